From an optimization exercise on the open Yosys and OpenROAD flow, aimed at small area, a short achievable clock period and few clock cycles; shortcuts taken in it are not production practice.
Where RTL was checked, it was by simulation tests only, not by an equivalence proof against the original.
Order is by start time. A run may have started before the one above it ended, and the first run may already hold edits.
Some runs may be left out. An edit can pass the tests and still lose a function that they never use.
No functional check of the RTL was part of runs 5 to 10.
No activity file was given, so power comes from the tool's default toggle rates.

<file path="flow/design.v">
`default_nettype none
module proc (
    clk, rst,
    imem_addr, imem_rd, imem_rdata,
    dmem_addr, dmem_wdata, dmem_wr, dmem_rd, dmem_rdata,
    wb_en, wb_reg, wb_data, st_en, st_addr, st_data, halt
    );
    input  wire        clk;
    input  wire        rst;
    output wire [15:0] imem_addr;
    output wire        imem_rd;
    input  wire [15:0] imem_rdata;
    output wire [15:0] dmem_addr;
    output wire [15:0] dmem_wdata;
    output wire        dmem_wr;
    output wire        dmem_rd;
    input  wire [15:0] dmem_rdata;
    output wire        wb_en;
    output wire [2:0]  wb_reg;
    output wire [15:0] wb_data;
    output wire        st_en;
    output wire [15:0] st_addr;
    output wire [15:0] st_data;
    output wire        halt;
    function stop_op;
        input [15:0] i;
        begin
            stop_op = (i[15:13] == 3'b001) | (i[15:11] == 5'b00000) |
                      ((i[15:13] == 3'b011) & (i[11] & ~i[12] | i[7]));
        end
    endfunction
    reg  [15:1] fa;               
    reg         l1, l2;           
    reg         iv1, iv2, iv3;    
    reg  [1:0]  ib1, ib2, ib3;    
    reg         fstop;            
    reg  [15:0] q0, q1, q2, q3;
    reg  [2:0]  qc;
    reg  [15:1] pcd;              
    reg         dstop;            
    reg  [15:0] rf [0:7];
    reg  [7:0]  rfv;              
    reg         ev;
    reg  [15:0] eA, eB, eimm;
    reg  [15:1] epcx;             
    reg  [2:0]  edst;
    reg         ewr, eld, est, ehalt, ebr, ejr, epredT;
    reg  [1:0]  ebc;              
    reg  [2:0]  efa, efb;         
    reg         euimm;            
    reg         einv;             
    reg  [1:0]  eshop;            
    reg  [1:0]  esetop;           
    reg         rs_sum, rs_xor, rs_andn, rs_sh, rs_btr, rs_imm, rs_slbi, rs_set, rs_link;
    reg         m1v, m1wr, m1ld, m1st, m1halt;
    reg  [15:0] m1res, m1sd;
    reg  [2:0]  m1dst;
    reg         dv1, dv2, dv3;
    reg  [1:0]  db1, db2, db3;
    reg         m2v, m2wr, m2ld, m2halt;
    reg  [15:0] m2res;
    reg  [2:0]  m2dst;
    reg         m3v, m3wr, m3ld, m3halt;
    reg  [15:0] m3res;
    reg  [2:0]  m3dst;
    reg         wen, whalt;
    reg  [2:0]  wreg;
    reg  [15:0] wdat;
    wire [1:0] mbank = m1res[2:1];
    wire m1mem = m1v & (m1ld | m1st);
    wire m1_stall = m1mem & ((dv1 & (db1 == mbank)) | (dv2 & (db2 == mbank)) | (dv3 & (db3 == mbank)));
    wire m1_go = m1mem & ~m1_stall;
    wire [15:0] m3val = m3ld ? dmem_rdata : m3res;
    wire m3w = m3v & m3wr;
    wire [15:0] opA = efa[0] ? m1res : efa[1] ? m2res : efa[2] ? m3res : eA;
    wire [15:0] rB  = efb[0] ? m1res : efb[1] ? m2res : efb[2] ? m3res : eB;
    wire [15:0] opB = euimm ? eimm : rB;
    wire [15:0] ain = einv ? ~opA : opA;
    wire [16:0] sum17 = {1'b0, ain} + {1'b0, opB} + {16'b0, einv};
    wire [15:0] sum = sum17[15:0];
    wire        cout = sum17[16];
    wire        shr = eshop[1];
    wire [3:0]  sa  = opB[3:0];
    wire [3:0]  ka  = shr ? ~sa : sa;
    wire [15:0] r0  = shr ? {opA[14:0], opA[15]} : opA;
    wire [15:0] r1  = ka[0] ? {r0[14:0], r0[15]}    : r0;
    wire [15:0] r2  = ka[1] ? {r1[13:0], r1[15:14]} : r1;
    wire [15:0] r3  = ka[2] ? {r2[11:0], r2[15:12]} : r2;
    wire [15:0] r4  = ka[3] ? {r3[7:0],  r3[15:8]}  : r3;
    wire [15:0] lmask = 16'hffff << sa;
    wire [15:0] rmask = 16'hffff >> sa;
    wire [15:0] shmask = ~eshop[0] ? 16'hffff : (shr ? rmask : lmask);
    wire [15:0] shres = r4 & shmask;
    wire [15:0] btr;
    genvar gi;
    generate for (gi = 0; gi < 16; gi = gi + 1) begin : g_btr
        assign btr[gi] = opA[15 - gi];
    end endgenerate
    wire eq  = (opA == rB);
    wire sle = (opA[15] ^ rB[15]) ? opA[15] : ~sum[15];
    wire setv = (esetop == 2'b00) ? eq :
                (esetop == 2'b01) ? (sle & ~eq) :
                (esetop == 2'b10) ? sle : cout;
    wire [15:0] eres =
        ({16{rs_sum}}  & sum) |
        ({16{rs_xor}}  & (opA ^ opB)) |
        ({16{rs_andn}} & (opA & ~opB)) |
        ({16{rs_sh}}   & shres) |
        ({16{rs_btr}}  & btr) |
        ({16{rs_imm}}  & eimm) |
        ({16{rs_slbi}} & {opA[7:0], eimm[7:0]}) |
        ({16{rs_set}}  & {15'b0, setv}) |
        ({16{rs_link}} & {epcx, 1'b0});
    wire azero = (opA == 16'h0000);
    wire taken = (ebc == 2'b00) ? azero :
                 (ebc == 2'b01) ? ~azero :
                 (ebc == 2'b10) ? opA[15] : ~opA[15];
    wire e_redir = ev & ~m1_stall & (ejr | (ebr & (taken ^ epredT)));
    wire [15:1] e_target = ejr ? sum[15:1] : epcx;
    wire [15:0] ir = q0;
    wire [4:0]  op = ir[15:11];
    wire dv = (qc != 3'd0) & ~dstop;
    wire is_rr    = (op == 5'b11011);                   
    wire is_rsh   = (op == 5'b11010);                   
    wire is_set   = (op[4:2] == 3'b111);                
    wire is_btr   = (op == 5'b11001);
    wire is_ia    = (op[4:2] == 3'b010);                
    wire is_ish   = (op[4:2] == 3'b101);                
    wire is_st    = (op == 5'b10000);
    wire is_ld    = (op == 5'b10001);
    wire is_stu   = (op == 5'b10011);
    wire is_lbi   = (op == 5'b11000);
    wire is_slbi  = (op == 5'b10010);
    wire is_br    = (op[4:2] == 3'b011);
    wire is_j     = (op == 5'b00100);
    wire is_jal   = (op == 5'b00110);
    wire is_jr    = (op == 5'b00101);
    wire is_jalr  = (op == 5'b00111);
    wire is_halt  = (op == 5'b00000);
    wire [2:0] rsA = ir[10:8];
    wire [2:0] rsB = ir[7:5];
    wire useA = is_rr | is_rsh | is_set | is_btr | is_ia | is_ish | is_st | is_ld | is_stu |
                is_slbi | is_br | is_jr | is_jalr;
    wire useB = is_rr | is_rsh | is_set | is_st | is_stu;
    wire dwr  = is_rr | is_rsh | is_set | is_btr | is_ia | is_ish | is_ld | is_stu |
                is_lbi | is_slbi | is_jal | is_jalr;
    wire [2:0] ddst = (is_rr | is_rsh | is_set | is_btr) ? ir[4:2] :
                      (is_ia | is_ish | is_ld) ? ir[7:5] :
                      (is_jal | is_jalr) ? 3'd7 : ir[10:8];
    wire [15:0] sx5 = {{11{ir[4]}}, ir[4:0]};
    wire [15:0] zx5 = {11'b0, ir[4:0]};
    wire [15:0] sx8 = {{8{ir[7]}}, ir[7:0]};
    wire [15:0] zx8 = {8'b0, ir[7:0]};
    wire [15:0] dimm = (is_lbi | is_jr | is_jalr) ? sx8 :
                       is_slbi ? zx8 :
                       ((op[4:1] == 4'b0101) | is_ish) ? zx5 : sx5;
    wire predT = is_br & (ir[7] | (op[1:0] == 2'b01));
    wire [15:1] pc2 = pcd + 15'd1;
    wire [15:0] boff = is_br ? sx8 : {{5{ir[10]}}, ir[10:0]};
    wire [15:1] dtgt = pc2 + boff[15:1];
    function ldpend;
        input [2:0] r;
        begin
            ldpend = (ev & eld & (edst == r)) | (m1v & m1ld & (m1dst == r)) |
                     (m2v & m2ld & (m2dst == r));
        end
    endfunction
    wire hazard = (useA & ldpend(rsA)) | (useB & ldpend(rsB));
    wire d_go = dv & ~hazard & ~m1_stall & ~e_redir;
    wire d_redir = d_go & (is_j | is_jal | predT);
    wire redirect = e_redir | d_redir;
    wire [15:1] rtarget = e_redir ? e_target : dtgt;
    wire [15:0] rdA = (m3w & (m3dst == rsA)) ? m3val : (rfv[rsA] ? rf[rsA] : 16'h0000);
    wire [15:0] rdB = (m3w & (m3dst == rsB)) ? m3val : (rfv[rsB] ? rf[rsB] : 16'h0000);
    wire ewrv  = ev & ewr;
    wire m1wrv = m1v & m1wr;
    wire m2wrv = m2v & m2wr;
    wire [2:0] fA = (ewrv & (edst == rsA)) ? 3'b001 :
                    (m1wrv & (m1dst == rsA)) ? 3'b010 :
                    (m2wrv & (m2dst == rsA)) ? 3'b100 : 3'b000;
    wire [2:0] fB = (ewrv & (edst == rsB)) ? 3'b001 :
                    (m1wrv & (m1dst == rsB)) ? 3'b010 :
                    (m2wrv & (m2dst == rsB)) ? 3'b100 : 3'b000;
    wire [1:0] fbank = fa[2:1];
    wire ibusy = (iv1 & (ib1 == fbank)) | (iv2 & (ib2 == fbank)) | (iv3 & (ib3 == fbank));
    wire [2:0] inq = qc + {2'b0, l1} + {2'b0, l2};
    wire issue = ~rst & ~fstop & ~ibusy & (inq < 3'd4);
    assign imem_rd = issue;
    assign imem_addr = {fa, 1'b0};
    wire push = l2 & ~redirect;
    always @(posedge clk) begin
        if (rst) begin
            fa <= 15'd0;
            l1 <= 1'b0; l2 <= 1'b0;
            iv1 <= 1'b0; iv2 <= 1'b0; iv3 <= 1'b0;
            fstop <= 1'b0;
        end else begin
            if (redirect) fa <= rtarget;
            else if (issue) fa <= fa + 15'd1;
            l1 <= issue & ~redirect;
            l2 <= l1 & ~redirect;
            iv1 <= issue; iv2 <= iv1; iv3 <= iv2;
            if (redirect) fstop <= 1'b0;
            else if (push & stop_op(imem_rdata)) fstop <= 1'b1;
        end
        ib1 <= fbank; ib2 <= ib1; ib3 <= ib2;
        if (rst | redirect) begin
            qc <= 3'd0;
        end else begin
            qc <= qc - {2'b0, d_go} + {2'b0, push};
        end
        if (d_go) begin
            q0 <= (push && qc == 3'd1) ? imem_rdata : q1;
            q1 <= (push && qc == 3'd2) ? imem_rdata : q2;
            q2 <= (push && qc == 3'd3) ? imem_rdata : q3;
            q3 <= imem_rdata;
        end else begin
            if (push && qc == 3'd0) q0 <= imem_rdata;
            if (push && qc == 3'd1) q1 <= imem_rdata;
            if (push && qc == 3'd2) q2 <= imem_rdata;
            if (push && qc == 3'd3) q3 <= imem_rdata;
        end
        if (rst) begin
            pcd <= 15'd0;
            dstop <= 1'b0;
        end else begin
            if (redirect) pcd <= rtarget;
            else if (d_go) pcd <= pc2;
            if (d_go & is_halt) dstop <= 1'b1;
        end
        if (rst) begin
            ev <= 1'b0;
        end else if (m1_stall) begin
            eA <= opA;
            eB <= rB;
            efa <= 3'b000;
            efb <= 3'b000;
        end else begin
            ev <= d_go;
        end
        if (~m1_stall) begin
            eA <= rdA;
            eB <= rdB;
            efa <= useA ? fA : 3'b000;
            efb <= useB ? fB : 3'b000;
            eimm <= dimm;
            epcx <= (is_br & ~predT) ? dtgt : pc2;
            edst <= ddst;
            ewr <= dwr;
            eld <= is_ld;
            est <= is_st | is_stu;
            ehalt <= is_halt;
            ebr <= is_br;
            ejr <= is_jr | is_jalr;
            epredT <= predT;
            ebc <= op[1:0];
            euimm <= ~(is_rr | is_rsh | is_set);
            einv <= (is_rr & (ir[1:0] == 2'b01)) | (op == 5'b01001) | (is_set & (op[1:0] != 2'b11));
            eshop <= is_rsh ? ir[1:0] : op[1:0];
            esetop <= op[1:0];
            rs_sum  <= (is_rr & (ir[1:0] == 2'b00 || ir[1:0] == 2'b01)) | (op == 5'b01000) | (op == 5'b01001) | is_ld | is_st | is_stu;
            rs_xor  <= (is_rr & (ir[1:0] == 2'b10)) | (op == 5'b01010);
            rs_andn <= (is_rr & (ir[1:0] == 2'b11)) | (op == 5'b01011);
            rs_sh   <= is_rsh | is_ish;
            rs_btr  <= is_btr;
            rs_imm  <= is_lbi;
            rs_slbi <= is_slbi;
            rs_set  <= is_set;
            rs_link <= is_jal | is_jalr;
        end
        if (rst) begin
            m1v <= 1'b0;
        end else if (~m1_stall) begin
            m1v <= ev;
        end
        if (~m1_stall) begin
            m1wr <= ewr; m1ld <= eld; m1st <= est; m1halt <= ehalt;
            m1res <= eres; m1sd <= rB; m1dst <= edst;
        end
        if (rst) begin
            dv1 <= 1'b0; dv2 <= 1'b0; dv3 <= 1'b0;
        end else begin
            dv1 <= m1_go; dv2 <= dv1; dv3 <= dv2;
        end
        db1 <= mbank; db2 <= db1; db3 <= db2;
        if (rst) begin
            m2v <= 1'b0; m3v <= 1'b0;
        end else begin
            m2v <= m1v & ~m1_stall;
            m3v <= m2v;
        end
        m2wr <= m1wr; m2ld <= m1ld; m2halt <= m1halt; m2res <= m1res; m2dst <= m1dst;
        m3wr <= m2wr; m3ld <= m2ld; m3halt <= m2halt; m3res <= m2res; m3dst <= m2dst;
        if (m3w) rf[m3dst] <= m3val;
        if (rst) begin
            rfv <= 8'h00;
            wen <= 1'b0;
            whalt <= 1'b0;
        end else begin
            if (m3w) rfv[m3dst] <= 1'b1;
            wen <= m3w;
            if (m3v & m3halt) whalt <= 1'b1;
        end
        wreg <= m3dst;
        wdat <= m3val;
    end
    assign dmem_addr  = m1res;
    assign dmem_wdata = m1sd;
    assign dmem_rd    = m1v & m1ld & ~m1_stall;
    assign dmem_wr    = m1v & m1st & ~m1_stall;
    assign st_en      = m1v & m1st & ~m1_stall;
    assign st_addr    = m1res;
    assign st_data    = m1sd;
    assign wb_en      = wen;
    assign wb_reg     = wreg;
    assign wb_data    = wdat;
    assign halt       = whalt;
endmodule
`default_nettype wire
</file>
<file path="flow/run.sh">
#!/bin/bash
# synth_recipe.tcl (not shown) runs the flow's synth.tcl, then flattens the netlist and writes it again
# the make line also repeats each setting of config.mk as NAME=value (left out here)
make -C /OpenROAD-flow-scripts/flow DESIGN_CONFIG=/design/flow/config.mk WORK_HOME=/design/flow/orfs CLKGATE_MAP_FILE= SYNTH_SCRIPT=/design/flow/synth_recipe.tcl finish
</file>
<file path="flow/config.mk">
export PLATFORM = sky130hd
export DESIGN_NAME = proc
export DESIGN_NICKNAME = proc
export VERILOG_FILES = /design/flow/design.v
export SDC_FILE = /design/flow/constraint.sdc
export NUM_CORES = 4
export LEC_CHECK = 0
export CAP_MARGIN = 20
export CORE_MARGIN = 2
export CORE_UTILIZATION = 40
export SLEW_MARGIN = 20
</file>
<file path="flow/constraint.sdc">
create_clock -name core_clock -period 12.0 [get_ports {clk}]
set_input_delay 2.4000 -clock core_clock [delete_from_list [all_inputs] [get_ports {clk}]]
set_output_delay 2.4000 -clock core_clock [all_outputs]
set_load 0.01 [all_outputs]
</file>
==> key figures, run 1 <==
Place
  – Buffers on Ports: 137
  – DP HPWL: 54,300 um
  – Post-place setup slack: 5.07 ns
  – Gpl congestion: 0.967

CTS
  – CTS Sinks: 452
  – Skew-Pair Late Insertion Delay: 0.61 ns
  – Post-cts sizing count: 0
  – Setup bufs post-CTS: 0
  – Num CTS Buffers: 47
  – Clock root cell: clkbuf_16
  – Hold-fix buffers, CTS: 0
  – CTS clock-pin slew for the worst setup and hold paths: 0.06 ns
  – Worst-case clock buffer depth: 3
  – H-tree depth: 2
  – CTS tree: built

Synthesis
  – Yosys top cell by area: edfxtp_1
  – Ys async rst share: 0%
  – Ys Warns: 1
  – Post-synth EDFFs: 270
  – Syn_area_per_cell: 10.9 um2
  – Seq/Total Area, Yosys: 47.1%
  – Synth Flop Type: edfxtp_1
  – Synthesized area: 0.0250 mm2
  – Netlist cell types: 91
  – Leading cell types by total area after synthesis: edfxtp_1, dfxtp_1, mux4_2
  – Share of the synthesized area in the top cell type: 32.5%
  – Post-Syn Instances: 2,283
  – Top-count cell post-synth: edfxtp_1
  – Most frequent cells after synthesis: edfxtp_1, dfxtp_1, nor2_1
  – Syn nets: 2,373
  – Number of synthesized register bits: 452

Timing
  – Tmin final: 6.92 ns
  – Period utilization: 57.6%
  – Tightest Pin Transition: 1.15 ns
  – Max Slew Vio Count: 0
  – RSZ-0062 raised after global routing: false
  – Setup WS post-layout: 5.08 ns
  – Hold Vio Cnt, Final: 0
  – WHS: 0.329 ns
  – Setup TNS: 0 ns
  – Final worst clock skew: 0.0201 ns
  – Final setup viols: 0
  – Relative slew slack: 22.8%
  – Max Fclk: 0.145 GHz

Critical path
  – Crit-path max FO: 45
  – Reg2reg start: efb[2]
  – Crit-path leading delay family: buffers and inverters
  – Crit end category: primary output
  – CP Cell Sequence: buf_2 > buf_4 > a311o_1 > or3_1 > inv_1 > clkdlybuf4s50_1
  – Slowest CP cell: clkdlybuf4s50_1
  – Crit Path Class: input pin to primary output
  – Crit path launch type: input pin
  – WP buf/inv: 4
  – CP Data Arrival Time: 4.52 ns
  – Worst EP required: 9.60 ns
  – Slowest stage delay, CP: 0.59 ns
  – Launch point of the critical path: rst

Global route
  – Vias in the first global route: 18,500
  – First-pass GRT wire length: 116,000 um
  – GRT Util Overall: 23.8%
  – Largest net degree at the start of global routing: 59
  – Initial antenna violation count: 1
  – Grt total ovfl: 0

Final layout
  – Area of the multi-input gates: 0.0120 mm2
  – Final #Nets: 2,436
  – Share of post-route cells with drive strength above 1: 14.5%
  – Register area: 0.0118 mm2
  – Fillers: 5,728
  – Diodes inserted: 0
  – Area growth syn-to-layout: 14.5%
  – Max reg flops: 128
  – Biggest register: rf

Power
  – Switching Share: 42.2%
  – Clock power frac: 18.8%
  – Int Power: 4.52 mW
  – Power per cell area: 273 mW/mm2
  – Pwr Total: 7.81 mW
  – Seq pwr share: 32.9%
  – Comb power frac: 48.4%
  – Net Sw Power: 3.30 mW
  – Peak supply drop: 136 uV
  – Static leakage: 10.8 nW

Floorplanning
  – Initial core utilization: 40.4%
  – Die width: 254 um
  – CORE AREA: 0.0617 mm2
  – Cell Rows: 91
  – DIE AREA: 0.0644 mm2
  – I/O pin cnt: 139
  – Chip Height: 254 um

Hold path
  – HP Class: flip-flop to flip-flop
  – Min-delay src: m2halt

Status
  – Status: timing/DRC/antenna clean

Drt
  – DR WL/cell: 24.0 um
  – Initial DRC count: 1,822
  – Antenna Nets Post-Route: 0
  – First drt pass iteration count: 7
  – Drt total wl: 77,200 um
  – Via density: 5.96
  – # DRC: 0
  – Total number of vias: 19,200

Run
  – Max cap viols: 0
cell type report:
class / count / share of cell area, %
multi-input cells: 1530 / 41.9
flip-flops and latches: 452 / 41.1
repair buffers: 190 / 6.21
clock buffers: 74 / 5.02
well taps: 837 / 3.66
inverters: 125 / 1.65
clock inverters: 14 / 0.398
power by group through the flow:
| stage | logic [mW] | clock network, mW | registers, mW |
|---|---|---|---|
| after floorplan | 2.81 | 0 | 2.32 |
| after global placement | 3.68 | 0 | 2.58 |
| after detailed placement | 3.73 | 0 | 2.59 |
| after CTS | 3.75 | 1.49 | 2.56 |
| after global routing | 4.09 | 1.55 | 2.61 |
| final | 3.78 | 1.47 | 2.57 |
worst paths after layout:
kind	end	slack [ns]	cells after the start
setup / recovery	imem_rd	5.08	6
hold / removal	m3halt	0.33	0
setup reg to reg	fa[14]	6.73	17
hold reg to reg	m3halt	0.33	0
layout by cell type, fill, tap and decap left out, drive strengths merged, types with 46 or more instances in the layout:
master	netlist	routed
nand2	164	164
dfxtp	182	182
xnor2	70	70
mux2i	65	65
xor2	46	46
inv	121	123
mux4	77	77
a21oi	136	136
mux2	106	106
o21ai	87	87
a221oi	55	55
buf	73	54
clkbuf	103	74
ha	53	53
clkdlybuf4s50	0	136
edfxtp	270	270
nor2	175	175
logic make-up (layout without fill, tap and decap cells):
kind of cell | Yosys count | in the layout | share of synthesized area (%)
AO/OA/AOI/OAI | 517 | 517 | 14.6
XOR/XNOR | 116 | 116 | 4.10
adder cells (fa/ha/maj) | 57 | 57 | 2.94
flip-flops | 452 | 452 | 47.1
buffers and inverters | 301 | 403 | 5.29
other | 1 | 1 | 0.0150
multiplexers | 248 | 248 | 14.5
AND/OR/NAND/NOR | 591 | 591 | 11.4
per-layer routing:
layer  GRT usage (%)  wire [um]  up-vias
met5               0          0        -
met2            38.0      35600      829
met3            3.48       5760      114
met1            33.3      33700     9567
li1                -          -     8703
met4            7.63       2250        0
through the flow:
step | util, % | instances | cell area (um2)
after floorplan | - | 2283 | 25000
after global placement | 43.7 | 3132 | 27000
after detailed placement | 43.7 | 3132 | 27000
after CTS | 46.3 | 3220 | 28500
after global routing | 46.3 | 3222 | 28600
final | 46.3 | 3222 | 28600
Testbench counts, summed over its fixed seeds: cycles 115,156.
==> run 2, diff against run 1 <==
--- a/flow/design.v
+++ b/flow/design.v
@@ -46,7 +46,7 @@
     reg  [2:0]  edst;
     reg         ewr, eld, est, ehalt, ebr, ejr, epredT;
     reg  [1:0]  ebc;              
-    reg  [2:0]  efa, efb;         
+    reg  [3:0]  efa, efb;         
     reg         euimm;            
     reg         einv;             
     reg  [1:0]  eshop;            
@@ -72,8 +72,8 @@
     wire m1_go = m1mem & ~m1_stall;
     wire [15:0] m3val = m3ld ? dmem_rdata : m3res;
     wire m3w = m3v & m3wr;
-    wire [15:0] opA = efa[0] ? m1res : efa[1] ? m2res : efa[2] ? m3res : eA;
-    wire [15:0] rB  = efb[0] ? m1res : efb[1] ? m2res : efb[2] ? m3res : eB;
+    wire [15:0] opA = ({16{efa[0]}} & m1res) | ({16{efa[1]}} & m2res) | ({16{efa[2]}} & m3res) | ({16{efa[3]}} & eA);
+    wire [15:0] rB  = ({16{efb[0]}} & m1res) | ({16{efb[1]}} & m2res) | ({16{efb[2]}} & m3res) | ({16{efb[3]}} & eB);
     wire [15:0] opB = euimm ? eimm : rB;
     wire [15:0] ain = einv ? ~opA : opA;
     wire [16:0] sum17 = {1'b0, ain} + {1'b0, opB} + {16'b0, einv};
@@ -154,7 +154,6 @@
     wire [15:0] dimm = (is_lbi | is_jr | is_jalr) ? sx8 :
                        is_slbi ? zx8 :
                        ((op[4:1] == 4'b0101) | is_ish) ? zx5 : sx5;
-    wire predT = is_br & (ir[7] | (op[1:0] == 2'b01));
     wire [15:1] pc2 = pcd + 15'd1;
     wire [15:0] boff = is_br ? sx8 : {{5{ir[10]}}, ir[10:0]};
     wire [15:1] dtgt = pc2 + boff[15:1];
@@ -166,10 +165,26 @@
         end
     endfunction
     wire hazard = (useA & ldpend(rsA)) | (useB & ldpend(rsB));
+    wire e_early = rs_imm | rs_slbi;
+    wire [15:0] e_early_val = rs_slbi ? {opA[7:0], eimm[7:0]} : eimm;
+    wire sA_E  = ev & ewr & (edst == rsA);
+    wire sA_M1 = m1v & m1wr & (m1dst == rsA);
+    wire sA_M2 = m2v & m2wr & (m2dst == rsA);
+    wire sA_M3 = m3w & (m3dst == rsA);
+    wire [15:0] rfA = rfv[rsA] ? rf[rsA] : 16'h0000;
+    wire availA = sA_E ? e_early : sA_M1 ? ~m1ld : sA_M2 ? ~m2ld : sA_M3 ? ~m3ld : 1'b1;
+    wire [15:0] dvalA = sA_E ? e_early_val : sA_M1 ? m1res : sA_M2 ? m2res : sA_M3 ? m3res : rfA;
+    wire dzero = (dvalA == 16'h0000);
+    wire dtaken = (op[1:0] == 2'b00) ? dzero :
+                  (op[1:0] == 2'b01) ? ~dzero :
+                  (op[1:0] == 2'b10) ? dvalA[15] : ~dvalA[15];
+    wire predT = is_br & (availA ? dtaken : (ir[7] | (op[1:0] == 2'b01)));
+    wire is_jrx = is_jr | is_jalr;
+    wire [15:0] jsum = dvalA + sx8;
     wire d_go = dv & ~hazard & ~m1_stall & ~e_redir;
-    wire d_redir = d_go & (is_j | is_jal | predT);
+    wire d_redir = d_go & (is_j | is_jal | predT | (is_jrx & availA));
     wire redirect = e_redir | d_redir;
-    wire [15:1] rtarget = e_redir ? e_target : dtgt;
+    wire [15:1] rtarget = e_redir ? e_target : is_jrx ? jsum[15:1] : dtgt;
     wire [15:0] rdA = (m3w & (m3dst == rsA)) ? m3val : (rfv[rsA] ? rf[rsA] : 16'h0000);
     wire [15:0] rdB = (m3w & (m3dst == rsB)) ? m3val : (rfv[rsB] ? rf[rsB] : 16'h0000);
     wire ewrv  = ev & ewr;
@@ -184,7 +199,7 @@
     wire [1:0] fbank = fa[2:1];
     wire ibusy = (iv1 & (ib1 == fbank)) | (iv2 & (ib2 == fbank)) | (iv3 & (ib3 == fbank));
     wire [2:0] inq = qc + {2'b0, l1} + {2'b0, l2};
-    wire issue = ~rst & ~fstop & ~ibusy & (inq < 3'd4);
+    wire issue = ~fstop & ~ibusy & (inq < 3'd4);
     assign imem_rd = issue;
     assign imem_addr = {fa, 1'b0};
     wire push = l2 & ~redirect;
@@ -202,6 +217,7 @@
             iv1 <= issue; iv2 <= iv1; iv3 <= iv2;
             if (redirect) fstop <= 1'b0;
             else if (push & stop_op(imem_rdata)) fstop <= 1'b1;
+            else if (d_go & is_br & ~predT) fstop <= 1'b0;
         end
         ib1 <= fbank; ib2 <= ib1; ib3 <= ib2;
         if (rst | redirect) begin
@@ -233,16 +249,16 @@
         end else if (m1_stall) begin
             eA <= opA;
             eB <= rB;
-            efa <= 3'b000;
-            efb <= 3'b000;
+            efa <= 4'b1000;
+            efb <= 4'b1000;
         end else begin
             ev <= d_go;
         end
         if (~m1_stall) begin
             eA <= rdA;
             eB <= rdB;
-            efa <= useA ? fA : 3'b000;
-            efb <= useB ? fB : 3'b000;
+            efa <= (useA & (fA != 3'b000)) ? {1'b0, fA} : 4'b1000;
+            efb <= (useB & (fB != 3'b000)) ? {1'b0, fB} : 4'b1000;
             eimm <= dimm;
             epcx <= (is_br & ~predT) ? dtgt : pc2;
             edst <= ddst;
@@ -250,8 +266,8 @@
             eld <= is_ld;
             est <= is_st | is_stu;
             ehalt <= is_halt;
-            ebr <= is_br;
-            ejr <= is_jr | is_jalr;
+            ebr <= is_br & ~availA;
+            ejr <= is_jrx & ~availA;
             epredT <= predT;
             ebc <= op[1:0];
             euimm <= ~(is_rr | is_rsh | is_set);
==> flow/flow/run.sh (new file) <==
#!/bin/bash
set -euo pipefail
bash standard.sh SETUP_SLACK_MARGIN=7 finish > make.log 2>&1
==> flow/standard.sh (new file) <==
#!/bin/bash
# synth_recipe.tcl (not shown) runs the flow's synth.tcl, then flattens the netlist and writes it again
# the make line also repeats each setting of config.mk as NAME=value (left out here)
make -C /OpenROAD-flow-scripts/flow DESIGN_CONFIG=/design/flow/config.mk WORK_HOME=/design/flow/orfs CLKGATE_MAP_FILE= SYNTH_SCRIPT=/design/flow/synth_recipe.tcl "${@:-finish}"
removed: flow/run.sh
==> key figures, run 2 <==
Run
  – Max cap viols: 0 (unchanged)

Global route
  – Initial antenna violation count: 2 (was 1)
  – First-pass GRT wire length: 130,000 um (was 116,000 um)
  – Vias in the first global route: 20,000 (was 18,500)
  – Grt total ovfl: 0 (unchanged)
  – Largest net degree at the start of global routing: 104 (was 59)
  – GRT Util Overall: 25.7% (was 23.8%)

Synthesis
  – Ys Warns: 1 (unchanged)
  – Syn nets: 2,556 (was 2,373)
  – Number of synthesized register bits: 454 (was 452)
  – Post-synthesis mux area share: 11.6% (was 14.5%)
  – Post-Syn Instances: 2,451 (was 2,283)
  – Netlist cell types: 88 (was 91)
  – Top-count cell post-synth: edfxtp_1 (unchanged)
  – Largest family of logic cells by synthesized area: compound AO/OA/AOI/OAI gates (unchanged)
  – Leading cell types by total area after synthesis: edfxtp_1, dfxtp_1, mux4_2 (unchanged)
  – Synth Area in Simple Gates: 11.9% (was 11.4%)
  – Yosys top cell by area: edfxtp_1 (unchanged)
  – Share of the synthesized area in the top cell type: 31.7% (was 32.5%)
  – Seq/Total Area, Yosys: 45.8% (was 47.1%)
  – Synth Flop Type: edfxtp_1 (unchanged)
  – Compound-Gate Fraction of Synth Area: 17.1% (was 14.6%)
  – Synthesized area: 0.0258 mm2 (was 0.0250 mm2)
  – Post-synth EDFFs: 272 (was 270)
  – Most frequent cells after synthesis: edfxtp_1, nand2_1, dfxtp_1 (was edfxtp_1, dfxtp_1, nor2_1)
  – Syn_area_per_cell: 10.5 um2 (was 10.9 um2)
  – Ys async rst share: 0% (unchanged)
  – XOR/XNOR Fraction of Synth Area: 4.76% (was 4.10%)
  – Post-synthesis adder-cell area fraction: 3.56% (was 2.94%)

Final layout
  – Biggest register: rf (unchanged)
  – Final #Nets: 2,643 (was 2,436)
  – Cell Count, Final, Fillers Out: 3,437 (was 3,222)
  – Area growth syn-to-layout: 17.2% (was 14.5%)
  – Max reg flops: 128 (unchanged)
  – Commonest non-fill, non-tap cell in the layout: edfxtp_1 (unchanged)
  – Share of post-route cells with drive strength above 1: 15.6% (was 14.5%)
  – Fillers: 5,828 (was 5,728)
  – Most frequent cells in the layout: edfxtp_1, nand2_1, dfxtp_1, nor2_1, clkdlybuf4s50_1 (was edfxtp_1, dfxtp_1, nor2_1, nand2_1, clkdlybuf4s50_1)
  – Finished Cell Area: 0.0302 mm2 (was 0.0286 mm2)

CTS
  – Worst-case clock buffer depth: 3 (unchanged)
  – CTS clock-pin slew for the worst setup and hold paths: 0.07 ns (was 0.06 ns)
  – Num CTS Buffers: 51 (was 47)
  – H-tree depth: 2 (unchanged)
  – Hold-fix buffers, CTS: 0 (unchanged)
  – CTS tree: built (unchanged)
  – Clock root cell: clkbuf_16 (unchanged)
  – CTS Sinks: 454 (was 452)
  – Skew-Pair Late Insertion Delay: 0.62 ns (was 0.61 ns)

Drt
  – Antenna Nets Post-Route: 0 (unchanged)
  – First drt pass iteration count: 6 (was 7)
  – Total number of vias: 21,000 (was 19,200)
  – Initial DRC count: 2,250 (was 1,822)
  – Drt total wl: 88,400 um (was 77,200 um)
  – Via density: 6.10 (was 5.96)
  – DR WL/cell: 25.7 um (was 24.0 um)
  – # DRC: 0 (unchanged)

Critical path
  – Reg-to-reg setup timing slack: 7.02 ns (was 6.73 ns)
  – R2R Path End: qc[2] (was fa[14])
  – Slowest CP cell: or4_4 (was clkdlybuf4s50_1)
  – CP Cell Sequence: buf_4 > a22o_1 > o21ai_0 > nand3_1 > o221ai_1 > o32ai_1 > or4_4 > o21a_1 > nor3_4 > buf_12 > inv_2 > o21ai_4 > nand2_1 > ha_1 > inv_1 > ha_1 > inv_1 > fa_1 > xnor2_1 > nor3_1 (was buf_2 > buf_4 > a311o_1 > or3_1 > inv_1 > clkdlybuf4s50_1)
  – Reg2reg start: m1res[2] (was efb[2])
  – CP Data Arrival Time: 5.45 ns (was 4.52 ns)
  – Crit-path max FO: 10 (was 45)
  – Slowest stage delay, CP: 0.60 ns (was 0.59 ns)
  – Crit-path leading delay family: compound AO/OA/AOI/OAI gates (was buffers and inverters)
  – Worst EP required: 12.47 ns (was 9.60 ns)
  – Crit end category: flip-flop (was primary output)
  – Crit Path Class: flip-flop to flip-flop (was input pin to primary output)
  – Reg2reg path depth: 20 (was 17)
  – Crit path launch type: flip-flop (was input pin)
  – WP buf/inv: 5 (was 4)

Hold path
  – Hold Path End: m3halt (unchanged)
  – Min-delay src: m2halt (unchanged)
  – Hold depth: 0 (unchanged)
  – HP Class: flip-flop to flip-flop (unchanged)

Timing
  – Hold Vio Cnt, Final: 0 (unchanged)
  – Tightest Pin Transition: 1.09 ns (was 1.15 ns)
  – Tmin final: 4.98 ns (was 6.92 ns)
  – Relative slew slack: 27.2% (was 22.8%)
  – Setup WS post-layout: 7.02 ns (was 5.08 ns)
  – Period utilization: 41.5% (was 57.6%)
  – WHS: 0.329 ns (about the same)
  – Final setup viols: 0 (unchanged)
  – Setup TNS: 0 ns (unchanged)
  – RSZ-0062 raised after global routing: true (was false)
  – Max Fclk: 0.201 GHz (was 0.145 GHz)
  – Final worst clock skew: 0.0399 ns (was 0.0201 ns)
  – Max Slew Vio Count: 0 (unchanged)

Floorplanning
  – Die width: 258 um (was 254 um)
  – DIE AREA: 0.0665 mm2 (was 0.0644 mm2)
  – Cell Rows: 93 (was 91)
  – Chip Height: 258 um (was 254 um)
  – Initial core utilization: 40.2% (was 40.4%)
  – I/O pin cnt: 139 (unchanged)
  – CORE AREA: 0.0641 mm2 (was 0.0617 mm2)

Status
  – Status: timing/DRC/antenna clean (unchanged)

Place
  – DP Cell Count: 3,290 (was 3,132)
  – Cell Area, Placed: 0.0277 mm2 (was 0.0270 mm2)
  – Post-place setup slack: 5.96 ns (was 5.07 ns)
  – Gpl congestion: 0.986 (was 0.967)
  – DP HPWL: 63,000 um (was 54,300 um)
  – Buffers on Ports: 137 (unchanged)

Power
  – Peak supply drop: 138 uV (was 136 uV)
  – Power per cell area: 293 mW/mm2 (was 273 mW/mm2)
  – Static leakage: 11.8 nW (was 10.8 nW)
[run 2: changes by cell type in the layout (fill, tap and decap cells not counted), moves of 19 or more]
cell / before / now
a22oi_1: 11 / 69
xor2_1: 46 / 71
a221o_1: 25 / 3
a221oi_1: 53 / 12
nand2_1: 162 / 209
mux2i_1: 65 / 93
mux2_2: 82 / 42
nor2_1: 173 / 148
o21ai_0: 85 / 110
or2_2: 6 / 25
[run 2: logic make-up (layout without fill, tap and decap cells)]
family                     count (synthesis)  after routing
AOI/OAI and AO/OA                        622            623
xor gates and xnor gates                 140            140
adders and majority gates                 71             71
buffers and inverters                    318            445
DFF                                      454            454
muxes                                    205            205
other                                      1              2
and+or+nand+nor                          640            642
[run 2: how the worst max path moves through the flow]
stage | start | endpoint | slack, ns | cells after the start
final | m1res[2] | qc[2] | 7.02 | 20
after global routing | q0[9] | qc[2] | 6.86 | 20
after CTS | efa[2] | qc[2] | 6.94 | 17
after detailed placement | q0[8] | qc[2] | 5.96 | 18
after global placement | q0[8] | qc[2] | 5.97 | 18
after floorplan | m1res[1] | efb[3] | 7.03 | 10
[run 2: what timing repair did]
item,in CTS,in global routing
pin swaps,6,13
setup buffers,20,22
gates resized for setup,34,34
cloned,2,3
endpoints found under the setup margin,109,69
[run 2: routing by layer]
layer  vias to the layer above  GRT usage (%)  wire, um
li1                       9374              -         -
met1                     10400           35.0     36800
met2                      1024           41.4     40700
met3                       218           3.77      7010
met4                         4           10.3      3750
met5                         -              0        27
[run 2: report_power, final]
group	switching [mW]	internal, mW	total [mW]
Sequential	0.513	2.15	2.66
Combinational	2.67	1.88	4.55
Clock	0.687	0.969	1.66
Total	3.87	5.00	8.87
[run 2: worst reg2reg max path, stage by stage (launching register included)]
cell and delay, ns:
edfxtp_1 0.55, buf_4 0.23, a22o_1 0.21, o21ai_0 0.58, nand3_1 0.24, o221ai_1 0.16, o32ai_1 0.19, or4_4 0.60
o21a_1 0.22, nor3_4 0.16, buf_12 0.15, inv_2 0.11, o21ai_4 0.19, nand2_1 0.08, ha_1 0.29, inv_1 0.06
ha_1 0.13, inv_1 0.05, fa_1 0.40, xnor2_1 0.17, nor3_1 0.06
[run 2: cell type report]
class / count / area, um2 / area share, %
clock inverter: 28 / 323 / 1.07
clock buffer: 68 / 1460 / 4.81
timing repair buffer: 219 / 2150 / 7.10
multi-input combinational: 1682 / 12900 / 42.7
inverter: 130 / 495 / 1.64
sequential: 454 / 11800 / 39.1
antenna: 1 / 2.50 / 0.00828
tap: 855 / 1070 / 3.54
[run 2: stage by stage]
| step | power [mW] | util, % |
|---|---|---|
| 2_1_floorplan | 5.55 | - |
| 3_3_place_gp | 6.87 | 43.2 |
| 3_5_place_dp | 6.94 | 43.2 |
| 4_1_cts | 8.72 | 46.5 |
| 5_1_grt | 9.34 | 47.1 |
| 6_report | 8.87 | 47.1 |
Testbench counts for the RTL of run 2, summed over its fixed seeds: cycles 109,946.
==> run 3, diff against run 2 <==
==> flow/run.sh (new file) <==
#!/bin/bash
# synth_recipe.tcl (not shown) runs the flow's synth.tcl, then flattens the netlist and writes it again
# the make line also repeats each setting of config.mk as NAME=value (left out here)
make -C /OpenROAD-flow-scripts/flow DESIGN_CONFIG=/design/flow/config.mk WORK_HOME=/design/flow/orfs CLKGATE_MAP_FILE= SYNTH_SCRIPT=/design/flow/synth_recipe.tcl finish
removed: flow/flow/run.sh
removed: flow/standard.sh
==> key figures, run 3 <==
Synthesis
  – Ys Warns: 1 (unchanged)
  – Leading cell types by total area after synthesis: edfxtp_1, dfxtp_1, mux4_2 (unchanged)
  – Seq/Total Area, Yosys: 45.8% (unchanged)
  – Top-count cell post-synth: edfxtp_1 (unchanged)
  – Ys async rst share: 0% (unchanged)
  – Syn nets: 2,556 (unchanged)
  – Netlist cell types: 88 (unchanged)
  – Most frequent cells after synthesis: edfxtp_1, nand2_1, dfxtp_1 (unchanged)
  – Synthesized area: 0.0258 mm2 (unchanged)
  – Number of synthesized register bits: 454 (unchanged)
  – Yosys top cell by area: edfxtp_1 (unchanged)
  – Synth Flop Type: edfxtp_1 (unchanged)
  – Post-Syn Instances: 2,451 (unchanged)
  – Syn_area_per_cell: 10.5 um2 (unchanged)
  – Post-synth EDFFs: 272 (unchanged)
  – Share of the synthesized area in the top cell type: 31.7% (unchanged)

Place
  – Buffers on Ports: 137 (unchanged)
  – Post-place setup slack: 5.96 ns (unchanged)
  – DP Cell Count: 3,290 (unchanged)
  – Cell Area, Placed: 0.0277 mm2 (unchanged)
  – DP HPWL: 63,000 um (unchanged)
  – Gpl congestion: 0.986 (unchanged)

Floorplanning
  – Chip Height: 258 um (unchanged)
  – Cell Rows: 93 (unchanged)
  – Die width: 258 um (unchanged)
  – DIE AREA: 0.0665 mm2 (unchanged)
  – CORE AREA: 0.0641 mm2 (unchanged)
  – Initial core utilization: 40.2% (unchanged)
  – I/O pin cnt: 139 (unchanged)

CTS
  – Post-cts sizing count: 0 (was 34)
  – CTS clock-pin slew for the worst setup and hold paths: 0.06 ns (was 0.07 ns)
  – CTS tree: built (unchanged)
  – Hold-fix buffers, CTS: 0 (unchanged)
  – CTS Sinks: 454 (unchanged)
  – H-tree depth: 2 (unchanged)
  – Skew-Pair Late Insertion Delay: 0.62 ns (about the same)
  – Num CTS Buffers: 51 (unchanged)
  – Setup bufs post-CTS: 0 (was 20)
  – Clock root cell: clkbuf_16 (unchanged)
  – Worst-case clock buffer depth: 3 (unchanged)

Drt
  – Via density: 6.07 (was 6.10)
  – Drt total wl: 86,500 um (was 88,400 um)
  – Antenna Nets Post-Route: 0 (unchanged)
  – # DRC: 0 (unchanged)
  – First drt pass iteration count: 6 (unchanged)
  – Total number of vias: 20,600 (was 21,000)
  – DR WL/cell: 25.5 um (was 25.7 um)
  – Initial DRC count: 2,160 (was 2,250)

Critical path
  – Reg2reg start: q0[8] (was m1res[2])
  – Reg2reg path depth: 18 (was 20)
  – CP Data Arrival Time: 6.57 ns (was 5.45 ns)
  – Worst EP required: 12.46 ns (was 12.47 ns)
  – Reg-to-reg setup timing slack: 5.89 ns (was 7.02 ns)
  – Crit path launch type: flip-flop (unchanged)
  – Crit Path Class: flip-flop to flip-flop (unchanged)
  – Crit end category: flip-flop (unchanged)
  – R2R Path End: qc[2] (unchanged)
  – Crit-path max FO: 25 (was 10)

Global route
  – Vias in the first global route: 19,900 (was 20,000)
  – Grt total ovfl: 0 (unchanged)
  – GRT Util Overall: 25.4% (was 25.7%)
  – Largest net degree at the start of global routing: 104 (unchanged)
  – Initial antenna violation count: 3 (was 2)
  – First-pass GRT wire length: 129,000 um (was 130,000 um)

Final layout
  – Diodes inserted: 0 (was 1)
  – Area growth syn-to-layout: 14.5% (was 17.2%)
  – Share of post-route cells with drive strength above 1: 12.5% (was 15.6%)
  – Cell Count, Final, Fillers Out: 3,389 (was 3,437)
  – Commonest non-fill, non-tap cell in the layout: edfxtp_1 (unchanged)
  – Finished Cell Area: 0.0295 mm2 (was 0.0302 mm2)
  – Fin util: 46.0% (was 47.1%)
  – Final #Nets: 2,596 (was 2,643)
  – Biggest register: rf (unchanged)
  – Max reg flops: 128 (unchanged)
  – Most frequent cells in the layout: edfxtp_1, nand2_1, dfxtp_1, nor2_1, clkdlybuf4s50_1 (unchanged)

Timing
  – Max Slew Vio Count: 0 (unchanged)
  – Hold Vio Cnt, Final: 0 (unchanged)
  – WHS: 0.329 ns (about the same)
  – Max Fclk: 0.164 GHz (was 0.201 GHz)
  – Tmin final: 6.11 ns (was 4.98 ns)
  – RSZ-0062 raised after global routing: false (was true)
  – Final setup viols: 0 (unchanged)
  – Tightest Pin Transition: 1.06 ns (was 1.09 ns)
  – Setup WS post-layout: 5.89 ns (was 7.02 ns)
  – Final worst clock skew: 0.0380 ns (was 0.0399 ns)
  – Relative slew slack: 28.8% (was 27.2%)
  – Period utilization: 50.9% (was 41.5%)
  – Setup TNS: 0 ns (unchanged)

Power
  – Peak supply drop: 133 uV (was 138 uV)
  – Static leakage: 11.5 nW (was 11.8 nW)
  – Power per cell area: 294 mW/mm2 (was 293 mW/mm2)
  – Pwr Total: 8.66 mW (was 8.87 mW)

Run
  – Max cap viols: 0 (unchanged)

Hold path
  – Min-delay src: m2halt (unchanged)
  – Hold depth: 0 (unchanged)
  – Hold Path End: m3halt (unchanged)
  – HP Class: flip-flop to flip-flop (unchanged)

Status
  – Status: timing/DRC/antenna clean (unchanged)
-- run 3: changes by cell type in the layout (fill, tap and decap cells not counted), moves of 3 or more --
cell / delta
o21ai_0: +4
o21ai_1: -3
dfxtp_1: +6
dlygate4sd2_1: -3
nand2_2: -3
o221ai_2: -3
buf_12: -8
dfxtp_2: -4
clkdlybuf4s50_1: +3
or3_4: -3
o221ai_1: +3
buf_4: -33
nand2_1: +4
-- run 3: where the power goes --
group	internal, mW	switching, mW
Combinational	1.76	2.56
Sequential	2.15	0.540
Clock	0.970	0.683
Total	4.88	3.79
-- run 3: cell families after synthesis --
logic type / Yosys count / synth area share [%]
adders and majority gates: 71 / 3.56
muxes: 205 / 11.6
AOI/OAI and AO/OA: 622 / 17.1
buffers and inverters: 318 / 5.36
other: 1 / 0.0145
xor gates and xnor gates: 140 / 4.76
DFF: 454 / 45.8
and+or+nand+nor: 640 / 11.9
-- run 3: cell type report --
type,instances,area [um2]
clock buffer,68,1460
clock inverter,28,323
fill,5875,34600
inverter,130,493
multi-input combinational,1679,12700
sequential,454,11800
tap,855,1070
timing repair buffer,175,1670
-- run 3: critical path, cell delays in order (launching register included) --
cell and delay [ns]:
edfxtp_1 0.60, xnor2_1 0.23, and4b_1 0.44, or3_1 0.74, a211o_1 0.45, o2bb2ai_1 0.16, or4_1 0.60, o21a_1 0.27
nor3_4 0.38, inv_2 0.19, o21ai_4 0.61, nand2_1 0.13, ha_1 0.31, inv_1 0.06, ha_1 0.13, inv_1 0.05
fa_1 0.40, xnor2_1 0.17, nor3_1 0.06
-- run 3: per-layer routing --
layer | GRT usage (%) | vias to the layer above | part of all wire, %
li1 | - | 9241 | -
met1 | 34.4 | 10100 | 41
met2 | 41.0 | 997 | 46
met3 | 4.00 | 200 | 8.2
met4 | 9.81 | 6 | 4.1
met5 | 0 | - | 0.039
-- run 3: worst max-delay path by stage --
stage | start | to | cells after the start
5_1_grt | q0[8] | qc[2] | 18
6_report | q0[8] | qc[2] | 18
2_1_floorplan | m1res[1] | efb[3] | 10
3_3_place_gp | q0[8] | qc[2] | 18
3_5_place_dp | q0[8] | qc[2] | 18
4_1_cts | q0[8] | qc[2] | 18
==> run 4, diff against run 3 <==
==> flow/flow/run.sh (new file) <==
#!/bin/bash
set -euo pipefail
bash standard.sh SETUP_SLACK_MARGIN=8 finish > make.log 2>&1
==> flow/standard.sh (new file) <==
#!/bin/bash
# synth_recipe.tcl (not shown) runs the flow's synth.tcl, then flattens the netlist and writes it again
# the make line also repeats each setting of config.mk as NAME=value (left out here)
make -C /OpenROAD-flow-scripts/flow DESIGN_CONFIG=/design/flow/config.mk WORK_HOME=/design/flow/orfs CLKGATE_MAP_FILE= SYNTH_SCRIPT=/design/flow/synth_recipe.tcl "${@:-finish}"
removed: flow/run.sh
==> key figures, run 4 <==
Critical path
  – Launch point of the critical path: q0[8] (unchanged)
  – CP Data Arrival Time: 5.19 ns (was 6.57 ns)
  – Worst EP required: 12.44 ns (was 12.46 ns)
  – Reg2reg path depth: 20 (was 18)
  – Crit end category: flip-flop (unchanged)
  – Crit-path leading delay family: compound AO/OA/AOI/OAI gates (was simple AND/OR/NAND/NOR gates)
  – Crit-path max FO: 7 (was 25)
  – Reg2reg start: q0[8] (unchanged)
  – CP Cell Sequence: buf_4 > buf_6 > mux4_2 > mux2i_4 > buf_12 > buf_16 > nor3_4 > a211oi_4 > o32ai_2 > or4_4 > buf_6 > nor3_4 > nor3_4 > buf_12 > inv_12 > o21ai_4 > buf_6 > buf_8 > o2111a_2 > a222oi_1 (was xnor2_1 > and4b_1 > or3_1 > a211o_1 > o2bb2ai_1 > or4_1 > o21a_1 > nor3_4 > inv_2 > o21ai_4 > nand2_1 > ha_1 > inv_1 > ha_1 > inv_1 > fa_1 > xnor2_1 > nor3_1)
  – Slowest stage delay, CP: 0.59 ns (was 0.74 ns)
  – Slowest CP cell: or4_4 (was or3_1)
  – Crit path launch type: flip-flop (unchanged)
  – Reg-to-reg setup timing slack: 7.24 ns (was 5.89 ns)
  – Critical Path Stages: 20 (was 18)
  – WP buf/inv: 9 (was 3)
  – Crit Path Class: flip-flop to flip-flop (unchanged)

Final layout
  – Share of post-route cells with drive strength above 1: 25.7% (was 12.5%)
  – Most frequent cells in the layout: edfxtp_1, nand2_1, dfxtp_1, buf_4, nor2_1 (was edfxtp_1, nand2_1, dfxtp_1, nor2_1, clkdlybuf4s50_1)
  – Finished Cell Area: 0.0329 mm2 (was 0.0295 mm2)
  – Fillers: 5,600 (was 5,875)
  – Fin util: 51.2% (was 46.0%)
  – Max reg flops: 128 (unchanged)
  – Commonest non-fill, non-tap cell in the layout: edfxtp_1 (unchanged)
  – Biggest register: rf (unchanged)
  – Register area: 0.0118 mm2 (about the same)
  – Area growth syn-to-layout: 27.4% (was 14.5%)
  – Area of the multi-input gates: 0.0140 mm2 (was 0.0127 mm2)
  – Final #Nets: 2,792 (was 2,596)

CTS
  – CTS Sinks: 454 (unchanged)
  – Worst-case clock buffer depth: 3 (unchanged)
  – H-tree depth: 2 (unchanged)
  – Num CTS Buffers: 51 (unchanged)
  – CTS tree: built (unchanged)
  – Skew-Pair Late Insertion Delay: 0.63 ns (was 0.62 ns)
  – CTS clock-pin slew for the worst setup and hold paths: 0.07 ns (was 0.06 ns)
  – Hold-fix buffers, CTS: 0 (unchanged)
  – Clock root cell: clkbuf_16 (unchanged)

Synthesis
  – Leading cell types by total area after synthesis: edfxtp_1, dfxtp_1, mux4_2 (unchanged)
  – Synth Flop Type: edfxtp_1 (unchanged)
  – Seq/Total Area, Yosys: 45.8% (unchanged)
  – Netlist cell types: 88 (unchanged)
  – Syn nets: 2,556 (unchanged)
  – Share of the synthesized area in the top cell type: 31.7% (unchanged)
  – Synthesized area: 0.0258 mm2 (unchanged)
  – Post-Syn Instances: 2,451 (unchanged)
  – Ys async rst share: 0% (unchanged)
  – Top-count cell post-synth: edfxtp_1 (unchanged)
  – Yosys top cell by area: edfxtp_1 (unchanged)
  – Post-synth EDFFs: 272 (unchanged)
  – Ys Warns: 1 (unchanged)
  – Syn_area_per_cell: 10.5 um2 (unchanged)
  – Number of synthesized register bits: 454 (unchanged)
  – Most frequent cells after synthesis: edfxtp_1, nand2_1, dfxtp_1 (unchanged)

Global route
  – Grt total ovfl: 0 (unchanged)
  – Initial antenna violation count: 1 (was 3)
  – First-pass GRT wire length: 136,000 um (was 129,000 um)
  – Vias in the first global route: 21,000 (was 19,900)
  – Largest net degree at the start of global routing: 82 (was 104)
  – GRT Util Overall: 27.2% (was 25.4%)

Timing
  – RSZ-0062 raised after global routing: true (was false)
  – Max Fclk: 0.210 GHz (was 0.164 GHz)
  – Hold Vio Cnt, Final: 0 (unchanged)
  – Period utilization: 39.6% (was 50.9%)
  – Final worst clock skew: 0.0452 ns (was 0.0380 ns)
  – Final setup viols: 0 (unchanged)
  – Setup WS post-layout: 7.24 ns (was 5.89 ns)
  – Setup TNS: 0 ns (unchanged)
  – Tmin final: 4.76 ns (was 6.11 ns)
  – Relative slew slack: 28.2% (was 28.8%)
  – Max Slew Vio Count: 0 (unchanged)
  – Tightest Pin Transition: 1.07 ns (was 1.06 ns)

Drt
  – Initial DRC count: 2,383 (was 2,160)
  – Via density: 6.06 (was 6.07)
  – Antenna Nets Post-Route: 0 (unchanged)
  – DR WL/cell: 26.3 um (was 25.5 um)
  – Total number of vias: 21,700 (was 20,600)
  – First drt pass iteration count: 7 (was 6)
  – # DRC: 0 (unchanged)
  – Drt total wl: 94,200 um (was 86,500 um)

Status
  – Status: timing/DRC/antenna clean (unchanged)

Power
  – Pwr Total: 9.87 mW (was 8.66 mW)
  – Peak supply drop: 139 uV (was 133 uV)
  – Power per cell area: 300 mW/mm2 (was 294 mW/mm2)
  – Static leakage: 13.1 nW (was 11.5 nW)

Hold path
  – Min-delay src: m2halt (unchanged)
  – HP Class: flip-flop to flip-flop (unchanged)

Place
  – Gpl congestion: 0.967 (was 0.986)
  – Post-place setup slack: 6.17 ns (was 5.96 ns)
  – Buffers on Ports: 137 (unchanged)
  – DP HPWL: 63,200 um (was 63,000 um)
  – Cell Area, Placed: 0.0277 mm2 (about the same)

Floorplanning
  – Chip Height: 258 um (unchanged)
  – DIE AREA: 0.0665 mm2 (unchanged)
  – Die width: 258 um (unchanged)
  – CORE AREA: 0.0641 mm2 (unchanged)
  – Initial core utilization: 40.2% (unchanged)
  – Cell Rows: 93 (unchanged)
  – I/O pin cnt: 139 (unchanged)

Run
  – Max cap viols: 0 (unchanged)
## run 4: cell counts after synthesis
Identical to the previous run, type by type.
## run 4: logic make-up (layout without fill, tap and decap cells)
family	Yosys count	after routing	share of synthesized area [%]
mux	205	205	11.6
other cells	1	2	0.0145
fa+ha+maj	71	71	3.56
flops	454	454	45.8
xor+xnor	140	140	4.76
compound gates	622	625	17.1
simple gates	640	642	11.9
buf+inv	318	592	5.36
## run 4: layout make-up
type / count / area share (%)
antenna: 1 / 0.00762
clock buffer: 66 / 4.46
clock inverter: 30 / 1.04
inverter: 130 / 1.57
multi-input combinational: 1684 / 42.5
sequential: 454 / 36.0
tap: 855 / 3.26
timing repair buffer: 366 / 11.1
## run 4: where the power goes
group          internal, mW  switching [mW]  total (mW)
Combinational          2.47            3.08        5.55
Sequential             2.15           0.490        2.64
Clock                 0.982           0.696        1.68
## run 4: worst min-delay path by stage
stage	slack, ns	to	depth (start not counted)
finish	0.33	m3halt	0
global route	0.34	m3halt	0
CTS	0.33	m3halt	0
detailed placement	0.32	m3halt	0
global placement	0.31	m3halt	0
floorplan	0.31	m3halt	0
## run 4: metrics by stage
stage | std cells | hold slack, ns
final | 3586 | 0.328
after global routing | 3585 | 0.344
after CTS | 3526 | 0.333
after detailed placement | 3288 | 0.319
after global placement | 3288 | 0.314
after floorplan | 2451 | 0.310
## run 4: layer usage
metal  global-route usage, %  up-vias  share of wire, %
met5                       0        -                 0
met4                    10.8        0               4.5
met3                    4.42      223               7.9
met2                    44.7     1057                47
met1                    35.9    10800                41
li1                        -     9674                 -
## run 4: what timing repair did
action / in CTS / in global routing
setup endpoints to repair: 202 / 159
cloned: 9 / 6
hold endpoints to repair: 0 / 0
buffers inserted: 133 / 49
pin swaps: 51 / 56
gates resized for setup: 300 / 120
==> run 5, diff against run 4 <==
--- a/flow/design.v
+++ b/flow/design.v
@@ -30,9 +30,10 @@
         end
     endfunction
     reg  [15:1] fa;               
+    reg         issue;            
     reg         l1, l2;           
-    reg         iv1, iv2, iv3;    
-    reg  [1:0]  ib1, ib2, ib3;    
+    reg         iv1, iv2;         
+    reg  [1:0]  ib1, ib2;         
     reg         fstop;            
     reg  [15:0] q0, q1, q2, q3;
     reg  [2:0]  qc;
@@ -42,10 +43,9 @@
     reg  [7:0]  rfv;              
     reg         ev;
     reg  [15:0] eA, eB, eimm;
-    reg  [15:1] epcx;             
+    reg  [15:1] elink;
     reg  [2:0]  edst;
-    reg         ewr, eld, est, ehalt, ebr, ejr, epredT;
-    reg  [1:0]  ebc;              
+    reg         ewr, eld, est, ehalt;
     reg  [3:0]  efa, efb;         
     reg         euimm;            
     reg         einv;             
@@ -55,8 +55,10 @@
     reg         m1v, m1wr, m1ld, m1st, m1halt;
     reg  [15:0] m1res, m1sd;
     reg  [2:0]  m1dst;
-    reg         dv1, dv2, dv3;
-    reg  [1:0]  db1, db2, db3;
+    reg         m1_stall;         
+    reg         m1rd, m1wrq;      
+    reg         dv1, dv2;
+    reg  [1:0]  db1, db2;
     reg         m2v, m2wr, m2ld, m2halt;
     reg  [15:0] m2res;
     reg  [2:0]  m2dst;
@@ -66,10 +68,6 @@
     reg         wen, whalt;
     reg  [2:0]  wreg;
     reg  [15:0] wdat;
-    wire [1:0] mbank = m1res[2:1];
-    wire m1mem = m1v & (m1ld | m1st);
-    wire m1_stall = m1mem & ((dv1 & (db1 == mbank)) | (dv2 & (db2 == mbank)) | (dv3 & (db3 == mbank)));
-    wire m1_go = m1mem & ~m1_stall;
     wire [15:0] m3val = m3ld ? dmem_rdata : m3res;
     wire m3w = m3v & m3wr;
     wire [15:0] opA = ({16{efa[0]}} & m1res) | ({16{efa[1]}} & m2res) | ({16{efa[2]}} & m3res) | ({16{efa[3]}} & eA);
@@ -110,13 +108,7 @@
         ({16{rs_imm}}  & eimm) |
         ({16{rs_slbi}} & {opA[7:0], eimm[7:0]}) |
         ({16{rs_set}}  & {15'b0, setv}) |
-        ({16{rs_link}} & {epcx, 1'b0});
-    wire azero = (opA == 16'h0000);
-    wire taken = (ebc == 2'b00) ? azero :
-                 (ebc == 2'b01) ? ~azero :
-                 (ebc == 2'b10) ? opA[15] : ~opA[15];
-    wire e_redir = ev & ~m1_stall & (ejr | (ebr & (taken ^ epredT)));
-    wire [15:1] e_target = ejr ? sum[15:1] : epcx;
+        ({16{rs_link}} & {elink, 1'b0});
     wire [15:0] ir = q0;
     wire [4:0]  op = ir[15:11];
     wire dv = (qc != 3'd0) & ~dstop;
@@ -134,13 +126,13 @@
     wire is_br    = (op[4:2] == 3'b011);
     wire is_j     = (op == 5'b00100);
     wire is_jal   = (op == 5'b00110);
-    wire is_jr    = (op == 5'b00101);
+    wire is_jrx   = (op[4:2] == 3'b001) & op[0];       
     wire is_jalr  = (op == 5'b00111);
     wire is_halt  = (op == 5'b00000);
     wire [2:0] rsA = ir[10:8];
     wire [2:0] rsB = ir[7:5];
     wire useA = is_rr | is_rsh | is_set | is_btr | is_ia | is_ish | is_st | is_ld | is_stu |
-                is_slbi | is_br | is_jr | is_jalr;
+                is_slbi | is_br | is_jrx;
     wire useB = is_rr | is_rsh | is_set | is_st | is_stu;
     wire dwr  = is_rr | is_rsh | is_set | is_btr | is_ia | is_ish | is_ld | is_stu |
                 is_lbi | is_slbi | is_jal | is_jalr;
@@ -151,12 +143,9 @@
     wire [15:0] zx5 = {11'b0, ir[4:0]};
     wire [15:0] sx8 = {{8{ir[7]}}, ir[7:0]};
     wire [15:0] zx8 = {8'b0, ir[7:0]};
-    wire [15:0] dimm = (is_lbi | is_jr | is_jalr) ? sx8 :
+    wire [15:0] dimm = (is_lbi | is_jrx) ? sx8 :
                        is_slbi ? zx8 :
                        ((op[4:1] == 4'b0101) | is_ish) ? zx5 : sx5;
-    wire [15:1] pc2 = pcd + 15'd1;
-    wire [15:0] boff = is_br ? sx8 : {{5{ir[10]}}, ir[10:0]};
-    wire [15:1] dtgt = pc2 + boff[15:1];
     function ldpend;
         input [2:0] r;
         begin
@@ -175,66 +164,86 @@
     wire availA = sA_E ? e_early : sA_M1 ? ~m1ld : sA_M2 ? ~m2ld : sA_M3 ? ~m3ld : 1'b1;
     wire [15:0] dvalA = sA_E ? e_early_val : sA_M1 ? m1res : sA_M2 ? m2res : sA_M3 ? m3res : rfA;
     wire dzero = (dvalA == 16'h0000);
-    wire dtaken = (op[1:0] == 2'b00) ? dzero :
-                  (op[1:0] == 2'b01) ? ~dzero :
-                  (op[1:0] == 2'b10) ? dvalA[15] : ~dvalA[15];
-    wire predT = is_br & (availA ? dtaken : (ir[7] | (op[1:0] == 2'b01)));
-    wire is_jrx = is_jr | is_jalr;
+    wire taken = (op[1:0] == 2'b00) ? dzero :
+                 (op[1:0] == 2'b01) ? ~dzero :
+                 (op[1:0] == 2'b10) ? dvalA[15] : ~dvalA[15];
+    wire ctl_wait = (is_br | is_jrx) & ~availA;
+    wire [15:1] pc2 = pcd + 15'd1;
+    wire [15:0] boff = is_br ? sx8 : {{5{ir[10]}}, ir[10:0]};
+    wire [15:1] dtgt = pc2 + boff[15:1];
     wire [15:0] jsum = dvalA + sx8;
-    wire d_go = dv & ~hazard & ~m1_stall & ~e_redir;
-    wire d_redir = d_go & (is_j | is_jal | predT | (is_jrx & availA));
-    wire redirect = e_redir | d_redir;
-    wire [15:1] rtarget = e_redir ? e_target : is_jrx ? jsum[15:1] : dtgt;
-    wire [15:0] rdA = (m3w & (m3dst == rsA)) ? m3val : (rfv[rsA] ? rf[rsA] : 16'h0000);
+    wire d_go = dv & ~hazard & ~ctl_wait & ~m1_stall;
+    wire redirect = d_go & (is_j | is_jal | is_jrx | (is_br & taken));
+    wire [15:1] rtarget = is_jrx ? jsum[15:1] : dtgt;
+    wire [15:0] rdA = sA_M3 ? m3val : rfA;
     wire [15:0] rdB = (m3w & (m3dst == rsB)) ? m3val : (rfv[rsB] ? rf[rsB] : 16'h0000);
-    wire ewrv  = ev & ewr;
     wire m1wrv = m1v & m1wr;
     wire m2wrv = m2v & m2wr;
-    wire [2:0] fA = (ewrv & (edst == rsA)) ? 3'b001 :
-                    (m1wrv & (m1dst == rsA)) ? 3'b010 :
-                    (m2wrv & (m2dst == rsA)) ? 3'b100 : 3'b000;
-    wire [2:0] fB = (ewrv & (edst == rsB)) ? 3'b001 :
-                    (m1wrv & (m1dst == rsB)) ? 3'b010 :
-                    (m2wrv & (m2dst == rsB)) ? 3'b100 : 3'b000;
-    wire [1:0] fbank = fa[2:1];
-    wire ibusy = (iv1 & (ib1 == fbank)) | (iv2 & (ib2 == fbank)) | (iv3 & (ib3 == fbank));
-    wire [2:0] inq = qc + {2'b0, l1} + {2'b0, l2};
-    wire issue = ~fstop & ~ibusy & (inq < 3'd4);
+    wire [3:0] fA = ~useA ? 4'b1000 :
+                    sA_E ? 4'b0001 :
+                    sA_M1 ? 4'b0010 :
+                    sA_M2 ? 4'b0100 : 4'b1000;
+    wire [3:0] fB = ~useB ? 4'b1000 :
+                    (ev & ewr & (edst == rsB)) ? 4'b0001 :
+                    (m1wrv & (m1dst == rsB)) ? 4'b0010 :
+                    (m2wrv & (m2dst == rsB)) ? 4'b0100 : 4'b1000;
     assign imem_rd = issue;
     assign imem_addr = {fa, 1'b0};
     wire push = l2 & ~redirect;
+    wire [15:1] fa_seq = issue ? fa + 15'd1 : fa;
+    wire fstop_nr = (push & stop_op(imem_rdata)) ? 1'b1 :
+                    (d_go & is_br) ? 1'b0 : fstop;
+    wire [2:0] qc_go   = qc - 3'd1 + {2'b0, l2};
+    wire [2:0] qc_nogo = qc + {2'b0, l2};
+    function nbusy;
+        input [1:0] b;
+        begin
+            nbusy = (issue & (fa[2:1] == b)) | (iv1 & (ib1 == b)) | (iv2 & (ib2 == b));
+        end
+    endfunction
+    wire [2:0] inf_n = {2'b0, issue} + {2'b0, l1};
+    wire room_go   = (qc_go + inf_n) < 3'd4;
+    wire room_nogo = (qc_nogo + inf_n) < 3'd4;
+    wire issue_nr = ~fstop_nr & ~nbusy(fa_seq[2:1]) & (d_go ? room_go : room_nogo);
+    wire issue_r  = ~nbusy(rtarget[2:1]);
+    wire [1:0] mbank = m1res[2:1];
+    wire m1mem = m1v & (m1ld | m1st);
+    wire [1:0] ebank = sum[2:1];
+    wire emem = ev & (eld | est);
+    wire stall_n = m1_stall ?
+        (m1mem & ((dv1 & (db1 == mbank)) | (dv2 & (db2 == mbank)))) :
+        (emem & ((m1mem & (mbank == ebank)) | (dv1 & (db1 == ebank)) | (dv2 & (db2 == ebank))));
     always @(posedge clk) begin
         if (rst) begin
             fa <= 15'd0;
+            issue <= 1'b1;
             l1 <= 1'b0; l2 <= 1'b0;
-            iv1 <= 1'b0; iv2 <= 1'b0; iv3 <= 1'b0;
+            iv1 <= 1'b0; iv2 <= 1'b0;
             fstop <= 1'b0;
         end else begin
-            if (redirect) fa <= rtarget;
-            else if (issue) fa <= fa + 15'd1;
+            fa <= redirect ? rtarget : fa_seq;
+            issue <= redirect ? issue_r : issue_nr;
             l1 <= issue & ~redirect;
             l2 <= l1 & ~redirect;
-            iv1 <= issue; iv2 <= iv1; iv3 <= iv2;
-            if (redirect) fstop <= 1'b0;
-            else if (push & stop_op(imem_rdata)) fstop <= 1'b1;
-            else if (d_go & is_br & ~predT) fstop <= 1'b0;
+            iv1 <= issue; iv2 <= iv1;
+            fstop <= redirect ? 1'b0 : fstop_nr;
         end
-        ib1 <= fbank; ib2 <= ib1; ib3 <= ib2;
+        ib1 <= fa[2:1]; ib2 <= ib1;
         if (rst | redirect) begin
             qc <= 3'd0;
         end else begin
-            qc <= qc - {2'b0, d_go} + {2'b0, push};
+            qc <= d_go ? qc_go : qc_nogo;
         end
         if (d_go) begin
-            q0 <= (push && qc == 3'd1) ? imem_rdata : q1;
-            q1 <= (push && qc == 3'd2) ? imem_rdata : q2;
-            q2 <= (push && qc == 3'd3) ? imem_rdata : q3;
+            q0 <= (l2 && qc == 3'd1) ? imem_rdata : q1;
+            q1 <= (l2 && qc == 3'd2) ? imem_rdata : q2;
+            q2 <= (l2 && qc == 3'd3) ? imem_rdata : q3;
             q3 <= imem_rdata;
         end else begin
-            if (push && qc == 3'd0) q0 <= imem_rdata;
-            if (push && qc == 3'd1) q1 <= imem_rdata;
-            if (push && qc == 3'd2) q2 <= imem_rdata;
-            if (push && qc == 3'd3) q3 <= imem_rdata;
+            if (l2 && qc == 3'd0) q0 <= imem_rdata;
+            if (l2 && qc == 3'd1) q1 <= imem_rdata;
+            if (l2 && qc == 3'd2) q2 <= imem_rdata;
+            if (l2 && qc == 3'd3) q3 <= imem_rdata;
         end
         if (rst) begin
             pcd <= 15'd0;
@@ -246,35 +255,31 @@
         end
         if (rst) begin
             ev <= 1'b0;
-        end else if (m1_stall) begin
+        end else if (~m1_stall) begin
+            ev <= d_go;
+        end
+        if (m1_stall) begin
             eA <= opA;
             eB <= rB;
             efa <= 4'b1000;
             efb <= 4'b1000;
         end else begin
-            ev <= d_go;
-        end
-        if (~m1_stall) begin
             eA <= rdA;
             eB <= rdB;
-            efa <= (useA & (fA != 3'b000)) ? {1'b0, fA} : 4'b1000;
-            efb <= (useB & (fB != 3'b000)) ? {1'b0, fB} : 4'b1000;
+            efa <= fA;
+            efb <= fB;
             eimm <= dimm;
-            epcx <= (is_br & ~predT) ? dtgt : pc2;
+            elink <= pc2;
             edst <= ddst;
             ewr <= dwr;
             eld <= is_ld;
             est <= is_st | is_stu;
             ehalt <= is_halt;
-            ebr <= is_br & ~availA;
-            ejr <= is_jrx & ~availA;
-            epredT <= predT;
-            ebc <= op[1:0];
             euimm <= ~(is_rr | is_rsh | is_set);
             einv <= (is_rr & (ir[1:0] == 2'b01)) | (op == 5'b01001) | (is_set & (op[1:0] != 2'b11));
             eshop <= is_rsh ? ir[1:0] : op[1:0];
             esetop <= op[1:0];
-            rs_sum  <= (is_rr & (ir[1:0] == 2'b00 || ir[1:0] == 2'b01)) | (op == 5'b01000) | (op == 5'b01001) | is_ld | is_st | is_stu;
+            rs_sum  <= (is_rr & ~ir[1]) | (op[4:1] == 4'b0100) | is_ld | is_st | is_stu;
             rs_xor  <= (is_rr & (ir[1:0] == 2'b10)) | (op == 5'b01010);
             rs_andn <= (is_rr & (ir[1:0] == 2'b11)) | (op == 5'b01011);
             rs_sh   <= is_rsh | is_ish;
@@ -286,19 +291,25 @@
         end
         if (rst) begin
             m1v <= 1'b0;
-        end else if (~m1_stall) begin
-            m1v <= ev;
+            m1_stall <= 1'b0;
+            m1rd <= 1'b0;
+            m1wrq <= 1'b0;
+        end else begin
+            if (~m1_stall) m1v <= ev;
+            m1_stall <= stall_n;
+            m1rd  <= (m1_stall ? (m1v & m1ld) : (ev & eld)) & ~stall_n;
+            m1wrq <= (m1_stall ? (m1v & m1st) : (ev & est)) & ~stall_n;
         end
         if (~m1_stall) begin
             m1wr <= ewr; m1ld <= eld; m1st <= est; m1halt <= ehalt;
             m1res <= eres; m1sd <= rB; m1dst <= edst;
         end
         if (rst) begin
-            dv1 <= 1'b0; dv2 <= 1'b0; dv3 <= 1'b0;
+            dv1 <= 1'b0; dv2 <= 1'b0;
         end else begin
-            dv1 <= m1_go; dv2 <= dv1; dv3 <= dv2;
+            dv1 <= m1rd | m1wrq; dv2 <= dv1;
         end
-        db1 <= mbank; db2 <= db1; db3 <= db2;
+        db1 <= mbank; db2 <= db1;
         if (rst) begin
             m2v <= 1'b0; m3v <= 1'b0;
         end else begin
@@ -322,9 +333,9 @@
     end
     assign dmem_addr  = m1res;
     assign dmem_wdata = m1sd;
-    assign dmem_rd    = m1v & m1ld & ~m1_stall;
-    assign dmem_wr    = m1v & m1st & ~m1_stall;
-    assign st_en      = m1v & m1st & ~m1_stall;
+    assign dmem_rd    = m1rd;
+    assign dmem_wr    = m1wrq;
+    assign st_en      = m1wrq;
     assign st_addr    = m1res;
     assign st_data    = m1sd;
     assign wb_en      = wen;
==> key figures, run 5 <==
Status
  – Status: timing/DRC/antenna clean (unchanged)

Drt
  – Via density: 6.13 (was 6.06)
  – DR WL/cell: 25.3 um (was 26.3 um)
  – Antenna Nets Post-Route: 0 (unchanged)
  – # DRC: 0 (unchanged)
  – Drt total wl: 84,900 um (was 94,200 um)
  – First drt pass iteration count: 6 (was 7)
  – Initial DRC count: 2,268 (was 2,383)
  – Total number of vias: 20,500 (was 21,700)

Power
  – Int Power: 4.85 mW (was 5.61 mW)
  – Comb power frac: 51.1% (was 56.2%)
  – Clock power frac: 18.3% (was 17.0%)
  – Pwr Total: 8.57 mW (was 9.87 mW)
  – Power per cell area: 288 mW/mm2 (was 300 mW/mm2)
  – Switching Share: 43.4% (was 43.2%)
  – Net Sw Power: 3.72 mW (was 4.26 mW)
  – Static leakage: 11.5 nW (was 13.1 nW)
  – Peak supply drop: 158 uV (was 139 uV)
  – Seq pwr share: 30.6% (was 26.8%)

Timing
  – Final setup viols: 0 (unchanged)
  – Setup TNS: 0 ns (unchanged)
  – Hold Vio Cnt, Final: 0 (unchanged)
  – Tightest Pin Transition: 1.08 ns (was 1.07 ns)
  – Tmin final: 4.31 ns (was 4.76 ns)
  – RSZ-0062 raised after global routing: true (unchanged)
  – Max Fclk: 0.232 GHz (was 0.210 GHz)
  – Max Slew Vio Count: 0 (unchanged)
  – Period utilization: 35.9% (was 39.6%)
  – Relative slew slack: 28.3% (was 28.2%)
  – Final worst clock skew: 0.0406 ns (was 0.0452 ns)

Hold path
  – Hold Path End: m3halt (unchanged)
  – HP Class: flip-flop to flip-flop (unchanged)
  – Min-delay src: m2halt (unchanged)
  – Hold depth: 0 (unchanged)

Floorplanning
  – Die width: 252 um (was 258 um)
  – I/O pin cnt: 139 (unchanged)
  – Initial core utilization: 40.6% (was 40.2%)
  – Cell Rows: 90 (was 93)
  – Chip Height: 252 um (was 258 um)
  – DIE AREA: 0.0635 mm2 (was 0.0665 mm2)
  – CORE AREA: 0.0606 mm2 (was 0.0641 mm2)

Final layout
  – Area growth syn-to-layout: 21.0% (was 27.4%)
  – Area of the multi-input gates: 0.0130 mm2 (was 0.0140 mm2)
  – Commonest non-fill, non-tap cell in the layout: edfxtp_1 (unchanged)
  – Biggest register: rf (unchanged)
  – Cell Count, Final, Fillers Out: 3,353 (was 3,586)
  – Fillers: 5,466 (was 5,600)
  – Max reg flops: 128 (unchanged)
  – Register area: 0.0113 mm2 (was 0.0118 mm2)
  – Share of post-route cells with drive strength above 1: 21.4% (was 25.7%)
  – Most frequent cells in the layout: edfxtp_1, nor2_1, dfxtp_1, nand2_1, buf_4 (was edfxtp_1, nand2_1, dfxtp_1, buf_4, nor2_1)
  – Final #Nets: 2,636 (was 2,792)
  – Fin util: 49.2% (was 51.2%)
  – Finished Cell Area: 0.0298 mm2 (was 0.0329 mm2)

Synthesis
  – Leading cell types by total area after synthesis: edfxtp_1, dfxtp_1, mux4_2 (unchanged)
  – Synthesized area: 0.0246 mm2 (was 0.0258 mm2)
  – XOR/XNOR Fraction of Synth Area: 5.02% (was 4.76%)
  – Top-count cell post-synth: edfxtp_1 (unchanged)
  – Synth Flop Type: edfxtp_1 (unchanged)
  – Netlist cell types: 83 (was 88)
  – Most frequent cells after synthesis: edfxtp_1, dfxtp_1, nor2_1 (was edfxtp_1, nand2_1, dfxtp_1)
  – Compound-Gate Fraction of Synth Area: 15.9% (was 17.1%)
  – Post-synth EDFFs: 229 (was 272)
  – Largest family of logic cells by synthesized area: compound AO/OA/AOI/OAI gates (unchanged)
  – Synth Area in Simple Gates: 12.8% (was 11.9%)
  – Ys async rst share: 0% (unchanged)
  – Ys Warns: 1 (unchanged)
  – Seq/Total Area, Yosys: 45.9% (was 45.8%)
  – Post-Syn Instances: 2,371 (was 2,451)
  – Share of the synthesized area in the top cell type: 27.9% (was 31.7%)
  – Post-synthesis adder-cell area fraction: 3.96% (was 3.56%)
  – Number of synthesized register bits: 449 (was 454)
  – Syn_area_per_cell: 10.4 um2 (was 10.5 um2)
  – Yosys top cell by area: edfxtp_1 (unchanged)
  – Syn nets: 2,481 (was 2,556)
  – Post-synthesis mux area share: 11.8% (was 11.6%)

Critical path
  – Reg2reg path depth: 18 (was 20)
  – Worst EP required: 12.52 ns (was 12.44 ns)
  – Crit path launch type: flip-flop (unchanged)
  – R2R Path End: pcd[15]
  – Crit-path max FO: 8 (was 7)
  – Crit end category: flip-flop (unchanged)
  – Reg2reg start: q0[10] (was q0[8])
  – Crit Path Class: flip-flop to flip-flop (unchanged)
  – CP Data Arrival Time: 4.83 ns (was 5.19 ns)
  – Reg-to-reg setup timing slack: 7.69 ns (was 7.24 ns)

CTS
  – Skew-Pair Late Insertion Delay: 0.64 ns (was 0.63 ns)
  – Worst-case clock buffer depth: 3 (unchanged)
  – Clock root cell: clkbuf_16 (unchanged)
  – CTS clock-pin slew for the worst setup and hold paths: 0.06 ns (was 0.07 ns)
  – H-tree depth: 2 (unchanged)
  – Num CTS Buffers: 50 (was 51)
  – CTS Sinks: 449 (was 454)
  – CTS tree: built (unchanged)

Global route
  – Largest net degree at the start of global routing: 60 (was 82)
  – First-pass GRT wire length: 125,000 um (was 136,000 um)
  – Vias in the first global route: 19,700 (was 21,000)
  – Initial antenna violation count: 5 (was 1)
  – GRT Util Overall: 25.9% (was 27.2%)
  – Grt total ovfl: 0 (unchanged)

Place
  – Cell Area, Placed: 0.0264 mm2 (was 0.0277 mm2)
  – DP HPWL: 57,900 um (was 63,200 um)
  – DP Cell Count: 3,142 (was 3,288)
  – Buffers on Ports: 137 (unchanged)
  – Gpl congestion: 0.957 (was 0.967)

Run
  – Max cap viols: 0 (unchanged)
==> run 5: per-stage QoR <==
step / hold WS, ns / worst slack [ns]
global route: 0.336 / 7.49
detailed placement: 0.322 / 6.79
floorplan: 0.310 / 8.00
finish: 0.329 / 7.69
global placement: 0.316 / 6.88
CTS: 0.335 / 7.77
==> run 5: worst max path at each step <==
stage / start / to / slack (ns) / cells past startpoint
after floorplan: q0[9] / pcd[14] / 8.00 / 20
after global placement: flip-flop / pcd[11] / 6.88 / 17
after detailed placement: flip-flop / pcd[11] / 6.79 / 17
after CTS: q0[8] / pcd[4] / 7.77 / 13
after global routing: q0[8] / pcd[12] / 7.49 / 19
final: q0[10] / pcd[15] / 7.69 / 18
==> run 5: kinds of logic (layout without fill, tap and decap cells) <==
family / Yosys count / in the layout
and+or+nand+nor: 679 / 681
AOI/OAI and AO/OA: 574 / 575
DFF: 449 / 449
buffers and inverters: 259 / 453
muxes: 192 / 192
xor gates and xnor gates: 141 / 141
adders and majority gates: 76 / 76
other: 1 / 4
==> run 5: worst max-delay path, cell delays in order (launching register included) <==
cell      delay [ns]
edfxtp_1        0.54
buf_4           0.21
xnor2_1         0.24
and4_4          0.39
buf_4           0.19
buf_4           0.13
nor3_1          0.04
a311oi_1        0.60
nand2b_2        0.34
ha_1            0.28
a21o_1          0.16
a21oi_2         0.07
nor3b_1         0.14
o211ai_1        0.09
a31oi_1         0.12
xnor2_1         0.14
mux2i_1         0.20
nand2_1         0.08
a221oi_1        0.24
==> run 5: area by class of cell <==
cell class | count | area share, %
timing repair inverter | 3 | 0.0588
inverter | 78 | 1.04
clock buffer | 74 | 4.98
multi-input combinational | 1666 | 43.5
timing repair buffer | 278 | 8.42
sequential | 449 | 38.0
tap | 782 | 3.29
clock inverter | 20 | 0.672
antenna | 3 | 0.0252
==> run 5: timing repair <==
action	CTS	global route
endpoints found under the setup margin	182	111
cloned	1	6
pin swaps	26	36
resized for setup	150	98
setup buffers	70	35
hold buffers	0	0
==> run 5: routing by layer <==
| layer | routed length (um) | global-route usage [%] | vias to the layer above |
|---|---|---|---|
| met5 | 32 | 0 | - |
| met4 | 3030 | 9.69 | 6 |
| met3 | 7130 | 4.63 | 169 |
| met2 | 38900 | 41.1 | 985 |
| met1 | 35800 | 35.2 | 10200 |
| li1 | - | - | 9213 |
==> run 5: power groups by stage <==
| stage | logic (mW) | clock network, mW | registers, mW |
|---|---|---|---|
| 2_1_floorplan | 2.85 | 0 | 2.38 |
| 3_3_place_gp | 3.79 | 0 | 2.68 |
| 3_5_place_dp | 3.83 | 0 | 2.70 |
| 4_1_cts | 4.14 | 1.59 | 2.60 |
| 5_1_grt | 4.74 | 1.65 | 2.66 |
| 6_report | 4.38 | 1.57 | 2.62 |
==> run 6, diff against run 5 <==
--- a/flow/design.v
+++ b/flow/design.v
@@ -42,8 +42,10 @@
     reg  [15:0] rf [0:7];
     reg  [7:0]  rfv;              
     reg         ev;
-    reg  [15:0] eA, eB, eimm;
-    reg  [15:1] elink;
+    reg  [15:0] eA, eB;
+    reg  [7:0]  eimm;
+    reg         esx;              
+    reg  [1:0]  ebk;              
     reg  [2:0]  edst;
     reg         ewr, eld, est, ehalt;
     reg  [3:0]  efa, efb;         
@@ -55,10 +57,9 @@
     reg         m1v, m1wr, m1ld, m1st, m1halt;
     reg  [15:0] m1res, m1sd;
     reg  [2:0]  m1dst;
-    reg         m1_stall;         
     reg         m1rd, m1wrq;      
-    reg         dv1, dv2;
-    reg  [1:0]  db1, db2;
+    reg         dv1;
+    reg  [1:0]  db1;
     reg         m2v, m2wr, m2ld, m2halt;
     reg  [15:0] m2res;
     reg  [2:0]  m2dst;
@@ -72,7 +73,8 @@
     wire m3w = m3v & m3wr;
     wire [15:0] opA = ({16{efa[0]}} & m1res) | ({16{efa[1]}} & m2res) | ({16{efa[2]}} & m3res) | ({16{efa[3]}} & eA);
     wire [15:0] rB  = ({16{efb[0]}} & m1res) | ({16{efb[1]}} & m2res) | ({16{efb[2]}} & m3res) | ({16{efb[3]}} & eB);
-    wire [15:0] opB = euimm ? eimm : rB;
+    wire [15:0] eimm16 = {{8{esx & eimm[7]}}, eimm};
+    wire [15:0] opB = euimm ? eimm16 : rB;
     wire [15:0] ain = einv ? ~opA : opA;
     wire [16:0] sum17 = {1'b0, ain} + {1'b0, opB} + {16'b0, einv};
     wire [15:0] sum = sum17[15:0];
@@ -105,10 +107,10 @@
         ({16{rs_andn}} & (opA & ~opB)) |
         ({16{rs_sh}}   & shres) |
         ({16{rs_btr}}  & btr) |
-        ({16{rs_imm}}  & eimm) |
+        ({16{rs_imm}}  & eimm16) |
         ({16{rs_slbi}} & {opA[7:0], eimm[7:0]}) |
         ({16{rs_set}}  & {15'b0, setv}) |
-        ({16{rs_link}} & {elink, 1'b0});
+        ({16{rs_link}} & rB);
     wire [15:0] ir = q0;
     wire [4:0]  op = ir[15:11];
     wire dv = (qc != 3'd0) & ~dstop;
@@ -155,7 +157,7 @@
     endfunction
     wire hazard = (useA & ldpend(rsA)) | (useB & ldpend(rsB));
     wire e_early = rs_imm | rs_slbi;
-    wire [15:0] e_early_val = rs_slbi ? {opA[7:0], eimm[7:0]} : eimm;
+    wire [15:0] e_early_val = rs_slbi ? {opA[7:0], eimm[7:0]} : eimm16;
     wire sA_E  = ev & ewr & (edst == rsA);
     wire sA_M1 = m1v & m1wr & (m1dst == rsA);
     wire sA_M2 = m2v & m2wr & (m2dst == rsA);
@@ -168,11 +170,17 @@
                  (op[1:0] == 2'b01) ? ~dzero :
                  (op[1:0] == 2'b10) ? dvalA[15] : ~dvalA[15];
     wire ctl_wait = (is_br | is_jrx) & ~availA;
+    wire is_mem = is_ld | is_st | is_stu;
+    wire [1:0] dbank = dvalA[2:1] + ir[2:1] + {1'b0, dvalA[0] & ir[0]};
+    wire mem_wait = is_mem & (~availA |
+        (ev & (eld | est) & (ebk == dbank)) |
+        (m1v & (m1ld | m1st) & (m1res[2:1] == dbank)) |
+        (dv1 & (db1 == dbank)));
     wire [15:1] pc2 = pcd + 15'd1;
     wire [15:0] boff = is_br ? sx8 : {{5{ir[10]}}, ir[10:0]};
     wire [15:1] dtgt = pc2 + boff[15:1];
     wire [15:0] jsum = dvalA + sx8;
-    wire d_go = dv & ~hazard & ~ctl_wait & ~m1_stall;
+    wire d_go = dv & ~hazard & ~ctl_wait & ~mem_wait;
     wire redirect = d_go & (is_j | is_jal | is_jrx | (is_br & taken));
     wire [15:1] rtarget = is_jrx ? jsum[15:1] : dtgt;
     wire [15:0] rdA = sA_M3 ? m3val : rfA;
@@ -206,13 +214,6 @@
     wire room_nogo = (qc_nogo + inf_n) < 3'd4;
     wire issue_nr = ~fstop_nr & ~nbusy(fa_seq[2:1]) & (d_go ? room_go : room_nogo);
     wire issue_r  = ~nbusy(rtarget[2:1]);
-    wire [1:0] mbank = m1res[2:1];
-    wire m1mem = m1v & (m1ld | m1st);
-    wire [1:0] ebank = sum[2:1];
-    wire emem = ev & (eld | est);
-    wire stall_n = m1_stall ?
-        (m1mem & ((dv1 & (db1 == mbank)) | (dv2 & (db2 == mbank)))) :
-        (emem & ((m1mem & (mbank == ebank)) | (dv1 & (db1 == ebank)) | (dv2 & (db2 == ebank))));
     always @(posedge clk) begin
         if (rst) begin
             fa <= 15'd0;
@@ -253,67 +254,51 @@
             else if (d_go) pcd <= pc2;
             if (d_go & is_halt) dstop <= 1'b1;
         end
-        if (rst) begin
-            ev <= 1'b0;
-        end else if (~m1_stall) begin
-            ev <= d_go;
-        end
-        if (m1_stall) begin
-            eA <= opA;
-            eB <= rB;
-            efa <= 4'b1000;
-            efb <= 4'b1000;
-        end else begin
-            eA <= rdA;
-            eB <= rdB;
-            efa <= fA;
-            efb <= fB;
-            eimm <= dimm;
-            elink <= pc2;
-            edst <= ddst;
-            ewr <= dwr;
-            eld <= is_ld;
-            est <= is_st | is_stu;
-            ehalt <= is_halt;
-            euimm <= ~(is_rr | is_rsh | is_set);
-            einv <= (is_rr & (ir[1:0] == 2'b01)) | (op == 5'b01001) | (is_set & (op[1:0] != 2'b11));
-            eshop <= is_rsh ? ir[1:0] : op[1:0];
-            esetop <= op[1:0];
-            rs_sum  <= (is_rr & ~ir[1]) | (op[4:1] == 4'b0100) | is_ld | is_st | is_stu;
-            rs_xor  <= (is_rr & (ir[1:0] == 2'b10)) | (op == 5'b01010);
-            rs_andn <= (is_rr & (ir[1:0] == 2'b11)) | (op == 5'b01011);
-            rs_sh   <= is_rsh | is_ish;
-            rs_btr  <= is_btr;
-            rs_imm  <= is_lbi;
-            rs_slbi <= is_slbi;
-            rs_set  <= is_set;
-            rs_link <= is_jal | is_jalr;
-        end
+        if (rst) ev <= 1'b0;
+        else ev <= d_go;
+        eA <= rdA;
+        eB <= (is_jal | is_jalr) ? {pc2, 1'b0} : rdB;
+        efa <= fA;
+        efb <= fB;
+        eimm <= dimm[7:0];
+        esx <= dimm[15];
+        ebk <= dbank;
+        edst <= ddst;
+        ewr <= dwr;
+        eld <= is_ld;
+        est <= is_st | is_stu;
+        ehalt <= is_halt;
+        euimm <= ~(is_rr | is_rsh | is_set);
+        einv <= (is_rr & (ir[1:0] == 2'b01)) | (op == 5'b01001) | (is_set & (op[1:0] != 2'b11));
+        eshop <= is_rsh ? ir[1:0] : op[1:0];
+        esetop <= op[1:0];
+        rs_sum  <= (is_rr & ~ir[1]) | (op[4:1] == 4'b0100) | is_ld | is_st | is_stu;
+        rs_xor  <= (is_rr & (ir[1:0] == 2'b10)) | (op == 5'b01010);
+        rs_andn <= (is_rr & (ir[1:0] == 2'b11)) | (op == 5'b01011);
+        rs_sh   <= is_rsh | is_ish;
+        rs_btr  <= is_btr;
+        rs_imm  <= is_lbi;
+        rs_slbi <= is_slbi;
+        rs_set  <= is_set;
+        rs_link <= is_jal | is_jalr;
         if (rst) begin
             m1v <= 1'b0;
-            m1_stall <= 1'b0;
             m1rd <= 1'b0;
             m1wrq <= 1'b0;
         end else begin
-            if (~m1_stall) m1v <= ev;
-            m1_stall <= stall_n;
-            m1rd  <= (m1_stall ? (m1v & m1ld) : (ev & eld)) & ~stall_n;
-            m1wrq <= (m1_stall ? (m1v & m1st) : (ev & est)) & ~stall_n;
-        end
-        if (~m1_stall) begin
-            m1wr <= ewr; m1ld <= eld; m1st <= est; m1halt <= ehalt;
-            m1res <= eres; m1sd <= rB; m1dst <= edst;
-        end
-        if (rst) begin
-            dv1 <= 1'b0; dv2 <= 1'b0;
-        end else begin
-            dv1 <= m1rd | m1wrq; dv2 <= dv1;
-        end
-        db1 <= mbank; db2 <= db1;
+            m1v <= ev;
+            m1rd <= ev & eld;
+            m1wrq <= ev & est;
+        end
+        m1wr <= ewr; m1ld <= eld; m1st <= est; m1halt <= ehalt;
+        m1res <= eres; m1sd <= rB; m1dst <= edst;
+        if (rst) dv1 <= 1'b0;
+        else dv1 <= m1rd | m1wrq;
+        db1 <= m1res[2:1];
         if (rst) begin
             m2v <= 1'b0; m3v <= 1'b0;
         end else begin
-            m2v <= m1v & ~m1_stall;
+            m2v <= m1v;
             m3v <= m2v;
         end
         m2wr <= m1wr; m2ld <= m1ld; m2halt <= m1halt; m2res <= m1res; m2dst <= m1dst;
==> key figures, run 6 <==
Synthesis
  – Ys async rst share: 0% (unchanged)
  – XOR/XNOR Fraction of Synth Area: 5.05% (was 5.02%)
  – Most frequent cells after synthesis: dfxtp_1, nor2_1, nand2_1 (was edfxtp_1, dfxtp_1, nor2_1)
  – Syn nets: 2,493 (was 2,481)
  – Number of synthesized register bits: 434 (was 449)
  – Syn_area_per_cell: 9.97 um2 (was 10.4 um2)
  – Post-synthesis mux area share: 12.9% (was 11.8%)
  – Netlist cell types: 88 (was 83)
  – Ys Warns: 1 (unchanged)
  – Top-count cell post-synth: dfxtp_1 (was edfxtp_1)
  – Seq/Total Area, Yosys: 42.6% (was 45.9%)
  – Leading cell types by total area after synthesis: dfxtp_1, edfxtp_1, mux4_2 (was edfxtp_1, dfxtp_1, mux4_2)
  – Share of the synthesized area in the top cell type: 24.4% (was 27.9%)
  – Largest family of logic cells by synthesized area: compound AO/OA/AOI/OAI gates (unchanged)
  – Post-synth EDFFs: 144 (was 229)
  – Synth Area in Simple Gates: 13.5% (was 12.8%)
  – Post-synthesis adder-cell area fraction: 3.99% (was 3.96%)
  – Synthesized area: 0.0238 mm2 (was 0.0246 mm2)
  – Yosys top cell by area: dfxtp_1 (was edfxtp_1)
  – Post-Syn Instances: 2,385 (was 2,371)
  – Synth Flop Type: dfxtp_1 (was edfxtp_1)
  – Compound-Gate Fraction of Synth Area: 17.2% (was 15.9%)

Power
  – Static leakage: 11.5 nW (about the same)
  – Peak supply drop: 162 uV (was 158 uV)
  – Power per cell area: 295 mW/mm2 (was 288 mW/mm2)
  – Pwr Total: 8.65 mW (was 8.57 mW)

CTS
  – CTS Sinks: 434 (was 449)
  – Skew-Pair Late Insertion Delay: 0.61 ns (was 0.64 ns)
  – Hold-fix buffers, CTS: 0 (unchanged)
  – H-tree depth: 2 (unchanged)
  – Worst-case clock buffer depth: 3 (unchanged)
  – CTS clock-pin slew for the worst setup and hold paths: 0.06 ns (about the same)
  – Clock root cell: clkbuf_16 (unchanged)
  – Num CTS Buffers: 49 (was 50)
  – CTS tree: built (unchanged)

Drt
  – Drt total wl: 80,500 um (was 84,900 um)
  – Via density: 6.07 (was 6.13)
  – # DRC: 0 (unchanged)
  – DR WL/cell: 24.2 um (was 25.3 um)
  – Initial DRC count: 1,919 (was 2,268)
  – Total number of vias: 20,200 (was 20,500)
  – Antenna Nets Post-Route: 0 (unchanged)
  – First drt pass iteration count: 8 (was 6)

Timing
  – Tmin final: 4.67 ns (was 4.31 ns)
  – RSZ-0062 raised after global routing: true (unchanged)
  – Final setup viols: 0 (unchanged)
  – Final worst clock skew: 0.0173 ns (was 0.0406 ns)
  – Tightest Pin Transition: 1.18 ns (was 1.08 ns)
  – Setup WS post-layout: 7.33 ns (was 7.69 ns)
  – Relative slew slack: 20.7% (was 28.3%)
  – Hold Vio Cnt, Final: 0 (unchanged)
  – Period utilization: 38.9% (was 35.9%)
  – Max Fclk: 0.214 GHz (was 0.232 GHz)
  – Setup TNS: 0 ns (unchanged)
  – Max Slew Vio Count: 0 (unchanged)

Floorplanning
  – Chip Height: 248 um (was 252 um)
  – I/O pin cnt: 139 (unchanged)
  – Initial core utilization: 40.3% (was 40.6%)
  – CORE AREA: 0.0589 mm2 (was 0.0606 mm2)
  – Cell Rows: 89 (was 90)
  – Die width: 248 um (was 252 um)
  – DIE AREA: 0.0614 mm2 (was 0.0635 mm2)

Run
  – Max cap viols: 0 (unchanged)

Final layout
  – Area growth syn-to-layout: 23.5% (was 21.0%)
  – Final #Nets: 2,623 (was 2,636)
  – Commonest non-fill, non-tap cell in the layout: dfxtp_1 (was edfxtp_1)
  – Cell Count, Final, Fillers Out: 3,329 (was 3,353)
  – Fin util: 49.8% (was 49.2%)
  – Share of post-route cells with drive strength above 1: 21.8% (was 21.4%)
  – Biggest register: rf (unchanged)
  – Most frequent cells in the layout: dfxtp_1, nor2_1, nand2_1, edfxtp_1, a21oi_1 (was edfxtp_1, nor2_1, dfxtp_1, nand2_1, buf_4)
  – Diodes inserted: 0 (was 3)
  – Max reg flops: 128 (unchanged)

Global route
  – First-pass GRT wire length: 120,000 um (was 125,000 um)
  – Grt total ovfl: 0 (unchanged)
  – Vias in the first global route: 19,400 (was 19,700)
  – Initial antenna violation count: 0 (was 5)
  – GRT Util Overall: 25.5% (was 25.9%)
  – Largest net degree at the start of global routing: 56 (was 60)

Critical path
  – Crit end category: flip-flop (unchanged)
  – Crit Path Class: flip-flop to flip-flop (unchanged)
  – Crit path launch type: flip-flop (unchanged)
  – CP Data Arrival Time: 5.16 ns (was 4.83 ns)
  – Crit-path max FO: 8 (unchanged)
  – Worst EP required: 12.49 ns (was 12.52 ns)

Place
  – DP HPWL: 55,100 um (was 57,900 um)
  – Gpl congestion: 0.967 (was 0.957)
  – Post-place setup slack: 5.78 ns (was 6.79 ns)
  – Buffers on Ports: 137 (unchanged)
  – DP Cell Count: 3,149 (was 3,142)

Status
  – Status: timing/DRC/antenna clean (unchanged)

Hold path
  – HP Class: flip-flop to flip-flop (unchanged)
==> run 6: worst max-delay path, cell delays in order (launching register included) <==
cell       delay (ns)
edfxtp_1         0.35
buf_4            0.14
mux4_2           0.54
mux2i_4          0.28
nor4_4           0.07
nor4_2           0.15
buf_4            0.18
o21ai_2          0.06
and2_4           0.14
fa_2             0.62
xor2_2           0.22
nor3b_2          0.07
o21ai_1          0.19
a311oi_2         0.15
a2111oi_4        0.25
buf_4            0.17
and2_4           0.20
buf_12           0.18
nand2_8          0.09
mux2_2           0.32
nor2_1           0.11
nor2_1           0.06
==> run 6: metrics by stage <==
step	hold slack [ns]	cell area [um2]
detailed placement	0.313	25700
global route	0.352	29300
CTS	0.329	28800
global placement	0.319	25700
finish	0.329	29300
floorplan	0.310	24000
==> run 6: timing repair <==
item                       4_1_cts  5_1_grt
gates cloned                    11        3
pin swaps                       24       20
setup buffers                   56       17
setup endpoints to repair      168      151
gates resized for setup        185       83
==> run 6: report_power, final <==
part | switching (mW) | leakage (nW) | internal (mW)
Sequential | 0.501 | 3.74 | 1.95
Clock | 0.643 | 0.790 | 0.875
Combinational | 2.58 | 7.00 | 2.09
Total | 3.73 | 11.5 | 4.92
==> run 6: cell families (layout without fill, tap and decap cells) <==
| group | count (synthesis) | after routing |
|---|---|---|
| compound gates | 610 | 610 |
| xor+xnor | 137 | 137 |
| fa+ha+maj | 74 | 74 |
| buf+inv | 246 | 414 |
| flops | 434 | 434 |
| mux | 209 | 209 |
| other cells | 1 | 1 |
| simple gates | 674 | 677 |
==> run 6: cell type report <==
class	count	area (um2)
sequential	434	10200
clock buffer	67	1330
fill	5190	29600
inverter	65	251
timing repair buffer	257	2750
tap	773	967
clock inverter	25	292
multi-input combinational	1708	13500
==> run 6: final timing paths <==
check / slack, ns / end / cells past startpoint / start
setup reg to reg: 7.33 / flip-flop / 21 / q0[9]
hold / removal: 0.33 / m2halt / 0 / m1halt
hold reg to reg: 0.33 / m2halt / 0 / m1halt
setup / recovery: 7.33 / flip-flop / 21 / q0[9]
==> run 6: routing by layer <==
| metal | global-route usage, % | part of all wire (%) |
|---|---|---|
| met4 | 11.3 | 5.1 |
| met2 | 41.3 | 46 |
| met1 | 33.2 | 40 |
| met5 | 0 | 0 |
| met3 | 4.83 | 8.5 |
==> run 7, diff against run 6 <==
--- a/flow/config.mk
+++ b/flow/config.mk
@@ -5,6 +5,7 @@
 export SDC_FILE = /design/flow/constraint.sdc
 export NUM_CORES = 4
 export LEC_CHECK = 0
+export ABC_AREA = 1
 export CAP_MARGIN = 20
 export CORE_MARGIN = 2
 export CORE_UTILIZATION = 40
==> key figures, run 7 <==
Place
  – Buffers on Ports: 137 (unchanged)
  – DP HPWL: 56,800 um (was 55,100 um)
  – Gpl congestion: 0.934 (was 0.967)
  – DP Cell Count: 4,145 (was 3,149)

Hold path
  – Min-delay src: m1halt (unchanged)
  – HP Class: flip-flop to flip-flop (unchanged)

Timing
  – Setup TNS: 0 ns (unchanged)
  – RSZ-0062 raised after global routing: true (unchanged)
  – Max Slew Vio Count: 0 (unchanged)
  – Period utilization: 33.6% (was 38.9%)
  – Final worst clock skew: 0.0142 ns (was 0.0173 ns)
  – Tightest Pin Transition: 1.03 ns (was 1.18 ns)
  – Hold Vio Cnt, Final: 0 (unchanged)
  – Final setup viols: 0 (unchanged)
  – Tmin final: 4.03 ns (was 4.67 ns)
  – Max Fclk: 0.248 GHz (was 0.214 GHz)
  – Relative slew slack: 31.0% (was 20.7%)

Floorplanning
  – I/O pin cnt: 139 (unchanged)
  – Chip Height: 250 um (was 248 um)
  – Die width: 250 um (was 248 um)
  – CORE AREA: 0.0601 mm2 (was 0.0589 mm2)
  – Cell Rows: 90 (was 89)
  – DIE AREA: 0.0626 mm2 (was 0.0614 mm2)
  – Initial core utilization: 40.3% (about the same)

Power
  – Peak supply drop: 168 uV (was 162 uV)
  – Power per cell area: 328 mW/mm2 (was 295 mW/mm2)
  – Static leakage: 12.9 nW (was 11.5 nW)

CTS
  – CTS tree: built (unchanged)
  – Skew-Pair Late Insertion Delay: 0.59 ns (was 0.61 ns)
  – Worst-case clock buffer depth: 3 (unchanged)
  – CTS Sinks: 434 (unchanged)
  – Num CTS Buffers: 50 (was 49)
  – Clock root cell: clkbuf_16 (unchanged)
  – CTS clock-pin slew for the worst setup and hold paths: 0.06 ns (about the same)
  – H-tree depth: 2 (unchanged)

Synthesis
  – Synthesized area: 0.0242 mm2 (was 0.0238 mm2)
  – Share of the synthesized area in the top cell type: 24.0% (was 24.4%)
  – Ys async rst share: 0% (unchanged)
  – Post-Syn Instances: 3,366 (was 2,385)
  – Number of synthesized register bits: 434 (unchanged)
  – Most frequent cells after synthesis: nand2_1, o21ai_0, inv_1 (was dfxtp_1, nor2_1, nand2_1)
  – Top-count cell post-synth: nand2_1 (was dfxtp_1)
  – Ys Warns: 1 (unchanged)
  – Netlist cell types: 56 (was 88)
  – Leading cell types by total area after synthesis: dfxtp_1, edfxtp_1, nand2_1 (was dfxtp_1, edfxtp_1, mux4_2)
  – Syn nets: 3,474 (was 2,493)
  – Seq/Total Area, Yosys: 41.8% (was 42.6%)
  – Synth Flop Type: dfxtp_1 (unchanged)
  – Post-synth EDFFs: 144 (unchanged)
  – Yosys top cell by area: dfxtp_1 (unchanged)
  – Syn_area_per_cell: 7.20 um2 (was 9.97 um2)

Drt
  – Via density: 5.40 (was 6.07)
  – # DRC: 0 (unchanged)
  – Antenna Nets Post-Route: 0 (unchanged)
  – Total number of vias: 23,300 (was 20,200)
  – DR WL/cell: 19.4 um (was 24.2 um)
  – First drt pass iteration count: 6 (was 8)
  – Initial DRC count: 2,356 (was 1,919)
  – Drt total wl: 83,800 um (was 80,500 um)

Final layout
  – Fin util: 49.5% (was 49.8%)
  – Final #Nets: 3,609 (was 2,623)
  – Most frequent cells in the layout: nand2_1, inv_1, o21ai_0, nor2_1, dfxtp_1 (was dfxtp_1, nor2_1, nand2_1, edfxtp_1, a21oi_1)
  – Cell Count, Final, Fillers Out: 4,325 (was 3,329)
  – Diodes inserted: 0 (unchanged)
  – Max reg flops: 128 (unchanged)
  – Area growth syn-to-layout: 22.9% (was 23.5%)
  – Commonest non-fill, non-tap cell in the layout: nand2_1 (was dfxtp_1)
  – Biggest register: rf (unchanged)
  – Share of post-route cells with drive strength above 1: 11.9% (was 21.8%)

Critical path
  – Crit Path Class: flip-flop to flip-flop (unchanged)
  – Crit end category: flip-flop (unchanged)
  – Worst EP required: 12.47 ns (was 12.49 ns)
  – Reg2reg start: q0[9] (unchanged)
  – Crit path launch type: flip-flop (unchanged)
  – Reg2reg path depth: 25 (was 21)
  – Critical path capture point: q1[6]
  – Launch point of the critical path: q0[9] (unchanged)
  – Crit-path max FO: 9 (was 8)
  – R2R Path End: q1[6]
  – CP Data Arrival Time: 4.50 ns (was 5.16 ns)
  – Reg-to-reg setup timing slack: 7.97 ns (was 7.33 ns)

Global route
  – Initial antenna violation count: 1 (was 0)
  – Vias in the first global route: 21,300 (was 19,400)
  – First-pass GRT wire length: 125,000 um (was 120,000 um)
  – GRT Util Overall: 25.5% (about the same)
  – Largest net degree at the start of global routing: 93 (was 56)
  – Grt total ovfl: 0 (unchanged)

Status
  – Status: timing/DRC/antenna clean (unchanged)

Run
  – Max cap viols: 0 (unchanged)
[run 7: cell count changes after synthesis, moves of 26 or more]
| cell | delta |
|---|---|
| nand2_1 | +628 |
| inv_1 | +341 |
| o21ai_0 | +333 |
| mux2_2 | -97 |
| nor2_1 | +97 |
| nand3_1 | +96 |
| a22oi_1 | -86 |
| a21oi_1 | +84 |
| mux4_2 | -68 |
| xnor2_1 | -66 |
| mux2i_1 | -36 |
| a211oi_1 | -28 |
| nor2b_1 | -26 |
[run 7: worst min path at each step]
| stage | to | slack [ns] | depth (start not counted) |
|---|---|---|---|
| 2_1_floorplan | m1halt | 0.31 | 0 |
| 3_3_place_gp | m1halt | 0.31 | 0 |
| 3_5_place_dp | m2halt | 0.31 | 0 |
| 4_1_cts | m2halt | 0.33 | 0 |
| 5_1_grt | m2halt | 0.35 | 0 |
| 6_report | m2halt | 0.33 | 0 |
[run 7: per-stage QoR]
stage          cell area, um2  hold WS, ns  power, mW  setup slack, ns
2_1_floorplan           24200        0.310       5.57             8.04
3_3_place_gp            26000        0.311       7.05             5.76
3_5_place_dp            26000        0.312       7.06             5.65
4_1_cts                 28700        0.326       9.13             7.95
5_1_grt                 29800        0.349       10.4             7.74
6_report                29800        0.326       9.76             7.97
[run 7: layout make-up]
type                       instances  area, um2
timing repair buffer             257       2720
clock buffer                      62       1380
clock inverter                    32        268
tap                              782        978
sequential                       434      10200
multi-input combinational       2338      12500
inverter                         416       1640
fill                            5919      30400
timing repair inverter             4       63.8
[run 7: metal layers]
metal  wire, um  vias up  part of all wire (%)  GRT usage (%)
met5          0        -                     0              0
met4       2470        0                   3.0           7.97
met1      37400    10900                    45           36.2
li1           -    11400                     -              -
met2      37800      958                    45           40.2
met3       6180      154                   7.4           3.12
[run 7: critical path, stage by stage (launching register included)]
cell       delay (ns)
edfxtp_1         0.53
buf_4            0.20
xor2_1           0.16
nor2_4           0.22
nand3_4          0.20
o21ai_0          0.13
inv_1            0.06
nand2_2          0.07
nand2_2          0.05
nand2_2          0.07
inv_2            0.05
fa_2             0.41
xor2_4           0.27
xor2_1           0.19
o2111ai_1        0.13
nand3_1          0.09
nand2_1          0.06
o21ai_2          0.06
nor2_1           0.06
nand2_2          0.12
buf_16           0.20
buf_12           0.16
clkinv_16        0.09
clkbuf_16        0.19
nand2_2          0.05
o21ai_1          0.05
[run 7: repair_timing]
action	CTS	global route
pin swaps	17	37
endpoints found under the setup margin	166	145
buffers inserted	43	20
resized for setup	138	219
hold buffers	0	0
cloned	9	14
[run 7: cells by family (layout without fill, tap and decap cells)]
family,after synthesis,count (layout),synth area share [%]
AOI/OAI and AO/OA,799,799,18.0
xor gates and xnor gates,89,89,3.22
adders and majority gates,74,74,3.91
buffers and inverters,599,771,10.1
DFF,434,434,41.8
muxes,6,6,0.248
other,1,1,0.0155
and+or+nand+nor,1364,1369,22.7
[run 7: report_power, final]
group          switching (mW)  leakage [nW]  internal, mW  total, mW
clock network           0.642         0.812         0.901       1.54
registers               0.359          3.74          2.00       2.36
logic                    3.73          8.39          2.13       5.85
==> run 8, diff against run 7 <==
--- a/flow/design.v
+++ b/flow/design.v
@@ -96,7 +96,7 @@
     generate for (gi = 0; gi < 16; gi = gi + 1) begin : g_btr
         assign btr[gi] = opA[15 - gi];
     end endgenerate
-    wire eq  = (opA == rB);
+    wire eq  = (sum == 16'h0000);      
     wire sle = (opA[15] ^ rB[15]) ? opA[15] : ~sum[15];
     wire setv = (esetop == 2'b00) ? eq :
                 (esetop == 2'b01) ? (sle & ~eq) :
@@ -156,8 +156,8 @@
         end
     endfunction
     wire hazard = (useA & ldpend(rsA)) | (useB & ldpend(rsB));
-    wire e_early = rs_imm | rs_slbi;
-    wire [15:0] e_early_val = rs_slbi ? {opA[7:0], eimm[7:0]} : eimm16;
+    wire e_early = rs_imm | rs_slbi | rs_link;
+    wire [15:0] e_early_val = rs_slbi ? {opA[7:0], eimm[7:0]} : rs_link ? eB : eimm16;
     wire sA_E  = ev & ewr & (edst == rsA);
     wire sA_M1 = m1v & m1wr & (m1dst == rsA);
     wire sA_M2 = m2v & m2wr & (m2dst == rsA);
@@ -178,11 +178,12 @@
         (dv1 & (db1 == dbank)));
     wire [15:1] pc2 = pcd + 15'd1;
     wire [15:0] boff = is_br ? sx8 : {{5{ir[10]}}, ir[10:0]};
-    wire [15:1] dtgt = pc2 + boff[15:1];
-    wire [15:0] jsum = dvalA + sx8;
+    wire [15:1] tga = is_jrx ? dvalA[15:1] : pc2;
+    wire [15:1] tgb = is_jrx ? sx8[15:1] : boff[15:1];
+    wire [15:1] dtgt = tga + tgb + {14'b0, is_jrx & dvalA[0] & ir[0]};
     wire d_go = dv & ~hazard & ~ctl_wait & ~mem_wait;
     wire redirect = d_go & (is_j | is_jal | is_jrx | (is_br & taken));
-    wire [15:1] rtarget = is_jrx ? jsum[15:1] : dtgt;
+    wire [15:1] rtarget = dtgt;
     wire [15:0] rdA = sA_M3 ? m3val : rfA;
     wire [15:0] rdB = (m3w & (m3dst == rsB)) ? m3val : (rfv[rsB] ? rf[rsB] : 16'h0000);
     wire m1wrv = m1v & m1wr;
==> key figures, run 8 <==
CTS
  – Clock root cell: clkbuf_16 (unchanged)
  – CTS Sinks: 434 (unchanged)
  – CTS clock-pin slew for the worst setup and hold paths: 0.06 ns (about the same)
  – Skew-Pair Late Insertion Delay: 0.61 ns (was 0.59 ns)
  – H-tree depth: 2 (unchanged)
  – CTS tree: built (unchanged)
  – Num CTS Buffers: 49 (was 50)
  – Worst-case clock buffer depth: 3 (unchanged)
  – Hold-fix buffers, CTS: 0 (unchanged)

Critical path
  – Slowest CP cell: edfxtp_1 (unchanged)
  – Launch point of the critical path: q0[9] (unchanged)
  – Reg2reg start: q0[9] (unchanged)
  – Crit Path Class: flip-flop to flip-flop (unchanged)
  – Worst EP required: 12.54 ns (was 12.47 ns)
  – Crit-path max FO: 5 (was 9)
  – CP Data Arrival Time: 4.72 ns (was 4.50 ns)
  – Most used cell, CP: nand2_1 (was nand2_2)
  – Crit end category: flip-flop (unchanged)
  – Crit path launch type: flip-flop (unchanged)
  – Slowest stage delay, CP: 0.45 ns (was 0.53 ns)
  – Reg2reg path depth: 33 (was 25)

Drt
  – Initial DRC count: 2,668 (was 2,356)
  – First drt pass iteration count: 6 (unchanged)
  – Antenna Nets Post-Route: 0 (unchanged)
  – # DRC: 0 (unchanged)
  – DR WL/cell: 19.8 um (was 19.4 um)
  – Via density: 5.37 (was 5.40)
  – Total number of vias: 23,300 (about the same)
  – Drt total wl: 86,000 um (was 83,800 um)

Place
  – DP HPWL: 57,700 um (was 56,800 um)
  – DP Cell Count: 4,141 (was 4,145)
  – Gpl congestion: 0.984 (was 0.934)
  – Buffers on Ports: 137 (unchanged)
  – Post-place setup slack: 6.11 ns (was 5.65 ns)

Global route
  – Grt total ovfl: 0 (unchanged)
  – Largest net degree at the start of global routing: 61 (was 93)
  – Initial antenna violation count: 0 (was 1)
  – First-pass GRT wire length: 130,000 um (was 125,000 um)
  – Vias in the first global route: 21,700 (was 21,300)
  – GRT Util Overall: 26.7% (was 25.5%)

Final layout
  – Area growth syn-to-layout: 22.6% (was 22.9%)
  – Biggest register: rf (unchanged)
  – Most frequent cells in the layout: nand2_1, inv_1, o21ai_0, nor2_1, dfxtp_1 (unchanged)
  – Final #Nets: 3,614 (was 3,609)
  – Fin util: 49.3% (was 49.5%)
  – Fillers: 5,923 (was 5,919)
  – Cell Count, Final, Fillers Out: 4,341 (was 4,325)
  – Share of post-route cells with drive strength above 1: 11.6% (was 11.9%)
  – Max reg flops: 128 (unchanged)
  – Commonest non-fill, non-tap cell in the layout: nand2_1 (unchanged)
  – Diodes inserted: 0 (unchanged)

Synthesis
  – Number of synthesized register bits: 434 (unchanged)
  – Seq/Total Area, Yosys: 41.9% (was 41.8%)
  – Syn nets: 3,459 (was 3,474)
  – Syn_area_per_cell: 7.19 um2 (was 7.20 um2)
  – Top-count cell post-synth: nand2_1 (unchanged)
  – Share of the synthesized area in the top cell type: 24.0% (about the same)
  – Ys async rst share: 0% (unchanged)
  – Netlist cell types: 59 (was 56)
  – Yosys top cell by area: dfxtp_1 (unchanged)
  – Leading cell types by total area after synthesis: dfxtp_1, edfxtp_1, nand2_1 (unchanged)
  – Synthesized area: 0.0242 mm2 (about the same)
  – Synth Flop Type: dfxtp_1 (unchanged)
  – Ys Warns: 1 (unchanged)
  – Post-Syn Instances: 3,365 (was 3,366)
  – Most frequent cells after synthesis: nand2_1, inv_1, o21ai_0 (was nand2_1, o21ai_0, inv_1)
  – Post-synth EDFFs: 144 (unchanged)

Power
  – Peak supply drop: 172 uV (was 168 uV)
  – Power per cell area: 309 mW/mm2 (was 328 mW/mm2)
  – Static leakage: 13.1 nW (was 12.9 nW)
  – Pwr Total: 9.16 mW (was 9.76 mW)

Floorplanning
  – Cell Rows: 90 (unchanged)
  – Initial core utilization: 40.2% (was 40.3%)
  – DIE AREA: 0.0625 mm2 (was 0.0626 mm2)
  – Chip Height: 250 um (about the same)
  – CORE AREA: 0.0601 mm2 (unchanged)
  – I/O pin cnt: 139 (unchanged)
  – Die width: 250 um (about the same)

Timing
  – Setup TNS: 0 ns (unchanged)
  – RSZ-0062 raised after global routing: true (unchanged)
  – Period utilization: 34.9% (was 33.6%)
  – Hold Vio Cnt, Final: 0 (unchanged)
  – Tmin final: 4.19 ns (was 4.03 ns)
  – Relative slew slack: 30.0% (was 31.0%)
  – Final setup viols: 0 (unchanged)
  – Tightest Pin Transition: 1.05 ns (was 1.03 ns)
  – Setup WS post-layout: 7.81 ns (was 7.97 ns)
  – Max Slew Vio Count: 0 (unchanged)
  – Max Fclk: 0.239 GHz (was 0.248 GHz)
  – Final worst clock skew: 0.0266 ns (was 0.0142 ns)

Hold path
  – Hold depth: 0 (unchanged)
  – HP Class: flip-flop to flip-flop (unchanged)
  – Min-delay src: m2halt (was m1halt)

Run
  – Max cap viols: 0 (unchanged)

Status
  – Status: timing/DRC/antenna clean (unchanged)
==> run 8: metrics by stage <==
step	cell area, um2	hold WS [ns]
finish	29700	0.335
global route	29700	0.344
CTS	29100	0.328
detailed placement	25900	0.314
global placement	25900	0.314
floorplan	24200	0.310
==> run 8: final cells by class <==
| cell class | instances | area, um2 | share of cell area (%) |
|---|---|---|---|
| clock buffers | 62 | 1360 | 4.58 |
| clock inverters | 28 | 335 | 1.13 |
| inverters | 436 | 1690 | 5.70 |
| multi-input cells | 2314 | 12000 | 40.4 |
| flip-flops and latches | 434 | 10200 | 34.4 |
| well taps | 782 | 978 | 3.30 |
| repair buffers | 285 | 3120 | 10.5 |
==> run 8: report_power, final <==
group | internal, mW | switching, mW | leakage (nW) | total [mW]
clock network | 0.933 | 0.650 | 0.817 | 1.58
registers | 1.98 | 0.392 | 3.74 | 2.37
logic | 1.92 | 3.28 | 8.54 | 5.20
total | 4.84 | 4.32 | 13.1 | 9.16
==> run 8: timing repair <==
action	4_1_cts	5_1_grt
resized for setup	181	67
gates cloned	17	8
setup buffers	69	14
pin swaps	44	17
setup endpoints to repair	171	140
==> run 8: worst paths after layout <==
check / slack, ns / endpoint
max: 7.81 / fa[13]
min: 0.34 / m3halt
min reg2reg: 0.34 / m3halt
max reg2reg: 7.81 / fa[13]
==> run 8: logic make-up after synthesis <==
kind of cell / after synthesis / synth area share, %
compound gates: 744 / 16.8
xor+xnor: 85 / 3.11
fa+ha+maj: 60 / 3.23
buf+inv: 622 / 10.8
flops: 434 / 41.9
mux: 11 / 0.455
other cells: 1 / 0.0155
simple gates: 1408 / 23.7
==> run 8: worst max-delay path: cells and delay by family (launching register included) <==
kind            cells  cell delay, ns
simple gates       21            1.87
fa+ha+maj           2            0.63
compound gates      5            0.49
flops               1            0.45
buf+inv             4            0.43
xor+xnor            1            0.25
==> run 8: routing by layer <==
metal	share of wire, %	vias up	track usage, %	routed length (um)
met1	44	10800	37.7	37800
li1	-	11300	-	-
met2	44	1053	40.9	37700
met4	3.8	0	10.2	3270
met5	0	-	0	0
met3	8.4	185	4.35	7180
==> run 9, diff against run 8 <==
--- a/flow/config.mk
+++ b/flow/config.mk
@@ -8,5 +8,5 @@
 export ABC_AREA = 1
 export CAP_MARGIN = 20
 export CORE_MARGIN = 2
-export CORE_UTILIZATION = 40
+export CORE_UTILIZATION = 60
 export SLEW_MARGIN = 20
==> key figures, run 9 <==
Critical path
  – Reg-to-reg setup timing slack: 7.81 ns (about the same)
  – Slowest stage delay, CP: 0.48 ns (was 0.45 ns)
  – Crit path launch type: flip-flop (unchanged)
  – CP Data Arrival Time: 4.73 ns (was 4.72 ns)
  – Crit Path Class: flip-flop to flip-flop (unchanged)
  – Slowest CP cell: edfxtp_1 (unchanged)
  – Worst EP required: 12.54 ns (about the same)
  – Crit end category: flip-flop (unchanged)
  – Most used cell, CP: nand2_1 (unchanged)
  – Crit-path max FO: 6 (was 5)

CTS
  – Hold-fix buffers, CTS: 0 (unchanged)
  – Num CTS Buffers: 47 (was 49)
  – Skew-Pair Late Insertion Delay: 0.60 ns (was 0.61 ns)
  – CTS Sinks: 434 (unchanged)
  – CTS tree: built (unchanged)
  – Worst-case clock buffer depth: 3 (unchanged)
  – Clock root cell: clkbuf_16 (unchanged)
  – CTS clock-pin slew for the worst setup and hold paths: 0.06 ns (about the same)
  – H-tree depth: 2 (unchanged)

Global route
  – Initial antenna violation count: 0 (unchanged)
  – First-pass GRT wire length: 130,000 um (about the same)
  – GRT Util Overall: 40.3% (was 26.7%)
  – Grt total ovfl: 0 (unchanged)
  – Largest net degree at the start of global routing: 81 (was 61)
  – Vias in the first global route: 22,700 (was 21,700)

Status
  – Status: timing/DRC/antenna clean (unchanged)

Timing
  – Final worst clock skew: 0.0182 ns (was 0.0266 ns)
  – Setup TNS: 0 ns (unchanged)
  – Tmin final: 4.19 ns (about the same)
  – Hold Vio Cnt, Final: 0 (unchanged)
  – RSZ-0062 raised after global routing: true (unchanged)
  – Final setup viols: 0 (unchanged)
  – Max Fclk: 0.238 GHz (was 0.239 GHz)
  – Period utilization: 34.9% (about the same)
  – Max Slew Vio Count: 0 (unchanged)
  – WHS: 0.326 ns (was 0.335 ns)
  – Relative slew slack: 32.7% (was 30.0%)
  – Tightest Pin Transition: 1.01 ns (was 1.05 ns)

Floorplanning
  – Chip Height: 205 um (was 250 um)
  – Cell Rows: 73 (was 90)
  – CORE AREA: 0.0397 mm2 (was 0.0601 mm2)
  – Initial core utilization: 60.9% (was 40.2%)
  – DIE AREA: 0.0419 mm2 (was 0.0625 mm2)
  – I/O pin cnt: 139 (unchanged)
  – Die width: 205 um (was 250 um)

Synthesis
  – Top-count cell post-synth: nand2_1 (unchanged)
  – Syn nets: 3,459 (unchanged)
  – Most frequent cells after synthesis: nand2_1, inv_1, o21ai_0 (unchanged)
  – Seq/Total Area, Yosys: 41.9% (unchanged)
  – Yosys top cell by area: dfxtp_1 (unchanged)
  – Post-Syn Instances: 3,365 (unchanged)
  – Number of synthesized register bits: 434 (unchanged)
  – Netlist cell types: 59 (unchanged)
  – Synthesized area: 0.0242 mm2 (unchanged)
  – Syn_area_per_cell: 7.19 um2 (unchanged)
  – Ys Warns: 1 (unchanged)
  – Post-synth EDFFs: 144 (unchanged)
  – Share of the synthesized area in the top cell type: 24.0% (unchanged)
  – Ys async rst share: 0% (unchanged)
  – Synth Flop Type: dfxtp_1 (unchanged)
  – Leading cell types by total area after synthesis: dfxtp_1, edfxtp_1, nand2_1 (unchanged)

Drt
  – Via density: 6.09 (was 5.37)
  – Drt total wl: 87,400 um (was 86,000 um)
  – Total number of vias: 24,900 (was 23,300)
  – Initial DRC count: 3,649 (was 2,668)
  – First drt pass iteration count: 9 (was 6)
  – Antenna Nets Post-Route: 0 (unchanged)
  – DR WL/cell: 21.4 um (was 19.8 um)
  – # DRC: 0 (unchanged)

Place
  – Gpl congestion: 1.06 (was 0.984)
  – Buffers on Ports: 137 (unchanged)
  – DP HPWL: 57,900 um (was 57,700 um)

Power
  – Static leakage: 13.0 nW (was 13.1 nW)
  – Power per cell area: 314 mW/mm2 (was 309 mW/mm2)
  – Peak supply drop: 188 uV (was 172 uV)

Final layout
  – Area of the multi-input gates: 0.0121 mm2 (was 0.0120 mm2)
  – Max reg flops: 128 (unchanged)
  – Share of post-route cells with drive strength above 1: 11.4% (was 11.6%)
  – Diodes inserted: 0 (unchanged)
  – Fillers: 3,094 (was 5,923)
  – Register area: 0.0102 mm2 (about the same)
  – Area growth syn-to-layout: 19.9% (was 22.6%)
  – Biggest register: rf (unchanged)
  – Most frequent cells in the layout: nand2_1, inv_1, o21ai_0, nor2_1, dfxtp_1 (unchanged)
  – Commonest non-fill, non-tap cell in the layout: nand2_1 (unchanged)
  – Final #Nets: 3,617 (was 3,614)

Run
  – Max cap viols: 0 (unchanged)

Hold path
  – HP Class: flip-flop to flip-flop (unchanged)
[run 9: metal layers]
layer | wire length [um] | GRT usage [%] | vias up
met4 | 4720 | 19.8 | 0
li1 | - | - | 11300
met2 | 37700 | 61.1 | 1831
met3 | 11400 | 8.42 | 352
met5 | 0 | 0 | -
met1 | 33600 | 54.7 | 11400
[run 9: stage by stage]
step	instances	setup WS (ns)	utilization [%]	area [um2]	power, mW
after floorplan	3365	8.05	-	24200	5.30
after global placement	3875	6.37	64.2	25500	6.55
after detailed placement	3876	6.19	64.2	25500	6.64
after CTS	4032	7.96	71.1	28200	8.56
after global routing	4085	7.60	73.0	29000	9.58
final	4085	7.81	73.0	29000	9.10
[run 9: logic make-up (layout without fill, tap and decap cells)]
kind of cell,count (synthesis),count (layout),share of synthesized area (%)
and+or+nand+nor,1408,1416,23.7
AOI/OAI and AO/OA,744,744,16.8
buffers and inverters,622,809,10.8
DFF,434,434,41.9
xor gates and xnor gates,85,85,3.11
adders and majority gates,60,60,3.23
muxes,11,11,0.455
other,1,1,0.0155
[run 9: path summary, 6_finish.rpt]
| check | endpoint | start | cells past startpoint |
|---|---|---|---|
| setup / recovery | pcd[13] | q0[10] | 31 |
| hold / removal | m1halt | ehalt | 0 |
| setup reg to reg | pcd[13] | q0[10] | 31 |
| hold reg to reg | m1halt | ehalt | 0 |
[run 9: power breakdown]
part           internal, mW  switching (mW)
clock                 0.749           0.621
combinational          1.91            3.46
sequential             1.98           0.379
total                  4.64            4.46
[run 9: worst max-delay path: cells and delay by family, from the launching register on]
kind	cells	cell delay (ns)
buffers and inverters	4	0.37
adders and majority gates	2	0.65
DFF	1	0.48
AOI/OAI and AO/OA	6	0.76
and+or+nand+nor	18	1.62
xor gates and xnor gates	1	0.23
[run 9: area by class of cell]
cell class,count,share of cell area (%)
Timing Repair Buffer,286,10.0
Clock buffer,65,4.40
Timing Repair inverter,1,0.0302
Clock inverter,21,0.457
Tap cell,525,2.26
Multi-Input combinational cell,2317,41.8
Sequential cell,434,35.1
Inverter,436,5.86
[run 9: what timing repair did]
| action | in CTS | in global routing |
|---|---|---|
| setup endpoints to repair | 167 | 141 |
| resized for setup | 161 | 98 |
| buffers inserted | 53 | 47 |
| gates cloned | 17 | 4 |
| pin swaps | 34 | 45 |
| endpoints found under the hold margin | 0 | 0 |
==> run 10, diff against run 9 <==
--- a/flow/design.v
+++ b/flow/design.v
@@ -35,8 +35,10 @@
     reg         iv1, iv2;         
     reg  [1:0]  ib1, ib2;         
     reg         fstop;            
-    reg  [15:0] q0, q1, q2, q3;
-    reg  [2:0]  qc;
+    reg  [15:0] q0, b0, b1, b2;
+    reg         qv;               
+    reg  [1:0]  bc;               
+    reg  [1:0]  rp, wp;           
     reg  [15:1] pcd;              
     reg         dstop;            
     reg  [15:0] rf [0:7];
@@ -113,7 +115,8 @@
         ({16{rs_link}} & rB);
     wire [15:0] ir = q0;
     wire [4:0]  op = ir[15:11];
-    wire dv = (qc != 3'd0) & ~dstop;
+    wire [2:0] qc = {1'b0, bc} + {2'b0, qv};
+    wire dv = qv & ~dstop;
     wire is_rr    = (op == 5'b11011);                   
     wire is_rsh   = (op == 5'b11010);                   
     wire is_set   = (op[4:2] == 3'b111);                
@@ -199,6 +202,8 @@
     assign imem_rd = issue;
     assign imem_addr = {fa, 1'b0};
     wire push = l2 & ~redirect;
+    wire to_q0 = (bc == 2'd0) & (~qv | d_go);
+    wire [15:0] bhead = (rp == 2'd0) ? b0 : (rp == 2'd1) ? b1 : b2;
     wire [15:1] fa_seq = issue ? fa + 15'd1 : fa;
     wire fstop_nr = (push & stop_op(imem_rdata)) ? 1'b1 :
                     (d_go & is_br) ? 1'b0 : fstop;
@@ -231,21 +236,23 @@
             fstop <= redirect ? 1'b0 : fstop_nr;
         end
         ib1 <= fa[2:1]; ib2 <= ib1;
-        if (rst | redirect) begin
-            qc <= 3'd0;
-        end else begin
-            qc <= d_go ? qc_go : qc_nogo;
+        if (l2) begin
+            if (wp == 2'd0) b0 <= imem_rdata;
+            if (wp == 2'd1) b1 <= imem_rdata;
+            if (wp == 2'd2) b2 <= imem_rdata;
         end
-        if (d_go) begin
-            q0 <= (l2 && qc == 3'd1) ? imem_rdata : q1;
-            q1 <= (l2 && qc == 3'd2) ? imem_rdata : q2;
-            q2 <= (l2 && qc == 3'd3) ? imem_rdata : q3;
-            q3 <= imem_rdata;
+        if (d_go) q0 <= (bc != 2'd0) ? bhead : imem_rdata;
+        else if (~qv) q0 <= imem_rdata;
+        if (rst | redirect) begin
+            qv <= 1'b0;
+            bc <= 2'd0;
+            rp <= 2'd0;
+            wp <= 2'd0;
         end else begin
-            if (l2 && qc == 3'd0) q0 <= imem_rdata;
-            if (l2 && qc == 3'd1) q1 <= imem_rdata;
-            if (l2 && qc == 3'd2) q2 <= imem_rdata;
-            if (l2 && qc == 3'd3) q3 <= imem_rdata;
+            qv <= d_go ? ((bc != 2'd0) | push) : (qv | push);
+            bc <= bc + {1'b0, push & ~to_q0} - {1'b0, d_go & (bc != 2'd0)};
+            if (d_go & (bc != 2'd0)) rp <= (rp == 2'd2) ? 2'd0 : rp + 2'd1;
+            if (push & ~to_q0) wp <= (wp == 2'd2) ? 2'd0 : wp + 2'd1;
         end
         if (rst) begin
             pcd <= 15'd0;
--- a/flow/config.mk
+++ b/flow/config.mk
@@ -8,5 +8,5 @@
 export ABC_AREA = 1
 export CAP_MARGIN = 20
 export CORE_MARGIN = 2
-export CORE_UTILIZATION = 60
+export CORE_UTILIZATION = 40
 export SLEW_MARGIN = 20
==> key figures, run 10 <==
Synthesis
  – Synthesized area: 0.0241 mm2 (was 0.0242 mm2)
  – Ys async rst share: 0% (unchanged)
  – Netlist cell types: 59 (unchanged)
  – Post-Syn Instances: 3,219 (was 3,365)
  – Syn nets: 3,318 (was 3,459)
  – Top-count cell post-synth: nand2_1 (unchanged)
  – Most frequent cells after synthesis: nand2_1, inv_1, o21ai_0 (unchanged)
  – Synth Flop Type: dfxtp_1 (unchanged)
  – Post-synth EDFFs: 192 (was 144)
  – Share of the synthesized area in the top cell type: 23.9% (was 24.0%)
  – Ys Warns: 1 (unchanged)
  – Number of synthesized register bits: 438 (was 434)
  – Yosys top cell by area: edfxtp_1 (was dfxtp_1)
  – Seq/Total Area, Yosys: 44.3% (was 41.9%)
  – Leading cell types by total area after synthesis: edfxtp_1, dfxtp_1, nand2_1 (was dfxtp_1, edfxtp_1, nand2_1)
  – Syn_area_per_cell: 7.49 um2 (was 7.19 um2)

Floorplanning
  – I/O pin cnt: 139 (unchanged)
  – Initial core utilization: 40.6% (was 60.9%)
  – Chip Height: 250 um (was 205 um)
  – DIE AREA: 0.0623 mm2 (was 0.0419 mm2)
  – Cell Rows: 89 (was 73)
  – Die width: 250 um (was 205 um)
  – CORE AREA: 0.0594 mm2 (was 0.0397 mm2)

Global route
  – Largest net degree at the start of global routing: 78 (was 81)
  – Vias in the first global route: 21,200 (was 22,700)
  – Grt total ovfl: 0 (unchanged)
  – Initial antenna violation count: 0 (unchanged)
  – GRT Util Overall: 26.6% (was 40.3%)
  – First-pass GRT wire length: 128,000 um (was 130,000 um)

Place
  – DP HPWL: 58,300 um (was 57,900 um)
  – Gpl congestion: 0.964 (was 1.06)
  – Buffers on Ports: 137 (unchanged)
  – Cell Area, Placed: 0.0260 mm2 (was 0.0255 mm2)

Final layout
  – Finished Cell Area: 0.0297 mm2 (was 0.0290 mm2)
  – Final #Nets: 3,481 (was 3,617)
  – Share of post-route cells with drive strength above 1: 13.0% (was 11.4%)
  – Most frequent cells in the layout: nand2_1, inv_1, o21ai_0, nor2_1, dfxtp_1 (unchanged)
  – Biggest register: rf (unchanged)
  – Max reg flops: 128 (unchanged)
  – Area growth syn-to-layout: 23.2% (was 19.9%)
  – Commonest non-fill, non-tap cell in the layout: nand2_1 (unchanged)

Timing
  – Max Slew Vio Count: 0 (unchanged)
  – Period utilization: 34.8% (was 34.9%)
  – RSZ-0062 raised after global routing: true (unchanged)
  – Tmin final: 4.18 ns (was 4.19 ns)
  – Max Fclk: 0.239 GHz (was 0.238 GHz)
  – Final worst clock skew: 0.0225 ns (was 0.0182 ns)
  – Tightest Pin Transition: 1.04 ns (was 1.01 ns)
  – Relative slew slack: 30.0% (was 32.7%)
  – Final setup viols: 0 (unchanged)
  – Hold Vio Cnt, Final: 0 (unchanged)
  – Setup TNS: 0 ns (unchanged)

Drt
  – Antenna Nets Post-Route: 0 (unchanged)
  – Initial DRC count: 2,624 (was 3,649)
  – Total number of vias: 23,000 (was 24,900)
  – Via density: 5.49 (was 6.09)
  – DRT met1 WL: 37,500 um (was 33,600 um)
  – Drt total wl: 85,700 um (was 87,400 um)
  – Wire length on met2: 37,100 um (was 37,700 um)
  – Max Used Layer: met4 (unchanged)
  – DR WL/cell: 20.4 um (was 21.4 um)
  – Routed wl met3: 7210 um (was 11,400 um)
  – # DRC: 0 (unchanged)
  – First drt pass iteration count: 10 (was 9)

Critical path
  – Slowest CP cell: fa_2 (was edfxtp_1)
  – Crit end category: flip-flop (unchanged)
  – Worst EP required: 12.55 ns (was 12.54 ns)
  – Slowest stage delay, CP: 0.61 ns (was 0.48 ns)
  – Crit Path Class: flip-flop to flip-flop (unchanged)
  – Crit-path max FO: 6 (unchanged)
  – Crit path launch type: flip-flop (unchanged)
  – CP Data Arrival Time: 4.73 ns (about the same)

CTS
  – Hold-fix buffers, CTS: 0 (unchanged)
  – Clock root cell: clkbuf_16 (unchanged)
  – CTS tree: built (unchanged)
  – H-tree depth: 2 (unchanged)
  – Num CTS Buffers: 50 (was 47)
  – Worst-case clock buffer depth: 3 (unchanged)
  – CTS clock-pin slew for the worst setup and hold paths: 0.06 ns (about the same)
  – Skew-Pair Late Insertion Delay: 0.61 ns (was 0.60 ns)
  – CTS Sinks: 438 (was 434)

Run
  – Max cap viols: 0 (unchanged)

Power
  – Power per cell area: 189 mW/mm2 (was 314 mW/mm2)
  – Static leakage: 12.6 nW (was 13.0 nW)
  – Peak supply drop: 128 uV (was 188 uV)

Status
  – Status: timing/DRC/antenna clean (unchanged)

Hold path
  – HP Class: flip-flop to flip-flop (unchanged)
## run 10: final timing paths
path         start  endpoint  slack, ns  cells after the start
max          q0[8]     bc[1]       7.82                     31
min          ehalt    m1halt       0.33                      0
max reg2reg  q0[8]     bc[1]       7.82                     31
min reg2reg  ehalt    m1halt       0.33                      0
## run 10: routing by layer
metal / vias to the layer above / global-route usage [%]
met2: 1089 / 40.4
met4: 0 / 11.8
met3: 226 / 4.40
li1: 10900 / -
met1: 10800 / 37.1
met5: - / 0
## run 10: through the flow
| stage | power, mW | util [%] | std cells | hold WS (ns) | setup WS (ns) |
|---|---|---|---|---|---|
| 6_report | 5.62 | 50.0 | 4195 | 0.327 | 7.82 |
| 5_1_grt | 5.88 | 50.0 | 4194 | 0.330 | 7.59 |
| 4_1_cts | 5.50 | 48.6 | 4163 | 0.325 | 7.90 |
| 3_5_place_dp | 3.74 | 43.7 | 3996 | 0.312 | 6.26 |
| 3_3_place_gp | 3.75 | 43.7 | 3996 | 0.311 | 6.29 |
| 2_1_floorplan | 3.07 | - | 3219 | 0.310 | 8.04 |
## run 10: logic make-up (layout without fill, tap and decap cells)
| kind of cell | Yosys count | in the layout | share of synthesized area (%) |
|---|---|---|---|
| simple gates | 1328 | 1333 | 22.7 |
| other cells | 1 | 2 | 0.0156 |
| xor+xnor | 78 | 78 | 2.86 |
| fa+ha+maj | 65 | 65 | 3.50 |
| compound gates | 685 | 685 | 15.8 |
| mux | 6 | 6 | 0.249 |
| buf+inv | 618 | 815 | 10.5 |
| flops | 438 | 438 | 44.3 |
## run 10: worst max-delay path: cells and delay by family (launching register included)
kind,cells,cell delay [ns]
AO/OA/AOI/OAI,5,0.58
adder cells (fa/ha/maj),3,1.06
buffers and inverters,4,0.38
flip-flops,1,0.43
AND/OR/NAND/NOR,19,1.63
## run 10: final cells by class
cell class,instances,area (um2)
antenna,1,2.50
clock buffer,66,1370
sequential,438,10800
timing repair inverter,5,55.1
timing repair buffer,275,2690
multi-input combinational,2168,11800
fill,5728,29700
clock inverter,25,334
tap,773,967
inverter,444,1750
## run 10: what timing repair did
item,in CTS,in global routing
cloned,10,4
gates resized for setup,160,172
buffers inserted,66,27
pin swaps,39,53
setup endpoints to repair,130,85
## run 10: power breakdown
| group | internal (mW) | switching, mW |
|---|---|---|
| Combinational | 0.725 | 1.24 |
| Sequential | 1.81 | 0.223 |
| Clock | 0.958 | 0.653 |
==> run 11, diff against run 10 <==
--- a/flow/design.v
+++ b/flow/design.v
@@ -39,6 +39,7 @@
     reg         qv;               
     reg  [1:0]  bc;               
     reg  [1:0]  rp, wp;           
+    reg         mA_E, mA_M1, mA_M2, mA_M3, mB_E, mB_M1, mB_M2, mB_M3;
     reg  [15:1] pcd;              
     reg         dstop;            
     reg  [15:0] rf [0:7];
@@ -151,20 +152,14 @@
     wire [15:0] dimm = (is_lbi | is_jrx) ? sx8 :
                        is_slbi ? zx8 :
                        ((op[4:1] == 4'b0101) | is_ish) ? zx5 : sx5;
-    function ldpend;
-        input [2:0] r;
-        begin
-            ldpend = (ev & eld & (edst == r)) | (m1v & m1ld & (m1dst == r)) |
-                     (m2v & m2ld & (m2dst == r));
-        end
-    endfunction
-    wire hazard = (useA & ldpend(rsA)) | (useB & ldpend(rsB));
+    wire hazard = (useA & ((mA_E & eld) | (mA_M1 & m1ld) | (mA_M2 & m2ld))) |
+                  (useB & ((mB_E & eld) | (mB_M1 & m1ld) | (mB_M2 & m2ld)));
     wire e_early = rs_imm | rs_slbi | rs_link;
     wire [15:0] e_early_val = rs_slbi ? {opA[7:0], eimm[7:0]} : rs_link ? eB : eimm16;
-    wire sA_E  = ev & ewr & (edst == rsA);
-    wire sA_M1 = m1v & m1wr & (m1dst == rsA);
-    wire sA_M2 = m2v & m2wr & (m2dst == rsA);
-    wire sA_M3 = m3w & (m3dst == rsA);
+    wire sA_E  = mA_E;
+    wire sA_M1 = mA_M1;
+    wire sA_M2 = mA_M2;
+    wire sA_M3 = mA_M3;
     wire [15:0] rfA = rfv[rsA] ? rf[rsA] : 16'h0000;
     wire availA = sA_E ? e_early : sA_M1 ? ~m1ld : sA_M2 ? ~m2ld : sA_M3 ? ~m3ld : 1'b1;
     wire [15:0] dvalA = sA_E ? e_early_val : sA_M1 ? m1res : sA_M2 ? m2res : sA_M3 ? m3res : rfA;
@@ -188,7 +183,7 @@
     wire redirect = d_go & (is_j | is_jal | is_jrx | (is_br & taken));
     wire [15:1] rtarget = dtgt;
     wire [15:0] rdA = sA_M3 ? m3val : rfA;
-    wire [15:0] rdB = (m3w & (m3dst == rsB)) ? m3val : (rfv[rsB] ? rf[rsB] : 16'h0000);
+    wire [15:0] rdB = mB_M3 ? m3val : (rfv[rsB] ? rf[rsB] : 16'h0000);
     wire m1wrv = m1v & m1wr;
     wire m2wrv = m2v & m2wr;
     wire [3:0] fA = ~useA ? 4'b1000 :
@@ -196,14 +191,15 @@
                     sA_M1 ? 4'b0010 :
                     sA_M2 ? 4'b0100 : 4'b1000;
     wire [3:0] fB = ~useB ? 4'b1000 :
-                    (ev & ewr & (edst == rsB)) ? 4'b0001 :
-                    (m1wrv & (m1dst == rsB)) ? 4'b0010 :
-                    (m2wrv & (m2dst == rsB)) ? 4'b0100 : 4'b1000;
+                    mB_E ? 4'b0001 :
+                    mB_M1 ? 4'b0010 :
+                    mB_M2 ? 4'b0100 : 4'b1000;
     assign imem_rd = issue;
     assign imem_addr = {fa, 1'b0};
     wire push = l2 & ~redirect;
     wire to_q0 = (bc == 2'd0) & (~qv | d_go);
     wire [15:0] bhead = (rp == 2'd0) ? b0 : (rp == 2'd1) ? b1 : b2;
+    wire [15:0] nq0 = d_go ? ((bc != 2'd0) ? bhead : imem_rdata) : (qv ? q0 : imem_rdata);
     wire [15:1] fa_seq = issue ? fa + 15'd1 : fa;
     wire fstop_nr = (push & stop_op(imem_rdata)) ? 1'b1 :
                     (d_go & is_br) ? 1'b0 : fstop;
@@ -241,8 +237,20 @@
             if (wp == 2'd1) b1 <= imem_rdata;
             if (wp == 2'd2) b2 <= imem_rdata;
         end
-        if (d_go) q0 <= (bc != 2'd0) ? bhead : imem_rdata;
-        else if (~qv) q0 <= imem_rdata;
+        q0 <= nq0;
+        if (rst) begin
+            mA_E <= 1'b0; mA_M1 <= 1'b0; mA_M2 <= 1'b0; mA_M3 <= 1'b0;
+            mB_E <= 1'b0; mB_M1 <= 1'b0; mB_M2 <= 1'b0; mB_M3 <= 1'b0;
+        end else begin
+            mA_E  <= d_go & dwr & (ddst == nq0[10:8]);
+            mA_M1 <= ev & ewr & (edst == nq0[10:8]);
+            mA_M2 <= m1v & m1wr & (m1dst == nq0[10:8]);
+            mA_M3 <= m2v & m2wr & (m2dst == nq0[10:8]);
+            mB_E  <= d_go & dwr & (ddst == nq0[7:5]);
+            mB_M1 <= ev & ewr & (edst == nq0[7:5]);
+            mB_M2 <= m1v & m1wr & (m1dst == nq0[7:5]);
+            mB_M3 <= m2v & m2wr & (m2dst == nq0[7:5]);
+        end
         if (rst | redirect) begin
             qv <= 1'b0;
             bc <= 2'd0;
==> flow/flow/run.sh (replaced) <==
#!/bin/bash
set -euo pipefail
bash standard.sh SETUP_SLACK_MARGIN=9 finish > make.log 2>&1
==> key figures, run 11 <==
Synthesis
  – Top-count cell post-synth: nand2_1 (unchanged)
  – Seq/Total Area, Yosys: 44.5% (was 44.3%)
  – Ys Warns: 1 (unchanged)
  – Leading cell types by total area after synthesis: edfxtp_1, dfxtp_1, nand2_1 (unchanged)
  – Synthesized area: 0.0240 mm2 (was 0.0241 mm2)
  – Ys async rst share: 0% (unchanged)
  – Netlist cell types: 62 (was 59)
  – Syn_area_per_cell: 7.64 um2 (was 7.49 um2)
  – Yosys top cell by area: edfxtp_1 (unchanged)
  – Share of the synthesized area in the top cell type: 23.3% (was 23.9%)
  – Most frequent cells after synthesis: nand2_1, inv_1, o21ai_0 (unchanged)
  – Syn nets: 3,237 (was 3,318)
  – Post-synth EDFFs: 186 (was 192)
  – Number of synthesized register bits: 440 (was 438)
  – Synth Flop Type: dfxtp_1 (unchanged)
  – Post-Syn Instances: 3,139 (was 3,219)

CTS
  – Clock root cell: clkbuf_16 (unchanged)
  – H-tree depth: 2 (unchanged)
  – CTS tree: built (unchanged)
  – Worst-case clock buffer depth: 3 (unchanged)
  – Hold-fix buffers, CTS: 0 (unchanged)
  – CTS Sinks: 440 (was 438)
  – Skew-Pair Late Insertion Delay: 0.62 ns (was 0.61 ns)
  – Num CTS Buffers: 49 (was 50)
  – CTS clock-pin slew for the worst setup and hold paths: 0.06 ns (about the same)

Final layout
  – Fin util: 54.8% (was 50.0%)
  – Most frequent cells in the layout: nand2_1, inv_1, o21ai_0, nor2_1, buf_4 (was nand2_1, inv_1, o21ai_0, nor2_1, dfxtp_1)
  – Fillers: 5,434 (was 5,728)
  – Area growth syn-to-layout: 35.0% (was 23.2%)
  – Commonest non-fill, non-tap cell in the layout: nand2_1 (unchanged)
  – Max reg flops: 128 (unchanged)
  – Biggest register: rf (unchanged)
  – Cell Count, Final, Fillers Out: 4,284 (was 4,195)
  – Final #Nets: 3,568 (was 3,481)
  – Share of post-route cells with drive strength above 1: 27.7% (was 13.0%)

Run
  – Max cap viols: 0 (unchanged)

Floorplanning
  – I/O pin cnt: 139 (unchanged)
  – Chip Height: 249 um (was 250 um)
  – Cell Rows: 89 (unchanged)
  – Die width: 249 um (was 250 um)
  – CORE AREA: 0.0591 mm2 (was 0.0594 mm2)
  – Initial core utilization: 40.6% (about the same)
  – DIE AREA: 0.0619 mm2 (was 0.0623 mm2)

Power
  – Net Sw Power: 3.47 mW (was 2.12 mW)
  – Int Power: 4.51 mW (was 3.50 mW)
  – Comb power frac: 53.3% (was 35.1%)
  – Clock power frac: 19.9% (was 28.7%)
  – Seq pwr share: 26.8% (was 36.3%)
  – Static leakage: 13.7 nW (was 12.6 nW)
  – Peak supply drop: 122 uV (was 128 uV)
  – Power per cell area: 246 mW/mm2 (was 189 mW/mm2)
  – Switching Share: 43.5% (was 37.7%)

Hold path
  – HP Class: flip-flop to flip-flop (unchanged)
  – Hold Path End: m1halt (unchanged)
  – Hold depth: 0 (unchanged)
  – Min-delay src: ehalt (unchanged)

Global route
  – Vias in the first global route: 22,700 (was 21,200)
  – Initial antenna violation count: 3 (was 0)
  – First-pass GRT wire length: 140,000 um (was 128,000 um)
  – Grt total ovfl: 0 (unchanged)
  – GRT Util Overall: 29.3% (was 26.6%)
  – Largest net degree at the start of global routing: 92 (was 78)

Timing
  – Tmin final: 4.16 ns (was 4.18 ns)
  – Final setup viols: 0 (unchanged)
  – Relative slew slack: 27.8% (was 30.0%)
  – Max Slew Vio Count: 0 (unchanged)
  – Period utilization: 34.7% (was 34.8%)
  – Tightest Pin Transition: 1.08 ns (was 1.04 ns)
  – RSZ-0062 raised after global routing: true (unchanged)
  – Setup TNS: 0 ns (unchanged)
  – WHS: 0.327 ns (about the same)
  – Hold Vio Cnt, Final: 0 (unchanged)
  – Max Fclk: 0.240 GHz (was 0.239 GHz)
  – Final worst clock skew: 0.0332 ns (was 0.0225 ns)

Critical path
  – Slowest stage delay, CP: 0.51 ns (was 0.61 ns)
  – Slowest CP cell: fa_2 (unchanged)
  – Crit path launch type: flip-flop (unchanged)
  – Reg2reg path depth: 32 (was 31)
  – Reg-to-reg setup timing slack: 7.84 ns (was 7.82 ns)
  – Reg2reg start: q0[8] (unchanged)
  – Worst EP required: 12.55 ns (about the same)
  – Crit Path Class: flip-flop to flip-flop (unchanged)
  – Crit end category: flip-flop (unchanged)
  – CP Data Arrival Time: 4.71 ns (was 4.73 ns)
  – R2R Path End: bc[1] (unchanged)
  – Crit-path max FO: 6 (unchanged)

Place
  – Buffers on Ports: 137 (unchanged)
  – Gpl congestion: 1.01 (was 0.964)
  – DP HPWL: 62,600 um (was 58,300 um)
  – DP Cell Count: 3,910 (was 3,996)

Drt
  – # DRC: 0 (unchanged)
  – Initial DRC count: 2,297 (was 2,624)
  – Via density: 5.63 (was 5.49)
  – Total number of vias: 24,100 (was 23,000)
  – First drt pass iteration count: 6 (was 10)
  – Drt total wl: 95,100 um (was 85,700 um)
  – DR WL/cell: 22.2 um (was 20.4 um)
  – Antenna Nets Post-Route: 0 (unchanged)

Status
  – Status: timing/DRC/antenna clean (unchanged)
-- run 11: changes by cell type in the layout (fill, tap and decap cells not counted), moves of 35 or more --
cell	before	now
buf_4	100	196
buf_6	20	156
clkdlybuf4s50_1	119	28
inv_1	411	315
inv_2	11	46
nand2_1	769	654
nand3_1	168	115
o21ai_0	296	256
-- run 11: logic make-up (layout without fill, tap and decap cells) --
logic type,Yosys count,after routing,share of synthesized area [%]
compound gates,762,763,18.0
xor+xnor,68,68,2.48
fa+ha+maj,64,64,3.46
buf+inv,566,933,9.96
flops,440,440,44.5
mux,8,8,0.334
other cells,1,2,0.0156
simple gates,1230,1233,21.3
-- run 11: what timing repair did --
| action | 4_1_cts | 5_1_grt |
|---|---|---|
| setup buffers | 196 | 60 |
| cloned | 23 | 3 |
| pin swaps | 99 | 99 |
| endpoints found under the setup margin | 307 | 305 |
| resized for setup | 988 | 244 |
| endpoints found under the hold margin | 0 | 0 |
-- run 11: per-layer routing --
layer / up-vias / GRT usage [%] / routed length [um]
met5: - / 0 / 13
met2: 1252 / 47.5 / 43700
li1: 11100 / - / -
met4: 2 / 9.89 / 3390
met1: 11500 / 39.7 / 39600
met3: 226 / 4.92 / 8420
-- run 11: final cells by class --
cell class / count / area [um2] / area share (%)
Antenna cell: 1 / 2.50 / 0.00773
Timing Repair inverter: 11 / 77.6 / 0.240
Inverter: 395 / 1630 / 5.03
Clock buffer: 66 / 1480 / 4.57
Timing Repair Buffer: 436 / 4470 / 13.8
Multi-Input combinational cell: 2137 / 12700 / 39.1
Sequential cell: 440 / 10800 / 33.5
Tap cell: 773 / 967 / 2.99
Clock inverter: 25 / 233 / 0.719
-- run 11: worst max-delay path by stage --
| stage | from | to | slack, ns | depth (start not counted) |
|---|---|---|---|---|
| after floorplan | q0[8] | bc[1] | 8.08 | 32 |
| after global placement | q0[8] | bc[1] | 5.59 | 31 |
| after detailed placement | q0[8] | bc[1] | 5.41 | 31 |
| after CTS | q0[8] | bc[1] | 7.91 | 33 |
| after global routing | q0[8] | bc[1] | 7.63 | 33 |
| final | q0[8] | bc[1] | 7.84 | 32 |
-- run 11: power by group through the flow --
stage               Sequential [mW]  Combinational (mW)  Clock [mW]
floorplan                      2.04                1.93           0
global placement               2.13                2.86           0
detailed placement             2.13                2.88           0
CTS                            2.12                3.75        1.61
global route                   2.16                4.53        1.67
finish                         2.14                4.25        1.59
-- run 11: stage by stage --
step,setup slack [ns],power (mW),instance area (um2)
5_1_grt,7.63,8.36,32400
4_1_cts,7.91,7.48,31000
2_1_floorplan,8.08,3.97,24100
6_report,7.84,7.98,32400
3_3_place_gp,5.59,4.99,25800
3_5_place_dp,5.41,5.01,25800
-- run 11: critical path, delay by kind of cell (launching register included) --
kind                       cells  cell delay (ns)
AOI/OAI and AO/OA              6             0.77
DFF                            1             0.42
adders and majority gates      3             0.93
buffers and inverters          6             0.56
and+or+nand+nor               17             1.42
Testbench counts for the RTL of run 11, summed over its fixed seeds: cycles 109,283.
==> run 12, diff against run 11 <==
==> flow/flow/run.sh (replaced) <==
#!/bin/bash
set -euo pipefail
bash standard.sh SETUP_SLACK_MARGIN=8 finish > make.log 2>&1
==> key figures, run 12 <==
Power
  – Static leakage: 12.3 nW (was 13.7 nW)
  – Pwr Total: 7.01 mW (was 7.98 mW)
  – Peak supply drop: 121 uV (was 122 uV)
  – Power per cell area: 238 mW/mm2 (was 246 mW/mm2)

Synthesis
  – Syn nets: 3,237 (unchanged)
  – Syn_area_per_cell: 7.64 um2 (unchanged)
  – Netlist cell types: 62 (unchanged)
  – Synthesized area: 0.0240 mm2 (unchanged)
  – Post-Syn Instances: 3,139 (unchanged)
  – Yosys top cell by area: edfxtp_1 (unchanged)
  – Most frequent cells after synthesis: nand2_1, inv_1, o21ai_0 (unchanged)
  – Ys async rst share: 0% (unchanged)
  – Number of synthesized register bits: 440 (unchanged)
  – Share of the synthesized area in the top cell type: 23.3% (unchanged)
  – Synth Flop Type: dfxtp_1 (unchanged)
  – Seq/Total Area, Yosys: 44.5% (unchanged)
  – Leading cell types by total area after synthesis: edfxtp_1, dfxtp_1, nand2_1 (unchanged)
  – Post-synth EDFFs: 186 (unchanged)
  – Top-count cell post-synth: nand2_1 (unchanged)
  – Ys Warns: 1 (unchanged)

Global route
  – Initial antenna violation count: 1 (was 3)
  – First-pass GRT wire length: 132,000 um (was 140,000 um)
  – Grt total ovfl: 0 (unchanged)
  – Gr busiest metal: met2 (unchanged)
  – Met3 GRT Util: 3.91% (was 4.92%)
  – Largest net degree at the start of global routing: 92 (unchanged)
  – GR Layer Usage met2: 44.3% (was 47.5%)
  – Vias in the first global route: 21,700 (was 22,700)
  – Met1 GRT Util: 37.8% (was 39.7%)
  – GRT Util Overall: 27.4% (was 29.3%)

CTS
  – Worst-case clock buffer depth: 3 (unchanged)
  – CTS clock-pin slew for the worst setup and hold paths: 0.06 ns (about the same)
  – Hold-fix buffers, CTS: 0 (unchanged)
  – CTS tree: built (unchanged)
  – Clock root cell: clkbuf_16 (unchanged)
  – Num CTS Buffers: 49 (unchanged)
  – Skew-Pair Late Insertion Delay: 0.61 ns (was 0.62 ns)
  – H-tree depth: 2 (unchanged)
  – CTS Sinks: 440 (unchanged)

Timing
  – Tightest Pin Transition: 0.970 ns (was 1.08 ns)
  – Relative slew slack: 34.9% (was 27.8%)
  – Hold Vio Cnt, Final: 0 (unchanged)
  – Max Slew Vio Count: 0 (unchanged)
  – Final setup viols: 0 (unchanged)
  – Max Fclk: 0.238 GHz (was 0.240 GHz)
  – Tmin final: 4.20 ns (was 4.16 ns)
  – RSZ-0062 raised after global routing: true (unchanged)
  – Setup TNS: 0 ns (unchanged)
  – Period utilization: 35.0% (was 34.7%)
  – Final worst clock skew: 0.0302 ns (was 0.0332 ns)

Final layout
  – Max reg flops: 128 (unchanged)
  – Final #Nets: 3,384 (was 3,568)
  – Share of post-route cells with drive strength above 1: 14.1% (was 27.7%)
  – Finished Cell Area: 0.0294 mm2 (was 0.0324 mm2)
  – Fin util: 49.8% (was 54.8%)
  – Most frequent cells in the layout: nand2_1, inv_1, o21ai_0, nor2_1, dfxtp_1 (was nand2_1, inv_1, o21ai_0, nor2_1, buf_4)
  – Commonest non-fill, non-tap cell in the layout: nand2_1 (unchanged)
  – Area growth syn-to-layout: 22.7% (was 35.0%)
  – Biggest register: rf (unchanged)
  – Fillers: 5,725 (was 5,434)

Floorplanning
  – Cell Rows: 89 (unchanged)
  – Die width: 249 um (unchanged)
  – Initial core utilization: 40.6% (unchanged)
  – CORE AREA: 0.0591 mm2 (unchanged)
  – Chip Height: 249 um (unchanged)
  – I/O pin cnt: 139 (unchanged)
  – DIE AREA: 0.0619 mm2 (unchanged)

Status
  – Status: timing/DRC/antenna clean (unchanged)

Drt
  – Total number of vias: 22,800 (was 24,100)
  – Via density: 5.57 (was 5.63)
  – Antenna Nets Post-Route: 0 (unchanged)
  – Initial DRC count: 2,565 (was 2,297)
  – Drt total wl: 87,900 um (was 95,100 um)
  – # DRC: 0 (unchanged)
  – DR WL/cell: 21.4 um (was 22.2 um)
  – First drt pass iteration count: 6 (unchanged)

Critical path
  – Crit-path max FO: 24 (was 6)
  – Crit end category: flip-flop (unchanged)
  – R2R Path End: bc[1] (unchanged)
  – CP Data Arrival Time: 4.74 ns (was 4.71 ns)
  – Crit path launch type: flip-flop (unchanged)
  – Reg2reg path depth: 24 (was 32)
  – Reg-to-reg setup timing slack: 7.80 ns (was 7.84 ns)
  – Crit Path Class: flip-flop to flip-flop (unchanged)
  – Worst EP required: 12.54 ns (was 12.55 ns)
  – Reg2reg start: mA_E (was q0[8])

Run
  – Max cap viols: 0 (unchanged)

Place
  – DP HPWL: 61,400 um (was 62,600 um)
  – Gpl congestion: 0.993 (was 1.01)
  – Cell Area, Placed: 0.0257 mm2 (was 0.0258 mm2)
  – Buffers on Ports: 137 (unchanged)

Hold path
  – Hold depth: 0 (unchanged)
  – Hold Path End: m3halt (was m1halt)
  – HP Class: flip-flop to flip-flop (unchanged)
  – Min-delay src: m2halt (was ehalt)
[run 12: cell counts after synthesis]
Identical to the previous run, type by type.
[run 12: worst max-delay path by stage]
stage / endpoint / from / slack, ns
after floorplan: bc[1] / q0[8] / 8.04
after global placement: bc[1] / q0[8] / 5.55
after detailed placement: bc[1] / q0[8] / 5.40
after CTS: bc[1] / q0[8] / 7.90
after global routing: bc[1] / q0[8] / 7.64
final: bc[1] / mA_E / 7.80
[run 12: cell families (layout without fill, tap and decap cells)]
group | count (synthesis) | after routing | share of synthesized area, %
mux | 8 | 8 | 0.334
compound gates | 762 | 763 | 18.0
xor+xnor | 68 | 68 | 2.48
simple gates | 1230 | 1232 | 21.3
other cells | 1 | 2 | 0.0156
buf+inv | 566 | 750 | 9.96
flops | 440 | 440 | 44.5
fa+ha+maj | 64 | 64 | 3.46
[run 12: timing repair]
action | CTS | global route
pin swaps | 32 | 68
setup endpoints to repair | 117 | 50
gates cloned | 14 | 3
resized for setup | 175 | 161
buffers inserted | 45 | 35
[run 12: critical path, cell delays in order, from the launching register on]
cell,delay (ns)
dfxtp_1,0.31
buf_4,0.30
inv_1,0.37
nor2_1,0.24
o21ai_2,0.09
nand2_4,0.10
nand2_2,0.05
fa_2,0.62
inv_2,0.06
buf_4,0.13
buf_4,0.13
a21oi_1,0.17
nand3_1,0.11
nand2_2,0.08
nand2_4,0.07
nand2_8,0.12
buf_8,0.14
nand2_8,0.05
nand2_4,0.07
nand3_4,0.08
ha_4,0.28
inv_2,0.04
ha_4,0.15
or2_4,0.22
a21oi_2,0.10
[run 12: routing by layer]
metal  up-vias  share of wire, %
met5         -             0.015
met4         2               3.1
met3       196               7.9
met2      1068                46
met1     10800                43
li1      10800                 -
[run 12: power breakdown]
| part | leakage, nW | internal [mW] | switching [mW] |
|---|---|---|---|
| Clock | 0.804 | 0.898 | 0.660 |
| Combinational | 7.67 | 1.16 | 2.16 |
| Sequential | 3.82 | 1.87 | 0.258 |
| Total | 12.3 | 3.93 | 3.08 |
[run 12: final cells by class]
cell class	instances	area (um2)	area share [%]
multi-input cells	2136	11800	40.0
well taps	773	967	3.29
diodes	1	2.50	0.00851
flip-flops and latches	440	10800	36.6
clock buffers	58	1280	4.35
inverters	395	1570	5.34
clock inverters	33	360	1.22
repair inverters	4	33.8	0.115
repair buffers	260	2670	9.09
[run 12: through the flow]
stage,instances,hold slack (ns),worst slack (ns)
3_5_place_dp,3911,0.314,5.40
5_1_grt,4099,0.331,7.64
6_report,4100,0.315,7.80
4_1_cts,4061,0.328,7.90
2_1_floorplan,3139,0.310,8.04
3_3_place_gp,3911,0.316,5.55
==> run 13, diff against run 12 <==
--- a/flow/design.v
+++ b/flow/design.v
@@ -42,6 +42,7 @@
     reg         mA_E, mA_M1, mA_M2, mA_M3, mB_E, mB_M1, mB_M2, mB_M3;
     reg  [15:1] pcd;              
     reg         dstop;            
+    reg         pcd_fa;           
     reg  [15:0] rf [0:7];
     reg  [7:0]  rfv;              
     reg         ev;
@@ -169,11 +170,21 @@
                  (op[1:0] == 2'b10) ? dvalA[15] : ~dvalA[15];
     wire ctl_wait = (is_br | is_jrx) & ~availA;
     wire is_mem = is_ld | is_st | is_stu;
-    wire [1:0] dbank = dvalA[2:1] + ir[2:1] + {1'b0, dvalA[0] & ir[0]};
-    wire mem_wait = is_mem & (~availA |
-        (ev & (eld | est) & (ebk == dbank)) |
-        (m1v & (m1ld | m1st) & (m1res[2:1] == dbank)) |
-        (dv1 & (db1 == dbank)));
+    function [1:0] bk;
+        input [2:0] v;
+        begin
+            bk = v[2:1] + ir[2:1] + {1'b0, v[0] & ir[0]};
+        end
+    endfunction
+    wire [3:0] busyv = ({4{ev & (eld | est)}} & (4'b0001 << ebk)) |
+                       ({4{m1v & (m1ld | m1st)}} & (4'b0001 << m1res[2:1])) |
+                       ({4{dv1}} & (4'b0001 << db1));
+    wire [1:0] bkE = bk(e_early_val[2:0]), bk1 = bk(m1res[2:0]), bk2 = bk(m2res[2:0]),
+               bk3 = bk(m3res[2:0]), bkR = bk(rfA[2:0]);
+    wire [1:0] dbank = sA_E ? bkE : sA_M1 ? bk1 : sA_M2 ? bk2 : sA_M3 ? bk3 : bkR;
+    wire bconf = sA_E ? busyv[bkE] : sA_M1 ? busyv[bk1] : sA_M2 ? busyv[bk2] :
+                 sA_M3 ? busyv[bk3] : busyv[bkR];
+    wire mem_wait = is_mem & (~availA | bconf);
     wire [15:1] pc2 = pcd + 15'd1;
     wire [15:0] boff = is_br ? sx8 : {{5{ir[10]}}, ir[10:0]};
     wire [15:1] tga = is_jrx ? dvalA[15:1] : pc2;
@@ -199,7 +210,15 @@
     wire push = l2 & ~redirect;
     wire to_q0 = (bc == 2'd0) & (~qv | d_go);
     wire [15:0] bhead = (rp == 2'd0) ? b0 : (rp == 2'd1) ? b1 : b2;
-    wire [15:0] nq0 = d_go ? ((bc != 2'd0) ? bhead : imem_rdata) : (qv ? q0 : imem_rdata);
+    wire [15:0] nq0_go   = (bc != 2'd0) ? bhead : imem_rdata;
+    wire [15:0] nq0_nogo = qv ? q0 : imem_rdata;
+    wire [15:0] nq0 = d_go ? nq0_go : nq0_nogo;
+    wire [1:0] bc_go   = (bc == 2'd0) ? 2'd0 : bc - 2'd1 + {1'b0, l2};
+    wire [1:0] bc_nogo = bc + {1'b0, l2 & ~((bc == 2'd0) & ~qv)};
+    wire wp_inc_go   = l2 & (bc != 2'd0);
+    wire wp_inc_nogo = l2 & ~((bc == 2'd0) & ~qv);
+    wire [1:0] wp_next = (wp == 2'd2) ? 2'd0 : wp + 2'd1;
+    wire [1:0] rp_next = (rp == 2'd2) ? 2'd0 : rp + 2'd1;
     wire [15:1] fa_seq = issue ? fa + 15'd1 : fa;
     wire fstop_nr = (push & stop_op(imem_rdata)) ? 1'b1 :
                     (d_go & is_br) ? 1'b0 : fstop;
@@ -242,14 +261,14 @@
             mA_E <= 1'b0; mA_M1 <= 1'b0; mA_M2 <= 1'b0; mA_M3 <= 1'b0;
             mB_E <= 1'b0; mB_M1 <= 1'b0; mB_M2 <= 1'b0; mB_M3 <= 1'b0;
         end else begin
-            mA_E  <= d_go & dwr & (ddst == nq0[10:8]);
-            mA_M1 <= ev & ewr & (edst == nq0[10:8]);
-            mA_M2 <= m1v & m1wr & (m1dst == nq0[10:8]);
-            mA_M3 <= m2v & m2wr & (m2dst == nq0[10:8]);
-            mB_E  <= d_go & dwr & (ddst == nq0[7:5]);
-            mB_M1 <= ev & ewr & (edst == nq0[7:5]);
-            mB_M2 <= m1v & m1wr & (m1dst == nq0[7:5]);
-            mB_M3 <= m2v & m2wr & (m2dst == nq0[7:5]);
+            mA_E  <= d_go & dwr & (ddst == nq0_go[10:8]);
+            mA_M1 <= ev & ewr & (edst == (d_go ? nq0_go[10:8] : nq0_nogo[10:8]));
+            mA_M2 <= m1v & m1wr & (m1dst == (d_go ? nq0_go[10:8] : nq0_nogo[10:8]));
+            mA_M3 <= m2v & m2wr & (m2dst == (d_go ? nq0_go[10:8] : nq0_nogo[10:8]));
+            mB_E  <= d_go & dwr & (ddst == nq0_go[7:5]);
+            mB_M1 <= ev & ewr & (edst == (d_go ? nq0_go[7:5] : nq0_nogo[7:5]));
+            mB_M2 <= m1v & m1wr & (m1dst == (d_go ? nq0_go[7:5] : nq0_nogo[7:5]));
+            mB_M3 <= m2v & m2wr & (m2dst == (d_go ? nq0_go[7:5] : nq0_nogo[7:5]));
         end
         if (rst | redirect) begin
             qv <= 1'b0;
@@ -257,16 +276,18 @@
             rp <= 2'd0;
             wp <= 2'd0;
         end else begin
-            qv <= d_go ? ((bc != 2'd0) | push) : (qv | push);
-            bc <= bc + {1'b0, push & ~to_q0} - {1'b0, d_go & (bc != 2'd0)};
-            if (d_go & (bc != 2'd0)) rp <= (rp == 2'd2) ? 2'd0 : rp + 2'd1;
-            if (push & ~to_q0) wp <= (wp == 2'd2) ? 2'd0 : wp + 2'd1;
+            qv <= d_go ? ((bc != 2'd0) | l2) : (qv | l2);
+            bc <= d_go ? bc_go : bc_nogo;
+            if (d_go & (bc != 2'd0)) rp <= rp_next;
+            if (d_go ? wp_inc_go : wp_inc_nogo) wp <= wp_next;
         end
         if (rst) begin
             pcd <= 15'd0;
+            pcd_fa <= 1'b0;
             dstop <= 1'b0;
         end else begin
-            if (redirect) pcd <= rtarget;
+            pcd_fa <= redirect;
+            if (pcd_fa) pcd <= fa;
             else if (d_go) pcd <= pc2;
             if (d_go & is_halt) dstop <= 1'b1;
         end
==> flow/flow/run.sh (replaced) <==
#!/bin/bash
set -euo pipefail
bash standard.sh SETUP_SLACK_MARGIN=7.5 finish > make.log 2>&1
==> key figures, run 13 <==
Global route
  – First-pass GRT wire length: 126,000 um (was 132,000 um)
  – Vias in the first global route: 20,700 (was 21,700)
  – GRT Util Overall: 26.1% (was 27.4%)
  – Grt total ovfl: 0 (unchanged)
  – Largest net degree at the start of global routing: 93 (was 92)
  – Initial antenna violation count: 0 (was 1)

Critical path
  – Reg2reg start: efa[1] (was mA_E)
  – Crit-path max FO: 8 (was 24)
  – Critical path capture point: imem_addr[1] (was bc[1])
  – Slowest stage delay, CP: 0.64 ns (was 0.62 ns)
  – Reg-to-reg setup timing slack: 7.78 ns (was 7.80 ns)
  – Crit path launch type: flip-flop (unchanged)
  – Crit Path Class: flip-flop to primary output (was flip-flop to flip-flop)
  – Crit-path leading delay family: flip-flops (was simple AND/OR/NAND/NOR gates)
  – Worst EP required: 9.60 ns (was 12.54 ns)
  – CP Data Arrival Time: 1.89 ns (was 4.74 ns)
  – Slowest CP cell: dfxtp_1 (was fa_2)
  – Critical Path Stages: 1 (was 24)
  – WP buf/inv: 1 (was 7)
  – CP Cell Sequence: clkdlybuf4s50_1 (was buf_4 > inv_1 > nor2_1 > o21ai_2 > nand2_4 > nand2_2 > fa_2 > inv_2 > buf_4 > buf_4 > a21oi_1 > nand3_1 > nand2_2 > nand2_4 > nand2_8 > buf_8 > nand2_8 > nand2_4 > nand3_4 > ha_4 > inv_2 > ha_4 > or2_4 > a21oi_2)
  – Reg2reg path depth: 23 (was 24)
  – Launch point of the critical path: fa[1] (was mA_E)
  – R2R Path End: m1res[0] (was bc[1])
  – Crit end category: primary output (was flip-flop)

Run
  – Max cap viols: 0 (unchanged)

Place
  – DP HPWL: 59,300 um (was 61,400 um)
  – Buffers on Ports: 137 (unchanged)
  – Gpl congestion: 0.972 (was 0.993)

Final layout
  – Max reg flops: 128 (unchanged)
  – Diodes inserted: 0 (was 1)
  – Fillers: 6,135 (was 5,725)
  – Area growth syn-to-layout: 14.3% (was 22.7%)
  – Commonest non-fill, non-tap cell in the layout: nand2_1 (unchanged)
  – Final #Nets: 3,367 (was 3,384)
  – Most frequent cells in the layout: nand2_1, inv_1, o21ai_0, nor2_1, dfxtp_1 (unchanged)
  – Share of post-route cells with drive strength above 1: 5.20% (was 14.1%)
  – Biggest register: rf (unchanged)
  – Fin util: 46.1% (was 49.8%)

Timing
  – Tmin final: 4.29 ns (was 4.20 ns)
  – WHS: 0.326 ns (was 0.315 ns)
  – Hold Vio Cnt, Final: 0 (unchanged)
  – Final worst clock skew: 0.0188 ns (was 0.0302 ns)
  – Final setup viols: 0 (unchanged)
  – Max Fclk: 0.233 GHz (was 0.238 GHz)
  – Setup TNS: 0 ns (unchanged)
  – Relative slew slack: 30.3% (was 34.9%)
  – Period utilization: 35.8% (was 35.0%)
  – RSZ-0062 raised after global routing: false (was true)
  – Tightest Pin Transition: 1.03 ns (was 0.970 ns)
  – Max Slew Vio Count: 0 (unchanged)

Power
  – Pwr Total: 6.38 mW (was 7.01 mW)
  – Static leakage: 11.7 nW (was 12.3 nW)
  – Power per cell area: 230 mW/mm2 (was 238 mW/mm2)
  – Peak supply drop: 107 uV (was 121 uV)

Drt
  – # DRC: 0 (unchanged)
  – DR WL/cell: 20.4 um (was 21.4 um)
  – First drt pass iteration count: 8 (was 6)
  – Total number of vias: 22,500 (was 22,800)
  – Drt total wl: 83,600 um (was 87,900 um)
  – Antenna Nets Post-Route: 0 (unchanged)
  – Via density: 5.51 (was 5.57)
  – Initial DRC count: 2,567 (was 2,565)

CTS
  – Worst-case clock buffer depth: 3 (unchanged)
  – Hold-fix buffers, CTS: 0 (unchanged)
  – Skew-Pair Late Insertion Delay: 0.61 ns (about the same)
  – CTS Sinks: 441 (was 440)
  – CTS clock-pin slew for the worst setup and hold paths: 0.06 ns (about the same)
  – Num CTS Buffers: 49 (unchanged)
  – CTS tree: built (unchanged)
  – Clock root cell: clkbuf_16 (unchanged)
  – H-tree depth: 2 (unchanged)

Synthesis
  – Syn_area_per_cell: 7.54 um2 (was 7.64 um2)
  – Top-count cell post-synth: nand2_1 (unchanged)
  – Most frequent cells after synthesis: nand2_1, inv_1, o21ai_0 (unchanged)
  – Synthesized area: 0.0242 mm2 (was 0.0240 mm2)
  – Number of synthesized register bits: 441 (was 440)
  – Yosys top cell by area: edfxtp_1 (unchanged)
  – Ys Warns: 1 (unchanged)
  – Synth Flop Type: dfxtp_1 (unchanged)
  – Leading cell types by total area after synthesis: edfxtp_1, dfxtp_1, nand2_1 (unchanged)
  – Share of the synthesized area in the top cell type: 23.0% (was 23.3%)
  – Ys async rst share: 0% (unchanged)
  – Post-Syn Instances: 3,214 (was 3,139)
  – Netlist cell types: 59 (was 62)
  – Seq/Total Area, Yosys: 44.1% (was 44.5%)
  – Post-synth EDFFs: 186 (unchanged)
  – Syn nets: 3,315 (was 3,237)

Floorplanning
  – I/O pin cnt: 139 (unchanged)
  – DIE AREA: 0.0626 mm2 (was 0.0619 mm2)
  – Chip Height: 250 um (was 249 um)
  – Die width: 250 um (was 249 um)
  – CORE AREA: 0.0601 mm2 (was 0.0591 mm2)
  – Cell Rows: 90 (was 89)
  – Initial core utilization: 40.3% (was 40.6%)

Hold path
  – HP Class: flip-flop to flip-flop (unchanged)

Status
  – Status: timing/DRC/antenna clean (unchanged)
run 13: repair_timing:
item	CTS	global route
endpoints found under the hold margin	0	0
pin swaps	0	1
gates resized for setup	16	19
endpoints found under the setup margin	78	53
cloned	1	2
setup buffers	3	2
run 13: final cells by class:
class | count | area, um2 | share of cell area (%)
clock buffers | 70 | 1370 | 4.95
clock inverters | 21 | 183 | 0.659
inverters | 379 | 1460 | 5.26
multi-input cells | 2218 | 11300 | 40.7
flip-flops and latches | 441 | 10700 | 38.6
well taps | 782 | 978 | 3.53
repair buffers | 176 | 1730 | 6.25
repair inverters | 1 | 5.00 | 0.0181
run 13: per-layer routing:
| metal | global-route usage (%) | vias up | wire [um] |
|---|---|---|---|
| met3 | 5.08 | 183 | 7470 |
| met5 | 0.232 | - | 0 |
| met2 | 39.1 | 1101 | 35900 |
| li1 | - | 10800 | - |
| met1 | 37.0 | 10400 | 36800 |
| met4 | 10.6 | 0 | 3470 |
run 13: worst min path at each step:
| stage | to | cells after the start | slack [ns] | startpoint |
|---|---|---|---|---|
| global placement | m3halt | 0 | 0.31 | m2halt |
| detailed placement | m1halt | 0 | 0.31 | ehalt |
| finish | m3halt | 0 | 0.33 | m2halt |
| CTS | m3halt | 0 | 0.33 | m2halt |
| global route | m3halt | 0 | 0.34 | m2halt |
| floorplan | m1halt | 0 | 0.31 | ehalt |
run 13: kinds of logic after synthesis:
logic type,share of synthesized area (%)
compound gates,16.6
xor+xnor,2.57
fa+ha+maj,3.71
buf+inv,9.62
flops,44.1
mux,0.289
other cells,0.0155
simple gates,23.1
run 13: stage by stage:
stage          cell area (um2)  worst slack (ns)  std cells
2_1_floorplan            24200              8.49       3214
3_3_place_gp             25900              6.44       3989
3_5_place_dp             25900              6.37       3989
4_1_cts                  27600              7.52       4084
5_1_grt                  27700              7.50       4088
6_report                 27700              7.71       4088
run 13: power breakdown:
group	switching, mW	internal (mW)
clock network	0.637	0.841
registers	0.270	1.85
logic	1.85	0.934
Testbench counts for the RTL of run 13, summed over its fixed seeds: cycles 109,283.
==> run 14, diff against run 13 <==
==> flow/flow/run.sh (replaced) <==
#!/bin/bash
set -euo pipefail
bash standard.sh SETUP_SLACK_MARGIN=8.5 finish > make.log 2>&1
==> key figures, run 14 <==
CTS
  – Num CTS Buffers: 50 (was 49)
  – H-tree depth: 2 (unchanged)
  – Skew-Pair Late Insertion Delay: 0.61 ns (about the same)
  – CTS Sinks: 441 (unchanged)
  – CTS tree: built (unchanged)
  – Clock root cell: clkbuf_16 (unchanged)
  – CTS clock-pin slew for the worst setup and hold paths: 0.06 ns (about the same)
  – Worst-case clock buffer depth: 3 (unchanged)

Synthesis
  – Synth Flop Type: dfxtp_1 (unchanged)
  – Synthesized area: 0.0242 mm2 (unchanged)
  – Number of synthesized register bits: 441 (unchanged)
  – XOR/XNOR Fraction of Synth Area: 2.57% (unchanged)
  – Largest family of logic cells by synthesized area: simple AND/OR/NAND/NOR gates (unchanged)
  – Post-synth EDFFs: 186 (unchanged)
  – Post-synthesis adder-cell area fraction: 3.71% (unchanged)
  – Syn nets: 3,315 (unchanged)
  – Synth Area in Simple Gates: 23.1% (unchanged)
  – Share of the synthesized area in the top cell type: 23.0% (unchanged)
  – Leading cell types by total area after synthesis: edfxtp_1, dfxtp_1, nand2_1 (unchanged)
  – Post-Syn Instances: 3,214 (unchanged)
  – Seq/Total Area, Yosys: 44.1% (unchanged)
  – Yosys top cell by area: edfxtp_1 (unchanged)
  – Compound-Gate Fraction of Synth Area: 16.6% (unchanged)
  – Netlist cell types: 59 (unchanged)
  – Most frequent cells after synthesis: nand2_1, inv_1, o21ai_0 (unchanged)
  – Syn_area_per_cell: 7.54 um2 (unchanged)
  – Post-synthesis mux area share: 0.289% (unchanged)
  – Ys Warns: 1 (unchanged)
  – Ys async rst share: 0% (unchanged)
  – Top-count cell post-synth: nand2_1 (unchanged)

Final layout
  – Share of post-route cells with drive strength above 1: 19.3% (was 5.20%)
  – Max reg flops: 128 (unchanged)
  – Fillers: 5,826 (was 6,135)
  – Final #Nets: 3,517 (was 3,367)
  – Finished Cell Area: 0.0304 mm2 (was 0.0277 mm2)
  – Fin util: 50.6% (was 46.1%)
  – Diodes inserted: 0 (unchanged)
  – Commonest non-fill, non-tap cell in the layout: nand2_1 (unchanged)
  – Biggest register: rf (unchanged)
  – Cell Count, Final, Fillers Out: 4,239 (was 4,088)
  – Most frequent cells in the layout: nand2_1, inv_1, o21ai_0, nor2_1, dfxtp_1 (unchanged)
  – Area growth syn-to-layout: 25.4% (was 14.3%)

Hold path
  – Hold Path End: m3halt (unchanged)
  – Hold depth: 0 (unchanged)
  – Min-delay src: m2halt (unchanged)
  – HP Class: flip-flop to flip-flop (unchanged)

Critical path
  – Crit path launch type: flip-flop (unchanged)
  – Reg2reg start: q0[8] (was efa[1])
  – Most used cell, CP: nand2_1
  – Worst EP required: 12.49 ns (was 9.60 ns)
  – Crit Path Class: flip-flop to flip-flop (was flip-flop to primary output)
  – CP Data Arrival Time: 4.26 ns (was 1.89 ns)
  – Reg-to-reg setup timing slack: 8.23 ns (was 7.78 ns)
  – Slowest CP cell: fa_1 (was dfxtp_1)
  – Slowest stage delay, CP: 0.48 ns (was 0.64 ns)
  – Crit-path max FO: 7 (was 8)
  – Crit end category: flip-flop (was primary output)
  – R2R Path End: mB_M3 (was m1res[0])
  – Reg2reg path depth: 31 (was 23)

Power
  – Pwr Total: 7.03 mW (was 6.38 mW)
  – Static leakage: 13.1 nW (was 11.7 nW)
  – Power per cell area: 231 mW/mm2 (was 230 mW/mm2)
  – Peak supply drop: 112 uV (was 107 uV)

Drt
  – # DRC: 0 (unchanged)
  – Via density: 5.57 (was 5.51)
  – DR WL/cell: 21.1 um (was 20.4 um)
  – Total number of vias: 23,600 (was 22,500)
  – Initial DRC count: 2,666 (was 2,567)
  – Drt total wl: 89,300 um (was 83,600 um)
  – Antenna Nets Post-Route: 0 (unchanged)
  – First drt pass iteration count: 7 (was 8)

Timing
  – Relative slew slack: 30.5% (was 30.3%)
  – Setup TNS: 0 ns (unchanged)
  – Max Fclk: 0.266 GHz (was 0.233 GHz)
  – Tightest Pin Transition: 1.04 ns (was 1.03 ns)
  – Max Slew Vio Count: 0 (unchanged)
  – Tmin final: 3.77 ns (was 4.29 ns)
  – RSZ-0062 raised after global routing: true (was false)
  – Final worst clock skew: 0.0176 ns (was 0.0188 ns)
  – Period utilization: 31.4% (was 35.8%)
  – Hold Vio Cnt, Final: 0 (unchanged)
  – Final setup viols: 0 (unchanged)

Floorplanning
  – Die width: 250 um (unchanged)
  – CORE AREA: 0.0601 mm2 (unchanged)
  – Cell Rows: 90 (unchanged)
  – DIE AREA: 0.0626 mm2 (unchanged)
  – Chip Height: 250 um (unchanged)
  – I/O pin cnt: 139 (unchanged)
  – Initial core utilization: 40.3% (unchanged)

Place
  – Gpl congestion: 0.952 (was 0.972)
  – DP HPWL: 59,500 um (was 59,300 um)
  – DP Cell Count: 3,991 (was 3,989)
  – Cell Area, Placed: 0.0260 mm2 (was 0.0259 mm2)
  – Buffers on Ports: 137 (unchanged)

Global route
  – First-pass GRT wire length: 132,000 um (was 126,000 um)
  – Grt total ovfl: 0 (unchanged)
  – Initial antenna violation count: 1 (was 0)
  – Vias in the first global route: 21,600 (was 20,700)
  – Largest net degree at the start of global routing: 92 (was 93)
  – GRT Util Overall: 27.5% (was 26.1%)

Status
  – Status: timing/DRC/antenna clean (unchanged)

Run
  – Max cap viols: 0 (unchanged)
==> run 14: layout make-up <==
cell class              instances  area [um2]  area share, %
repair buffers                316        2990           9.83
repair inverters                7        95.1          0.313
clock inverters                22         288          0.947
flip-flops and latches        441       10900           35.8
well taps                     782         978           3.22
inverters                     379        1510           4.98
clock buffers                  71        1520           4.99
multi-input cells            2221       12100           40.0
==> run 14: logic make-up after synthesis <==
logic type | after synthesis
muxes | 7
buffers and inverters | 555
xor gates and xnor gates | 71
and+or+nand+nor | 1368
DFF | 441
other | 1
adders and majority gates | 67
AOI/OAI and AO/OA | 704
==> run 14: routing by layer <==
layer  up-vias  wire [um]  track usage (%)
met5         -          0                0
met4         0       3460             9.99
met3       206       8620             4.61
met2      1230      38700             41.5
met1     11100      38500             39.4
li1      11100          -                -
==> run 14: report_power, final <==
part           switching, mW  internal, mW  leakage, nW
sequential             0.235          1.87         3.84
clock                  0.660          1.01        0.888
combinational           2.09          1.17         8.42
==> run 14: how the worst max path moves through the flow <==
stage / from / end / slack (ns) / cells past startpoint
6_report: q0[8] / mB_M3 / 8.23 / 31
5_1_grt: q0[8] / fa[14] / 8.01 / 35
4_1_cts: q0[8] / mA_M2 / 8.32 / 30
3_5_place_dp: q0[9] / pcd[1] / 6.96 / 26
3_3_place_gp: q0[9] / issue / 6.97 / 26
2_1_floorplan: q0[8] / fa[15] / 8.54 / 32
==> run 14: metrics by stage <==
stage          hold slack [ns]  worst slack (ns)
6_report                 0.331              8.23
5_1_grt                  0.347              8.01
4_1_cts                  0.333              8.32
3_5_place_dp             0.316              6.96
3_3_place_gp             0.316              6.97
2_1_floorplan            0.310              8.54
==> run 14: timing repair <==
item / 4_1_cts / 5_1_grt
setup endpoints to repair: 199 / 136
gates resized for setup: 724 / 181
gates cloned: 15 / 3
buffers inserted: 91 / 46
hold buffers: 0 / 0
pin swaps: 52 / 84
==> run 14: critical path, delay by kind of cell (launching register included) <==
kind | cells | cell delay [ns]
compound gates | 6 | 0.68
fa+ha+maj | 1 | 0.48
buf+inv | 6 | 0.81
flops | 1 | 0.38
simple gates | 18 | 1.29
==> run 15, diff against run 14 <==
==> flow/flow/run.sh (replaced) <==
#!/bin/bash
set -euo pipefail
bash standard.sh SETUP_SLACK_MARGIN=8 finish > make.log 2>&1
==> key figures, run 15 <==
Drt
  – # DRC: 0 (unchanged)
  – Via density: 5.50 (was 5.57)
  – Total number of vias: 22,600 (was 23,600)
  – Drt total wl: 85,000 um (was 89,300 um)
  – Max Used Layer: met4 (unchanged)
  – DRT met1 WL: 37,200 um (was 38,500 um)
  – Wire length on met2: 36,400 um (was 38,700 um)
  – Initial DRC count: 2,472 (was 2,666)
  – DR WL/cell: 20.7 um (was 21.1 um)
  – First drt pass iteration count: 6 (was 7)
  – Routed wl met3: 7700 um (was 8620 um)
  – Antenna Nets Post-Route: 0 (unchanged)

Status
  – Status: timing/DRC/antenna clean (unchanged)

Global route
  – Initial antenna violation count: 0 (was 1)
  – Vias in the first global route: 20,800 (was 21,600)
  – Grt total ovfl: 0 (unchanged)
  – GRT Util Overall: 26.4% (was 27.5%)
  – First-pass GRT wire length: 127,000 um (was 132,000 um)
  – Largest net degree at the start of global routing: 92 (unchanged)

Timing
  – Setup WS post-layout: 8.01 ns (was 8.23 ns)
  – Relative slew slack: 33.8% (was 30.5%)
  – Final setup viols: 0 (unchanged)
  – Tightest Pin Transition: 0.990 ns (was 1.04 ns)
  – Tmin final: 3.99 ns (was 3.77 ns)
  – WHS: 0.326 ns (was 0.331 ns)
  – Setup TNS: 0 ns (unchanged)
  – Period utilization: 33.3% (was 31.4%)
  – Max Slew Vio Count: 0 (unchanged)
  – RSZ-0062 raised after global routing: true (unchanged)
  – Final worst clock skew: 0.0181 ns (was 0.0176 ns)
  – Max Fclk: 0.251 GHz (was 0.266 GHz)
  – Hold Vio Cnt, Final: 0 (unchanged)

Final layout
  – Fillers: 6,079 (was 5,826)
  – Area growth syn-to-layout: 17.2% (was 25.4%)
  – Most frequent cells in the layout: nand2_1, inv_1, o21ai_0, nor2_1, dfxtp_1 (unchanged)
  – Share of post-route cells with drive strength above 1: 8.34% (was 19.3%)
  – Max reg flops: 128 (unchanged)
  – Diodes inserted: 0 (unchanged)
  – Final #Nets: 3,395 (was 3,517)
  – Commonest non-fill, non-tap cell in the layout: nand2_1 (unchanged)
  – Biggest register: rf (unchanged)

Synthesis
  – XOR/XNOR Fraction of Synth Area: 2.57% (unchanged)
  – Seq/Total Area, Yosys: 44.1% (unchanged)
  – Largest family of logic cells by synthesized area: simple AND/OR/NAND/NOR gates (unchanged)
  – Syn_area_per_cell: 7.54 um2 (unchanged)
  – Synth Flop Type: dfxtp_1 (unchanged)
  – Most frequent cells after synthesis: nand2_1, inv_1, o21ai_0 (unchanged)
  – Synthesized area: 0.0242 mm2 (unchanged)
  – Leading cell types by total area after synthesis: edfxtp_1, dfxtp_1, nand2_1 (unchanged)
  – Post-synthesis mux area share: 0.289% (unchanged)
  – Syn nets: 3,315 (unchanged)
  – Netlist cell types: 59 (unchanged)
  – Synth Area in Simple Gates: 23.1% (unchanged)
  – Post-Syn Instances: 3,214 (unchanged)
  – Yosys top cell by area: edfxtp_1 (unchanged)
  – Ys async rst share: 0% (unchanged)
  – Number of synthesized register bits: 441 (unchanged)
  – Share of the synthesized area in the top cell type: 23.0% (unchanged)
  – Top-count cell post-synth: nand2_1 (unchanged)
  – Post-synthesis adder-cell area fraction: 3.71% (unchanged)
  – Compound-Gate Fraction of Synth Area: 16.6% (unchanged)
  – Ys Warns: 1 (unchanged)
  – Post-synth EDFFs: 186 (unchanged)

Power
  – Static leakage: 12.1 nW (was 13.1 nW)
  – Peak supply drop: 109 uV (was 112 uV)
  – Power per cell area: 228 mW/mm2 (was 231 mW/mm2)

Place
  – Gpl congestion: 0.972 (was 0.952)
  – Post-place setup slack: 6.37 ns (was 6.96 ns)
  – DP HPWL: 59,300 um (was 59,500 um)
  – Buffers on Ports: 137 (unchanged)

Critical path
  – CP Data Arrival Time: 1.59 ns (was 4.26 ns)
  – Crit Path Class: flip-flop to primary output (was flip-flop to flip-flop)
  – Crit-path leading delay family: buffers and inverters (was simple AND/OR/NAND/NOR gates)
  – WP buf/inv: 1 (was 6)
  – Worst EP required: 9.60 ns (was 12.49 ns)
  – CP Cell Sequence: clkdlybuf4s50_1
  – Crit path launch type: flip-flop (unchanged)
  – Crit end category: primary output (was flip-flop)
  – Crit-path max FO: 4 (was 7)
  – Slowest stage delay, CP: 0.57 ns (was 0.48 ns)
  – Slowest CP cell: clkdlybuf4s50_1 (was fa_1)

Floorplanning
  – Die width: 250 um (unchanged)
  – Cell Rows: 90 (unchanged)
  – DIE AREA: 0.0626 mm2 (unchanged)
  – I/O pin cnt: 139 (unchanged)
  – CORE AREA: 0.0601 mm2 (unchanged)
  – Chip Height: 250 um (unchanged)
  – Initial core utilization: 40.3% (unchanged)

CTS
  – Worst-case clock buffer depth: 3 (unchanged)
  – CTS Sinks: 441 (unchanged)
  – Clock root cell: clkbuf_16 (unchanged)
  – Hold-fix buffers, CTS: 0 (unchanged)
  – H-tree depth: 2 (unchanged)
  – Num CTS Buffers: 49 (was 50)
  – CTS clock-pin slew for the worst setup and hold paths: 0.06 ns (about the same)
  – CTS tree: built (unchanged)
  – Skew-Pair Late Insertion Delay: 0.61 ns (about the same)

Run
  – Max cap viols: 0 (unchanged)

Hold path
  – HP Class: flip-flop to flip-flop (unchanged)
[run 15: cell counts after synthesis]
No cell type changed its count.
[run 15: repair_timing]
item                                    4_1_cts  5_1_grt
gates resized for setup                      92       83
endpoints found under the setup margin      128       88
pin swaps                                     2       11
gates cloned                                  4        5
setup buffers                                 6       21
[run 15: path summary, 6_finish.rpt]
check                    end  cells past startpoint  slack [ns]     start
hold / removal        m3halt                      0        0.33    m2halt
setup reg to reg      fa[14]                     33        8.26     q0[8]
setup / recovery  st_addr[3]                      1        8.01  m1res[3]
hold reg to reg       m3halt                      0        0.33    m2halt
[run 15: metrics by stage]
| step | cell area (um2) | std cells | power [mW] | util, % |
|---|---|---|---|---|
| final | 28400 | 4116 | 6.49 | 47.2 |
| after global routing | 28400 | 4116 | 6.88 | 47.2 |
| after CTS | 27800 | 4090 | 6.36 | 46.3 |
| after detailed placement | 25900 | 3989 | 4.81 | 43.1 |
| after global placement | 25900 | 3989 | 4.82 | 43.1 |
| after floorplan | 24200 | 3214 | 3.85 | - |
[run 15: power breakdown]
| group | total, mW | internal (mW) | switching [mW] |
|---|---|---|---|
| Clock | 1.48 | 0.841 | 0.635 |
| Combinational | 2.89 | 0.990 | 1.90 |
| Sequential | 2.13 | 1.86 | 0.263 |
[run 15: layout make-up]
| class | count | area (um2) | share of cell area (%) |
|---|---|---|---|
| timing repair buffer | 201 | 2050 | 7.23 |
| tap | 782 | 978 | 3.44 |
| clock buffer | 70 | 1370 | 4.82 |
| clock inverter | 21 | 183 | 0.643 |
| sequential | 441 | 10800 | 38.0 |
| inverter | 379 | 1520 | 5.35 |
| multi-input combinational | 2219 | 11500 | 40.4 |
| timing repair inverter | 3 | 21.3 | 0.0749 |
[run 15: cell families (layout without fill, tap and decap cells)]
kind of cell | count (synthesis) | count (layout)
AOI/OAI and AO/OA | 704 | 704
buffers and inverters | 555 | 674
muxes | 7 | 7
adders and majority gates | 67 | 67
DFF | 441 | 441
and+or+nand+nor | 1368 | 1369
other | 1 | 1
xor gates and xnor gates | 71 | 71
[run 15: metal layers]
| metal | GRT usage [%] | up-vias |
|---|---|---|
| li1 | - | 10900 |
| met1 | 37.1 | 10500 |
| met2 | 39.4 | 1076 |
| met3 | 5.30 | 194 |
| met4 | 10.9 | 0 |
| met5 | 0.232 | - |
==> run 16, diff against run 15 <==
--- a/flow/config.mk
+++ b/flow/config.mk
@@ -8,5 +8,5 @@
 export ABC_AREA = 1
 export CAP_MARGIN = 20
 export CORE_MARGIN = 2
-export CORE_UTILIZATION = 40
+export CORE_UTILIZATION = 55
 export SLEW_MARGIN = 20
==> key figures, run 16 <==
Power
  – Comb power frac: 45.3% (was 44.5%)
  – Static leakage: 12.3 nW (was 12.1 nW)
  – Power per cell area: 231 mW/mm2 (was 228 mW/mm2)
  – Peak supply drop: 134 uV (was 109 uV)
  – Switching Share: 43.0% (was 43.1%)
  – Seq pwr share: 32.1% (was 32.8%)
  – Int Power: 3.76 mW (was 3.69 mW)
  – Net Sw Power: 2.84 mW (was 2.80 mW)
  – Clock power frac: 22.6% (was 22.8%)

Final layout
  – Area growth syn-to-layout: 18.0% (was 17.2%)
  – Final #Nets: 3,414 (was 3,395)
  – Most frequent cells in the layout: nand2_1, inv_1, o21ai_0, nor2_1, dfxtp_1 (unchanged)
  – Max reg flops: 128 (unchanged)
  – Commonest non-fill, non-tap cell in the layout: nand2_1 (unchanged)
  – Fillers: 3,693 (was 6,079)
  – Cell Count, Final, Fillers Out: 3,939 (was 4,116)
  – Finished Cell Area: 0.0286 mm2 (was 0.0284 mm2)
  – Biggest register: rf (unchanged)
  – Share of post-route cells with drive strength above 1: 9.60% (was 8.34%)

Critical path
  – Worst EP required: 9.60 ns (about the same)
  – R2R Path End: fa[15] (was fa[14])
  – CP Data Arrival Time: 1.59 ns (about the same)
  – Crit end category: primary output (unchanged)
  – CP Cell Sequence: clkdlybuf4s50_1 (unchanged)
  – Reg2reg start: q0[8] (unchanged)
  – Crit Path Class: flip-flop to primary output (unchanged)
  – Crit path launch type: flip-flop (unchanged)
  – Slowest stage delay, CP: 0.58 ns (was 0.57 ns)
  – Launch point of the critical path: m1res[13] (was m1res[3])
  – WP buf/inv: 1 (unchanged)
  – Crit-path leading delay family: buffers and inverters (unchanged)
  – Slowest CP cell: clkdlybuf4s50_1 (unchanged)
  – Crit-path max FO: 5 (was 4)
  – Reg2reg path depth: 30 (was 33)
  – Reg-to-reg setup timing slack: 8.15 ns (was 8.26 ns)

CTS
  – Clock root cell: clkbuf_16 (unchanged)
  – CTS Sinks: 441 (unchanged)
  – Worst-case clock buffer depth: 3 (unchanged)
  – Skew-Pair Late Insertion Delay: 0.61 ns (about the same)
  – CTS clock-pin slew for the worst setup and hold paths: 0.06 ns (about the same)
  – CTS tree: built (unchanged)
  – Num CTS Buffers: 48 (was 49)
  – H-tree depth: 2 (unchanged)

Global route
  – Initial antenna violation count: 3 (was 0)
  – GRT Util Overall: 35.2% (was 26.4%)
  – First-pass GRT wire length: 126,000 um (was 127,000 um)
  – Grt total ovfl: 0 (unchanged)
  – Vias in the first global route: 22,000 (was 20,800)
  – Largest net degree at the start of global routing: 92 (unchanged)

Timing
  – RSZ-0062 raised after global routing: true (unchanged)
  – Tmin final: 3.99 ns (about the same)
  – Period utilization: 33.3% (about the same)
  – Setup TNS: 0 ns (unchanged)
  – Final setup viols: 0 (unchanged)
  – Final worst clock skew: 0.0442 ns (was 0.0181 ns)
  – Max Slew Vio Count: 0 (unchanged)
  – Relative slew slack: 28.5% (was 33.8%)
  – Max Fclk: 0.251 GHz (about the same)
  – WHS: 0.329 ns (was 0.326 ns)
  – Tightest Pin Transition: 1.07 ns (was 0.990 ns)
  – Hold Vio Cnt, Final: 0 (unchanged)

Synthesis
  – Ys Warns: 1 (unchanged)
  – Netlist cell types: 59 (unchanged)
  – Synth Flop Type: dfxtp_1 (unchanged)
  – Syn_area_per_cell: 7.54 um2 (unchanged)
  – Top-count cell post-synth: nand2_1 (unchanged)
  – Number of synthesized register bits: 441 (unchanged)
  – Ys async rst share: 0% (unchanged)
  – XOR/XNOR Fraction of Synth Area: 2.57% (unchanged)
  – Post-synth EDFFs: 186 (unchanged)
  – Seq/Total Area, Yosys: 44.1% (unchanged)
  – Largest family of logic cells by synthesized area: simple AND/OR/NAND/NOR gates (unchanged)
  – Most frequent cells after synthesis: nand2_1, inv_1, o21ai_0 (unchanged)
  – Synthesized area: 0.0242 mm2 (unchanged)
  – Post-Syn Instances: 3,214 (unchanged)
  – Syn nets: 3,315 (unchanged)
  – Post-synthesis adder-cell area fraction: 3.71% (unchanged)
  – Leading cell types by total area after synthesis: edfxtp_1, dfxtp_1, nand2_1 (unchanged)
  – Compound-Gate Fraction of Synth Area: 16.6% (unchanged)
  – Share of the synthesized area in the top cell type: 23.0% (unchanged)
  – Post-synthesis mux area share: 0.289% (unchanged)
  – Synth Area in Simple Gates: 23.1% (unchanged)
  – Yosys top cell by area: edfxtp_1 (unchanged)

Hold path
  – Hold depth: 0 (unchanged)
  – Hold Path End: m3halt (unchanged)
  – HP Class: flip-flop to flip-flop (unchanged)
  – Min-delay src: m2halt (unchanged)

Floorplanning
  – CORE AREA: 0.0433 mm2 (was 0.0601 mm2)
  – Die width: 214 um (was 250 um)
  – I/O pin cnt: 139 (unchanged)
  – Cell Rows: 76 (was 90)
  – Initial core utilization: 56.0% (was 40.3%)
  – DIE AREA: 0.0458 mm2 (was 0.0626 mm2)
  – Chip Height: 214 um (was 250 um)

Drt
  – DR WL/cell: 21.5 um (was 20.7 um)
  – Via density: 6.00 (was 5.50)
  – Drt total wl: 84,600 um (was 85,000 um)
  – Total number of vias: 23,600 (was 22,600)
  – First drt pass iteration count: 7 (was 6)
  – Antenna Nets Post-Route: 0 (unchanged)
  – # DRC: 0 (unchanged)
  – Initial DRC count: 3,579 (was 2,472)

Place
  – Buffers on Ports: 137 (unchanged)
  – Gpl congestion: 1.01 (was 0.972)
  – Cell Area, Placed: 0.0257 mm2 (was 0.0259 mm2)
  – DP HPWL: 59,100 um (was 59,300 um)
  – DP Cell Count: 3,790 (was 3,989)

Run
  – Max cap viols: 0 (unchanged)

Status
  – Status: timing/DRC/antenna clean (unchanged)
## run 16: power groups by stage
stage	clock network, mW	logic, mW	registers [mW]
floorplan	0	1.81	2.04
global placement	0	2.65	2.12
detailed placement	0	2.68	2.13
CTS	1.50	2.75	2.11
global route	1.56	3.23	2.14
finish	1.49	2.99	2.12
## run 16: area by class of cell
| type | instances | area, um2 | share of cell area [%] |
|---|---|---|---|
| antenna | 1 | 2.50 | 0.00875 |
| clock buffer | 71 | 1380 | 4.82 |
| clock inverter | 19 | 219 | 0.766 |
| inverter | 379 | 1530 | 5.35 |
| multi-input combinational | 2218 | 11600 | 40.6 |
| sequential | 441 | 10800 | 37.6 |
| tap | 585 | 732 | 2.56 |
| timing repair buffer | 222 | 2340 | 8.17 |
| timing repair inverter | 3 | 27.5 | 0.0963 |
## run 16: what timing repair did
item                       4_1_cts  5_1_grt
setup buffers                    6       42
hold buffers                     0        0
resized for setup               73      135
cloned                           5        5
pin swaps                        3       38
setup endpoints to repair      115       98
## run 16: how the worst max path moves through the flow
stage,to,slack [ns],cells past startpoint
after floorplan,fa[15],8.49,26
after global placement,issue,7.18,26
after detailed placement,issue,7.01,26
after CTS,imem_addr[5],8.00,1
after global routing,fa[15],7.92,28
final,st_addr[13],8.01,1
## run 16: stage by stage
| stage | total power [mW] | setup slack, ns | utilization, % |
|---|---|---|---|
| CTS | 6.37 | 8.00 | 63.9 |
| detailed placement | 4.80 | 7.01 | 59.3 |
| finish | 6.60 | 8.01 | 66.1 |
| global route | 6.94 | 7.92 | 66.1 |
| global placement | 4.77 | 7.18 | 59.3 |
| floorplan | 3.85 | 8.49 | - |
## run 16: per-layer routing
metal  up-vias  global-route usage (%)  share of wire (%)  wire length [um]
met5         -                       0              0.051                43
met4         6                    15.9                4.6              3930
met3       277                    6.04                 11              9270
met2      1527                    54.3                 44             37000
met1     11000                    48.5                 41             34400
li1      10900                       -                  -                 -
## run 16: worst reg2reg max path, delay by kind of cell, from the launching register on
| family | cells | cell delay (ns) |
|---|---|---|
| adders and majority gates | 2 | 0.59 |
| and+or+nand+nor | 20 | 1.59 |
| AOI/OAI and AO/OA | 5 | 0.69 |
| buffers and inverters | 2 | 0.20 |
| xor gates and xnor gates | 1 | 0.20 |
| DFF | 1 | 0.51 |
## run 16: cell families after synthesis
group	after synthesis
simple gates	1368
compound gates	704
buf+inv	555
flops	441
xor+xnor	71
fa+ha+maj	67
mux	7
other cells	1
==> run 17, diff against run 16 <==
--- a/flow/config.mk
+++ b/flow/config.mk
@@ -8,5 +8,7 @@
 export ABC_AREA = 1
 export CAP_MARGIN = 20
 export CORE_MARGIN = 2
-export CORE_UTILIZATION = 55
+export CORE_UTILIZATION = 40
+export CTS_CLUSTER_DIAMETER = 90
+export CTS_CLUSTER_SIZE = 24
 export SLEW_MARGIN = 20
==> key figures, run 17 <==
Status
  – Status: timing/DRC/antenna clean (unchanged)

Power
  – Peak supply drop: 113 uV (was 134 uV)
  – Static leakage: 11.9 nW (was 12.3 nW)
  – Power per cell area: 215 mW/mm2 (was 231 mW/mm2)

Hold path
  – HP Class: flip-flop to flip-flop (unchanged)
  – Min-delay src: m2halt (unchanged)

Final layout
  – Most frequent cells in the layout: nand2_1, inv_1, o21ai_0, nor2_1, dfxtp_1 (unchanged)
  – Diodes inserted: 0 (was 1)
  – Biggest register: rf (unchanged)
  – Area growth syn-to-layout: 14.3% (was 18.0%)
  – Share of post-route cells with drive strength above 1: 7.47% (was 9.60%)
  – Max reg flops: 128 (unchanged)
  – Final #Nets: 3,377 (was 3,414)
  – Commonest non-fill, non-tap cell in the layout: nand2_1 (unchanged)
  – Fin util: 46.1% (was 66.1%)
  – Finished Cell Area: 0.0277 mm2 (was 0.0286 mm2)

Critical path
  – Crit path launch type: flip-flop (unchanged)
  – Crit-path leading delay family: buffers and inverters (unchanged)
  – Crit Path Class: flip-flop to primary output (unchanged)
  – Worst EP required: 9.60 ns (about the same)
  – Crit end category: primary output (unchanged)
  – CP Data Arrival Time: 1.57 ns (was 1.59 ns)
  – Reg-to-reg setup timing slack: 8.22 ns (was 8.15 ns)
  – CP Cell Sequence: clkdlybuf4s50_1 (unchanged)
  – WP buf/inv: 1 (unchanged)
  – Crit-path max FO: 4 (was 5)
  – Launch point of the critical path: m1res[4] (was m1res[13])
  – Reg2reg start: q0[8] (unchanged)
  – Slowest CP cell: clkdlybuf4s50_1 (unchanged)
  – Slowest stage delay, CP: 0.56 ns (was 0.58 ns)

Synthesis
  – Netlist cell types: 59 (unchanged)
  – Syn nets: 3,315 (unchanged)
  – Syn_area_per_cell: 7.54 um2 (unchanged)
  – Synth Flop Type: dfxtp_1 (unchanged)
  – Ys Warns: 1 (unchanged)
  – Number of synthesized register bits: 441 (unchanged)
  – Post-Syn Instances: 3,214 (unchanged)
  – Leading cell types by total area after synthesis: edfxtp_1, dfxtp_1, nand2_1 (unchanged)
  – Seq/Total Area, Yosys: 44.1% (unchanged)
  – Post-synth EDFFs: 186 (unchanged)
  – Most frequent cells after synthesis: nand2_1, inv_1, o21ai_0 (unchanged)
  – Top-count cell post-synth: nand2_1 (unchanged)
  – Ys async rst share: 0% (unchanged)
  – Yosys top cell by area: edfxtp_1 (unchanged)
  – Synthesized area: 0.0242 mm2 (unchanged)
  – Share of the synthesized area in the top cell type: 23.0% (unchanged)

Global route
  – First-pass GRT wire length: 126,000 um (about the same)
  – Vias in the first global route: 20,400 (was 22,000)
  – Grt total ovfl: 0 (unchanged)
  – Largest net degree at the start of global routing: 92 (unchanged)
  – Initial antenna violation count: 1 (was 3)
  – GRT Util Overall: 26.0% (was 35.2%)

Drt
  – Drt total wl: 84,100 um (was 84,600 um)
  – Antenna Nets Post-Route: 0 (unchanged)
  – First drt pass iteration count: 6 (was 7)
  – Total number of vias: 22,500 (was 23,600)
  – DR WL/cell: 20.6 um (was 21.5 um)
  – Via density: 5.53 (was 6.00)
  – Initial DRC count: 2,776 (was 3,579)
  – # DRC: 0 (unchanged)

Timing
  – RSZ-0062 raised after global routing: true (unchanged)
  – Max Slew Vio Count: 0 (unchanged)
  – Relative slew slack: 29.0% (was 28.5%)
  – Setup TNS: 0 ns (unchanged)
  – Final setup viols: 0 (unchanged)
  – WHS: 0.339 ns (was 0.329 ns)
  – Final worst clock skew: 0.0329 ns (was 0.0442 ns)
  – Tightest Pin Transition: 1.05 ns (was 1.07 ns)
  – Hold Vio Cnt, Final: 0 (unchanged)
  – Max Fclk: 0.252 GHz (was 0.251 GHz)
  – Tmin final: 3.97 ns (was 3.99 ns)
  – Period utilization: 33.0% (was 33.3%)

Floorplanning
  – Cell Rows: 90 (was 76)
  – Initial core utilization: 40.3% (was 56.0%)
  – Die width: 250 um (was 214 um)
  – Chip Height: 250 um (was 214 um)
  – CORE AREA: 0.0601 mm2 (was 0.0433 mm2)
  – DIE AREA: 0.0626 mm2 (was 0.0458 mm2)
  – I/O pin cnt: 139 (unchanged)

CTS
  – Num CTS Buffers: 25 (was 48)
  – Skew-Pair Late Insertion Delay: 0.61 ns (about the same)
  – Clock root cell: clkbuf_16 (unchanged)
  – Hold-fix buffers, CTS: 0 (unchanged)
  – Worst-case clock buffer depth: 3 (unchanged)
  – CTS clock-pin slew for the worst setup and hold paths: 0.10 ns (was 0.06 ns)
  – CTS tree: built (unchanged)
  – H-tree depth: 1 (was 2)
  – CTS Sinks: 441 (unchanged)

Place
  – Gpl congestion: 0.972 (was 1.01)
  – DP HPWL: 59,300 um (was 59,100 um)
  – Cell Area, Placed: 0.0259 mm2 (was 0.0257 mm2)
  – Buffers on Ports: 137 (unchanged)

Run
  – Max cap viols: 0 (unchanged)
run 17: final timing paths:
check | cells past startpoint | to
worst max register to register | 28 | pcd[1]
worst min-delay path | 0 | m3halt
worst min register to register | 0 | m3halt
worst max-delay path | 1 | st_addr[4]
run 17: cells by family (layout without fill, tap and decap cells):
group	after synthesis	count (layout)	synth area share (%)
and+or+nand+nor	1368	1369	23.1
AOI/OAI and AO/OA	704	704	16.6
buffers and inverters	555	635	9.62
DFF	441	441	44.1
xor gates and xnor gates	71	71	2.57
adders and majority gates	67	67	3.71
muxes	7	7	0.289
other	1	1	0.0155
run 17: repair_timing:
| item | CTS | global route |
|---|---|---|
| setup endpoints to repair | 130 | 98 |
| buffers inserted | 8 | 25 |
| pin swaps | 2 | 7 |
| resized for setup | 102 | 82 |
| gates cloned | 4 | 5 |
run 17: layout make-up:
| type | count | area [um2] |
|---|---|---|
| clock buffer | 35 | 673 |
| clock inverter | 11 | 121 |
| fill | 6105 | 32400 |
| inverter | 379 | 1500 |
| multi-input combinational | 2219 | 11500 |
| sequential | 441 | 10800 |
| tap | 782 | 978 |
| timing repair buffer | 207 | 2120 |
| timing repair inverter | 3 | 21.3 |
run 17: power by group:
part	internal, mW	switching [mW]	total (mW)	leakage [nW]
registers	1.86	0.253	2.11	3.83
clock network	0.412	0.544	0.956	0.382
logic	0.992	1.90	2.90	7.69
total	3.26	2.70	5.97	11.9
run 17: stage by stage:
step | std cells | power [mW] | setup slack [ns]
final | 4077 | 5.97 | 8.03
after floorplan | 3214 | 3.85 | 8.49
after detailed placement | 3989 | 4.81 | 6.37
after global routing | 4077 | 6.35 | 7.96
after global placement | 3989 | 4.82 | 6.44
after CTS | 4047 | 5.83 | 8.00
run 17: layer usage:
| layer | up-vias | global-route usage (%) | routed length (um) |
|---|---|---|---|
| met1 | 10500 | 37.6 | 36700 |
| met4 | 0 | 7.80 | 2690 |
| met5 | - | 0 | 0 |
| met3 | 144 | 3.95 | 7910 |
| met2 | 1127 | 40.0 | 36800 |
| li1 | 10800 | - | - |
==> run 18, diff against run 17 <==
--- a/flow/config.mk
+++ b/flow/config.mk
@@ -5,7 +5,6 @@
 export SDC_FILE = /design/flow/constraint.sdc
 export NUM_CORES = 4
 export LEC_CHECK = 0
-export ABC_AREA = 1
 export CAP_MARGIN = 20
 export CORE_MARGIN = 2
 export CORE_UTILIZATION = 40
==> key figures, run 18 <==
Status
  – Status: timing/DRC/antenna clean (unchanged)

Critical path
  – Reg2reg start: q0[9] (was q0[8])
  – Reg-to-reg setup timing slack: 7.41 ns (was 8.22 ns)
  – Crit end category: flip-flop (was primary output)
  – R2R Path End: mA_M1 (was pcd[1])
  – Crit-path max FO: 8 (was 4)
  – Reg2reg path depth: 18 (was 28)
  – Crit path launch type: flip-flop (unchanged)
  – CP Data Arrival Time: 5.08 ns (was 1.57 ns)
  – Crit Path Class: flip-flop to flip-flop (was flip-flop to primary output)
  – Worst EP required: 12.48 ns (was 9.60 ns)

Global route
  – Vias in the first global route: 18,900 (was 20,400)
  – First-pass GRT wire length: 121,000 um (was 126,000 um)
  – Largest net degree at the start of global routing: 45 (was 92)
  – Initial antenna violation count: 1 (unchanged)
  – Grt total ovfl: 0 (unchanged)
  – GRT Util Overall: 26.2% (was 26.0%)

Final layout
  – Final #Nets: 2,530 (was 3,377)
  – Finished Cell Area: 0.0282 mm2 (was 0.0277 mm2)
  – Area growth syn-to-layout: 19.1% (was 14.3%)
  – Area of the multi-input gates: 0.0126 mm2 (was 0.0115 mm2)
  – Max reg flops: 128 (unchanged)
  – Biggest register: rf (unchanged)
  – Most frequent cells in the layout: nand2_1, dfxtp_1, edfxtp_1, nor2_1, a21oi_1 (was nand2_1, inv_1, o21ai_0, nor2_1, dfxtp_1)
  – Fin util: 48.0% (was 46.1%)
  – Fillers: 5,310 (was 6,105)
  – Share of post-route cells with drive strength above 1: 18.6% (was 7.47%)
  – Register area: 0.0108 mm2 (about the same)

Floorplanning
  – CORE AREA: 0.0587 mm2 (was 0.0601 mm2)
  – I/O pin cnt: 139 (unchanged)
  – Cell Rows: 89 (was 90)
  – DIE AREA: 0.0611 mm2 (was 0.0626 mm2)
  – Chip Height: 247 um (was 250 um)
  – Initial core utilization: 40.3% (about the same)
  – Die width: 247 um (was 250 um)

Synthesis
  – Post-Syn Instances: 2,316 (was 3,214)
  – Post-synthesis mux area share: 11.9% (was 0.289%)
  – XOR/XNOR Fraction of Synth Area: 4.83% (was 2.57%)
  – Netlist cell types: 89 (was 59)
  – Most frequent cells after synthesis: dfxtp_1, nand2_1, edfxtp_1 (was nand2_1, inv_1, o21ai_0)
  – Synth Flop Type: dfxtp_1 (unchanged)
  – Largest family of logic cells by synthesized area: compound AO/OA/AOI/OAI gates (was simple AND/OR/NAND/NOR gates)
  – Leading cell types by total area after synthesis: edfxtp_1, dfxtp_1, mux4_2 (was edfxtp_1, dfxtp_1, nand2_1)
  – Ys async rst share: 0% (unchanged)
  – Synth Area in Simple Gates: 12.6% (was 23.1%)
  – Synthesized area: 0.0236 mm2 (was 0.0242 mm2)
  – Share of the synthesized area in the top cell type: 23.6% (was 23.0%)
  – Post-synthesis adder-cell area fraction: 3.80% (was 3.71%)
  – Post-synth EDFFs: 186 (unchanged)
  – Yosys top cell by area: edfxtp_1 (unchanged)
  – Seq/Total Area, Yosys: 45.2% (was 44.1%)
  – Compound-Gate Fraction of Synth Area: 16.6% (about the same)
  – Syn nets: 2,417 (was 3,315)
  – Top-count cell post-synth: dfxtp_1 (was nand2_1)
  – Syn_area_per_cell: 10.2 um2 (was 7.54 um2)
  – Ys Warns: 1 (unchanged)
  – Number of synthesized register bits: 441 (unchanged)

Timing
  – Period utilization: 38.3% (was 33.0%)
  – Tightest Pin Transition: 1.07 ns (was 1.05 ns)
  – RSZ-0062 raised after global routing: true (unchanged)
  – Hold Vio Cnt, Final: 0 (unchanged)
  – Final worst clock skew: 0.0347 ns (was 0.0329 ns)
  – Max Fclk: 0.218 GHz (was 0.252 GHz)
  – Max Slew Vio Count: 0 (unchanged)
  – Final setup viols: 0 (unchanged)
  – Tmin final: 4.59 ns (was 3.97 ns)
  – Relative slew slack: 28.8% (was 29.0%)
  – WHS: 0.347 ns (was 0.339 ns)
  – Setup TNS: 0 ns (unchanged)

Hold path
  – Hold depth: 0 (unchanged)
  – Hold Path End: m1halt (was m3halt)
  – HP Class: flip-flop to flip-flop (unchanged)
  – Min-delay src: ehalt (was m2halt)

Drt
  – Total number of vias: 19,300 (was 22,500)
  – Antenna Nets Post-Route: 0 (unchanged)
  – Initial DRC count: 1,982 (was 2,776)
  – Via density: 5.99 (was 5.53)
  – First drt pass iteration count: 7 (was 6)
  – DR WL/cell: 25.1 um (was 20.6 um)
  – Drt total wl: 81,000 um (was 84,100 um)
  – # DRC: 0 (unchanged)

Run
  – Max cap viols: 0 (unchanged)

Power
  – Static leakage: 10.8 nW (was 11.9 nW)
  – Peak supply drop: 114 uV (was 113 uV)
  – Power per cell area: 202 mW/mm2 (was 215 mW/mm2)
  – Pwr Total: 5.69 mW (was 5.97 mW)

Place
  – Buffers on Ports: 137 (unchanged)
  – Cell Area, Placed: 0.0256 mm2 (was 0.0259 mm2)
  – Gpl congestion: 0.967 (was 0.972)
  – DP HPWL: 57,900 um (was 59,300 um)

CTS
  – Num CTS Buffers: 25 (unchanged)
  – CTS Sinks: 441 (unchanged)
  – CTS tree: built (unchanged)
  – Worst-case clock buffer depth: 3 (unchanged)
  – Clock root cell: clkbuf_16 (unchanged)
  – Hold-fix buffers, CTS: 0 (unchanged)
  – CTS clock-pin slew for the worst setup and hold paths: 0.11 ns (was 0.10 ns)
  – Skew-Pair Late Insertion Delay: 0.60 ns (was 0.61 ns)
  – H-tree depth: 1 (unchanged)
run 18: layout make-up:
cell class	count	area share (%)
Clock inverter	8	0.373
Sequential cell	441	38.4
Timing Repair Buffer	256	9.42
Multi-Input combinational cell	1609	44.7
Timing Repair inverter	1	0.0178
Tap cell	773	3.44
Inverter	95	1.30
Antenna cell	1	0.00889
Clock buffer	36	2.37
run 18: kinds of logic (layout without fill, tap and decap cells):
family | Yosys count | after routing
simple gates | 653 | 655
mux | 190 | 190
buf+inv | 269 | 396
xor+xnor | 126 | 126
other cells | 1 | 2
fa+ha+maj | 67 | 67
compound gates | 569 | 570
flops | 441 | 441
run 18: report_power, final:
part / switching [mW] / internal, mW / total [mW]
registers: 0.312 / 1.85 / 2.16
clock network: 0.542 / 0.407 / 0.949
logic: 1.48 / 1.11 / 2.59
total: 2.33 / 3.36 / 5.69
run 18: worst max-delay path by stage:
stage                     startpoint      to  slack [ns]  cells after the start
final                          q0[9]   mA_M1        7.41                     18
after global routing           q0[9]   mB_M1        7.27                     18
after CTS                      q0[9]  fa[14]        7.48                     20
after detailed placement       q0[9]   mA_M3        5.86                     15
after global placement         q0[9]   mA_M1        6.10                     15
after floorplan                q0[9]  q0[14]        7.43                     18
run 18: metal layers:
layer	routed length [um]	part of all wire, %	vias up	GRT usage (%)
li1	-	-	8738	-
met1	33300	41	9468	34.2
met2	38100	47	885	43.4
met3	5260	6.5	182	2.92
met4	4280	5.3	0	12.6
met5	0	0	-	0
run 18: through the flow:
stage                     setup slack, ns  instances
after floorplan                      7.43       2316
after global placement               6.10       3088
after detailed placement             5.86       3088
after CTS                            7.48       3205
after global routing                 7.27       3219
final                                7.41       3220
run 18: worst max-delay path: stages, from the launching register on:
cell and delay [ns]:
dfxtp_4 0.36, buf_12 0.12, mux4_2 0.54, mux2_4 0.33
and3_4 0.18, fa_2 0.35, xnor2_2 0.15, a2111oi_2 0.23
a32oi_1 0.17, a32oi_2 0.20, buf_4 0.17, mux2_4 0.30
o211a_4 0.26, a21oi_4 0.19, buf_12 0.16, buf_12 0.14
mux2i_4 0.25, xor2_1 0.10, nor4_1 0.31
run 18: timing repair:
action / CTS / global route
gates resized for setup: 180 / 71
setup buffers: 63 / 13
pin swaps: 31 / 25
endpoints found under the setup margin: 117 / 92
cloned: 10 / 1
==> run 19, diff against run 18 <==
--- a/flow/config.mk
+++ b/flow/config.mk
@@ -5,9 +5,10 @@
 export SDC_FILE = /design/flow/constraint.sdc
 export NUM_CORES = 4
 export LEC_CHECK = 0
+export ABC_AREA = 1
 export CAP_MARGIN = 20
 export CORE_MARGIN = 2
 export CORE_UTILIZATION = 40
 export CTS_CLUSTER_DIAMETER = 90
-export CTS_CLUSTER_SIZE = 24
+export CTS_CLUSTER_SIZE = 30
 export SLEW_MARGIN = 20
==> key figures, run 19 <==
Status
  – Status: timing/DRC/antenna clean (unchanged)

Critical path
  – Crit path launch type: flip-flop (unchanged)
  – Slowest CP cell: clkdlybuf4s50_1 (was mux4_2)
  – Crit-path max FO: 5 (was 8)
  – Reg-to-reg setup timing slack: 8.15 ns (was 7.41 ns)
  – Crit end category: primary output (was flip-flop)
  – Slowest stage delay, CP: 0.56 ns (was 0.54 ns)
  – R2R Path End: fa[4] (was mA_M1)
  – WP buf/inv: 1 (was 4)
  – Reg2reg path depth: 29 (was 18)
  – Crit Path Class: flip-flop to primary output (was flip-flop to flip-flop)
  – CP Cell Sequence: clkdlybuf4s50_1 (was buf_12 > mux4_2 > mux2_4 > and3_4 > fa_2 > xnor2_2 > a2111oi_2 > a32oi_1 > a32oi_2 > buf_4 > mux2_4 > o211a_4 > a21oi_4 > buf_12 > buf_12 > mux2i_4 > xor2_1 > nor4_1)
  – Crit-path leading delay family: buffers and inverters (was multiplexers)
  – Worst EP required: 9.60 ns (was 12.48 ns)
  – CP Data Arrival Time: 1.59 ns (was 5.08 ns)
  – Reg2reg start: q0[8] (was q0[9])

Timing
  – Max Slew Vio Count: 0 (unchanged)
  – Tightest Pin Transition: 0.998 ns (was 1.07 ns)
  – RSZ-0062 raised after global routing: true (unchanged)
  – Relative slew slack: 32.8% (was 28.8%)
  – Final worst clock skew: 0.0379 ns (was 0.0347 ns)
  – Hold Vio Cnt, Final: 0 (unchanged)
  – Max Fclk: 0.251 GHz (was 0.218 GHz)
  – Period utilization: 33.2% (was 38.3%)
  – Setup TNS: 0 ns (unchanged)
  – Setup WS post-layout: 8.01 ns (was 7.41 ns)
  – Final setup viols: 0 (unchanged)
  – WHS: 0.351 ns (was 0.347 ns)
  – Tmin final: 3.99 ns (was 4.59 ns)

Power
  – Static leakage: 11.9 nW (was 10.8 nW)
  – Comb power frac: 48.1% (was 45.4%)
  – Switching Share: 45.7% (was 40.9%)
  – Peak supply drop: 120 uV (was 114 uV)
  – Seq pwr share: 35.1% (was 37.9%)
  – Clock power frac: 16.9% (was 16.7%)
  – Int Power: 3.28 mW (was 3.36 mW)
  – Pwr Total: 6.04 mW (was 5.69 mW)
  – Power per cell area: 217 mW/mm2 (was 202 mW/mm2)
  – Net Sw Power: 2.76 mW (was 2.33 mW)

Final layout
  – Final #Nets: 3,373 (was 2,530)
  – Area growth syn-to-layout: 14.8% (was 19.1%)
  – Max reg flops: 128 (unchanged)
  – Commonest non-fill, non-tap cell in the layout: nand2_1
  – Biggest register: rf (unchanged)
  – Most frequent cells in the layout: nand2_1, inv_1, o21ai_0, nor2_1, dfxtp_1 (was nand2_1, dfxtp_1, edfxtp_1, nor2_1, a21oi_1)
  – Share of post-route cells with drive strength above 1: 7.99% (was 18.6%)
  – Diodes inserted: 0 (was 1)
  – Cell Count, Final, Fillers Out: 4,073 (was 3,220)
  – Fillers: 6,074 (was 5,310)
  – Fin util: 46.3% (was 48.0%)
  – Finished Cell Area: 0.0278 mm2 (was 0.0282 mm2)

Drt
  – Drt total wl: 84,500 um (was 81,000 um)
  – Via density: 5.51 (was 5.99)
  – Initial DRC count: 2,670 (was 1,982)
  – Antenna Nets Post-Route: 0 (unchanged)
  – # DRC: 0 (unchanged)
  – DR WL/cell: 20.7 um (was 25.1 um)
  – Total number of vias: 22,400 (was 19,300)
  – First drt pass iteration count: 6 (was 7)

Synthesis
  – Leading cell types by total area after synthesis: edfxtp_1, dfxtp_1, nand2_1 (was edfxtp_1, dfxtp_1, mux4_2)
  – Most frequent cells after synthesis: nand2_1, inv_1, o21ai_0 (was dfxtp_1, nand2_1, edfxtp_1)
  – Share of the synthesized area in the top cell type: 23.0% (was 23.6%)
  – Syn_area_per_cell: 7.54 um2 (was 10.2 um2)
  – Top-count cell post-synth: nand2_1 (was dfxtp_1)
  – Seq/Total Area, Yosys: 44.1% (was 45.2%)
  – Synth Flop Type: dfxtp_1 (unchanged)
  – Yosys top cell by area: edfxtp_1 (unchanged)
  – Number of synthesized register bits: 441 (unchanged)
  – Post-Syn Instances: 3,214 (was 2,316)
  – Netlist cell types: 59 (was 89)
  – Synthesized area: 0.0242 mm2 (was 0.0236 mm2)
  – Ys async rst share: 0% (unchanged)
  – Ys Warns: 1 (unchanged)
  – Post-synth EDFFs: 186 (unchanged)
  – Syn nets: 3,315 (was 2,417)

CTS
  – Clock root cell: clkbuf_16 (unchanged)
  – Skew-Pair Late Insertion Delay: 0.61 ns (was 0.60 ns)
  – CTS Sinks: 441 (unchanged)
  – CTS clock-pin slew for the worst setup and hold paths: 0.12 ns (was 0.11 ns)
  – CTS tree: built (unchanged)
  – H-tree depth: 1 (unchanged)
  – Worst-case clock buffer depth: 3 (unchanged)
  – Num CTS Buffers: 25 (unchanged)

Hold path
  – Hold Path End: m1halt (unchanged)
  – Min-delay src: ehalt (unchanged)
  – Hold depth: 0 (unchanged)
  – HP Class: flip-flop to flip-flop (unchanged)

Global route
  – Largest net degree at the start of global routing: 92 (was 45)
  – Initial antenna violation count: 0 (was 1)
  – Grt total ovfl: 0 (unchanged)
  – GRT Util Overall: 26.0% (was 26.2%)
  – First-pass GRT wire length: 126,000 um (was 121,000 um)
  – Vias in the first global route: 20,500 (was 18,900)

Floorplanning
  – I/O pin cnt: 139 (unchanged)
  – Cell Rows: 90 (was 89)
  – DIE AREA: 0.0626 mm2 (was 0.0611 mm2)
  – Chip Height: 250 um (was 247 um)
  – CORE AREA: 0.0601 mm2 (was 0.0587 mm2)
  – Die width: 250 um (was 247 um)
  – Initial core utilization: 40.3% (about the same)

Place
  – DP HPWL: 59,300 um (was 57,900 um)
  – Gpl congestion: 0.972 (was 0.967)
  – DP Cell Count: 3,989 (was 3,088)
  – Post-place setup slack: 6.37 ns (was 5.86 ns)
  – Buffers on Ports: 137 (unchanged)
  – Cell Area, Placed: 0.0259 mm2 (was 0.0256 mm2)

Run
  – Max cap viols: 0 (unchanged)
==> run 19: area by class of cell <==
type / count / area (um2) / share of cell area (%)
clock buffers: 26 / 629 / 2.26
clock inverters: 20 / 262 / 0.940
inverters: 379 / 1520 / 5.46
multi-input cells: 2219 / 11500 / 41.5
flip-flops and latches: 441 / 10800 / 38.9
well taps: 782 / 978 / 3.52
repair buffers: 203 / 2060 / 7.40
repair inverters: 3 / 21.3 / 0.0764
==> run 19: how the worst max path moves through the flow <==
| stage | to | cells past startpoint | slack [ns] | from |
|---|---|---|---|---|
| global route | fa[15] | 31 | 7.89 | q0[8] |
| global placement | issue | 26 | 6.44 | q0[8] |
| detailed placement | issue | 26 | 6.37 | q0[8] |
| CTS | issue | 27 | 7.99 | q0[8] |
| finish | imem_addr[12] | 1 | 8.01 | fa[12] |
| floorplan | fa[15] | 26 | 8.49 | q0[14] |
==> run 19: kinds of logic after synthesis <==
logic type | Yosys count | synth area share, %
adders and majority gates | 67 | 3.71
AOI/OAI and AO/OA | 704 | 16.6
other | 1 | 0.0155
muxes | 7 | 0.289
and+or+nand+nor | 1368 | 23.1
buffers and inverters | 555 | 9.62
xor gates and xnor gates | 71 | 2.57
DFF | 441 | 44.1
==> run 19: layer usage <==
metal,part of all wire (%),GRT usage [%],routed length [um],vias up
met5,0,0.232,0,-
met4,3.2,7.82,2690,0
met3,8.7,3.78,7330,148
met2,44,40.0,36800,1030
met1,45,37.6,37600,10500
li1,-,-,-,10800
==> run 19: power groups by stage <==
stage | sequential (mW) | combinational [mW] | clock, mW
floorplan | 2.04 | 1.81 | 0
CTS | 2.12 | 2.74 | 1.04
detailed placement | 2.14 | 2.67 | 0
global placement | 2.14 | 2.68 | 0
finish | 2.12 | 2.90 | 1.02
global route | 2.14 | 3.18 | 1.10
==> run 19: timing repair <==
item | 4_1_cts | 5_1_grt
resized for setup | 106 | 98
pin swaps | 2 | 16
setup buffers | 8 | 21
hold buffers | 0 | 0
setup endpoints to repair | 132 | 96
gates cloned | 4 | 5
==> run 20, diff against run 19 <==
==> flow/flow/run.sh (replaced) <==
#!/bin/bash
set -euo pipefail
bash standard.sh SETUP_SLACK_MARGIN=8.25 finish > make.log 2>&1
--- a/flow/config.mk
+++ b/flow/config.mk
@@ -10,5 +10,5 @@
 export CORE_MARGIN = 2
 export CORE_UTILIZATION = 40
 export CTS_CLUSTER_DIAMETER = 90
-export CTS_CLUSTER_SIZE = 30
+export CTS_CLUSTER_SIZE = 24
 export SLEW_MARGIN = 20
==> key figures, run 20 <==
Status
  – Status: timing/DRC/antenna clean (unchanged)

Critical path
  – WP buf/inv: 4 (was 1)
  – R2R Path End: fa[4] (unchanged)
  – Crit Path Class: flip-flop to flip-flop (was flip-flop to primary output)
  – Most used cell, CP: nand2_1
  – Slowest CP cell: fa_1 (was clkdlybuf4s50_1)
  – Slowest stage delay, CP: 0.48 ns (was 0.56 ns)
  – Crit end category: flip-flop (was primary output)
  – Reg-to-reg setup timing slack: 8.22 ns (was 8.15 ns)
  – Reg2reg start: q0[8] (unchanged)
  – Critical Path Stages: 28 (was 1)
  – Crit-path leading delay family: simple AND/OR/NAND/NOR gates (was buffers and inverters)
  – Crit-path max FO: 8 (was 5)
  – Reg2reg path depth: 28 (was 29)
  – Worst EP required: 12.55 ns (was 9.60 ns)
  – CP Data Arrival Time: 4.33 ns (was 1.59 ns)
  – Crit path launch type: flip-flop (unchanged)

Timing
  – Setup TNS: 0 ns (unchanged)
  – Tightest Pin Transition: 0.980 ns (was 0.998 ns)
  – Period utilization: 31.5% (was 33.2%)
  – Final setup viols: 0 (unchanged)
  – RSZ-0062 raised after global routing: true (unchanged)
  – Final worst clock skew: 0.0320 ns (was 0.0379 ns)
  – Max Slew Vio Count: 0 (unchanged)
  – Tmin final: 3.78 ns (was 3.99 ns)
  – Relative slew slack: 34.6% (was 32.8%)
  – Max Fclk: 0.265 GHz (was 0.251 GHz)
  – Hold Vio Cnt, Final: 0 (unchanged)

Synthesis
  – Ys async rst share: 0% (unchanged)
  – Post-Syn Instances: 3,214 (unchanged)
  – Leading cell types by total area after synthesis: edfxtp_1, dfxtp_1, nand2_1 (unchanged)
  – Synthesized area: 0.0242 mm2 (unchanged)
  – Number of synthesized register bits: 441 (unchanged)
  – Seq/Total Area, Yosys: 44.1% (unchanged)
  – Synth Flop Type: dfxtp_1 (unchanged)
  – Share of the synthesized area in the top cell type: 23.0% (unchanged)
  – Syn nets: 3,315 (unchanged)
  – Syn_area_per_cell: 7.54 um2 (unchanged)
  – Post-synth EDFFs: 186 (unchanged)
  – Top-count cell post-synth: nand2_1 (unchanged)
  – Netlist cell types: 59 (unchanged)
  – Most frequent cells after synthesis: nand2_1, inv_1, o21ai_0 (unchanged)
  – Yosys top cell by area: edfxtp_1 (unchanged)
  – Ys Warns: 1 (unchanged)

Place
  – DP HPWL: 59,300 um (unchanged)
  – Cell Area, Placed: 0.0259 mm2 (unchanged)
  – Gpl congestion: 0.972 (unchanged)
  – DP Cell Count: 3,989 (unchanged)
  – Buffers on Ports: 137 (unchanged)

CTS
  – Clock root cell: clkbuf_16 (unchanged)
  – Skew-Pair Late Insertion Delay: 0.61 ns (about the same)
  – CTS clock-pin slew for the worst setup and hold paths: 0.10 ns (was 0.12 ns)
  – Worst-case clock buffer depth: 3 (unchanged)
  – Num CTS Buffers: 25 (unchanged)
  – H-tree depth: 1 (unchanged)
  – CTS Sinks: 441 (unchanged)
  – CTS tree: built (unchanged)

Final layout
  – Diodes inserted: 0 (unchanged)
  – Share of post-route cells with drive strength above 1: 11.0% (was 7.99%)
  – Final #Nets: 3,409 (was 3,373)
  – Biggest register: rf (unchanged)
  – Cell Count, Final, Fillers Out: 4,109 (was 4,073)
  – Commonest non-fill, non-tap cell in the layout: nand2_1 (unchanged)
  – Most frequent cells in the layout: nand2_1, inv_1, o21ai_0, nor2_1, dfxtp_1 (unchanged)
  – Finished Cell Area: 0.0283 mm2 (was 0.0278 mm2)
  – Max reg flops: 128 (unchanged)
  – Area growth syn-to-layout: 16.9% (was 14.8%)

Power
  – Int Power: 3.27 mW (was 3.28 mW)
  – Switching Share: 45.9% (was 45.7%)
  – Peak supply drop: 111 uV (was 120 uV)
  – Seq pwr share: 35.0% (was 35.1%)
  – Net Sw Power: 2.78 mW (was 2.76 mW)
  – Comb power frac: 49.1% (was 48.1%)
  – Clock power frac: 15.9% (was 16.9%)
  – Power per cell area: 214 mW/mm2 (was 217 mW/mm2)
  – Static leakage: 12.2 nW (was 11.9 nW)

Hold path
  – HP Class: flip-flop to flip-flop (unchanged)
  – Hold Path End: m3halt (was m1halt)
  – Min-delay src: m2halt (was ehalt)
  – Hold depth: 0 (unchanged)

Drt
  – Drt total wl: 86,100 um (was 84,500 um)
  – Via density: 5.56 (was 5.51)
  – Antenna Nets Post-Route: 0 (unchanged)
  – # DRC: 0 (unchanged)
  – Total number of vias: 22,900 (was 22,400)
  – Initial DRC count: 2,915 (was 2,670)
  – DR WL/cell: 21.0 um (was 20.7 um)
  – First drt pass iteration count: 7 (was 6)

Run
  – Max cap viols: 0 (unchanged)

Floorplanning
  – Chip Height: 250 um (unchanged)
  – CORE AREA: 0.0601 mm2 (unchanged)
  – I/O pin cnt: 139 (unchanged)
  – Die width: 250 um (unchanged)
  – Cell Rows: 90 (unchanged)
  – Initial core utilization: 40.3% (unchanged)
  – DIE AREA: 0.0626 mm2 (unchanged)

Global route
  – Initial antenna violation count: 1 (was 0)
  – First-pass GRT wire length: 128,000 um (was 126,000 um)
  – Grt total ovfl: 0 (unchanged)
  – Largest net degree at the start of global routing: 92 (unchanged)
  – GRT Util Overall: 26.5% (was 26.0%)
  – Vias in the first global route: 20,600 (was 20,500)
[run 20: cell counts after synthesis]
No cell type changed its count.
[run 20: cells by family (layout without fill, tap and decap cells)]
family                   count (synthesis)  count (layout)  share of synthesized area [%]
AO/OA/AOI/OAI                          704             704                           16.6
XOR/XNOR                                71              71                           2.57
adder cells (fa/ha/maj)                 67              67                           3.71
buffers and inverters                  555             667                           9.62
flip-flops                             441             441                           44.1
multiplexers                             7               7                          0.289
other                                    1               1                         0.0155
AND/OR/NAND/NOR                       1368            1369                           23.1
[run 20: per-stage QoR]
step | worst slack, ns | hold WS (ns) | utilization, % | power, mW
global placement | 6.44 | 0.314 | 43.1 | 4.82
floorplan | 8.49 | 0.310 | - | 3.85
finish | 8.22 | 0.331 | 47.1 | 6.05
global route | 8.06 | 0.338 | 47.1 | 6.42
CTS | 8.20 | 0.347 | 45.5 | 5.82
detailed placement | 6.37 | 0.315 | 43.1 | 4.81
[run 20: worst register-to-register path, delay by kind of cell (launching register included)]
family | cells | cell delay [ns]
AND/OR/NAND/NOR | 16 | 1.49
AO/OA/AOI/OAI | 7 | 0.73
buffers and inverters | 4 | 0.62
adder cells (fa/ha/maj) | 1 | 0.48
flip-flops | 1 | 0.44
[run 20: power by group through the flow]
stage | combinational (mW) | clock (mW) | sequential [mW]
3_3_place_gp | 2.68 | 0 | 2.14
6_report | 2.97 | 0.960 | 2.12
5_1_grt | 3.25 | 1.03 | 2.15
4_1_cts | 2.73 | 0.977 | 2.11
3_5_place_dp | 2.67 | 0 | 2.14
2_1_floorplan | 1.81 | 0 | 2.04
[run 20: layout make-up]
class / count / area (um2)
repair inverters: 8 / 68.8
clock inverters: 11 / 121
clock buffers: 35 / 673
flip-flops and latches: 441 / 10800
fillers: 6092 / 31800
well taps: 782 / 978
multi-input cells: 2219 / 11800
repair buffers: 234 / 2300
inverters: 379 / 1530
[run 20: worst max path at each step]
stage             end  startpoint
2_1_floorplan  fa[15]      q0[14]
6_report        fa[4]       q0[8]
3_5_place_dp    issue       q0[8]
3_3_place_gp    issue       q0[8]
5_1_grt        fa[14]       q0[8]
4_1_cts         issue       q0[8]
[run 20: layer usage]
| metal | global-route usage [%] | share of wire, % |
|---|---|---|
| met2 | 41.0 | 44 |
| met3 | 3.83 | 9.3 |
| met5 | 0.232 | 0 |
| met4 | 8.20 | 3.2 |
| met1 | 38.0 | 44 |
[run 20: timing repair]
action                     in CTS  in global routing
gates resized for setup       233                170
pin swaps                       5                 61
gates cloned                   11                  7
buffers inserted               22                 34
hold buffers                    0                  0
setup endpoints to repair     197                 97

-- port drivers added, routing unchanged --
How much do the figures lean on ideal ports? The routed layouts below were timed once more, with nothing changed but the port constraints. Step 1 assumes that a clkbuf_16 drives the clock port and a buf_2 every other input. Step 2, shift: input delay + t, output delay - t, t = (earliest + latest rising clock arrival at the registers) / 2. This alone moves slack from input paths to output paths. Slacks: ideal / step 1 / step 2; pairs: ideal / step 1.
run	shift t [ns]	setup WS [ns]	hold slack, ns	worst data-port slew with drivers (ns)	pins driven straight from the clock port
run 1	0.663	5.083 / 5.059 / 5.059	0.329 / 0.329 / 0.329	0.04	1
run 2	0.670	7.017 / 7.017 / 7.017	0.329 / 0.329 / 0.329	0.04	1
run 3	0.665	5.894 / 5.894 / 5.894	0.329 / 0.329 / 0.329	0.04	1
run 4	0.670	7.243 / 7.243 / 7.243	0.328 / 0.328 / 0.328	0.04	1
run 5	0.676	7.689 / 7.689 / 7.585	0.329 / 0.329 / 0.329	0.05	1
run 6	0.662	7.330 / 7.330 / 7.330	0.329 / 0.329 / 0.329	0.04	1
run 7	0.653	7.971 / 7.952 / 7.706	0.326 / 0.326 / 0.326	0.04	1
run 8	0.658	7.813 / 7.813 / 7.550	0.335 / 0.335 / 0.335	0.05	1
run 9	0.657	7.806 / 7.806 / 7.691	0.326 / 0.326 / 0.326	0.05	1
run 10	0.660	7.819 / 7.819 / 7.765	0.327 / 0.327 / 0.327	0.05	1
run 11	0.662	7.837 / 7.837 / 7.741	0.327 / 0.327 / 0.327	0.04	1
run 12	0.657	7.801 / 7.801 / 7.596	0.315 / 0.315 / 0.315	0.04	1
run 13	0.657	7.708 / 7.649 / 7.586	0.326 / 0.326 / 0.326	0.05	1
run 14	0.658	8.235 / 8.235 / 7.764	0.331 / 0.331 / 0.331	0.05	1
run 15	0.657	8.009 / 7.949 / 7.641	0.326 / 0.326 / 0.326	0.05	1
run 16	0.649	8.010 / 7.950 / 7.833	0.329 / 0.329 / 0.329	0.04	1
run 17	0.649	8.034 / 7.975 / 7.643	0.339 / 0.339 / 0.339	0.05	1
run 18	0.637	7.407 / 7.407 / 7.407	0.347 / 0.347 / 0.347	0.06	1
run 19	0.651	8.015 / 7.954 / 7.650	0.351 / 0.351 / 0.351	0.05	1
run 20	0.654	8.220 / 8.213 / 7.636	0.331 / 0.331 / 0.331	0.05	1
After both steps setup and hold are still met in every run listed. For run 20, which loses most, drivers alone change the setup slack by -0.007 ns; drivers and shift together by -0.584 ns.
